What follows belongs to an exercise in optimizing a design on an open flow for small area; a production flow would make more cautious choices. At most, simulation tests tie the RTL to the original design; equivalence was not proved. The runs stand in the order in which they began. Some may have run side by side, so a run need not build on the results above it, and the first need not be the original design. The series may have gaps, and a smaller design here may also do less where the tests do not look. Function not checked in runs 1, 2 and 4 to 6: the RTL went through the layout flow alone. No activity file was given, so power comes from the tool's default toggle rates.

==> design.v <==
module alu_top (
    input             clk,
    input      [15:0] a,
    input      [15:0] b,
    input      [2:0]  opcode,
    input             mode,
    output reg [15:0] result,
    output reg        za,
    output reg        zb,
    output reg        eq,
    output reg        gt,
    output reg        lt
);
    reg [15:0] a_q, b_q;
    reg [2:0]  opcode_q;
    reg        mode_q;
    wire [15:0] alu_out;
    wire        za_w, zb_w, eq_w, gt_w, lt_w;
    ALU u_alu (.a(a_q), .b(b_q), .opcode(opcode_q), .mode(mode_q),
               .outALU(alu_out), .za(za_w), .zb(zb_w), .eq(eq_w), .gt(gt_w), .lt(lt_w));
    always @(posedge clk) begin
        a_q      <= a;
        b_q      <= b;
        opcode_q <= opcode;
        mode_q   <= mode;
        result   <= alu_out;
        za       <= za_w;
        zb       <= zb_w;
        eq       <= eq_w;
        gt       <= gt_w;
        lt       <= lt_w;
    end
endmodule

module arith(a,b,opcode,outau);
input [15:0] a;
input [15:0] b;
input [2:0] opcode;
output [15:0] outau;
reg [15:0] outau;
always@(*)
begin
	case(opcode)
	3'b000: outau = a+b;
	3'b001: outau = a * b;
	3'b010: if (a > b) begin
		outau = a - b;
		end
		else begin
		outau = b - a;
		end
	3'b011: if (a > b) begin
		outau = (b == 16'h0000) ? 16'h0000 : a / b;
		end
		else begin
		outau = (a == 16'h0000) ? 16'h0000 : b / a;
		end
	default outau = 16'h0000;
	endcase
end
endmodule
module logic_unit(a,b,opcode,outlu,za,zb,eq,gt,lt);
input [15:0] a;
input [15:0] b;
input [2:0] opcode;
output [15:0] outlu;
output za, zb,eq,gt,lt;
reg [15:0] outlu;
reg za,zb,eq,gt,lt;
always@(*)
begin
	case(opcode)
	3'b000: outlu = (a & b);
	3'b001: outlu = (a | b);
	3'b010: outlu = (~(a | b));
	3'b011: outlu = (~(a & b));
	3'b100: outlu = (~ a);
	3'b101: outlu = (~ b);
	3'b110: outlu = (a ^ b);
	3'b111: outlu = (~(a ^ b));
	endcase
end
always@(*)
begin
	if( a == b) begin
	eq = 1;
	end
	else begin
	eq = 0;
	end
	if ( a > b) begin
	gt = 1;
	end
	else begin
	gt = 0;
	end
	if ( a < b) begin
	lt = 1;
	end
	else begin
	lt = 0;
	end
	if( a == 16'h0000) begin
	za = 1;
	end
	else begin
	za = 0;
	end
	if (b == 16'h0000) begin
	zb = 1;
	end
	else begin
	zb = 0;
	end
end
endmodule
module ALU( a, b, opcode, mode, outALU, za, zb, eq, gt, lt);
input [15:0] a;
input [15:0] b;
input [2:0] opcode;
input mode;
output [15:0] outALU;
output za, zb, eq, gt, lt;
reg [15:0] outALU;
reg za, zb, eq, gt, lt;
wire [15:0] outau;
wire [15:0] outlu;
wire tza, tzb, teq, tgt, tlt;
arith a1 (.a(a), .b(b), .opcode(opcode), .outau(outau));
logic_unit l1 (.a(a), .b(b), .opcode(opcode), .outlu(outlu), .za(tza), .zb(tzb), .eq(teq), .gt(tgt), .lt(tlt));
always@(*)
begin
	if(mode == 0) begin
	outALU = outau;
	end
	else if (mode == 1) begin
	outALU = outlu;
	end
	else begin
	outALU = 16'h0000;
	end
	za = tza;
	zb = tzb;
	eq = teq;
	gt = tgt;
	lt = tlt;
end
endmodule
==> run.sh <==
#!/bin/bash
# synth_recipe.tcl (not shown) runs the flow's synth.tcl, then flattens the netlist and writes it again
# the make line also repeats each setting of config.mk as NAME=value (left out here)
make -C /OpenROAD-flow-scripts/flow DESIGN_CONFIG=/design/flow/config.mk WORK_HOME=/design/flow/orfs CLKGATE_MAP_FILE= SYNTH_SCRIPT=/design/flow/synth_recipe.tcl finish
==> config.mk <==
export PLATFORM = sky130hd
export DESIGN_NAME = alu_top
export DESIGN_NICKNAME = alu_top
export VERILOG_FILES = /design/flow/design.v
export SDC_FILE = /design/flow/constraint.sdc
export NUM_CORES = 4
export LEC_CHECK = 0
export CAP_MARGIN = 20
export CORE_MARGIN = 2
export CORE_UTILIZATION = 40
export SLEW_MARGIN = 20
==> constraint.sdc <==
create_clock -name core_clock -period 45.0 [get_ports {clk}]
set_input_delay 9.0000 -clock core_clock [delete_from_list [all_inputs] [get_ports {clk}]]
set_output_delay 9.0000 -clock core_clock [all_outputs]
set_load 0.01 [all_outputs]
==> results of run 1 <==
[placed cells by master (no fill, tap or decap), types with 45 or more instances in the layout]
master,synthesis,routed
xor2_1,63,63
a21o_1,73,73
ha_1,390,390
inv_1,208,207
a21oi_1,213,213
dfxtp_1,57,55
nand2_1,269,269
fa_1,83,83
xnor2_1,123,123
clkdlybuf4s50_1,0,57
nand3_1,57,57
o21ai_0,165,165
mux2_2,59,59
buf_4,0,72
o21a_1,71,71
mux2i_1,45,45
nor3_1,87,86
nor2_1,257,256
[critical path, delay by kind of cell (launching register included)]
kind | cells | cell delay (ns)
multiplexers | 2 | 0.76
AO/OA/AOI/OAI | 75 | 20.71
adder cells (fa/ha/maj) | 15 | 4.73
buffers and inverters | 10 | 2.03
AND/OR/NAND/NOR | 25 | 7.02
flip-flops | 1 | 0.40
[metal layers]
metal / global-route usage / up-vias / part of all wire
met3: 0.0470 / 234 / 0.083
met4: 0.140 / 2 / 0.053
met1: 0.376 / 10744 / 0.42
met2: 0.476 / 987 / 0.44
met5: 0 / - / 0.00013
li1: - / 10592 / -
[state kept, by name, summed over array words and instances (netlist names)]
| name | flops |
|---|---|
| result | 16 |
| eq | 1 |
| gt | 1 |
| za | 1 |
| zb | 1 |
| a_q | 16 |
| b_q | 16 |
| lt | 1 |
| opcode_q | 3 |
| mode_q | 1 |
[synthesized netlist by cell type (all sizes together) (58+ instances only)]
library cell and n:
nand3 58, clkbuf 113, fa 83, inv 209
a21oi 214, mux2 60, o21a 71, nor3 88
nor2 257, xor2 63, a21o 73, xnor2 123
ha 390, o21ai 173, nand2 269
[metrics by stage]
step                 util  hold WS [ns]
floorplan               -         0.612
global placement    0.431         0.737
detailed placement  0.432         0.754
CTS                 0.438         0.763
global route        0.438         0.832
finish              0.438         0.764
[power by group]
group          total (W)  switching, W  internal (W)
combinational   0.000544      0.000318      0.000226
sequential     0.0000578    0.00000261     0.0000552
clock          0.0000830     0.0000328     0.0000502
total           0.000685      0.000354      0.000332
[cell type report]
type	count	area, um^2
clock inverter	6	90.1
clock buffer	10	239
timing repair buffer	130	1120
antenna	1	2.50
fill	5317	30200
sequential	57	1140
inverter	214	803
tap	696	871
multi-input combinational	2526	19300
[cell families (layout without fill, tap and decap cells)]
group / after synthesis / in the layout / share of synthesized area
AO/OA/AOI/OAI: 853 / 853 / 0.259
multiplexers: 105 / 105 / 0.0522
flip-flops: 57 / 57 / 0.0527
AND/OR/NAND/NOR: 909 / 909 / 0.199
buffers and inverters: 341 / 360 / 0.0595
adder cells (fa/ha/maj): 473 / 473 / 0.302
other: 0 / 1 / 0
XOR/XNOR: 186 / 186 / 0.0753
[how the worst max path moves through the flow]
stage / startpoint / endpoint / slack (ns) / cells after the start
after floorplan: b_q[0] / result[0] / 15.80 / 128
after global placement: b_q[14] / result[0] / 8.07 / 125
after detailed placement: b_q[14] / result[0] / 10.11 / 127
after CTS: b_q[14] / result[0] / 9.92 / 127
after global routing: b_q[14] / result[0] / 6.82 / 128
final: b_q[14] / result[0] / 9.22 / 127
==> results.sh, run 1 <==
export IMPL_outcome="finished clean"
export IMPL_cts_resized_gates=0
export IMPL_cts_sinks=57
export IMPL_netlist_instances=2924
export IMPL_r2r_end="result[0]"
export IMPL_r2r_cells=127
export IMPL_drv_cap=0
export IMPL_antenna_left=0
export IMPL_fin_crit_sh=0.795
export IMPL_syn_num_nets=3434
export IMPL_grt_pass1_wl_mm=128
export IMPL_syn2layout_area_growth_pct=8.73
export IMPL_antenna_found_initial=2
export IMPL_ys_warn_count=4
export IMPL_dr_pass1_iters=8
export IMPL_nNetsFinal=3448
export IMPL_power_density_mw_per_mm2=29.1
export IMPL_design_area_mm2=0.0235
export IMPL_relSlewSlack=0.246
export IMPL_period_needed_ns=35.78
export IMPL_rsz0062_at_grt="false"
export IMPL_hold_end="result[5]"
export IMPL_synth_top_area_cell="ha_1"
export IMPL_setup_viol=0
export IMPL_slew_viol_final=0
export IMPL_timing_rr_start="b_q[14]"
export IMPL_cpPeakStageDelay_ns=0.93
export IMPL_die_area_mm2=0.0560
export IMPL_dp_cells=3623
export IMPL_avgSynthCellArea_um2=7.40
export IMPL_finalSetupTns_ns=0
export IMPL_ys_top_cells_by_area="ha_1 23%, fa_1 7.7%, dfxtp_1 5.3%"
export IMPL_start_util=0.403
export IMPL_grt_use_total=0.292
export IMPL_grt_pass1_vias=22212
export IMPL_cts_hold_buffers=0
export IMPL_path_class="flop to flop"
export IMPL_port_buffers=57
export IMPL_insertion_delay_ns=0.39
export IMPL_ys_types=92
export IMPL_skew_ns=0.0181
export IMPL_die_w_um=237
export IMPL_boundaryPins=58
export IMPL_hold_start="opcode_q[2]"
export IMPL_leakagePower_nw=10.7
export IMPL_grt_max_degree=77
export IMPL_setup_ws_ns=9.22
export IMPL_synth_area_mm2=0.0216
export IMPL_hpwl_mm=62.6
export IMPL_cp_max_fo=25
export IMPL_cpMostUsedCell="o21ai_0"
export IMPL_path_clk_slew_ns=0.07
export IMPL_fp_row_count=85
export IMPL_ys_async_sr_fraction=0
export IMPL_peakVddDrop_mv=0.0275
export IMPL_endpoint_kind="flop"
export IMPL_routed_wl_mm=82.9
export IMPL_cts_made_buffers=9
export IMPL_place_congestion=0.987
export IMPL_p_total_w=0.000685
export IMPL_synth_top_area_frac=0.225
export IMPL_cts_tree="yes"
export IMPL_drive_above_1_share=0.0741
export IMPL_clockRootBuffer="clkbuf_16"
export IMPL_vias=22559
export IMPL_required_ns=45.27
export IMPL_cts_max_level=3
export IMPL_via_per_inst=6.20
export IMPL_drc=0
export IMPL_ys_flop_type="dfxtp_1"
export IMPL_final_cells=3640
export IMPL_post_cts_setup_buffers=0
export IMPL_ys_ff_latch=57
export IMPL_clock_path_buffers=2
export IMPL_hold_path_class="flop to flop"
export IMPL_worst_pin_slew_ns=1.13
export IMPL_startpoint_type="flop"
export IMPL_dp_slack_ns=10.11
export IMPL_drt_iter0_markers=2111
export IMPL_core_area_mm2=0.0537
export IMPL_die_h_um=237
export IMPL_r2r_slack_ns=9.22
export IMPL_critPathArrivalTime_ns=36.05
export IMPL_dpl_cell_area_mm2=0.0232
export IMPL_grt_ovfl_total=0
export IMPL_fmax_mhz=27.9
export IMPL_finalHoldViolCount=0
export IMPL_wl_per_cell_um=22.8
export IMPL_whs_path_depth=2
export IMPL_crit_path_top_delay_cell="a41oi_1"
export IMPL_synth_edff_count=0
export IMPL_ys_seq_area_frac=0.0527
==> inputs of run 2 (changes only) <==
==> design.v (replaced) <==
module alu_top (
    input             clk,
    input      [15:0] a,
    input      [15:0] b,
    input      [2:0]  opcode,
    input             mode,
    output reg [15:0] result,
    output reg        za,
    output reg        zb,
    output reg        eq,
    output reg        gt,
    output reg        lt
);
    reg [15:0] a_q, b_q;
    reg [2:0]  opcode_q;
    reg        mode_q;
    wire [15:0] alu_out;
    wire        za_w, zb_w, eq_w, gt_w, lt_w;
    ALU u_alu (.a(a_q), .b(b_q), .opcode(opcode_q), .mode(mode_q),
               .outALU(alu_out), .za(za_w), .zb(zb_w), .eq(eq_w), .gt(gt_w), .lt(lt_w));
    always @(posedge clk) begin
        a_q      <= a;
        b_q      <= b;
        opcode_q <= opcode;
        mode_q   <= mode;
        result   <= alu_out;
        za       <= za_w;
        zb       <= zb_w;
        eq       <= eq_w;
        gt       <= gt_w;
        lt       <= lt_w;
    end
endmodule

module arith(a, b, opcode, gt, divz, outau);
input [15:0] a;
input [15:0] b;
input [2:0] opcode;
input gt;              
input divz;            
output [15:0] outau;
wire mult = opcode[0] & ~opcode[1];
wire div  = opcode[0] & opcode[1];
wire sub  = opcode[1];
wire divok = div & ~divz;
wire [15:0] L = gt ? a : b;       
wire [15:0] S = gt ? b : a;       
wire [15:0] Y = S ^ {16{sub}};
wire [15:0] hz;
assign hz[0] = divok;
genvar i, j;
generate
for (j = 1; j < 16; j = j + 1) begin : hzc
    assign hz[j] = hz[j-1] & Y[16-j];
end
endgenerate
wire [15:0] X [0:16];
wire [15:0] sel;
assign X[16] = L & {16{~mult}};
generate
for (j = 15; j >= 0; j = j - 1) begin : row
    wire [16:j] c;
    wire [15:j] t;
    assign c[j] = sub;
    for (i = j; i < 16; i = i + 1) begin : bc
        wire x = X[j+1][i];
        wire y = Y[i-j];
        assign t[i] = x ^ y ^ c[i];
        assign c[i+1] = (x & y) | (x & c[i]) | (y & c[i]);
    end
    if (j == 0) begin : s0
        assign sel[j] = (mult & L[j]) | (hz[j] & c[16]) | ~opcode[0];
    end else begin : sj
        assign sel[j] = (mult & L[j]) | (hz[j] & c[16]);
    end
    assign X[j][15:j] = sel[j] ? t : X[j+1][15:j];
    if (j > 0) begin : keep
        assign X[j][j-1:0] = X[j+1][j-1:0];
    end
end
endgenerate
assign outau = opcode[2] ? 16'h0000 : (div ? sel : X[0]);
endmodule
module logic_unit(a, b, opcode, outlu, za, zb, eq, gt, lt);
input [15:0] a;
input [15:0] b;
input [2:0] opcode;
output reg [15:0] outlu;
output za, zb, eq, gt, lt;
always @(*)
begin
	case(opcode)
	3'b000: outlu = (a & b);
	3'b001: outlu = (a | b);
	3'b010: outlu = (~(a | b));
	3'b011: outlu = (~(a & b));
	3'b100: outlu = (~ a);
	3'b101: outlu = (~ b);
	3'b110: outlu = (a ^ b);
	default: outlu = (~(a ^ b));
	endcase
end
wire [16:0] g, l;
assign g[0] = 1'b0;
assign l[0] = 1'b0;
genvar i;
generate
for (i = 0; i < 16; i = i + 1) begin : cmp
    assign g[i+1] = (a[i] & ~b[i]) | (~(a[i] ^ b[i]) & g[i]);
    assign l[i+1] = (~a[i] & b[i]) | (~(a[i] ^ b[i]) & l[i]);
end
endgenerate
assign gt = g[16];
assign lt = l[16];
assign eq = ~(gt | lt);
assign za = ~|a;
assign zb = ~|b;
endmodule
module ALU( a, b, opcode, mode, outALU, za, zb, eq, gt, lt);
input [15:0] a;
input [15:0] b;
input [2:0] opcode;
input mode;
output [15:0] outALU;
output za, zb, eq, gt, lt;
wire [15:0] outau;
wire [15:0] outlu;
arith a1 (.a(a), .b(b), .opcode(opcode), .gt(gt), .divz(za | zb), .outau(outau));
logic_unit l1 (.a(a), .b(b), .opcode(opcode), .outlu(outlu), .za(za), .zb(zb), .eq(eq), .gt(gt), .lt(lt));
assign outALU = mode ? outlu : outau;
endmodule
==> results.sh, run 2 <==
export IMPL_vias=11966
export IMPL_core_area_mm2=0.0250
export IMPL_clockRootBuffer="clkbuf_16"
export IMPL_slew_viol_final=0
export IMPL_drive_above_1_share=0.488
export IMPL_regArea_mm2=0.00118
export IMPL_final_common_cell="buf_4"
export IMPL_multi_input_area_mm2=0.00957
export IMPL_cts_made_buffers=9
export IMPL_p_total_w=0.000725
export IMPL_r2r_slack_ns=-7.33
export IMPL_ys_flop_type="dfxtp_1"
export IMPL_finalHoldViolCount=0
export IMPL_fmax_mhz=19.1
export IMPL_rsz0062_at_grt="true"
export IMPL_check_faults="setup timing"
export IMPL_critPathArrivalTime_ns=52.54
export IMPL_fin_util=0.633
export IMPL_worst_pin_slew_ns=1.04
export IMPL_reg_top3="a_q (16), b_q (16), result (16)"
export IMPL_nNetsFinal=1919
export IMPL_cts_sinks=57
export IMPL_synth_edff_count=0
export IMPL_routed_wl_mm=45.5
export IMPL_ys_ff_latch=57
export IMPL_antenna_found_initial=0
export IMPL_synth_area_mm2=0.0102
export IMPL_netlist_instances=1236
export IMPL_final_cell_mix="449 x buf_4, 120 x nand2_1, 120 x fa_2"
export IMPL_setup_viol=16
export IMPL_hold_ws_ns=0.752
export IMPL_avgSynthCellArea_um2=8.23
export IMPL_ys_async_sr_fraction=0
export IMPL_syn_num_nets=1458
export IMPL_startpoint_type="flop"
export IMPL_clock_path_buffers=2
export IMPL_grt_max_degree=58
export IMPL_crit_path_top_delay_cell="or4_4"
export IMPL_hold_path_class="flop to flop"
export IMPL_required_ns=45.21
export IMPL_outcome="complete, but fails checks"
export IMPL_synth_top_area_cell="fa_1"
export IMPL_cpMostUsedCell="fa_2"
export IMPL_path_class="flop to flop"
export IMPL_dr_pass1_iters=5
export IMPL_cpPeakStageDelay_ns=0.56
export IMPL_antenna_left=0
export IMPL_power_density_mw_per_mm2=45.8
export IMPL_start_util=0.406
export IMPL_cts_tree="yes"
export IMPL_finalSetupTns_ns=-115.47
export IMPL_period_needed_ns=52.33
export IMPL_setup_ws_ns=-7.33
export IMPL_synth_top_area_frac=0.236
export IMPL_peakVddDrop_mv=0.0467
export IMPL_place_congestion=0.998
export IMPL_die_w_um=163
export IMPL_endpoint_kind="flop"
export IMPL_syn2layout_area_growth_pct=55.9
export IMPL_dpl_cell_area_mm2=0.0140
export IMPL_design_area_mm2=0.0158
export IMPL_grt_use_total=0.351
export IMPL_port_buffers=57
export IMPL_insertion_delay_ns=0.35
export IMPL_via_per_inst=5.89
export IMPL_grt_pass1_vias=12077
export IMPL_drc=0
export IMPL_grt_ovfl_total=0
export IMPL_ys_top_cells_by_count="125 x nand2_1, 120 x fa_1, 109 x nor2_1"
export IMPL_wl_per_cell_um=22.4
export IMPL_fp_row_count=58
export IMPL_ys_warn_count=3
export IMPL_boundaryPins=58
export IMPL_die_h_um=163
export IMPL_num_antenna_cells=0
export IMPL_fin_crit_sh=1.16
export IMPL_die_area_mm2=0.0267
export IMPL_skew_ns=0.00962
export IMPL_cts_max_level=3
export IMPL_ys_top_cells_by_area="fa_1 24%, dfxtp_1 11%, ha_1 8.0%"
export IMPL_hpwl_mm=32.6
export IMPL_path_clk_slew_ns=0.06
export IMPL_relSlewSlack=0.306
export IMPL_fill_cells=2031
export IMPL_cp_max_fo=4
export IMPL_ys_seq_area_frac=0.112
export IMPL_ys_types=93
export IMPL_synth_most_common_cell="nand2_1"
export IMPL_grt_pass1_wl_mm=70.3
export IMPL_drv_cap=0
export IMPL_leakagePower_nw=6.76
export IMPL_drt_iter0_markers=1010
-- run 2: cell types whose count changed in the layout (fill, tap and decap cells not counted), sizes merged, moves of 115 or more --
cell and delta:
buf +393, nor2 -147, ha -325, a21oi -115, nand2 -142, inv -137
-- run 2: final timing paths --
| check | endpoint | from | cells past startpoint |
|---|---|---|---|
| worst max register to register | result[4] | b_q[6] | 210 |
| worst min-delay path | eq | b_q[15] | 3 |
| worst min register to register | eq | b_q[15] | 3 |
| worst max-delay path | result[4] | b_q[6] | 210 |
-- run 2: kinds of logic (layout without fill, tap and decap cells) --
group / count (synthesis) / in the layout / share of synthesized area
muxes: 58 / 58 / 0.0655
buffers and inverters: 143 / 609 / 0.0561
xor gates and xnor gates: 25 / 25 / 0.0215
and+or+nand+nor: 378 / 378 / 0.174
DFF: 57 / 57 / 0.112
AOI/OAI and AO/OA: 390 / 390 / 0.254
adders and majority gates: 185 / 185 / 0.316
-- run 2: what timing repair did --
action	CTS	global route
buffers inserted	124	22
cloned	0	0
endpoints found under the setup margin	16	16
resized for setup	116	40
pin swaps	86	40
hold buffers	0	0
-- run 2: area by class of cell --
| class | instances | share of cell area |
|---|---|---|
| multi-input cells | 1036 | 0.604 |
| clock buffers | 9 | 0.0142 |
| clock inverters | 7 | 0.00324 |
| well taps | 330 | 0.0261 |
| flip-flops and latches | 57 | 0.0745 |
| inverters | 70 | 0.0167 |
| repair buffers | 523 | 0.262 |
-- run 2: report_power, final --
group	switching, W	internal, W
clock network	0.0000283	0.0000376
logic	0.000306	0.000292
registers	0.00000311	0.0000575
total	0.000338	0.000388
-- run 2: per-layer routing --
metal / GRT usage / share of wire / up-vias
li1: - / - / 5347
met1: 0.432 / 0.40 / 5800
met3: 0.0909 / 0.085 / 210
met5: 0 / 0 / -
met2: 0.547 / 0.44 / 609
met4: 0.222 / 0.073 / 0
-- run 2: per-stage QoR --
| step | instances | setup WS (ns) |
|---|---|---|
| floorplan | 1236 | -6.52 |
| global placement | 1879 | -8.51 |
| detailed placement | 1879 | -9.06 |
| CTS | 2016 | -6.65 |
| global route | 2032 | -8.79 |
| finish | 2032 | -7.33 |
-- run 2: worst max-delay path: cells and delay by family, from the launching register on --
family	cells	cell delay, ns
adders and majority gates	109	36.15
buffers and inverters	46	5.24
AOI/OAI and AO/OA	26	4.36
and+or+nand+nor	21	4.14
muxes	4	1.31
xor gates and xnor gates	4	0.61
DFF	1	0.32
==> inputs of run 3 (changes only) <==
--- a/design.v
+++ b/design.v
@@ -43,6 +43,7 @@
 wire div  = opcode[0] & opcode[1];
 wire sub  = opcode[1];
 wire divok = div & ~divz;
+localparam FAST = 1;
 wire [15:0] L = gt ? a : b;       
 wire [15:0] S = gt ? b : a;       
 wire [15:0] Y = S ^ {16{sub}};
@@ -60,20 +61,28 @@
 generate
 for (j = 15; j >= 0; j = j - 1) begin : row
     wire [16:j] c;
-    wire [15:j] t;
+    wire [15:j] xn;
     assign c[j] = sub;
     for (i = j; i < 16; i = i + 1) begin : bc
         wire x = X[j+1][i];
         wire y = Y[i-j];
-        assign t[i] = x ^ y ^ c[i];
-        assign c[i+1] = (x & y) | (x & c[i]) | (y & c[i]);
+        if ((i - j) % FAST == FAST - 1) begin : f
+            wire d = y ^ c[i];
+            wire h = x ^ y;
+            assign c[i+1] = h ? c[i] : x;
+            assign xn[i] = x ^ (sel[j] & d);
+        end else begin : s
+            wire t = x ^ y ^ c[i];
+            assign c[i+1] = (x & y) | (x & c[i]) | (y & c[i]);
+            assign xn[i] = sel[j] ? t : x;
+        end
     end
     if (j == 0) begin : s0
         assign sel[j] = (mult & L[j]) | (hz[j] & c[16]) | ~opcode[0];
     end else begin : sj
         assign sel[j] = (mult & L[j]) | (hz[j] & c[16]);
     end
-    assign X[j][15:j] = sel[j] ? t : X[j+1][15:j];
+    assign X[j][15:j] = xn;
     if (j > 0) begin : keep
         assign X[j][j-1:0] = X[j+1][j-1:0];
     end
@@ -85,29 +94,35 @@
 input [15:0] a;
 input [15:0] b;
 input [2:0] opcode;
-output reg [15:0] outlu;
+output [15:0] outlu;
 output za, zb, eq, gt, lt;
+reg [3:0] t;
 always @(*)
 begin
 	case(opcode)
-	3'b000: outlu = (a & b);
-	3'b001: outlu = (a | b);
-	3'b010: outlu = (~(a | b));
-	3'b011: outlu = (~(a & b));
-	3'b100: outlu = (~ a);
-	3'b101: outlu = (~ b);
-	3'b110: outlu = (a ^ b);
-	default: outlu = (~(a ^ b));
+	3'b000: t = 4'b1000;	 
+	3'b001: t = 4'b1110;	 
+	3'b010: t = 4'b0001;	 
+	3'b011: t = 4'b0111;	 
+	3'b100: t = 4'b0011;	 
+	3'b101: t = 4'b0101;	 
+	3'b110: t = 4'b0110;	 
+	default: t = 4'b1001;	 
 	endcase
 end
+genvar i;
+generate
+for (i = 0; i < 16; i = i + 1) begin : lu
+    assign outlu[i] = a[i] ? (b[i] ? t[3] : t[2]) : (b[i] ? t[1] : t[0]);
+end
+endgenerate
 wire [16:0] g, l;
 assign g[0] = 1'b0;
 assign l[0] = 1'b0;
-genvar i;
 generate
 for (i = 0; i < 16; i = i + 1) begin : cmp
-    assign g[i+1] = (a[i] & ~b[i]) | (~(a[i] ^ b[i]) & g[i]);
-    assign l[i+1] = (~a[i] & b[i]) | (~(a[i] ^ b[i]) & l[i]);
+    assign g[i+1] = b[i] ? (a[i] & g[i]) : (a[i] | g[i]);
+    assign l[i+1] = a[i] ? (b[i] & l[i]) : (b[i] | l[i]);
 end
 endgenerate
 assign gt = g[16];
--- a/config.mk
+++ b/config.mk
@@ -5,7 +5,8 @@
 export SDC_FILE = /design/flow/constraint.sdc
 export NUM_CORES = 4
 export LEC_CHECK = 0
+export ABC_AREA = 1
 export CAP_MARGIN = 20
 export CORE_MARGIN = 2
-export CORE_UTILIZATION = 40
+export CORE_UTILIZATION = 60
 export SLEW_MARGIN = 20
==> results.sh, run 3 <==
export IMPL_outcome="finished clean"
export IMPL_port_buffers=57
export IMPL_period_needed_ns=25.25
export IMPL_core_area_mm2=0.0189
export IMPL_hpwl_mm=24.2
export IMPL_cts_sinks=57
export IMPL_fill_cells=1869
export IMPL_antenna_left=0
export IMPL_fin_util=0.644
export IMPL_leakagePower_nw=6.32
export IMPL_required_ns=45.19
export IMPL_r2r_end="result[6]"
export IMPL_ys_top_cells_by_count="613 x nand2_1, 236 x inv_1, 226 x nand3_1"
export IMPL_peakVddDrop_mv=0.0349
export IMPL_routed_wl_mm=31.8
export IMPL_crit_path_top_delay_cell="o21ai_0"
export IMPL_crit_buf_inv=8
export IMPL_cts_resized_gates=0
export IMPL_hold_start="a_q[12]"
export IMPL_grt_pass1_wl_mm=52.4
export IMPL_cp_max_fo=58
export IMPL_die_h_um=143
export IMPL_hold_end="result[12]"
export IMPL_cts_max_level=3
export IMPL_dr_pass1_iters=6
export IMPL_clock_path_buffers=2
export IMPL_die_area_mm2=0.0205
export IMPL_skew_ns=0.00459
export IMPL_ys_ff_latch=57
export IMPL_clockRootBuffer="clkbuf_16"
export IMPL_cpPeakStageDelay_ns=0.54
export IMPL_timing_rr_start="b_q[1]"
export IMPL_ys_flop_type="dfxtp_1"
export IMPL_finalHoldViolCount=0
export IMPL_synth_area_mm2=0.0116
export IMPL_drv_cap=0
export IMPL_synth_top_area_cell="nand2_1"
export IMPL_num_antenna_cells=0
export IMPL_dp_slack_ns=20.02
export IMPL_synth_most_common_cell="nand2_1"
export IMPL_drc=0
export IMPL_antenna_found_initial=0
export IMPL_synth_top_area_frac=0.198
export IMPL_setup_viol=0
export IMPL_fin_crit_sh=0.561
export IMPL_boundaryPins=58
export IMPL_post_cts_setup_buffers=0
export IMPL_slew_viol_final=0
export IMPL_power_density_mw_per_mm2=60.3
export IMPL_grt_use_total=0.316
export IMPL_r2r_slack_ns=19.75
export IMPL_setup_ws_ns=19.75
export IMPL_path_clk_slew_ns=0.05
export IMPL_hold_path_class="flop to flop"
export IMPL_netlist_instances=1901
export IMPL_endpoint_kind="flop"
export IMPL_grt_pass1_vias=10602
export IMPL_final_common_cell="nand2_1"
export IMPL_relSlewSlack=0.376
export IMPL_startpoint_type="flop"
export IMPL_ys_types=62
export IMPL_drt_iter0_markers=984
export IMPL_cts_hold_buffers=0
export IMPL_finalSetupTns_ns=0
export IMPL_rsz0062_at_grt="false"
export IMPL_cpMostUsedCell="nand2_1"
export IMPL_whs_path_depth=3
export IMPL_drive_above_1_share=0.194
export IMPL_path_delay_family="simple AND/OR/NAND/NOR gates"
export IMPL_worst_pin_slew_ns=0.934
export IMPL_via_per_inst=5.36
export IMPL_r2r_cells=257
export IMPL_cts_made_buffers=9
export IMPL_reg_top3="a_q (16), b_q (16), result (16)"
export IMPL_grt_ovfl_total=0
export IMPL_grt_max_degree=59
export IMPL_place_congestion=0.938
export IMPL_start_util=0.616
export IMPL_fp_row_count=50
export IMPL_ys_async_sr_fraction=0
export IMPL_die_w_um=143
export IMPL_insertion_delay_ns=0.32
export IMPL_vias=11703
export IMPL_hold_ws_ns=0.644
export IMPL_ys_warn_count=3
export IMPL_nNetsFinal=1959
export IMPL_cts_tree="yes"
export IMPL_critPathArrivalTime_ns=25.43
export IMPL_final_cell_mix="613 x nand2_1, 236 x inv_1, 226 x nand3_1"
export IMPL_syn2layout_area_growth_pct=4.41
export IMPL_fmax_mhz=39.6
export IMPL_synth_edff_count=0
export IMPL_ys_seq_area_frac=0.0980
export IMPL_syn_num_nets=1939
export IMPL_ys_top_cells_by_area="nand2_1 20%, dfxtp_1 9.8%, nand3_1 9.7%"
export IMPL_avgSynthCellArea_um2=6.13
export IMPL_path_class="flop to flop"
export IMPL_wl_per_cell_um=14.6
==> run 3: cell count changes in the layout (fill, tap and decap cells not counted), sizes merged, moves of 39 or more <==
cell	previous run	this run
a21oi	99	27
buf	466	15
fa	120	0
ha	65	1
inv	73	275
mux2	39	0
nand2	127	738
nand3	29	324
xor2	6	121
==> run 3: how the worst max path moves through the flow <==
stage                 from         end  slack, ns  cells past startpoint
floorplan           b_q[2]  result[11]      24.88                    248
global placement    b_q[1]   result[6]      20.60                    249
detailed placement  b_q[1]   result[6]      20.02                    251
CTS                 b_q[1]   result[6]      19.93                    249
global route        b_q[1]   result[5]      16.37                    263
finish              b_q[1]   result[6]      19.75                    257
==> run 3: through the flow <==
stage / total power, W / cell area [um^2] / instances
floorplan: 0.000575 / 11600 / 1901
global placement: 0.000658 / 11900 / 2170
detailed placement: 0.000669 / 11900 / 2170
CTS: 0.000731 / 12200 / 2184
global route: 0.000814 / 12200 / 2184
finish: 0.000733 / 12200 / 2184
==> run 3: tightest hold or removal path, stage by stage, from the launching register on <==
cell     delay, ns
dfxtp_1       0.38
o22ai_1       0.11
nand2_1       0.06
nand2_1       0.04
==> run 3: power by group <==
group,leakage (nW),switching (W),internal (W),total (W)
combinational,5.72,0.000405,0.000207,0.000613
sequential,0.479,0.00000471,0.0000569,0.0000616
clock,0.124,0.0000221,0.0000362,0.0000582
==> run 3: kinds of logic after synthesis <==
group,count (synthesis),synth area share
AND/OR/NAND/NOR,1195,0.530
adder cells (fa/ha/maj),1,0.00107
XOR/XNOR,137,0.128
buffers and inverters,370,0.173
AO/OA/AOI/OAI,141,0.0707
flip-flops,57,0.0980
==> run 3: cell type report <==
type                    instances  area [um^2]  area share
repair buffers                 72          683      0.0562
well taps                     260          325      0.0268
inverters                     307         1250       0.103
multi-input cells            1474         8510       0.700
clock buffers                  10          229      0.0188
clock inverters                 4         22.5     0.00185
flip-flops and latches         57         1140      0.0938
==> run 3: metal layers <==
metal  global-route usage  wire [um]  vias to the layer above
li1                     -          -                     5950
met1                0.432      14500                     5299
met2                0.533      14400                      388
met3               0.0197       1830                       66
met4                0.106       1050                        0
met5                    0          0                        -
==> inputs of run 4 (changes only) <==
--- a/design.v
+++ b/design.v
@@ -43,7 +43,7 @@
 wire div  = opcode[0] & opcode[1];
 wire sub  = opcode[1];
 wire divok = div & ~divz;
-localparam FAST = 1;
+localparam [15:0] FASTROWS = 16'b0001010101010111;
 wire [15:0] L = gt ? a : b;       
 wire [15:0] S = gt ? b : a;       
 wire [15:0] Y = S ^ {16{sub}};
@@ -66,7 +66,7 @@
     for (i = j; i < 16; i = i + 1) begin : bc
         wire x = X[j+1][i];
         wire y = Y[i-j];
-        if ((i - j) % FAST == FAST - 1) begin : f
+        if (FASTROWS[j]) begin : f
             wire d = y ^ c[i];
             wire h = x ^ y;
             assign c[i+1] = h ? c[i] : x;
==> results.sh, run 4 <==
export IMPL_ys_flop_type="dfxtp_1"
export IMPL_r2r_end="result[5]"
export IMPL_required_ns=45.20
export IMPL_wl_per_cell_um=15.8
export IMPL_switchingPower_w=0.000325
export IMPL_cpPeakStageDelay_ns=0.75
export IMPL_fin_crit_sh=0.902
export IMPL_cp_max_fo=63
export IMPL_fp_row_count=46
export IMPL_cts_resized_gates=0
export IMPL_drc=0
export IMPL_r2r_slack_ns=4.40
export IMPL_nNetsFinal=1709
export IMPL_synth_edff_count=0
export IMPL_setup_ws_ns=4.40
export IMPL_antenna_found_initial=0
export IMPL_crit_path_top_delay_cell="xor2_1"
export IMPL_drv_cap=0
export IMPL_ys_async_sr_fraction=0
export IMPL_drive_above_1_share=0.120
export IMPL_cts_max_level=3
export IMPL_drt_iter0_markers=1017
export IMPL_synth_top_area_cell="nand2_1"
export IMPL_power_frac_seq=0.103
export IMPL_ys_warn_count=3
export IMPL_setup_viol=0
export IMPL_core_area_mm2=0.0157
export IMPL_post_cts_setup_buffers=0
export IMPL_hold_start="opcode_q[2]"
export IMPL_antenna_left=0
export IMPL_leakagePower_nw=5.48
export IMPL_ys_top_cells_by_area="nand2_1 21%, dfxtp_1 12%, nand3_1 9.6%"
export IMPL_ys_top_cells_by_count="521 x nand2_1, 216 x inv_1, 182 x nand3_1"
export IMPL_critPathArrivalTime_ns=40.80
export IMPL_reg_top3="a_q (16), b_q (16), result (16)"
export IMPL_crit_buf_inv=23
export IMPL_num_antenna_cells=0
export IMPL_p_clk_frac=0.124
export IMPL_insertion_delay_ns=0.32
export IMPL_hpwl_mm=22.3
export IMPL_slew_viol_final=0
export IMPL_hold_end="result[0]"
export IMPL_timing_rr_start="a_q[0]"
export IMPL_final_common_cell="nand2_1"
export IMPL_boundaryPins=58
export IMPL_peakVddDrop_mv=0.0334
export IMPL_vias=10175
export IMPL_final_cell_mix="521 x nand2_1, 216 x inv_1, 182 x nand3_1"
export IMPL_syn2layout_area_growth_pct=9.34
export IMPL_period_needed_ns=40.60
export IMPL_cts_hold_buffers=0
export IMPL_p_total_w=0.000589
export IMPL_endpoint_kind="flop"
export IMPL_via_per_inst=5.50
export IMPL_grt_pass1_vias=9081
export IMPL_netlist_instances=1592
export IMPL_die_h_um=130
export IMPL_cts_sinks=57
export IMPL_place_congestion=0.979
export IMPL_p_sw_frac=0.552
export IMPL_path_clk_slew_ns=0.05
export IMPL_port_buffers=57
export IMPL_die_w_um=130
export IMPL_clock_path_buffers=2
export IMPL_cts_tree="yes"
export IMPL_worst_pin_slew_ns=0.924
export IMPL_syn_num_nets=1673
export IMPL_routed_wl_mm=29.3
export IMPL_internal_power_w=0.000264
export IMPL_avgSynthCellArea_um2=5.98
export IMPL_fmax_mhz=24.6
export IMPL_finalHoldViolCount=0
export IMPL_grt_pass1_wl_mm=46.6
export IMPL_rsz0062_at_grt="false"
export IMPL_whs_path_depth=3
export IMPL_startpoint_type="flop"
export IMPL_p_comb_frac=0.773
export IMPL_start_util=0.605
export IMPL_dp_slack_ns=4.83
export IMPL_synth_most_common_cell="nand2_1"
export IMPL_dr_pass1_iters=5
export IMPL_synth_top_area_frac=0.206
export IMPL_ys_ff_latch=57
export IMPL_ys_seq_area_frac=0.120
export IMPL_grt_ovfl_total=0
export IMPL_cpMostUsedCell="nand2_1"
export IMPL_power_density_mw_per_mm2=56.6
export IMPL_hold_path_class="flop to flop"
export IMPL_cts_made_buffers=9
export IMPL_outcome="finished clean"
export IMPL_synth_area_mm2=0.00951
export IMPL_clockRootBuffer="clkbuf_16"
export IMPL_die_area_mm2=0.0169
export IMPL_finalSetupTns_ns=0
export IMPL_ys_types=45
export IMPL_grt_max_degree=64
export IMPL_grt_use_total=0.353
export IMPL_r2r_cells=263
export IMPL_skew_ns=0.00406
export IMPL_relSlewSlack=0.382
export IMPL_path_delay_family="simple AND/OR/NAND/NOR gates"
export IMPL_path_class="flop to flop"
==> run 4: routing by layer <==
metal / vias to the layer above / track usage / share of wire
met5: - / 0 / 0
met4: 0 / 0.171 / 0.051
met3: 97 / 0.0541 / 0.083
met2: 431 / 0.561 / 0.44
met1: 4581 / 0.470 / 0.43
li1: 5066 / - / -
==> run 4: cell families after synthesis <==
| logic type | share of synthesized area |
|---|---|
| XOR/XNOR | 0.0868 |
| buffers and inverters | 0.147 |
| adder cells (fa/ha/maj) | 0.0918 |
| AO/OA/AOI/OAI | 0.102 |
| AND/OR/NAND/NOR | 0.453 |
| flip-flops | 0.120 |
==> run 4: layout make-up <==
cell class                 instances  area [um^2]
fill                            1545         5310
timing repair buffer              73          691
multi-input combinational       1230         7010
tap                              216          270
inverter                         257          965
sequential                        57         1140
clock buffer                      11          243
clock inverter                     5         78.8
==> run 4: worst max path at each step <==
stage	startpoint	end	slack, ns	cells after the start
after detailed placement	a_q[0]	result[10]	4.83	263
after global routing	a_q[0]	result[9]	0.87	265
after floorplan	b_q[3]	result[13]	10.32	263
after CTS	a_q[0]	result[10]	4.70	263
after global placement	a_q[0]	result[10]	5.28	263
final	a_q[0]	result[5]	4.40	263
==> run 4: power by group through the flow <==
| stage | sequential [W] | combinational [W] | clock, W |
|---|---|---|---|
| global placement | 0.0000616 | 0.000441 | 0 |
| detailed placement | 0.0000616 | 0.000448 | 0 |
| floorplan | 0.0000623 | 0.000358 | 0 |
| global route | 0.0000614 | 0.000518 | 0.0000761 |
| finish | 0.0000608 | 0.000455 | 0.0000730 |
| CTS | 0.0000606 | 0.000451 | 0.0000738 |
==> run 4: worst reg2reg max path: cells and delay by family, from the launching register on <==
| family | cells | cell delay (ns) |
|---|---|---|
| simple gates | 183 | 17.83 |
| fa+ha+maj | 43 | 16.30 |
| buf+inv | 23 | 2.96 |
| compound gates | 11 | 1.77 |
| xor+xnor | 3 | 1.19 |
| flops | 1 | 0.43 |
==> run 4: metrics by stage <==
stage	instance area, um^2	instances	utilization	hold WS (ns)
floorplan	9510	1592	-	0.494
global placement	10100	1833	0.642	0.584
detailed placement	10100	1833	0.642	0.598
CTS	10400	1849	0.662	0.609
global route	10400	1849	0.662	0.661
finish	10400	1849	0.662	0.624
==> inputs of run 5 (changes only) <==
--- a/design.v
+++ b/design.v
@@ -43,7 +43,7 @@
 wire div  = opcode[0] & opcode[1];
 wire sub  = opcode[1];
 wire divok = div & ~divz;
-localparam [15:0] FASTROWS = 16'b0001010101010111;
+localparam [15:0] FASTROWS = 16'b0000010101010111;
 wire [15:0] L = gt ? a : b;       
 wire [15:0] S = gt ? b : a;       
 wire [15:0] Y = S ^ {16{sub}};
==> results.sh, run 5 <==
export IMPL_cts_made_buffers=9
export IMPL_grt_max_degree=61
export IMPL_rsz0062_at_grt="false"
export IMPL_nNetsFinal=1709
export IMPL_grt_pass1_vias=9208
export IMPL_cts_sinks=57
export IMPL_antenna_found_initial=0
export IMPL_synth_area_mm2=0.00941
export IMPL_synth_most_common_cell="nand2_1"
export IMPL_drc=0
export IMPL_ys_top_cells_by_count="550 x nand2_1, 207 x inv_1, 189 x nand3_1"
export IMPL_hpwl_mm=22.0
export IMPL_die_w_um=129
export IMPL_routed_wl_mm=28.8
export IMPL_period_needed_ns=40.29
export IMPL_r2r_slack_ns=4.71
export IMPL_netlist_instances=1592
export IMPL_drt_iter0_markers=956
export IMPL_clock_path_buffers=2
export IMPL_ys_types=45
export IMPL_cts_tree="yes"
export IMPL_fp_row_count=45
export IMPL_final_cells=1841
export IMPL_slew_viol_final=0
export IMPL_dr_pass1_iters=6
export IMPL_wl_per_cell_um=15.6
export IMPL_boundaryPins=58
export IMPL_finalHoldViolCount=0
export IMPL_required_ns=45.20
export IMPL_drv_cap=0
export IMPL_hold_ws_ns=0.603
export IMPL_ys_seq_area_frac=0.121
export IMPL_ys_flop_type="dfxtp_1"
export IMPL_multi_input_area_mm2=0.00708
export IMPL_final_common_cell="nand2_1"
export IMPL_cpMostUsedCell="nand2_1"
export IMPL_die_h_um=129
export IMPL_final_cell_mix="550 x nand2_1, 207 x inv_1, 189 x nand3_1"
export IMPL_setup_ws_ns=4.71
export IMPL_hold_start="opcode_q[2]"
export IMPL_port_buffers=57
export IMPL_leakagePower_nw=5.48
export IMPL_timing_rr_start="a_q[2]"
export IMPL_finalSetupTns_ns=0
export IMPL_antenna_left=0
export IMPL_syn_num_nets=1676
export IMPL_startpoint_type="flop"
export IMPL_fin_crit_sh=0.895
export IMPL_relSlewSlack=0.326
export IMPL_ys_top_cells_by_area="nand2_1 22%, dfxtp_1 12%, nand3_1 10%"
export IMPL_r2r_end="result[4]"
export IMPL_cpPeakStageDelay_ns=0.56
export IMPL_clockRootBuffer="clkbuf_16"
export IMPL_endpoint_kind="flop"
export IMPL_path_class="flop to flop"
export IMPL_hold_end="result[0]"
export IMPL_peakVddDrop_mv=0.0265
export IMPL_insertion_delay_ns=0.33
export IMPL_core_area_mm2=0.0153
export IMPL_critPathArrivalTime_ns=40.49
export IMPL_grt_ovfl_total=0
export IMPL_reg_top3="a_q (16), b_q (16), result (16)"
export IMPL_outcome="finished clean"
export IMPL_crit_path_top_delay_cell="clkinv_1"
export IMPL_setup_viol=0
export IMPL_r2r_cells=258
export IMPL_ys_async_sr_fraction=0
export IMPL_hold_path_class="flop to flop"
export IMPL_whs_path_depth=3
export IMPL_dp_cells=1824
export IMPL_ys_warn_count=3
export IMPL_num_antenna_cells=0
export IMPL_cts_max_level=3
export IMPL_fill_cells=1457
export IMPL_grt_use_total=0.354
export IMPL_cp_max_fo=60
export IMPL_place_congestion=0.982
export IMPL_avgSynthCellArea_um2=5.91
export IMPL_syn2layout_area_growth_pct=10.4
export IMPL_drive_above_1_share=0.121
export IMPL_cts_resized_gates=0
export IMPL_power_density_mw_per_mm2=55.4
export IMPL_vias=10205
export IMPL_dp_slack_ns=5.03
export IMPL_via_per_inst=5.54
export IMPL_synth_top_area_cell="nand2_1"
export IMPL_grt_pass1_wl_mm=46.3
export IMPL_worst_pin_slew_ns=1.01
export IMPL_post_cts_setup_buffers=0
export IMPL_skew_ns=0.00617
export IMPL_die_area_mm2=0.0167
export IMPL_path_clk_slew_ns=0.06
export IMPL_synth_edff_count=0
export IMPL_regArea_mm2=0.00114
export IMPL_start_util=0.617
export IMPL_ys_ff_latch=57
export IMPL_synth_top_area_frac=0.219
export IMPL_cts_hold_buffers=0
export IMPL_fmax_mhz=24.8
## run 5: critical path: cells and delay by family (launching register included)
family	cells	cell delay, ns
flip-flops	1	0.40
buffers and inverters	22	2.88
AO/OA/AOI/OAI	9	1.96
AND/OR/NAND/NOR	179	17.16
XOR/XNOR	2	0.39
adder cells (fa/ha/maj)	46	17.36
## run 5: logic make-up (layout without fill, tap and decap cells)
family | Yosys count | after routing | share of synthesized area
AND/OR/NAND/NOR | 948 | 948 | 0.469
buffers and inverters | 295 | 333 | 0.130
AO/OA/AOI/OAI | 155 | 155 | 0.0925
XOR/XNOR | 90 | 90 | 0.0881
flip-flops | 57 | 57 | 0.121
adder cells (fa/ha/maj) | 47 | 47 | 0.0992
## run 5: layer usage
layer  part of all wire  up-vias  GRT usage  wire (um)
met3              0.081       91     0.0454       2340
met2               0.44      461      0.558      12600
li1                   -     5065          -          -
met5                  0        -          0          0
met4              0.047        0      0.161       1360
met1               0.44     4588      0.485      12500
## run 5: cell type report
class | count | share of cell area
Clock buffer | 9 | 0.0217
Tap cell | 211 | 0.0254
Inverter | 244 | 0.0882
Sequential cell | 57 | 0.110
Multi-Input combinational cell | 1240 | 0.682
Clock inverter | 7 | 0.00675
Timing Repair Buffer | 73 | 0.0662
## run 5: how the worst max path moves through the flow
stage | slack (ns) | from | endpoint
2_1_floorplan | 10.34 | b_q[3] | result[15]
3_3_place_gp | 5.79 | a_q[2] | result[4]
3_5_place_dp | 5.03 | b_q[2] | result[4]
4_1_cts | 4.89 | b_q[3] | result[4]
5_1_grt | 1.49 | a_q[2] | result[13]
6_report | 4.71 | a_q[2] | result[4]
## run 5: power breakdown
group	switching, W	leakage (nW)	internal (W)
Combinational	0.000291	4.85	0.000157
Sequential	0.00000489	0.479	0.0000564
Clock	0.0000245	0.146	0.0000427
Total	0.000320	5.48	0.000256
## run 5: through the flow
| step | power (W) | cell area (um^2) | util |
|---|---|---|---|
| final | 0.000576 | 10400 | 0.681 |
| after global routing | 0.000643 | 10400 | 0.681 |
| after CTS | 0.000574 | 10400 | 0.680 |
| after detailed placement | 0.000504 | 10100 | 0.661 |
| after global placement | 0.000494 | 10100 | 0.661 |
| after floorplan | 0.000415 | 9410 | - |
==> inputs of run 6 (changes only) <==
--- a/design.v
+++ b/design.v
@@ -43,7 +43,7 @@
 wire div  = opcode[0] & opcode[1];
 wire sub  = opcode[1];
 wire divok = div & ~divz;
-localparam [15:0] FASTROWS = 16'b0000010101010111;
+localparam [15:0] FASTROWS = 16'b0000000101010111;
 wire [15:0] L = gt ? a : b;       
 wire [15:0] S = gt ? b : a;       
 wire [15:0] Y = S ^ {16{sub}};
--- a/config.mk
+++ b/config.mk
@@ -8,5 +8,6 @@
 export ABC_AREA = 1
 export CAP_MARGIN = 20
 export CORE_MARGIN = 2
-export CORE_UTILIZATION = 60
+export CORE_UTILIZATION = 70
+export CTS_BUF_LIST = sky130_fd_sc_hd__clkbuf_2 sky130_fd_sc_hd__clkbuf_4
 export SLEW_MARGIN = 20
==> results.sh, run 6 <==
export IMPL_netlist_instances=1564
export IMPL_crit_buf_inv=21
export IMPL_relSlewSlack=0.458
export IMPL_place_congestion=1.03
export IMPL_grt_use_total=0.419
export IMPL_path_delay_family="adder cells"
export IMPL_cts_made_buffers=9
export IMPL_slew_viol_final=0
export IMPL_synth_edff_count=0
export IMPL_dpl_cell_area_mm2=0.00993
export IMPL_ys_ff_latch=57
export IMPL_skew_ns=0.0133
export IMPL_port_buffers=57
export IMPL_dr_pass1_iters=8
export IMPL_boundaryPins=58
export IMPL_setup_viol=0
export IMPL_die_w_um=119
export IMPL_num_antenna_cells=0
export IMPL_p_comb_frac=0.826
export IMPL_peakVddDrop_mv=0.0261
export IMPL_cts_sinks=57
export IMPL_synth_top_area_cell="nand2_1"
export IMPL_fmax_mhz=23.7
export IMPL_insertion_delay_ns=0.41
export IMPL_synth_area_mm2=0.00932
export IMPL_critPathArrivalTime_ns=42.39
export IMPL_ys_top_cells_by_count="527 x nand2_1, 215 x nand3_1, 184 x inv_1"
export IMPL_die_h_um=119
export IMPL_clock_path_buffers=2
export IMPL_core_area_mm2=0.0131
export IMPL_hold_end="result[0]"
export IMPL_cpMostUsedCell="nand2_1"
export IMPL_start_util=0.709
export IMPL_fin_crit_sh=0.936
export IMPL_endpoint_kind="flop"
export IMPL_clockRootBuffer="clkbuf_4"
export IMPL_design_area_mm2=0.0102
export IMPL_outcome="finished clean"
export IMPL_cts_tree="yes"
export IMPL_hold_path_class="flop to flop"
export IMPL_wl_per_cell_um=16.5
export IMPL_avgSynthCellArea_um2=5.96
export IMPL_timing_rr_start="a_q[1]"
export IMPL_grt_max_degree=57
export IMPL_hold_ws_ns=0.631
export IMPL_grt_pass1_vias=9664
export IMPL_dp_cells=1758
export IMPL_hpwl_mm=22.8
export IMPL_leakagePower_nw=5.32
export IMPL_finalSetupTns_ns=0
export IMPL_r2r_slack_ns=2.89
export IMPL_die_area_mm2=0.0143
export IMPL_p_clk_frac=0.065
export IMPL_fp_row_count=42
export IMPL_whs_path_depth=3
export IMPL_p_sw_frac=0.584
export IMPL_ys_async_sr_fraction=0
export IMPL_rsz0062_at_grt="false"
export IMPL_reg_top3="a_q (16), b_q (16), result (16)"
export IMPL_fill_cells=1100
export IMPL_required_ns=45.27
export IMPL_via_per_inst=5.97
export IMPL_final_common_cell="nand2_1"
export IMPL_cp_max_fo=32
export IMPL_cpPeakStageDelay_ns=0.42
export IMPL_power_frac_seq=0.109
export IMPL_r2r_end="result[4]"
export IMPL_nNetsFinal=1695
export IMPL_grt_ovfl_total=0
export IMPL_finalHoldViolCount=0
export IMPL_final_cell_mix="524 x nand2_1, 215 x nand3_1, 180 x inv_1"
export IMPL_cts_max_level=3
export IMPL_syn_num_nets=1653
export IMPL_path_clk_slew_ns=0.11
export IMPL_ys_types=47
export IMPL_drt_iter0_markers=1446
export IMPL_grt_pass1_wl_mm=47.7
export IMPL_ys_top_cells_by_area="nand2_1 21%, dfxtp_1 12%, nand3_1 12%"
export IMPL_ys_seq_area_frac=0.122
export IMPL_antenna_left=0
export IMPL_drc=0
export IMPL_ys_warn_count=3
export IMPL_drive_above_1_share=0.128
export IMPL_startpoint_type="flop"
export IMPL_final_cells=1786
export IMPL_antenna_found_initial=0
export IMPL_synth_top_area_frac=0.212
export IMPL_internal_power_w=0.000232
export IMPL_synth_most_common_cell="nand2_1"
export IMPL_switchingPower_w=0.000325
export IMPL_power_density_mw_per_mm2=54.3
export IMPL_path_class="flop to flop"
export IMPL_period_needed_ns=42.11
export IMPL_worst_pin_slew_ns=0.804
export IMPL_hold_start="opcode_q[2]"
export IMPL_crit_path_top_delay_cell="fa_1"
export IMPL_syn2layout_area_growth_pct=9.84
export IMPL_routed_wl_mm=29.5
export IMPL_drv_cap=0
export IMPL_vias=10658
export IMPL_ys_flop_type="dfxtp_1"
export IMPL_r2r_cells=274
==> run 6: changes by cell type in the layout (fill, tap and decap cells not counted), moves of 9 or more <==
cell,before,now
clkbuf_4,0,9
nand2_1,550,524
clkbuf_16,9,0
nand2_2,56,67
inv_1,207,180
nand3_1,189,215
nand3_2,36,20
==> run 6: final cells by class <==
type / instances / area [um^2] / share of cell area
multi-input combinational: 1229 / 7130 / 0.696
inverter: 228 / 873 / 0.0853
sequential: 57 / 1140 / 0.111
clock buffer: 9 / 67.6 / 0.00660
tap: 176 / 220 / 0.0215
clock inverter: 6 / 60.1 / 0.00587
timing repair inverter: 1 / 5.00 / 0.000489
timing repair buffer: 80 / 743 / 0.0726
==> run 6: worst max-delay path by stage <==
stage | to | slack (ns) | cells past startpoint | start
after floorplan | result[7] | 8.00 | 276 | b_q[3]
after global placement | result[4] | 2.28 | 276 | a_q[1]
after detailed placement | result[11] | 1.51 | 276 | a_q[1]
after CTS | result[11] | 1.40 | 276 | a_q[1]
after global routing | result[4] | 0.03 | 277 | a_q[1]
final | result[4] | 2.89 | 274 | a_q[1]
==> run 6: logic make-up after synthesis <==
logic type               synth area share
flip-flops                          0.122
XOR/XNOR                           0.0941
adder cells (fa/ha/maj)             0.111
AND/OR/NAND/NOR                     0.462
AO/OA/AOI/OAI                      0.0882
buffers and inverters               0.122
==> run 6: tightest hold or removal path, cell delays in order (launching register included) <==
cell and delay (ns):
dfxtp_1 0.39, nor2_1 0.08, nand3_1 0.08, nand2_1 0.04
==> run 6: through the flow <==
stage	power [W]	util	worst slack [ns]
after floorplan	0.000410	-	8.00
after global placement	0.000488	0.756	2.28
after detailed placement	0.000505	0.756	1.51
after CTS	0.000542	0.765	1.40
after global routing	0.000619	0.779	0.0250
final	0.000556	0.779	2.89
==> run 6: routing by layer <==
layer	vias up	share of wire	wire length [um]	GRT usage
met5	-	0	0	0
li1	5008	-	-	-
met4	0	0.058	1730	0.213
met2	700	0.44	13000	0.665
met1	4802	0.39	11400	0.567
met3	148	0.11	3370	0.0469
==> run 6: power by group through the flow <==
stage               combinational [W]  sequential [W]   clock, W
global route                 0.000519       0.0000613  0.0000389
CTS                          0.000445       0.0000605  0.0000362
detailed placement           0.000444       0.0000617          0
global placement             0.000426       0.0000615          0
finish                       0.000459       0.0000608  0.0000362
floorplan                    0.000348       0.0000622          0
==> run 6: what timing repair did <==
action | 4_1_cts | 5_1_grt
buffers inserted | 0 | 11
hold buffers | 0 | 0
resized for setup | 0 | 16
endpoints found under the setup margin | 0 | 16
==> inputs of run 7 (changes only) <==
==> design.v (replaced) <==
module alu_top (
    input             clk,
    input      [15:0] a,
    input      [15:0] b,
    input      [2:0]  opcode,
    input             mode,
    output reg [15:0] result,
    output reg        za,
    output reg        zb,
    output reg        eq,
    output reg        gt,
    output reg        lt
);
    reg [15:0] a_q, b_q;
    reg [2:0]  opcode_q;
    reg        mode_q;
    wire [15:0] alu_out;
    wire        za_w, zb_w, eq_w, gt_w, lt_w;
    ALU u_alu (.a(a_q), .b(b_q), .opcode(opcode_q), .mode(mode_q),
               .outALU(alu_out), .za(za_w), .zb(zb_w), .eq(eq_w), .gt(gt_w), .lt(lt_w));
    always @(posedge clk) begin
        a_q      <= a;
        b_q      <= b;
        opcode_q <= opcode;
        mode_q   <= mode;
        result   <= alu_out;
        za       <= za_w;
        zb       <= zb_w;
        eq       <= eq_w;
        gt       <= gt_w;
        lt       <= lt_w;
    end
endmodule

module arith(a, b, opcode, mode, divz, gt, lt, xo, q);
input [15:0] a;
input [15:0] b;
input [2:0] opcode;
input mode;
input divz;              
output gt, lt;           
output [15:0] xo;        
output [15:0] q;         
genvar i, j;
wire [16:0] g, l;
assign g[0] = 1'b0;
assign l[0] = 1'b0;
generate
for (i = 0; i < 16; i = i + 1) begin : cmp
    assign g[i+1] = (a[i] & ~b[i]) | ((a[i] | ~b[i]) & g[i]);
    assign l[i+1] = (~a[i] & b[i]) | ((~a[i] | b[i]) & l[i]);
end
endgenerate
assign gt = g[16];
assign lt = l[16];
wire m0    = ~mode & ~opcode[2];
wire mult  = m0 & ~opcode[1] & opcode[0];
wire div   = m0 & opcode[1] & opcode[0];
wire as    = m0 & ~opcode[0];               
wire keepx = m0 & (~opcode[0] | opcode[1]);
wire sub   = opcode[1];
wire divok = div & ~divz;
wire sw    = gt | mult;
wire [15:0] L = sw ? a : b;
wire [15:0] S = sw ? b : a;
wire [15:0] Y = S ^ {16{sub}};
wire [15:0] hz;
assign hz[0] = divok;
generate
for (j = 1; j < 16; j = j + 1) begin : hzc
    assign hz[j] = divok & ~|S[15:16-j];
end
endgenerate
wire [15:0] X [0:16];
wire [15:0] sel;
assign X[16] = L & {16{keepx}};
generate
for (j = 15; j >= 0; j = j - 1) begin : row
    wire [16:j] c;
    wire [15:j] t;
    assign c[j] = sub;
    for (i = j; i < 16; i = i + 1) begin : bc
        wire x = X[j+1][i];
        wire y = Y[i-j];
        assign t[i] = x ^ y ^ c[i];
        assign c[i+1] = (x & y) | (x & c[i]) | (y & c[i]);
    end
    if (j == 0) begin : s0
        assign sel[j] = (mult & a[j]) | (hz[j] & c[16]) | as;
    end else begin : sj
        assign sel[j] = (mult & a[j]) | (hz[j] & c[16]);
    end
    assign X[j][15:j] = sel[j] ? t : X[j+1][15:j];
    if (j > 0) begin : keep
        assign X[j][j-1:0] = X[j+1][j-1:0];
    end
end
endgenerate
assign xo = X[0];
assign q  = sel;
endmodule
module logic_unit(a, b, opcode, outlu, za, zb);
input [15:0] a;
input [15:0] b;
input [2:0] opcode;
output [15:0] outlu;
output za, zb;
reg [3:0] t;
always @(*)
begin
	case(opcode)
	3'b000: t = 4'b1000;	 
	3'b001: t = 4'b1110;	 
	3'b010: t = 4'b0001;	 
	3'b011: t = 4'b0111;	 
	3'b100: t = 4'b0011;	 
	3'b101: t = 4'b0101;	 
	3'b110: t = 4'b0110;	 
	default: t = 4'b1001;	 
	endcase
end
genvar i;
generate
for (i = 0; i < 16; i = i + 1) begin : lu
    assign outlu[i] = a[i] ? (b[i] ? t[3] : t[2]) : (b[i] ? t[1] : t[0]);
end
endgenerate
assign za = ~|a;
assign zb = ~|b;
endmodule
module ALU( a, b, opcode, mode, outALU, za, zb, eq, gt, lt);
input [15:0] a;
input [15:0] b;
input [2:0] opcode;
input mode;
output [15:0] outALU;
output za, zb, eq, gt, lt;
wire [15:0] xo, q;
wire [15:0] outlu;
arith a1 (.a(a), .b(b), .opcode(opcode), .mode(mode), .divz(za | zb),
          .gt(gt), .lt(lt), .xo(xo), .q(q));
logic_unit l1 (.a(a), .b(b), .opcode(opcode), .outlu(outlu), .za(za), .zb(zb));
wire div = ~opcode[2] & opcode[1] & opcode[0];
assign eq = ~(gt | lt);
assign outALU = mode ? outlu : (div ? q : xo);
endmodule
==> flow/run.sh (new file) <==
#!/bin/bash
# Layout flow: the standard flow (standard.sh), with module arith of the
# design replaced by a cell-level netlist of the same function written by
# flow/gen_core.py, and the ports buffered with buf_1 cells.
set -euo pipefail
python3 flow/gen_core.py design.v design_core.v > gen_core.log 2>&1
bash standard.sh VERILOG_FILES="$PWD/design_core.v" \
    "BUFFER_PORTS_ARGS=-buffer_cell sky130_fd_sc_hd__buf_1" finish > standard.log 2>&1
==> flow/gen_core.py (new file) <==
#!/usr/bin/env python3
"""Write a cell-level (sky130hd) netlist of module arith, equivalent to the
module arith in rtl/ArithUnit.v, and put it in place of that module.

usage: gen_core.py design.v out.v      (replace module arith in design.v)
       gen_core.py - out.v             (write module arith alone)

The array rows use full adders (fa_1) except in the columns listed in FAST,
where the carry goes through a mux2i: it inverts, so the rows' carry chains
alternate between the full adder's slow falling and fast rising edge.
Signals are tracked with their polarity so that the restoring multiplexers
are mux2i cells and few inverters are needed.
"""
import re
import sys

FAST = {2, 5, 8, 11, 14}     # columns (bit positions) with a mux2i carry


class Netlist:
    def __init__(self):
        self.insts = []
        self.wires = []
        self.n = 0
        self.invcache = {}

    def wire(self):
        self.n += 1
        w = "n%d" % self.n
        self.wires.append(w)
        return w

    def cell(self, typ, out, **pins):
        """Add a cell; out is the output pin name (or a tuple); returns net(s)."""
        outs = out if isinstance(out, tuple) else (out,)
        nets = {o: self.wire() for o in outs}
        conn = dict(pins)
        conn.update(nets)
        self.n += 1
        self.insts.append((typ, "g%d" % self.n, conn))
        r = tuple(nets[o] for o in outs)
        return r if isinstance(out, tuple) else r[0]

    def inv(self, net):
        if net not in self.invcache:
            y = self.cell("inv_1", "Y", A=net)
            self.invcache[net] = y
            self.invcache[y] = net
        return self.invcache[net]

    def pol(self, lit, inv):
        """net carrying lit (net, inverted) with the polarity inv."""
        net, i = lit
        return net if i == inv else self.inv(net)

    def verilog(self, name, ports):
        out = ["module %s(%s);" % (name, ", ".join(p for p, _, _ in ports))]
        for p, d, w in ports:
            out.append("  %s %s%s;" % (d, "[%d:0] " % (w - 1) if w > 1 else "", p))
        for w in self.wires:
            out.append("  wire %s;" % w)
        for typ, nm, conn in self.insts:
            c = ", ".join(".%s(%s)" % (k, v) for k, v in conn.items())
            out.append("  sky130_fd_sc_hd__%s %s (%s);" % (typ, nm, c))
        return out


def build():
    N = Netlist()
    a = ["a[%d]" % i for i in range(16)]
    b = ["b[%d]" % i for i in range(16)]
    op = ["opcode[%d]" % i for i in range(3)]
    assigns = []

    # --- comparators: g, l chains alternating polarity -------------------
    an = [N.inv(x) for x in a]
    bn = [N.inv(x) for x in b]
    g = ("", False)
    l = ("", False)
    for i in range(16):
        if i == 0:
            g = (N.cell("nor2_1", "Y", A=an[0], B=b[0]), False)      # a0 & ~b0
            l = (N.cell("nand2_1", "Y", A=an[0], B=b[0]), True)      # ~(~a0 & b0)
        elif i % 2 == 1:
            # g true, l inverted in; p = a|~b, q = a&~b
            p = N.cell("nand2_1", "Y", A=an[i], B=b[i])
            q = N.cell("nor2_1", "Y", A=an[i], B=b[i])
            gn = N.cell("a21oi_1", "Y", A1=N.pol(g, False), A2=p, B1=q)
            lt = N.cell("o21ai_0", "Y", A1=q, A2=N.pol(l, True), B1=p)
            g, l = (gn, True), (lt, False)
        else:
            # g inverted, l true in; pn = ~a&b, qn = ~a|b
            pn = N.cell("nor2_1", "Y", A=a[i], B=bn[i])
            qn = N.cell("nand2_1", "Y", A=a[i], B=bn[i])
            gt = N.cell("o21ai_0", "Y", A1=pn, A2=N.pol(g, True), B1=qn)
            ln = N.cell("a21oi_1", "Y", A1=qn, A2=N.pol(l, False), B1=pn)
            g, l = (gt, False), (ln, True)
    assigns.append("  assign gt = %s;" % N.pol(g, False))
    assigns.append("  assign lt = %s;" % N.pol(l, False))

    # --- decode -----------------------------------------------------------
    m0 = N.cell("nor2_1", "Y", A="mode", B=op[2])
    op1n = N.inv(op[1])
    multn = N.cell("nand3_1", "Y", A=m0, B=op[0], C=op1n)
    mult = N.inv(multn)
    divzn = N.inv("divz")
    divokn = N.cell("nand4_1", "Y", A=m0, B=op[0], C=op[1], D=divzn)
    divok = N.inv(divokn)
    t = N.cell("nand2_1", "Y", A=op[0], B=op1n)                   # ~op0 | op1
    keepxn = N.cell("nand2_1", "Y", A=m0, B=t)
    sub = (op[1], False)
    sw = N.cell("nand2_1", "Y", A=N.pol(g, True), B=multn)       # gt | mult

    # --- operand order ------------------------------------------------------
    Sn = [N.cell("mux2i_1", "Y", A0=a[i], A1=b[i], S=sw) for i in range(16)]
    Y = [N.cell("xnor2_1", "Y", A=Sn[i], B=op[1]) for i in range(16)]  # S ^ sub

    def xinit(k, inv):
        """X[16][k] = keepx & L[k], with polarity inv."""
        if not inv:
            Ln = N.cell("mux2i_1", "Y", A0=b[k], A1=a[k], S=sw)
            return N.cell("nor2_1", "Y", A=Ln, B=keepxn)
        L = N.cell("mux2_1", "X", A0=b[k], A1=a[k], S=sw)
        return N.cell("nand2_1", "Y", A=L, B=N.inv(keepxn))

    # --- hz: divok & S[15:16-j] == 0 -------------------------------------
    P = {}
    P[1] = Sn[15]
    for j in range(2, 13):
        P[j] = N.cell("and2_1", "X", A=P[j - 1], B=Sn[16 - j])
    A4 = N.cell("nand4_1", "Y", A=Sn[15], B=Sn[14], C=Sn[13], D=Sn[12])
    B4 = N.cell("nand4_1", "Y", A=Sn[11], B=Sn[10], C=Sn[9], D=Sn[8])
    C4 = N.cell("nand4_1", "Y", A=Sn[7], B=Sn[6], C=Sn[5], D=Sn[4])
    P[13] = N.cell("nor4_1", "Y", A=A4, B=B4, C=C4, D=N.inv(Sn[3]))
    P[14] = N.cell("nor4_1", "Y", A=A4, B=B4, C=C4,
                   D=N.cell("nand2_1", "Y", A=Sn[3], B=Sn[2]))
    P[15] = N.cell("nor4_1", "Y", A=A4, B=B4, C=C4,
                   D=N.cell("nand3_1", "Y", A=Sn[3], B=Sn[2], C=Sn[1]))

    # --- the array ----------------------------------------------------------
    # polarity of the carry into row j (True: inverted); chosen so that the
    # restoring muxes all invert (mux2i)
    pc = {15: False}
    for j in range(15, 0, -1):
        pc[j - 1] = (not pc[j]) ^ (j in FAST)

    xrow = {}            # xrow[k] = (net, inverted): running X bit k
    sel = [None] * 16
    qs = [None] * 16
    for j in range(15, -1, -1):
        c = (N.pol(sub, pc[j]), pc[j])
        xrow[j] = (xinit(j, pc[j]), pc[j])
        T = {}
        for k in range(j, 16):
            x = xrow[k]
            d = c[1]
            assert x[1] == d, (j, k)
            if k in FAST and k != j:
                y = (Y[k - j], False)
                h = N.cell("xor2_1", "X", A=x[0], B=y[0])
                hi = x[1] ^ y[1]                  # h net = h ^ hi
                if not hi:
                    co = N.cell("mux2i_1", "Y", A0=x[0], A1=c[0], S=h)
                else:
                    co = N.cell("mux2i_1", "Y", A0=c[0], A1=x[0], S=h)
                # T net with polarity d: h_net ^ c_net ^ hi ^ d
                if hi:
                    tn = N.cell("xnor2_1", "Y", A=h, B=c[0])
                else:
                    tn = N.cell("xor2_1", "X", A=h, B=c[0])
                T[k] = (tn, d)
                c = (co, not d)
            else:
                co, s = N.cell("fa_1", ("COUT", "SUM"), A=x[0],
                               B=N.pol((Y[k - j], False), d), CIN=c[0])
                T[k] = (s, d)
                c = (co, d)
        # quotient / select bit
        if j == 0:
            if c[1]:
                man = N.cell("a21oi_1", "Y", A1=mult, A2=a[0],
                             B1=N.cell("nor2_1", "Y", A=N.inv(m0), B=op[0]))
                s_ = (N.cell("o21ai_0", "Y", A1=divokn, A2=c[0], B1=man), False)
            else:
                ma = N.cell("a21o_1", "X", A1=mult, A2=a[0],
                            B1=N.cell("nor2_1", "Y", A=N.inv(m0), B=op[0]))
                s_ = (N.cell("a21oi_1", "Y", A1=divok, A2=c[0], B1=ma), True)
        else:
            if c[1]:
                man = N.cell("nand2_1", "Y", A=mult, B=a[j])
                s_ = (N.cell("o31ai_1", "Y", A1=divokn, A2=N.inv(P[j]),
                             A3=c[0], B1=man), False)
            else:
                ma = N.cell("nor2_1", "Y", A=multn, B=an[j])
                s_ = (N.cell("a31oi_1", "Y", A1=divok, A2=P[j], A3=c[0],
                             B1=ma), True)
        sel[j] = s_
        qs[j] = N.pol(s_, False)
        # restoring muxes
        for k in range(j, 16):
            x = xrow[k]
            tk = T[k]
            if s_[1]:
                A0, A1 = tk[0], x[0]
            else:
                A0, A1 = x[0], tk[0]
            want = pc[j - 1] if j > 0 else False
            if j > 0:
                # polarity needed by row j-1 at bit k
                dn = pc[j - 1] ^ (sum(1 for m in range(j, k) if m in FAST) % 2 == 1)
                want = dn
            if want != x[1]:
                xrow[k] = (N.cell("mux2i_1", "Y", A0=A0, A1=A1, S=s_[0]), want)
            else:
                xrow[k] = (N.cell("mux2_1", "X", A0=A0, A1=A1, S=s_[0]), want)
    for k in range(16):
        assigns.append("  assign xo[%d] = %s;" % (k, N.pol(xrow[k], False)))
        assigns.append("  assign q[%d] = %s;" % (k, qs[k]))

    ports = [("a", "input", 16), ("b", "input", 16), ("opcode", "input", 3),
             ("mode", "input", 1), ("divz", "input", 1), ("gt", "output", 1),
             ("lt", "output", 1), ("xo", "output", 16), ("q", "output", 16)]
    lines = N.verilog("arith", ports) + assigns + ["endmodule"]
    return "\n".join(lines) + "\n", N


def main():
    src, dst = sys.argv[1], sys.argv[2]
    mod, N = build()
    if src == "-":
        text = mod
    else:
        text = open(src).read()
        m = re.search(r"^\s*module\s+arith\s*\(.*?^\s*endmodule\b", text, re.S | re.M)
        assert m, "module arith not found"
        text = text[:m.start()] + "\n" + mod + text[m.end():]
    open(dst, "w").write(text)
    cnt = {}
    for typ, _, _ in N.insts:
        cnt[typ] = cnt.get(typ, 0) + 1
    print("arith: %d cells" % len(N.insts), sorted(cnt.items()))


if __name__ == "__main__":
    main()
==> standard.sh (new file) <==
#!/bin/bash
# synth_recipe.tcl (not shown) runs the flow's synth.tcl, then flattens the netlist and writes it again
# the make line also repeats each setting of config.mk as NAME=value (left out here)
make -C /OpenROAD-flow-scripts/flow DESIGN_CONFIG=/design/flow/config.mk WORK_HOME=/design/flow/orfs CLKGATE_MAP_FILE= SYNTH_SCRIPT=/design/flow/synth_recipe.tcl "${@:-finish}"
--- a/config.mk
+++ b/config.mk
@@ -9,5 +9,5 @@
 export CAP_MARGIN = 20
 export CORE_MARGIN = 2
 export CORE_UTILIZATION = 70
-export CTS_BUF_LIST = sky130_fd_sc_hd__clkbuf_2 sky130_fd_sc_hd__clkbuf_4
+export CTS_BUF_LIST = sky130_fd_sc_hd__clkbuf_4 sky130_fd_sc_hd__clkbuf_8
 export SLEW_MARGIN = 20
removed: run.sh
==> results.sh, run 7 <==
export IMPL_outcome="stopped before the end"
export IMPL_lastStage="5_1_grt"
export IMPL_error_line="[ERROR GRT-0232] Routing congestion too high. Check the congestion heatmap in the GUI."
export IMPL_dp_cells=1132
export IMPL_synth_top_area_cell="fa_1"
export IMPL_ys_async_sr_fraction=0
export IMPL_endpoint_type="sequential cell input"
export IMPL_crit_endpoint="result[8]$_DFF_P_/D"
export IMPL_clockRootBuffer="clkbuf_8"
export IMPL_ys_top_cells_by_area="fa_1 24%, mux2i_1 23%, dfxtp_1 14%"
export IMPL_ys_flop_type="dfxtp_1"
export IMPL_ys_types=28
export IMPL_grt_ovfl_total=1380
export IMPL_grt_use_total=1.07
export IMPL_synth_most_common_cell="mux2i_1"
export IMPL_synth_top_area_frac=0.239
export IMPL_syn_num_nets=1020
export IMPL_ys_top_cells_by_count="184 x mux2i_1, 96 x fa_1, 92 x nand2_1"
export IMPL_die_h_um=111
export IMPL_ys_seq_area_frac=0.142
export IMPL_hpwl_mm=20.7
export IMPL_avgSynthCellArea_um2=9.08
export IMPL_ys_ff_latch=57
export IMPL_boundaryPins=58
export IMPL_clock_path_buffers=2
export IMPL_cts_hold_buffers=0
export IMPL_synth_edff_count=0
export IMPL_dpl_cell_area_mm2=0.00932
export IMPL_cts_made_buffers=9
export IMPL_place_congestion=0.987
export IMPL_die_w_um=111
export IMPL_grt_max_degree=34
export IMPL_cts_sinks=57
export IMPL_netlist_instances=887
export IMPL_ys_warn_count=2
export IMPL_start_util=0.712
export IMPL_cts_max_level=3
export IMPL_fp_row_count=39
export IMPL_synth_area_mm2=0.00806
export IMPL_port_buffers=57
-- run 7: changes by cell type after synthesis, moves of 45 or more --
cell,before,now
fa_1,51,96
inv_1,184,72
mux2i_1,0,184
nand2_1,527,92
nand2_2,66,2
nand3_1,215,50
-- run 7: what timing repair did --
action | in CTS
endpoints found under the setup margin | 16
gates resized for setup | 61
cloned | 2
setup buffers | 33
pin swaps | 23
-- run 7: power groups by stage --
| stage | clock network [W] | logic (W) | registers [W] |
|---|---|---|---|
| after CTS | 0.0000479 | 0.000216 | 0.0000598 |
| after detailed placement | 0 | 0.000203 | 0.0000606 |
| after global placement | 0 | 0.000183 | 0.0000604 |
| after floorplan | 0 | 0.000145 | 0.0000617 |
-- run 7: how the worst max path moves through the flow --
| stage | to | slack, ns | start | depth (start not counted) |
|---|---|---|---|---|
| after floorplan | result[0] | 0.001 | a_q[1] | 181 |
| after global placement | result[2] | 0.72 | a_q[0] | 184 |
| after detailed placement | result[1] | -1.51 | a_q[0] | 184 |
| after CTS | result[6] | 0.02 | a_q[0] | 183 |
-- run 7: routing by layer --
| metal | GRT overflow | global-route usage |
|---|---|---|
| met1 | 20 | 0.945 |
| met2 | 1003 | 1.39 |
| met3 | 20 | 0.814 |
| met4 | 337 | 1.20 |
| met5 | 0 | 0.596 |
-- run 7: metrics by stage --
stage / total power (W) / setup WS (ns) / util / hold slack [ns]
after floorplan: 0.000206 / 0.00131 / - / 0.527
after global placement: 0.000244 / 0.722 / 0.823 / 0.578
after detailed placement: 0.000264 / -1.51 / 0.823 / 0.590
after CTS: 0.000324 / 0.0176 / 0.892 / 0.623
-- run 7: logic make-up after synthesis --
| kind of cell | after synthesis | share of synthesized area |
|---|---|---|
| and+or+nand+nor | 263 | 0.152 |
| muxes | 208 | 0.262 |
| xor gates and xnor gates | 96 | 0.104 |
| adders and majority gates | 96 | 0.239 |
| buffers and inverters | 88 | 0.0484 |
| AOI/OAI and AO/OA | 79 | 0.0525 |
| DFF | 57 | 0.142 |
==> inputs of run 8 (changes only) <==
--- a/flow/gen_core.py
+++ b/flow/gen_core.py
@@ -11,10 +11,13 @@
 Signals are tracked with their polarity so that the restoring multiplexers
 are mux2i cells and few inverters are needed.
 """
+import os
 import re
 import sys
 
-FAST = {2, 5, 8, 11, 14}     # columns (bit positions) with a mux2i carry
+FAST = {1, 3, 5, 7, 9, 11, 13, 15}   # columns (bit positions) with a mux2i carry
+if os.environ.get("GEN_FAST"):
+    FAST = {int(v) for v in os.environ["GEN_FAST"].split(",")}
 
 
 class Netlist:
@@ -41,9 +44,9 @@
         r = tuple(nets[o] for o in outs)
         return r if isinstance(out, tuple) else r[0]
 
-    def inv(self, net):
+    def inv(self, net, typ="inv_1"):
         if net not in self.invcache:
-            y = self.cell("inv_1", "Y", A=net)
+            y = self.cell(typ, "Y", A=net)
             self.invcache[net] = y
             self.invcache[y] = net
         return self.invcache[net]
@@ -73,8 +76,14 @@
     assigns = []
 
     # --- comparators: g, l chains alternating polarity -------------------
-    an = [N.inv(x) for x in a]
-    bn = [N.inv(x) for x in b]
+    class Lazy:
+        def __init__(self, nets):
+            self.nets = nets
+
+        def __getitem__(self, i):
+            return N.inv(self.nets[i])
+    an = Lazy(a)
+    bn = Lazy(b)
     g = ("", False)
     l = ("", False)
     for i in range(16):
@@ -112,15 +121,18 @@
     sw = N.cell("nand2_1", "Y", A=N.pol(g, True), B=multn)       # gt | mult
 
     # --- operand order ------------------------------------------------------
-    Sn = [N.cell("mux2i_1", "Y", A0=a[i], A1=b[i], S=sw) for i in range(16)]
+    swn = [N.cell("inv_2", "Y", A=sw) for _ in range(4)]   # ~sw, 8 loads each
+    # ~S = ~(sw ? b : a)
+    Sn = [N.cell("mux2i_1", "Y", A0=b[i], A1=a[i], S=swn[i // 4]) for i in range(16)]
     Y = [N.cell("xnor2_1", "Y", A=Sn[i], B=op[1]) for i in range(16)]  # S ^ sub
 
     def xinit(k, inv):
         """X[16][k] = keepx & L[k], with polarity inv."""
         if not inv:
-            Ln = N.cell("mux2i_1", "Y", A0=b[k], A1=a[k], S=sw)
+            # ~L = ~(sw ? a : b)
+            Ln = N.cell("mux2i_1", "Y", A0=a[k], A1=b[k], S=swn[k // 4])
             return N.cell("nor2_1", "Y", A=Ln, B=keepxn)
-        L = N.cell("mux2_1", "X", A0=b[k], A1=a[k], S=sw)
+        L = N.cell("mux2i_1", "Y", A0=an[k], A1=bn[k], S=swn[k // 4])
         return N.cell("nand2_1", "Y", A=L, B=N.inv(keepxn))
 
     # --- hz: divok & S[15:16-j] == 0 -------------------------------------
@@ -138,11 +150,38 @@
                    D=N.cell("nand3_1", "Y", A=Sn[3], B=Sn[2], C=Sn[1]))
 
     # --- the array ----------------------------------------------------------
-    # polarity of the carry into row j (True: inverted); chosen so that the
-    # restoring muxes all invert (mux2i)
+    def is_m(j, k):
+        return k in FAST and k != j
+
+    def carry_pols(j, p0):
+        """polarity of the carry into each cell of row j, from p0 at bit j."""
+        cp = {j: p0}
+        for k in range(j, 16):
+            cp[k + 1] = cp[k] ^ is_m(j, k)
+        return cp
+
+    def x_need(j, p0):
+        """polarity row j needs for x at each bit (None: any)."""
+        cp = carry_pols(j, p0)
+        return {k: (None if is_m(j, k) else cp[k]) for k in range(j, 16)}
+
+    # carry polarity at the low end of each row (True: inverted); chosen so
+    # that few restoring muxes keep the polarity (mux2 instead of mux2i)
     pc = {15: False}
     for j in range(15, 0, -1):
-        pc[j - 1] = (not pc[j]) ^ (j in FAST)
+        pj = carry_pols(j, pc[j])
+        xpol = {k: pj[k] if not is_m(j, k) else None for k in range(j, 16)}
+        best = None
+        for p0 in (False, True):
+            need = x_need(j - 1, p0)
+            # a mux at bit k keeps polarity when need == polarity of x there;
+            # x polarity at an M cell is chosen later, count it as free
+            cost = sum(1 for k in range(j, 16)
+                       if need[k] is not None and xpol[k] is not None
+                       and need[k] == xpol[k])
+            if best is None or cost < best[0]:
+                best = (cost, p0)
+        pc[j - 1] = best[1]
 
     xrow = {}            # xrow[k] = (net, inverted): running X bit k
     sel = [None] * 16
@@ -154,26 +193,23 @@
         for k in range(j, 16):
             x = xrow[k]
             d = c[1]
-            assert x[1] == d, (j, k)
-            if k in FAST and k != j:
-                y = (Y[k - j], False)
-                h = N.cell("xor2_1", "X", A=x[0], B=y[0])
-                hi = x[1] ^ y[1]                  # h net = h ^ hi
+            yn = Y[k - j] if not d else N.inv(Y[k - j], "inv_2")   # y with polarity d
+            if is_m(j, k):
+                # h = x ^ y; carry = h ? c : y (y == x when h == 0)
+                h = N.cell("xor2_1", "X", A=x[0], B=yn)
+                hi = x[1] ^ d                     # h net = h ^ hi
                 if not hi:
-                    co = N.cell("mux2i_1", "Y", A0=x[0], A1=c[0], S=h)
+                    co = N.cell("mux2i_1", "Y", A0=yn, A1=c[0], S=h)
                 else:
-                    co = N.cell("mux2i_1", "Y", A0=c[0], A1=x[0], S=h)
-                # T net with polarity d: h_net ^ c_net ^ hi ^ d
-                if hi:
-                    tn = N.cell("xnor2_1", "Y", A=h, B=c[0])
-                else:
-                    tn = N.cell("xor2_1", "X", A=h, B=c[0])
-                T[k] = (tn, d)
+                    co = N.cell("mux2i_1", "Y", A0=c[0], A1=yn, S=h)
+                # h_net ^ c_net = h ^ c ^ x[1]: T with the polarity of x
+                tn = N.cell("xor2_1", "X", A=h, B=c[0])
+                T[k] = (tn, x[1])
                 c = (co, not d)
             else:
-                co, s = N.cell("fa_1", ("COUT", "SUM"), A=x[0],
-                               B=N.pol((Y[k - j], False), d), CIN=c[0])
-                T[k] = (s, d)
+                assert x[1] == d, (j, k)
+                co, s_sum = N.cell("fa_1", ("COUT", "SUM"), A=x[0], B=yn, CIN=c[0])
+                T[k] = (s_sum, d)
                 c = (co, d)
         # quotient / select bit
         if j == 0:
@@ -194,25 +230,26 @@
                 ma = N.cell("nor2_1", "Y", A=multn, B=an[j])
                 s_ = (N.cell("a31oi_1", "Y", A1=divok, A2=P[j], A3=c[0],
                              B1=ma), True)
+        if 16 - j > 4:
+            s_ = (N.cell("inv_4" if 16 - j > 8 else "inv_2", "Y", A=s_[0]),
+                  not s_[1])
         sel[j] = s_
         qs[j] = N.pol(s_, False)
         # restoring muxes
+        need = x_need(j - 1, pc[j - 1]) if j > 0 else {k: False for k in range(16)}
         for k in range(j, 16):
             x = xrow[k]
             tk = T[k]
+            assert tk[1] == x[1]
             if s_[1]:
                 A0, A1 = tk[0], x[0]
             else:
                 A0, A1 = x[0], tk[0]
-            want = pc[j - 1] if j > 0 else False
-            if j > 0:
-                # polarity needed by row j-1 at bit k
-                dn = pc[j - 1] ^ (sum(1 for m in range(j, k) if m in FAST) % 2 == 1)
-                want = dn
-            if want != x[1]:
-                xrow[k] = (N.cell("mux2i_1", "Y", A0=A0, A1=A1, S=s_[0]), want)
-            else:
-                xrow[k] = (N.cell("mux2_1", "X", A0=A0, A1=A1, S=s_[0]), want)
+            want = need[k]
+            if want is None or want != x[1]:
+                xrow[k] = (N.cell("mux2i_1", "Y", A0=A0, A1=A1, S=s_[0]), not x[1])
+            else:
+                xrow[k] = (N.cell("mux2_1", "X", A0=A0, A1=A1, S=s_[0]), x[1])
     for k in range(16):
         assigns.append("  assign xo[%d] = %s;" % (k, N.pol(xrow[k], False)))
         assigns.append("  assign q[%d] = %s;" % (k, qs[k]))
--- a/config.mk
+++ b/config.mk
@@ -8,6 +8,6 @@
 export ABC_AREA = 1
 export CAP_MARGIN = 20
 export CORE_MARGIN = 2
-export CORE_UTILIZATION = 70
+export CORE_UTILIZATION = 55
 export CTS_BUF_LIST = sky130_fd_sc_hd__clkbuf_4 sky130_fd_sc_hd__clkbuf_8
 export SLEW_MARGIN = 20
==> results.sh, run 8 <==
export IMPL_outcome="finished clean"
export IMPL_path_clk_slew_ns=0.09
export IMPL_drt_iter0_markers=692
export IMPL_synth_edff_count=0
export IMPL_antenna_left=0
export IMPL_grt_ovfl_total=0
export IMPL_endpoint_kind="flop"
export IMPL_cpMostUsedCell="fa_2"
export IMPL_grt_pass1_wl_mm=38.8
export IMPL_nNetsFinal=1258
export IMPL_fin_util=0.757
export IMPL_dr_pass1_iters=6
export IMPL_path_class="flop to flop"
export IMPL_die_h_um=127
export IMPL_avgSynthCellArea_um2=8.68
export IMPL_clockRootBuffer="clkbuf_8"
export IMPL_crit_buf_inv=18
export IMPL_grt_use_total=0.307
export IMPL_synth_area_mm2=0.00833
export IMPL_via_per_inst=5.81
export IMPL_die_area_mm2=0.0161
export IMPL_vias=7779
export IMPL_ys_ff_latch=57
export IMPL_antenna_found_initial=0
export IMPL_setup_ws_ns=1.10
export IMPL_syn2layout_area_growth_pct=33.1
export IMPL_dp_slack_ns=-0.207
export IMPL_r2r_end="result[8]"
export IMPL_p_comb_frac=0.719
export IMPL_skew_ns=0.0165
export IMPL_worst_pin_slew_ns=1.14
export IMPL_crit_path_top_delay_cell="fa_2"
export IMPL_ys_seq_area_frac=0.137
export IMPL_fp_row_count=44
export IMPL_critPathArrivalTime_ns=44.15
export IMPL_relSlewSlack=0.232
export IMPL_drv_cap=0
export IMPL_power_frac_seq=0.150
export IMPL_ys_async_sr_fraction=0
export IMPL_clock_path_buffers=2
export IMPL_r2r_cells=202
export IMPL_netlist_instances=959
export IMPL_fin_crit_sh=0.976
export IMPL_core_area_mm2=0.0146
export IMPL_grt_pass1_vias=7082
export IMPL_rsz0062_at_grt="true"
export IMPL_hpwl_mm=18.9
export IMPL_timing_rr_start="a_q[1]"
export IMPL_peakVddDrop_mv=0.0215
export IMPL_final_cell_mix="135 x mux2i_1, 130 x buf_4, 115 x xor2_1"
export IMPL_r2r_slack_ns=1.10
export IMPL_ys_types=29
export IMPL_period_needed_ns=43.90
export IMPL_final_common_cell="mux2i_1"
export IMPL_crit_cells=202
export IMPL_finalHoldViolCount=0
export IMPL_ys_top_cells_by_area="mux2i_1 27%, fa_1 17%, dfxtp_1 14%"
export IMPL_place_congestion=0.906
export IMPL_required_ns=45.26
export IMPL_synth_top_area_frac=0.269
export IMPL_crit_start="a_q[1]"
export IMPL_fmax_mhz=22.8
export IMPL_port_buffers=57
export IMPL_ys_flop_type="dfxtp_1"
export IMPL_p_clk_frac=0.131
export IMPL_reg_top3="a_q (16), b_q (16), result (16)"
export IMPL_insertion_delay_ns=0.36
export IMPL_p_sw_frac=0.462
export IMPL_drive_above_1_share=0.336
export IMPL_ys_top_cells_by_count="224 x mux2i_1, 128 x xor2_1, 90 x nand2_1"
export IMPL_cp_max_fo=8
export IMPL_cts_sinks=57
export IMPL_num_antenna_cells=0
export IMPL_hold_path_class="flop to flop"
export IMPL_cts_max_level=3
export IMPL_grt_max_degree=34
export IMPL_drc=0
export IMPL_slew_viol_final=0
export IMPL_endpoint="result[8]"
export IMPL_start_util=0.569
export IMPL_synth_most_common_cell="mux2i_1"
export IMPL_finalSetupTns_ns=0
export IMPL_cts_made_buffers=9
export IMPL_cts_tree="yes"
export IMPL_path_delay_family="adder cells"
export IMPL_ys_warn_count=2
export IMPL_leakagePower_nw=4.89
export IMPL_startpoint_type="flop"
export IMPL_routed_wl_mm=27.0
export IMPL_power_density_mw_per_mm2=36.1
export IMPL_boundaryPins=58
export IMPL_syn_num_nets=1068
export IMPL_switchingPower_w=0.000185
export IMPL_internal_power_w=0.000215
export IMPL_cpPeakStageDelay_ns=0.44
export IMPL_synth_top_area_cell="mux2i_1"
export IMPL_setup_viol=0
export IMPL_die_w_um=127
export IMPL_p_total_w=0.000400
export IMPL_wl_per_cell_um=20.2
-- run 8: cell types whose count changed after synthesis, moves of 8 or more --
cell,before,now
inv_2,4,27
fa_1,96,72
xnor2_1,37,16
xor2_1,59,128
mux2_1,24,8
mux2i_1,184,224
inv_4,0,8
-- run 8: how the worst min path moves through the flow --
stage          slack [ns]         end    start  depth (start not counted)
6_report             0.65  result[13]  a_q[13]                          3
5_1_grt              0.67  result[13]  a_q[13]                          3
4_1_cts              0.61  result[13]  a_q[13]                          3
3_5_place_dp         0.58  result[13]  a_q[13]                          3
3_3_place_gp         0.59  result[13]  a_q[13]                          3
2_1_floorplan        0.52  result[13]  a_q[13]                          3
-- run 8: power groups by stage --
stage	Combinational [W]	Sequential, W	Clock [W]
after floorplan	0.000161	0.0000620	0
after global placement	0.000206	0.0000604	0
after detailed placement	0.000210	0.0000606	0
after CTS	0.000212	0.0000594	0.0000531
after global routing	0.000312	0.0000605	0.0000555
final	0.000288	0.0000600	0.0000524
-- run 8: cell families after synthesis --
group	after synthesis	share of synthesized area
xor gates and xnor gates	144	0.151
adders and majority gates	72	0.173
buffers and inverters	112	0.0601
and+or+nand+nor	263	0.148
DFF	57	0.137
muxes	232	0.280
AOI/OAI and AO/OA	79	0.0508
-- run 8: area by class of cell --
type | instances | area (um^2)
multi-input cells | 790 | 7750
repair buffers | 189 | 1220
fillers | 1067 | 3560
flip-flops and latches | 57 | 1150
clock inverters | 7 | 85.1
repair inverters | 2 | 11.3
inverters | 100 | 513
well taps | 184 | 230
clock buffers | 9 | 124
-- run 8: worst reg2reg max path, delay by kind of cell (launching register included) --
kind | cells | cell delay [ns]
AOI/OAI and AO/OA | 32 | 4.95
xor gates and xnor gates | 14 | 3.15
adders and majority gates | 52 | 17.68
buffers and inverters | 18 | 3.10
DFF | 1 | 0.32
muxes | 81 | 13.99
and+or+nand+nor | 5 | 0.65
-- run 8: metrics by stage --
stage | hold slack [ns] | instances | cell area [um^2]
floorplan | 0.522 | 959 | 8330
global placement | 0.589 | 1231 | 8990
detailed placement | 0.582 | 1231 | 8990
CTS | 0.612 | 1247 | 9250
global route | 0.672 | 1338 | 11100
finish | 0.655 | 1338 | 11100
-- run 8: routing by layer --
metal | vias up | track usage | share of wire
met4 | 0 | 0.0524 | 0.025
met3 | 61 | 0.0616 | 0.069
li1 | 3599 | - | -
met1 | 3772 | 0.443 | 0.43
met5 | - | 0 | 0
met2 | 347 | 0.488 | 0.47
-- run 8: what timing repair did --
action	in CTS	in global routing
gates cloned	0	2
pin swaps	1	105
resized for setup	6	273
setup buffers	0	89
setup endpoints to repair	14	16
hold buffers	0	0
==> inputs of run 9 (changes only) <==
--- a/flow/gen_core.py
+++ b/flow/gen_core.py
@@ -95,13 +95,13 @@
             p = N.cell("nand2_1", "Y", A=an[i], B=b[i])
             q = N.cell("nor2_1", "Y", A=an[i], B=b[i])
             gn = N.cell("a21oi_1", "Y", A1=N.pol(g, False), A2=p, B1=q)
-            lt = N.cell("o21ai_0", "Y", A1=q, A2=N.pol(l, True), B1=p)
+            lt = N.cell("o21ai_1", "Y", A1=q, A2=N.pol(l, True), B1=p)
             g, l = (gn, True), (lt, False)
         else:
             # g inverted, l true in; pn = ~a&b, qn = ~a|b
             pn = N.cell("nor2_1", "Y", A=a[i], B=bn[i])
             qn = N.cell("nand2_1", "Y", A=a[i], B=bn[i])
-            gt = N.cell("o21ai_0", "Y", A1=pn, A2=N.pol(g, True), B1=qn)
+            gt = N.cell("o21ai_1", "Y", A1=pn, A2=N.pol(g, True), B1=qn)
             ln = N.cell("a21oi_1", "Y", A1=qn, A2=N.pol(l, False), B1=pn)
             g, l = (gt, False), (ln, True)
     assigns.append("  assign gt = %s;" % N.pol(g, False))
@@ -135,29 +135,48 @@
         L = N.cell("mux2i_1", "Y", A0=an[k], A1=bn[k], S=swn[k // 4])
         return N.cell("nand2_1", "Y", A=L, B=N.inv(keepxn))
 
-    # --- hz: divok & S[15:16-j] == 0 -------------------------------------
-    P = {}
-    P[1] = Sn[15]
-    for j in range(2, 13):
-        P[j] = N.cell("and2_1", "X", A=P[j - 1], B=Sn[16 - j])
+    # --- H[j] = divok & S[15:16-j] == 0 -----------------------------------
+    H = {0: divok}
+    for j in range(1, 13):
+        H[j] = N.cell("and2_1", "X", A=H[j - 1], B=Sn[16 - j])
     A4 = N.cell("nand4_1", "Y", A=Sn[15], B=Sn[14], C=Sn[13], D=Sn[12])
     B4 = N.cell("nand4_1", "Y", A=Sn[11], B=Sn[10], C=Sn[9], D=Sn[8])
     C4 = N.cell("nand4_1", "Y", A=Sn[7], B=Sn[6], C=Sn[5], D=Sn[4])
-    P[13] = N.cell("nor4_1", "Y", A=A4, B=B4, C=C4, D=N.inv(Sn[3]))
-    P[14] = N.cell("nor4_1", "Y", A=A4, B=B4, C=C4,
-                   D=N.cell("nand2_1", "Y", A=Sn[3], B=Sn[2]))
-    P[15] = N.cell("nor4_1", "Y", A=A4, B=B4, C=C4,
-                   D=N.cell("nand3_1", "Y", A=Sn[3], B=Sn[2], C=Sn[1]))
+    H[13] = N.cell("nor4_1", "Y", A=A4, B=B4, C=C4,
+                   D=N.cell("nand2_1", "Y", A=Sn[3], B=divok))
+    H[14] = N.cell("nor4_1", "Y", A=A4, B=B4, C=C4,
+                   D=N.cell("nand3_1", "Y", A=Sn[3], B=Sn[2], C=divok))
+    H[15] = N.cell("nor4_1", "Y", A=A4, B=B4, C=C4,
+                   D=N.cell("nand4_1", "Y", A=Sn[3], B=Sn[2], C=Sn[1], D=divok))
+
+    # Y with buffered copies of both polarities for the wide columns
+    Yl = {}
+    for m in range(16):
+        if 16 - m > 6:
+            yn = N.cell("inv_2", "Y", A=Y[m])
+            Yl[m] = {False: N.cell("inv_2", "Y", A=yn), True: yn}
+        else:
+            Yl[m] = {False: Y[m], True: None}
+
+    def ylit(m, p):
+        if Yl[m][p] is None:
+            Yl[m][p] = N.inv(Y[m], "inv_2")
+        return Yl[m][p]
 
     # --- the array ----------------------------------------------------------
     def is_m(j, k):
         return k in FAST and k != j
 
     def carry_pols(j, p0):
-        """polarity of the carry into each cell of row j, from p0 at bit j."""
+        """polarity of the carry into each cell of row j, from p0 at bit j.
+        Rows below 15 select the carry out of bit j+1 with a mux2i between
+        two precomputed candidates (for both values of sel[j+1])."""
         cp = {j: p0}
         for k in range(j, 16):
-            cp[k + 1] = cp[k] ^ is_m(j, k)
+            if k == j + 1:
+                cp[k + 1] = not pc[j + 1]
+            else:
+                cp[k + 1] = cp[k] ^ is_m(j, k)
         return cp
 
     def x_need(j, p0):
@@ -168,6 +187,8 @@
     # carry polarity at the low end of each row (True: inverted); chosen so
     # that few restoring muxes keep the polarity (mux2 instead of mux2i)
     pc = {15: False}
+    xin = {}             # xin[j] = (net, inverted): X[16][j]
+    lsum = {}            # lsum[j] = (net, inverted): sum of row j's low bit
     for j in range(15, 0, -1):
         pj = carry_pols(j, pc[j])
         xpol = {k: pj[k] if not is_m(j, k) else None for k in range(j, 16)}
@@ -185,15 +206,41 @@
 
     xrow = {}            # xrow[k] = (net, inverted): running X bit k
     sel = [None] * 16
+    selraw = [None] * 16
     qs = [None] * 16
     for j in range(15, -1, -1):
         c = (N.pol(sub, pc[j]), pc[j])
         xrow[j] = (xinit(j, pc[j]), pc[j])
+        xin[j] = xrow[j]
         T = {}
         for k in range(j, 16):
             x = xrow[k]
             d = c[1]
-            yn = Y[k - j] if not d else N.inv(Y[k - j], "inv_2")   # y with polarity d
+            yn = ylit(k - j, d)                   # y with polarity d
+            if k == j + 1:
+                # carry out = maj(x, y, c) for x = X[16][k] (sel[k] = 0) or
+                # x = low-bit sum of row k (sel[k] = 1), chosen by sel[k]
+                q = pc[k]
+                cq = N.pol(c, q)
+                yq = ylit(1, q)
+                w0 = N.cell("maj3_1", "X", A=xin[k][0], B=yq, C=cq)
+                w1 = N.cell("maj3_1", "X", A=lsum[k][0], B=yq, C=cq)
+                sr = selraw[k]
+                if sr[1]:
+                    A0, A1 = w1, w0
+                else:
+                    A0, A1 = w0, w1
+                co = N.cell("mux2i_1", "Y", A0=A0, A1=A1, S=sr[0])
+                if is_m(j, k):
+                    h = N.cell("xor2_1", "X", A=x[0], B=yn)
+                    tn = N.cell("xor2_1", "X", A=h, B=c[0])
+                    T[k] = (tn, x[1])
+                else:
+                    assert x[1] == d, (j, k)
+                    _, s_sum = N.cell("fa_1", ("COUT", "SUM"), A=x[0], B=yn, CIN=c[0])
+                    T[k] = (s_sum, d)
+                c = (co, not q)
+                continue
             if is_m(j, k):
                 # h = x ^ y; carry = h ? c : y (y == x when h == 0)
                 h = N.cell("xor2_1", "X", A=x[0], B=yn)
@@ -211,36 +258,38 @@
                 co, s_sum = N.cell("fa_1", ("COUT", "SUM"), A=x[0], B=yn, CIN=c[0])
                 T[k] = (s_sum, d)
                 c = (co, d)
-        # quotient / select bit
+        lsum[j] = T[j]
+        # quotient / select bit: sel = ma | (H & c16), ma = mult & a[j] (| as)
         if j == 0:
+            asb = N.cell("nor2_1", "Y", A=N.inv(m0), B=op[0])
             if c[1]:
-                man = N.cell("a21oi_1", "Y", A1=mult, A2=a[0],
-                             B1=N.cell("nor2_1", "Y", A=N.inv(m0), B=op[0]))
-                s_ = (N.cell("o21ai_0", "Y", A1=divokn, A2=c[0], B1=man), False)
+                man = N.cell("a21oi_1", "Y", A1=mult, A2=a[0], B1=asb)
+                s_ = (N.cell("o21ai_1", "Y", A1=divokn, A2=c[0], B1=man), False)
             else:
-                ma = N.cell("a21o_1", "X", A1=mult, A2=a[0],
-                            B1=N.cell("nor2_1", "Y", A=N.inv(m0), B=op[0]))
+                ma = N.cell("a21o_1", "X", A1=mult, A2=a[0], B1=asb)
                 s_ = (N.cell("a21oi_1", "Y", A1=divok, A2=c[0], B1=ma), True)
         else:
             if c[1]:
                 man = N.cell("nand2_1", "Y", A=mult, B=a[j])
-                s_ = (N.cell("o31ai_1", "Y", A1=divokn, A2=N.inv(P[j]),
-                             A3=c[0], B1=man), False)
+                s_ = (N.cell("o21ai_1", "Y", A1=N.inv(H[j]), A2=c[0], B1=man), False)
             else:
                 ma = N.cell("nor2_1", "Y", A=multn, B=an[j])
-                s_ = (N.cell("a31oi_1", "Y", A1=divok, A2=P[j], A3=c[0],
-                             B1=ma), True)
-        if 16 - j > 4:
-            s_ = (N.cell("inv_4" if 16 - j > 8 else "inv_2", "Y", A=s_[0]),
+                s_ = (N.cell("a21oi_1", "Y", A1=H[j], A2=c[0], B1=ma), True)
+        selraw[j] = s_
+        if 16 - j > 3:
+            sb = (N.cell("inv_4" if 16 - j > 8 else "inv_2", "Y", A=s_[0]),
                   not s_[1])
-        sel[j] = s_
-        qs[j] = N.pol(s_, False)
+        else:
+            sb = s_
+        sel[j] = sb
+        qs[j] = N.pol(s_, False) if not s_[1] else N.pol(sb, False)
         # restoring muxes
         need = x_need(j - 1, pc[j - 1]) if j > 0 else {k: False for k in range(16)}
         for k in range(j, 16):
             x = xrow[k]
             tk = T[k]
             assert tk[1] == x[1]
+            s_ = selraw[j] if k == j + 1 else sel[j]
             if s_[1]:
                 A0, A1 = tk[0], x[0]
             else:
==> results.sh, run 9 <==
export IMPL_outcome="finished clean"
export IMPL_crit_path_top_delay_cell="fa_1"
export IMPL_wl_per_cell_um=17.6
export IMPL_via_per_inst=5.46
export IMPL_fill_cells=1515
export IMPL_place_congestion=0.912
export IMPL_reg_top3="a_q (16), b_q (16), result (16)"
export IMPL_internal_power_w=0.000172
export IMPL_ys_top_cells_by_area="mux2i_1 23%, fa_1 16%, dfxtp_1 13%"
export IMPL_ys_async_sr_fraction=0
export IMPL_cts_sinks=57
export IMPL_grt_pass1_vias=6978
export IMPL_path_clk_slew_ns=0.07
export IMPL_insertion_delay_ns=0.34
export IMPL_finalSetupTns_ns=0
export IMPL_final_common_cell="mux2i_1"
export IMPL_fin_util=0.600
export IMPL_setup_viol=0
export IMPL_final_cell_mix="206 x mux2i_1, 128 x xor2_1, 89 x nand2_1"
export IMPL_routed_wl_mm=22.8
export IMPL_start_util=0.559
export IMPL_syn_num_nets=1124
export IMPL_fin_crit_sh=0.932
export IMPL_skew_ns=0.00989
export IMPL_startpoint_type="flop"
export IMPL_grt_use_total=0.279
export IMPL_peakVddDrop_mv=0.0270
export IMPL_cts_made_buffers=9
export IMPL_synth_edff_count=0
export IMPL_vias=7069
export IMPL_power_density_mw_per_mm2=33.8
export IMPL_dr_pass1_iters=4
export IMPL_post_cts_setup_buffers=0
export IMPL_ys_top_cells_by_count="206 x mux2i_1, 128 x xor2_1, 89 x nand2_1"
export IMPL_p_clk_frac=0.155
export IMPL_synth_most_common_cell="mux2i_1"
export IMPL_cts_hold_buffers=0
export IMPL_p_comb_frac=0.658
export IMPL_fmax_mhz=23.8
export IMPL_power_frac_seq=0.187
export IMPL_nNetsFinal=1183
export IMPL_netlist_instances=1015
export IMPL_regArea_mm2=0.00114
export IMPL_synth_top_area_cell="mux2i_1"
export IMPL_die_w_um=130
export IMPL_worst_pin_slew_ns=0.828
export IMPL_port_buffers=57
export IMPL_hold_path_class="flop to flop"
export IMPL_clockRootBuffer="clkbuf_8"
export IMPL_ys_seq_area_frac=0.130
export IMPL_avgSynthCellArea_um2=8.65
export IMPL_drt_iter0_markers=321
export IMPL_die_h_um=130
export IMPL_multi_input_area_mm2=0.00711
export IMPL_clock_path_buffers=2
export IMPL_required_ns=45.22
export IMPL_grt_max_degree=34
export IMPL_hpwl_mm=18.3
export IMPL_ys_flop_type="dfxtp_1"
export IMPL_core_area_mm2=0.0157
export IMPL_grt_ovfl_total=0
export IMPL_drv_cap=0
export IMPL_cpMostUsedCell="mux2i_1"
export IMPL_antenna_found_initial=0
export IMPL_p_sw_frac=0.461
export IMPL_drive_above_1_share=0.0769
export IMPL_boundaryPins=58
export IMPL_fp_row_count=46
export IMPL_ys_ff_latch=57
export IMPL_period_needed_ns=41.96
export IMPL_syn2layout_area_growth_pct=7.41
export IMPL_leakagePower_nw=4.44
export IMPL_synth_top_area_frac=0.235
export IMPL_num_antenna_cells=0
export IMPL_cts_max_level=3
export IMPL_slew_viol_final=0
export IMPL_finalHoldViolCount=0
export IMPL_die_area_mm2=0.0170
export IMPL_antenna_left=0
export IMPL_path_class="flop to flop"
export IMPL_endpoint_kind="flop"
export IMPL_relSlewSlack=0.444
export IMPL_cts_tree="yes"
export IMPL_switchingPower_w=0.000147
export IMPL_ys_types=28
export IMPL_drc=0
export IMPL_critPathArrivalTime_ns=42.18
export IMPL_cp_max_fo=15
export IMPL_grt_pass1_wl_mm=36.8
export IMPL_cpPeakStageDelay_ns=0.45
export IMPL_synth_area_mm2=0.00878
export IMPL_ys_warn_count=2
==> run 9: changes by cell type after synthesis, sizes merged, moves of 7 or more <==
cell / change
o31ai: -7
mux2i: -18
mux2: +25
a31oi: -8
maj3: +30
inv: +17
o21ai: +7
a21oi: +8
==> run 9: through the flow <==
stage	total power, W	setup WS [ns]	cell area, um^2	cells	hold WS, ns
5_1_grt	0.000350	-0.0609	9430	1295	0.660
3_5_place_dp	0.000269	2.35	9180	1279	0.593
3_3_place_gp	0.000265	2.98	9180	1279	0.601
2_1_floorplan	0.000226	7.39	8780	1015	0.522
4_1_cts	0.000320	2.23	9390	1295	0.616
6_report	0.000319	3.04	9430	1295	0.605
==> run 9: cell families (layout without fill, tap and decap cells) <==
group / count (synthesis) / count (layout) / share of synthesized area
and+or+nand+nor: 265 / 265 / 0.141
muxes: 239 / 239 / 0.277
xor gates and xnor gates: 144 / 144 / 0.144
buffers and inverters: 129 / 193 / 0.0643
adders and majority gates: 102 / 102 / 0.198
AOI/OAI and AO/OA: 79 / 79 / 0.0450
DFF: 57 / 57 / 0.130
==> run 9: final timing paths <==
check	depth (start not counted)	endpoint	slack, ns	from
setup reg to reg	180	result[10]	3.04	a_q[1]
hold / removal	3	result[9]	0.61	a_q[9]
setup / recovery	180	result[10]	3.04	a_q[1]
hold reg to reg	3	result[9]	0.61	a_q[9]
==> run 9: cell type report <==
cell class,count,share of cell area
Tap cell,216,0.0287
Sequential cell,57,0.121
Timing Repair Buffer,60,0.0251
Multi-Input combinational cell,829,0.754
Clock buffer,12,0.0169
Inverter,117,0.0487
Clock inverter,4,0.00544
==> run 9: what timing repair did <==
item | CTS | global route
endpoints found under the hold margin | 0 | 0
endpoints found under the setup margin | 0 | 16
gates resized for setup | 0 | 10
==> run 9: power groups by stage <==
| stage | Combinational [W] | Sequential, W | Clock (W) |
|---|---|---|---|
| final | 0.000210 | 0.0000596 | 0.0000493 |
| after global routing | 0.000237 | 0.0000602 | 0.0000527 |
| after CTS | 0.000209 | 0.0000596 | 0.0000509 |
| after detailed placement | 0.000209 | 0.0000606 | 0 |
| after global placement | 0.000204 | 0.0000606 | 0 |
| after floorplan | 0.000164 | 0.0000620 | 0 |
==> run 9: critical path: cells and delay by family (launching register included) <==
kind | cells | cell delay [ns]
compound gates | 31 | 5.73
xor+xnor | 16 | 4.00
fa+ha+maj | 44 | 14.47
buf+inv | 11 | 2.26
flops | 1 | 0.36
mux | 73 | 14.13
simple gates | 5 | 0.77
==> run 9: layer usage <==
metal  vias up  wire (um)  GRT usage  part of all wire
met5         -          0          0                 0
met4         0        584     0.0895             0.026
met3        30        810     0.0226             0.035
met2       187      11000      0.487              0.48
met1      3330      10400      0.368              0.46
li1       3522          -          -                 -
==> inputs of run 10 (changes only) <==
--- a/flow/gen_core.py
+++ b/flow/gen_core.py
@@ -167,42 +167,43 @@
     def is_m(j, k):
         return k in FAST and k != j
 
-    def carry_pols(j, p0):
+    def carry_pols(j, p0, ci=True):
         """polarity of the carry into each cell of row j, from p0 at bit j.
         Rows below 15 select the carry out of bit j+1 with a mux2i between
         two precomputed candidates (for both values of sel[j+1])."""
         cp = {j: p0}
         for k in range(j, 16):
             if k == j + 1:
-                cp[k + 1] = not pc[j + 1]
+                cp[k + 1] = (not pc[j + 1]) if ci else pc[j + 1]
             else:
                 cp[k + 1] = cp[k] ^ is_m(j, k)
         return cp
 
-    def x_need(j, p0):
+    def x_need(j, p0, ci=True):
         """polarity row j needs for x at each bit (None: any)."""
-        cp = carry_pols(j, p0)
+        cp = carry_pols(j, p0, ci)
         return {k: (None if is_m(j, k) else cp[k]) for k in range(j, 16)}
 
     # carry polarity at the low end of each row (True: inverted); chosen so
     # that few restoring muxes keep the polarity (mux2 instead of mux2i)
     pc = {15: False}
+    csinv = {15: True}   # carry select of row j by a mux2i (else mux2)
     xin = {}             # xin[j] = (net, inverted): X[16][j]
     lsum = {}            # lsum[j] = (net, inverted): sum of row j's low bit
-    for j in range(15, 0, -1):
-        pj = carry_pols(j, pc[j])
-        xpol = {k: pj[k] if not is_m(j, k) else None for k in range(j, 16)}
+
+    def choose_pc(j):
+        """carry polarity at the low end of row j-1: the one that lets the
+        most restoring muxes of row j invert (mux2i rather than mux2)."""
         best = None
         for p0 in (False, True):
-            need = x_need(j - 1, p0)
-            # a mux at bit k keeps polarity when need == polarity of x there;
-            # x polarity at an M cell is chosen later, count it as free
-            cost = sum(1 for k in range(j, 16)
-                       if need[k] is not None and xpol[k] is not None
-                       and need[k] == xpol[k])
-            if best is None or cost < best[0]:
-                best = (cost, p0)
-        pc[j - 1] = best[1]
+            for ci in (True, False):
+                need = x_need(j - 1, p0, ci)
+                cost = sum(1 for k in range(j, 16)
+                           if need[k] is not None and need[k] == xrow[k][1])
+                cost += 0 if ci or j - 1 > 14 else 1
+                if best is None or cost < best[0]:
+                    best = (cost, p0, ci)
+        return best[1], best[2]
 
     xrow = {}            # xrow[k] = (net, inverted): running X bit k
     sel = [None] * 16
@@ -230,7 +231,10 @@
                     A0, A1 = w1, w0
                 else:
                     A0, A1 = w0, w1
-                co = N.cell("mux2i_1", "Y", A0=A0, A1=A1, S=sr[0])
+                if csinv[j]:
+                    co = N.cell("mux2i_1", "Y", A0=A0, A1=A1, S=sr[0])
+                else:
+                    co = N.cell("mux2_1", "X", A0=A0, A1=A1, S=sr[0])
                 if is_m(j, k):
                     h = N.cell("xor2_1", "X", A=x[0], B=yn)
                     tn = N.cell("xor2_1", "X", A=h, B=c[0])
@@ -239,7 +243,7 @@
                     assert x[1] == d, (j, k)
                     _, s_sum = N.cell("fa_1", ("COUT", "SUM"), A=x[0], B=yn, CIN=c[0])
                     T[k] = (s_sum, d)
-                c = (co, not q)
+                c = (co, (not q) if csinv[j] else q)
                 continue
             if is_m(j, k):
                 # h = x ^ y; carry = h ? c : y (y == x when h == 0)
@@ -284,7 +288,9 @@
         sel[j] = sb
         qs[j] = N.pol(s_, False) if not s_[1] else N.pol(sb, False)
         # restoring muxes
-        need = x_need(j - 1, pc[j - 1]) if j > 0 else {k: False for k in range(16)}
+        if j > 0:
+            pc[j - 1], csinv[j - 1] = choose_pc(j)
+        need = x_need(j - 1, pc[j - 1], csinv[j - 1]) if j > 0 else {k: False for k in range(16)}
         for k in range(j, 16):
             x = xrow[k]
             tk = T[k]
@@ -298,6 +304,8 @@
             if want is None or want != x[1]:
                 xrow[k] = (N.cell("mux2i_1", "Y", A0=A0, A1=A1, S=s_[0]), not x[1])
             else:
+                if os.environ.get("GEN_DEBUG"):
+                    print("mux2", j, k, want, x[1], is_m(j - 1, k) if j > 0 else None)
                 xrow[k] = (N.cell("mux2_1", "X", A0=A0, A1=A1, S=s_[0]), x[1])
     for k in range(16):
         assigns.append("  assign xo[%d] = %s;" % (k, N.pol(xrow[k], False)))
==> results.sh, run 10 <==
export IMPL_avgSynthCellArea_um2=8.63
export IMPL_die_h_um=130
export IMPL_fin_crit_sh=0.937
export IMPL_cp_max_fo=15
export IMPL_cpPeakStageDelay_ns=0.47
export IMPL_p_total_w=0.000315
export IMPL_path_class="flop to flop"
export IMPL_synth_top_area_frac=0.248
export IMPL_start_util=0.558
export IMPL_vias=7419
export IMPL_period_needed_ns=42.16
export IMPL_peakVddDrop_mv=0.0231
export IMPL_switchingPower_w=0.000152
export IMPL_r2r_cells=177
export IMPL_hpwl_mm=19.8
export IMPL_power_density_mw_per_mm2=33.5
export IMPL_r2r_end="result[6]"
export IMPL_routed_wl_mm=25.6
export IMPL_ys_seq_area_frac=0.130
export IMPL_antenna_left=0
export IMPL_worst_pin_slew_ns=0.800
export IMPL_grt_max_degree=34
export IMPL_synth_edff_count=0
export IMPL_reg_top3="a_q (16), b_q (16), result (16)"
export IMPL_hold_path_class="flop to flop"
export IMPL_power_frac_seq=0.190
export IMPL_ys_async_sr_fraction=0
export IMPL_ys_flop_type="dfxtp_1"
export IMPL_setup_ws_ns=2.84
export IMPL_fill_cells=1478
export IMPL_clock_path_buffers=2
export IMPL_grt_ovfl_total=0
export IMPL_final_cells=1298
export IMPL_finalSetupTns_ns=0
export IMPL_ys_types=28
export IMPL_hold_end="result[13]"
export IMPL_num_antenna_cells=0
export IMPL_p_sw_frac=0.483
export IMPL_hold_ws_ns=0.587
export IMPL_clockRootBuffer="clkbuf_8"
export IMPL_setup_viol=0
export IMPL_relSlewSlack=0.466
export IMPL_antenna_found_initial=0
export IMPL_required_ns=45.23
export IMPL_rsz0062_at_grt="false"
export IMPL_ys_top_cells_by_area="mux2i_1 25%, fa_1 16%, dfxtp_1 13%"
export IMPL_syn2layout_area_growth_pct=7.02
export IMPL_crit_path_top_delay_cell="dfxtp_1"
export IMPL_wl_per_cell_um=19.7
export IMPL_dr_pass1_iters=5
export IMPL_skew_ns=0.0142
export IMPL_die_area_mm2=0.0170
export IMPL_final_cell_mix="217 x mux2i_1, 128 x xor2_1, 90 x nand2_1"
export IMPL_grt_pass1_wl_mm=38.8
export IMPL_outcome="finished clean"
export IMPL_dp_slack_ns=1.81
export IMPL_die_w_um=130
export IMPL_synth_most_common_cell="mux2i_1"
export IMPL_netlist_instances=1017
export IMPL_synth_area_mm2=0.00877
export IMPL_slew_viol_final=0
export IMPL_p_comb_frac=0.678
export IMPL_path_clk_slew_ns=0.07
export IMPL_cts_made_buffers=9
export IMPL_endpoint_kind="flop"
export IMPL_internal_power_w=0.000163
export IMPL_cts_hold_buffers=0
export IMPL_drt_iter0_markers=477
export IMPL_place_congestion=0.890
export IMPL_fp_row_count=46
export IMPL_final_common_cell="mux2i_1"
export IMPL_ys_top_cells_by_count="217 x mux2i_1, 128 x xor2_1, 90 x nand2_1"
export IMPL_dp_cells=1283
export IMPL_timing_rr_start="b_q[2]"
export IMPL_finalHoldViolCount=0
export IMPL_cpMostUsedCell="mux2i_1"
export IMPL_core_area_mm2=0.0157
export IMPL_drc=0
export IMPL_hold_start="a_q[13]"
export IMPL_port_buffers=57
export IMPL_whs_path_depth=3
export IMPL_startpoint_type="flop"
export IMPL_boundaryPins=58
export IMPL_critPathArrivalTime_ns=42.39
export IMPL_ys_ff_latch=57
export IMPL_via_per_inst=5.72
export IMPL_cts_max_level=3
export IMPL_grt_pass1_vias=6902
export IMPL_fmax_mhz=23.7
export IMPL_p_clk_frac=0.131
export IMPL_leakagePower_nw=4.45
export IMPL_grt_use_total=0.309
export IMPL_cts_sinks=57
export IMPL_syn_num_nets=1126
export IMPL_drive_above_1_share=0.0804
export IMPL_drv_cap=0
export IMPL_nNetsFinal=1187
export IMPL_synth_top_area_cell="mux2i_1"
export IMPL_r2r_slack_ns=2.84
export IMPL_cts_tree="yes"
export IMPL_ys_warn_count=2
export IMPL_insertion_delay_ns=0.36
-- run 10: cell count changes in the layout (fill, tap and decap cells not counted), sizes merged, moves of 2 or more --
cell    delta
clkbuf     -3
mux2      -11
inv        +2
buf        +2
clkinv     +3
mux2i     +11
-- run 10: area by class of cell --
type,count,area [um^2],area share
clock buffers,9,124,0.0132
clock inverters,6,36.3,0.00387
inverters,119,467,0.0497
multi-input cells,829,7100,0.756
flip-flops and latches,57,1140,0.122
well taps,216,270,0.0288
repair buffers,62,251,0.0268
-- run 10: worst max-delay path: cells and delay by family, from the launching register on --
family | cells | cell delay [ns]
fa+ha+maj | 45 | 14.89
mux | 73 | 14.03
compound gates | 30 | 6.09
xor+xnor | 15 | 3.76
buf+inv | 9 | 2.01
simple gates | 5 | 0.68
flops | 1 | 0.47
-- run 10: how the worst max path moves through the flow --
stage / from / end / cells after the start
6_report: b_q[2] / result[6] / 177
5_1_grt: a_q[0] / result[0] / 178
4_1_cts: a_q[0] / result[6] / 178
3_5_place_dp: b_q[2] / result[6] / 177
3_3_place_gp: b_q[0] / result[9] / 177
2_1_floorplan: opcode_q[1] / result[0] / 163
-- run 10: what timing repair did --
item | in CTS | in global routing
setup endpoints to repair | 0 | 16
setup buffers | 0 | 0
resized for setup | 0 | 10
-- run 10: metal layers --
| layer | share of wire | GRT usage | vias to the layer above |
|---|---|---|---|
| met5 | 0 | 0 | - |
| met4 | 0.024 | 0.0930 | 0 |
| met3 | 0.051 | 0.0504 | 39 |
| met2 | 0.48 | 0.516 | 221 |
| met1 | 0.45 | 0.412 | 3616 |
| li1 | - | - | 3543 |
-- run 10: stage by stage --
stage          instance area (um^2)   util
5_1_grt                        9390  0.597
6_report                       9390  0.597
3_3_place_gp                   9190  0.585
3_5_place_dp                   9190  0.585
2_1_floorplan                  8770      -
4_1_cts                        9350  0.595
-- run 10: cells by family (layout without fill, tap and decap cells) --
| family | Yosys count | in the layout | share of synthesized area |
|---|---|---|---|
| buf+inv | 131 | 196 | 0.0652 |
| simple gates | 265 | 265 | 0.141 |
| mux | 239 | 239 | 0.276 |
| fa+ha+maj | 102 | 102 | 0.199 |
| xor+xnor | 144 | 144 | 0.144 |
| compound gates | 79 | 79 | 0.0451 |
| flops | 57 | 57 | 0.130 |
-- run 10: power by group through the flow --
stage	clock network, W	registers, W	logic (W)
6_report	0.0000414	0.0000600	0.000214
5_1_grt	0.0000444	0.0000606	0.000237
4_1_cts	0.0000429	0.0000599	0.000212
3_5_place_dp	0	0.0000611	0.000211
3_3_place_gp	0	0.0000611	0.000207
2_1_floorplan	0	0.0000620	0.000165
==> inputs of run 11 (changes only) <==
--- a/design.v
+++ b/design.v
@@ -32,15 +32,15 @@
     end
 endmodule
 
-module arith(a, b, opcode, mode, divz, gt, lt, xo, q);
+module arith(a, b, opcode, mode, divz, tn, gt, lt, result);
 input [15:0] a;
 input [15:0] b;
 input [2:0] opcode;
 input mode;
 input divz;              
+input [3:0] tn;          
 output gt, lt;           
-output [15:0] xo;        
-output [15:0] q;         
+output [15:0] result;
 genvar i, j;
 wire [16:0] g, l;
 assign g[0] = 1'b0;
@@ -56,7 +56,6 @@
 wire m0    = ~mode & ~opcode[2];
 wire mult  = m0 & ~opcode[1] & opcode[0];
 wire div   = m0 & opcode[1] & opcode[0];
-wire as    = m0 & ~opcode[0];               
 wire keepx = m0 & (~opcode[0] | opcode[1]);
 wire sub   = opcode[1];
 wire divok = div & ~divz;
@@ -71,6 +70,7 @@
     assign hz[j] = divok & ~|S[15:16-j];
 end
 endgenerate
+wire g0 = keepx | (mult & a[0]);
 wire [15:0] X [0:16];
 wire [15:0] sel;
 assign X[16] = L & {16{keepx}};
@@ -78,32 +78,36 @@
 for (j = 15; j >= 0; j = j - 1) begin : row
     wire [16:j] c;
     wire [15:j] t;
-    assign c[j] = sub;
+    assign c[j] = (j == 0) ? (sub & g0) : sub;
     for (i = j; i < 16; i = i + 1) begin : bc
         wire x = X[j+1][i];
-        wire y = Y[i-j];
+        wire y = (j == 0) ? (Y[i] & g0) : Y[i-j];
         assign t[i] = x ^ y ^ c[i];
         assign c[i+1] = (x & y) | (x & c[i]) | (y & c[i]);
     end
     if (j == 0) begin : s0
-        assign sel[j] = (mult & a[j]) | (hz[j] & c[16]) | as;
+        assign sel[j] = hz[j] & c[16];
+        assign X[j] = t;
     end else begin : sj
         assign sel[j] = (mult & a[j]) | (hz[j] & c[16]);
-    end
-    assign X[j][15:j] = sel[j] ? t : X[j+1][15:j];
-    if (j > 0) begin : keep
+        assign X[j][15:j] = sel[j] ? t : X[j+1][15:j];
         assign X[j][j-1:0] = X[j+1][j-1:0];
     end
 end
 endgenerate
-assign xo = X[0];
-assign q  = sel;
+wire divsel = ~opcode[2] & opcode[1] & opcode[0];
+generate
+for (i = 0; i < 16; i = i + 1) begin : res
+    wire lu = ~tn[{a[i], b[i]}];
+    assign result[i] = mode ? lu : (divsel ? sel[i] : X[0][i]);
+end
+endgenerate
 endmodule
-module logic_unit(a, b, opcode, outlu, za, zb);
+module logic_unit(a, b, opcode, tn, za, zb);
 input [15:0] a;
 input [15:0] b;
 input [2:0] opcode;
-output [15:0] outlu;
+output [3:0] tn;         
 output za, zb;
 reg [3:0] t;
 always @(*)
@@ -119,12 +123,7 @@
 	default: t = 4'b1001;	 
 	endcase
 end
-genvar i;
-generate
-for (i = 0; i < 16; i = i + 1) begin : lu
-    assign outlu[i] = a[i] ? (b[i] ? t[3] : t[2]) : (b[i] ? t[1] : t[0]);
-end
-endgenerate
+assign tn = ~t;
 assign za = ~|a;
 assign zb = ~|b;
 endmodule
@@ -135,12 +134,9 @@
 input mode;
 output [15:0] outALU;
 output za, zb, eq, gt, lt;
-wire [15:0] xo, q;
-wire [15:0] outlu;
-arith a1 (.a(a), .b(b), .opcode(opcode), .mode(mode), .divz(za | zb),
-          .gt(gt), .lt(lt), .xo(xo), .q(q));
-logic_unit l1 (.a(a), .b(b), .opcode(opcode), .outlu(outlu), .za(za), .zb(zb));
-wire div = ~opcode[2] & opcode[1] & opcode[0];
+wire [3:0] tn;
+logic_unit l1 (.a(a), .b(b), .opcode(opcode), .tn(tn), .za(za), .zb(zb));
+arith a1 (.a(a), .b(b), .opcode(opcode), .mode(mode), .divz(za | zb), .tn(tn),
+          .gt(gt), .lt(lt), .result(outALU));
 assign eq = ~(gt | lt);
-assign outALU = mode ? outlu : (div ? q : xo);
 endmodule
--- a/flow/gen_core.py
+++ b/flow/gen_core.py
@@ -163,6 +163,24 @@
             Yl[m][p] = N.inv(Y[m], "inv_2")
         return Yl[m][p]
 
+    # row 0 takes its operand only when g0 = keepx | (mult & a[0])
+    keepx = N.inv(keepxn)
+    g0n = N.cell("a21oi_1", "Y", A1=mult, A2=a[0], B1=keepx)
+    Yg = {}
+
+    def ylit0(m, p):
+        if (m, p) not in Yg:
+            if not p:
+                Yg[(m, p)] = N.cell("nor2_1", "Y", A=ylit(m, True), B=g0n)
+            else:
+                Yg[(m, p)] = N.cell("nand2_1", "Y", A=ylit(m, False), B=N.inv(g0n))
+        return Yg[(m, p)]
+
+    def cin0(p):
+        if not p:
+            return N.cell("nor2_1", "Y", A=N.inv(op[1]), B=g0n)
+        return N.cell("nand2_1", "Y", A=op[1], B=N.inv(g0n))
+
     # --- the array ----------------------------------------------------------
     def is_m(j, k):
         return k in FAST and k != j
@@ -208,22 +226,25 @@
     xrow = {}            # xrow[k] = (net, inverted): running X bit k
     sel = [None] * 16
     selraw = [None] * 16
-    qs = [None] * 16
+    qlit = [None] * 16
     for j in range(15, -1, -1):
-        c = (N.pol(sub, pc[j]), pc[j])
+        if j == 0:
+            c = (cin0(pc[0]), pc[0])
+        else:
+            c = (N.pol(sub, pc[j]), pc[j])
         xrow[j] = (xinit(j, pc[j]), pc[j])
         xin[j] = xrow[j]
         T = {}
         for k in range(j, 16):
             x = xrow[k]
             d = c[1]
-            yn = ylit(k - j, d)                   # y with polarity d
+            yn = ylit(k - j, d) if j else ylit0(k, d)   # y with polarity d
             if k == j + 1:
                 # carry out = maj(x, y, c) for x = X[16][k] (sel[k] = 0) or
                 # x = low-bit sum of row k (sel[k] = 1), chosen by sel[k]
                 q = pc[k]
                 cq = N.pol(c, q)
-                yq = ylit(1, q)
+                yq = ylit(1, q) if j else ylit0(1, q)
                 w0 = N.cell("maj3_1", "X", A=xin[k][0], B=yq, C=cq)
                 w1 = N.cell("maj3_1", "X", A=lsum[k][0], B=yq, C=cq)
                 sr = selraw[k]
@@ -263,16 +284,17 @@
                 T[k] = (s_sum, d)
                 c = (co, d)
         lsum[j] = T[j]
-        # quotient / select bit: sel = ma | (H & c16), ma = mult & a[j] (| as)
+        # quotient / select bit: sel = ma | (H & c16), ma = mult & a[j]
         if j == 0:
-            asb = N.cell("nor2_1", "Y", A=N.inv(m0), B=op[0])
+            # quotient bit 0; row 0's sum is the final X
             if c[1]:
-                man = N.cell("a21oi_1", "Y", A1=mult, A2=a[0], B1=asb)
-                s_ = (N.cell("o21ai_1", "Y", A1=divokn, A2=c[0], B1=man), False)
+                qlit[0] = (N.cell("nor2_1", "Y", A=divokn, B=c[0]), False)
             else:
-                ma = N.cell("a21o_1", "X", A1=mult, A2=a[0], B1=asb)
-                s_ = (N.cell("a21oi_1", "Y", A1=divok, A2=c[0], B1=ma), True)
-        else:
+                qlit[0] = (N.cell("nand2_1", "Y", A=divok, B=c[0]), True)
+            for k in range(16):
+                xrow[k] = T[k]
+            break
+        if True:
             if c[1]:
                 man = N.cell("nand2_1", "Y", A=mult, B=a[j])
                 s_ = (N.cell("o21ai_1", "Y", A1=N.inv(H[j]), A2=c[0], B1=man), False)
@@ -286,11 +308,11 @@
         else:
             sb = s_
         sel[j] = sb
-        qs[j] = N.pol(s_, False) if not s_[1] else N.pol(sb, False)
+        qlit[j] = s_ if not s_[1] else sb
         # restoring muxes
         if j > 0:
             pc[j - 1], csinv[j - 1] = choose_pc(j)
-        need = x_need(j - 1, pc[j - 1], csinv[j - 1]) if j > 0 else {k: False for k in range(16)}
+        need = x_need(j - 1, pc[j - 1], csinv[j - 1]) if j > 0 else {k: None for k in range(16)}
         for k in range(j, 16):
             x = xrow[k]
             tk = T[k]
@@ -307,13 +329,29 @@
                 if os.environ.get("GEN_DEBUG"):
                     print("mux2", j, k, want, x[1], is_m(j - 1, k) if j > 0 else None)
                 xrow[k] = (N.cell("mux2_1", "X", A0=A0, A1=A1, S=s_[0]), x[1])
+    # --- result: mode ? ~tn[{a,b}] : (divsel ? q : X) --------------------
+    dsn = N.cell("nand3_1", "Y", A=N.inv(op[2]), B=op[1], C=op[0])   # ~divsel
+    dsb = [N.cell("inv_2", "Y", A=dsn) for _ in range(2)]             # divsel
+    mb = [N.cell("inv_2", "Y", A=N.cell("inv_2", "Y", A="mode")) for _ in range(2)]
+    t = ["tn[%d]" % i for i in range(4)]
     for k in range(16):
-        assigns.append("  assign xo[%d] = %s;" % (k, N.pol(xrow[k], False)))
-        assigns.append("  assign q[%d] = %s;" % (k, qs[k]))
+        # ARn = ~(divsel ? q : X)
+        xk = xrow[k]
+        qk = qlit[k]
+        if xk[1] and qk[1]:
+            arn = N.cell("mux2_1", "X", A0=xk[0], A1=qk[0], S=dsb[k // 8])
+        else:
+            arn = N.cell("mux2i_1", "Y", A0=N.pol(xk, False), A1=N.pol(qk, False),
+                         S=dsb[k // 8])
+        # LUn = ~lu = tn[{a,b}]
+        lun = N.cell("mux4_1", "X", A0=t[0], A1=t[1], A2=t[2], A3=t[3],
+                     S0=b[k], S1=a[k])
+        r = N.cell("mux2i_1", "Y", A0=arn, A1=lun, S=mb[k // 8])
+        assigns.append("  assign result[%d] = %s;" % (k, r))
 
     ports = [("a", "input", 16), ("b", "input", 16), ("opcode", "input", 3),
-             ("mode", "input", 1), ("divz", "input", 1), ("gt", "output", 1),
-             ("lt", "output", 1), ("xo", "output", 16), ("q", "output", 16)]
+             ("mode", "input", 1), ("divz", "input", 1), ("tn", "input", 4),
+             ("gt", "output", 1), ("lt", "output", 1), ("result", "output", 16)]
     lines = N.verilog("arith", ports) + assigns + ["endmodule"]
     return "\n".join(lines) + "\n", N
 
--- a/config.mk
+++ b/config.mk
@@ -8,6 +8,6 @@
 export ABC_AREA = 1
 export CAP_MARGIN = 20
 export CORE_MARGIN = 2
-export CORE_UTILIZATION = 55
+export CORE_UTILIZATION = 60
 export CTS_BUF_LIST = sky130_fd_sc_hd__clkbuf_4 sky130_fd_sc_hd__clkbuf_8
 export SLEW_MARGIN = 20
==> results.sh, run 11 <==
export IMPL_vias=6691
export IMPL_hold_ws_ns=0.681
export IMPL_synth_area_mm2=0.00842
export IMPL_clockRootBuffer="clkbuf_8"
export IMPL_cp_max_fo=15
export IMPL_core_area_mm2=0.0138
export IMPL_ys_seq_area_frac=0.135
export IMPL_fp_row_count=43
export IMPL_worst_pin_slew_ns=0.876
export IMPL_endpoint_kind="flop"
export IMPL_die_w_um=122
export IMPL_synth_edff_count=0
export IMPL_relSlewSlack=0.413
export IMPL_grt_pass1_wl_mm=37.8
export IMPL_dr_pass1_iters=5
export IMPL_final_cell_mix="244 x mux2i_1, 128 x xor2_1, 72 x fa_1"
export IMPL_path_class="flop to flop"
export IMPL_fin_util=0.661
export IMPL_wl_per_cell_um=21.1
export IMPL_peakVddDrop_mv=0.0283
export IMPL_post_cts_setup_buffers=0
export IMPL_num_antenna_cells=0
export IMPL_required_ns=45.29
export IMPL_cts_made_buffers=9
export IMPL_setup_viol=0
export IMPL_clock_path_buffers=2
export IMPL_fill_cells=1207
export IMPL_hpwl_mm=19.1
export IMPL_rsz0062_at_grt="false"
export IMPL_ys_warn_count=2
export IMPL_ys_flop_type="dfxtp_1"
export IMPL_critPathArrivalTime_ns=42.53
export IMPL_p_sw_frac=0.481
export IMPL_syn_num_nets=991
export IMPL_synth_top_area_cell="mux2i_1"
export IMPL_power_frac_seq=0.195
export IMPL_antenna_found_initial=0
export IMPL_cts_tree="yes"
export IMPL_drv_cap=0
export IMPL_netlist_instances=882
export IMPL_ys_top_cells_by_area="mux2i_1 29%, fa_1 17%, dfxtp_1 14%"
export IMPL_drt_iter0_markers=421
export IMPL_insertion_delay_ns=0.37
export IMPL_nNetsFinal=1062
export IMPL_syn2layout_area_growth_pct=8.07
export IMPL_finalHoldViolCount=0
export IMPL_outcome="finished clean"
export IMPL_ys_ff_latch=57
export IMPL_p_clk_frac=0.147
export IMPL_skew_ns=0.0155
export IMPL_fin_crit_sh=0.939
export IMPL_routed_wl_mm=24.0
export IMPL_grt_pass1_vias=7075
export IMPL_ys_async_sr_fraction=0
export IMPL_drc=0
export IMPL_leakagePower_nw=4.26
export IMPL_grt_max_degree=33
export IMPL_die_area_mm2=0.0150
export IMPL_die_h_um=122
export IMPL_synth_most_common_cell="mux2i_1"
export IMPL_setup_ws_ns=2.76
export IMPL_hold_path_class="flop to flop"
export IMPL_startpoint_type="flop"
export IMPL_internal_power_w=0.000162
export IMPL_ys_types=21
export IMPL_cpPeakStageDelay_ns=0.49
export IMPL_cpMostUsedCell="mux2i_1"
export IMPL_power_density_mw_per_mm2=34.3
export IMPL_switchingPower_w=0.000150
export IMPL_grt_ovfl_total=0
export IMPL_multi_input_area_mm2=0.00689
export IMPL_ys_top_cells_by_count="244 x mux2i_1, 128 x xor2_1, 72 x fa_1"
export IMPL_slew_viol_final=0
export IMPL_period_needed_ns=42.24
export IMPL_avgSynthCellArea_um2=9.55
export IMPL_finalSetupTns_ns=0
export IMPL_via_per_inst=5.88
export IMPL_reg_top3="a_q (16), b_q (16), result (16)"
export IMPL_final_common_cell="mux2i_1"
export IMPL_cts_max_level=3
export IMPL_cts_sinks=57
export IMPL_drive_above_1_share=0.0804
export IMPL_grt_use_total=0.337
export IMPL_path_clk_slew_ns=0.07
export IMPL_p_comb_frac=0.658
export IMPL_regArea_mm2=0.00114
export IMPL_place_congestion=0.908
export IMPL_dp_slack_ns=2.38
export IMPL_port_buffers=57
export IMPL_start_util=0.611
export IMPL_boundaryPins=58
export IMPL_crit_path_top_delay_cell="fa_1"
export IMPL_fmax_mhz=23.7
export IMPL_synth_top_area_frac=0.290
export IMPL_antenna_left=0
run 11: changes by cell type after synthesis, sizes merged, moves of 7 or more:
cell / previous run / this run
nand3: 51 / 3
nand2: 96 / 59
mux2i: 217 / 244
nand4: 25 / 5
o21ai: 40 / 23
mux4: 0 / 16
a21oi: 39 / 24
buf: 12 / 0
mux2: 22 / 11
inv: 119 / 110
nor2: 74 / 67
run 11: power groups by stage:
stage / sequential (W) / combinational (W) / clock (W)
2_1_floorplan: 0.0000635 / 0.000150 / 0
3_3_place_gp: 0.0000617 / 0.000193 / 0
3_5_place_dp: 0.0000620 / 0.000200 / 0
4_1_cts: 0.0000609 / 0.000202 / 0.0000467
5_1_grt: 0.0000615 / 0.000225 / 0.0000491
6_report: 0.0000609 / 0.000205 / 0.0000458
run 11: routing by layer:
metal	global-route usage	wire length, um
met1	0.423	10100
met5	0	0
met4	0.166	1040
met2	0.567	11700
met3	0.0493	1180
run 11: worst paths after layout:
path | startpoint | end | slack [ns] | cells after the start
setup / recovery | a_q[1] | result[15] | 2.76 | 173
hold / removal | a_q[13] | result[13] | 0.68 | 2
setup reg to reg | a_q[1] | result[15] | 2.76 | 173
hold reg to reg | a_q[13] | result[13] | 0.68 | 2
run 11: area by class of cell:
cell class                 count  share of cell area
clock inverter                 6             0.00467
inverter                     110              0.0473
sequential                    57               0.125
clock buffer                  10              0.0151
tap                          180              0.0247
timing repair buffer          60              0.0260
multi-input combinational    715               0.757
run 11: kinds of logic (layout without fill, tap and decap cells):
family	after synthesis	after routing	synth area share
buffers and inverters	110	186	0.0511
AOI/OAI and AO/OA	48	48	0.0287
DFF	57	57	0.135
muxes	271	271	0.355
xor gates and xnor gates	144	144	0.150
and+or+nand+nor	150	150	0.0735
adders and majority gates	102	102	0.207
run 11: repair_timing:
item / in CTS / in global routing
endpoints found under the setup margin: 0 / 6
hold buffers: 0 / 0
endpoints found under the hold margin: 0 / 0
gates resized for setup: 0 / 9
run 11: critical path, delay by kind of cell (launching register included):
kind / cells / cell delay, ns
AO/OA/AOI/OAI: 29 / 5.60
flip-flops: 1 / 0.34
adder cells (fa/ha/maj): 45 / 15.26
multiplexers: 73 / 14.84
buffers and inverters: 8 / 1.63
XOR/XNOR: 16 / 4.11
AND/OR/NAND/NOR: 2 / 0.27
run 11: metrics by stage:
step | instances | total power, W | area, um^2
3_3_place_gp | 1122 | 0.000254 | 8880
3_5_place_dp | 1122 | 0.000262 | 8880
2_1_floorplan | 882 | 0.000214 | 8420
6_report | 1138 | 0.000312 | 9100
5_1_grt | 1138 | 0.000335 | 9100
4_1_cts | 1138 | 0.000310 | 9060
==> inputs of run 12 (changes only) <==
--- a/flow/gen_core.py
+++ b/flow/gen_core.py
@@ -16,6 +16,9 @@
 import sys
 
 FAST = {1, 3, 5, 7, 9, 11, 13, 15}   # columns (bit positions) with a mux2i carry
+CS = set(range(15))          # rows whose carry out of bit j+1 is selected
+if os.environ.get("GEN_CS") is not None:
+    CS = {int(v) for v in os.environ["GEN_CS"].split(",") if v}
 if os.environ.get("GEN_FAST"):
     FAST = {int(v) for v in os.environ["GEN_FAST"].split(",")}
 
@@ -191,7 +194,7 @@
         two precomputed candidates (for both values of sel[j+1])."""
         cp = {j: p0}
         for k in range(j, 16):
-            if k == j + 1:
+            if k == j + 1 and j in CS:
                 cp[k + 1] = (not pc[j + 1]) if ci else pc[j + 1]
             else:
                 cp[k + 1] = cp[k] ^ is_m(j, k)
@@ -218,7 +221,9 @@
                 need = x_need(j - 1, p0, ci)
                 cost = sum(1 for k in range(j, 16)
                            if need[k] is not None and need[k] == xrow[k][1])
-                cost += 0 if ci or j - 1 > 14 else 1
+                cost += 0 if ci or j - 1 not in CS else 1
+                if j - 1 in CS and p0 != pc[j]:
+                    cost += 3          # inverter on the carry into the select
                 if best is None or cost < best[0]:
                     best = (cost, p0, ci)
         return best[1], best[2]
@@ -239,7 +244,7 @@
             x = xrow[k]
             d = c[1]
             yn = ylit(k - j, d) if j else ylit0(k, d)   # y with polarity d
-            if k == j + 1:
+            if k == j + 1 and j in CS:
                 # carry out = maj(x, y, c) for x = X[16][k] (sel[k] = 0) or
                 # x = low-bit sum of row k (sel[k] = 1), chosen by sel[k]
                 q = pc[k]
==> results.sh, run 12 <==
export IMPL_netlist_instances=868
export IMPL_cts_made_buffers=9
export IMPL_insertion_delay_ns=0.37
export IMPL_peakVddDrop_mv=0.0240
export IMPL_die_h_um=122
export IMPL_dp_cells=1108
export IMPL_crit_path_top_delay_cell="fa_1"
export IMPL_r2r_cells=172
export IMPL_cpPeakStageDelay_ns=0.49
export IMPL_synth_most_common_cell="mux2i_1"
export IMPL_hpwl_mm=17.5
export IMPL_ys_seq_area_frac=0.136
export IMPL_vias=6332
export IMPL_fp_row_count=43
export IMPL_power_density_mw_per_mm2=33.8
export IMPL_ys_top_cells_by_area="mux2i_1 28%, fa_1 17%, dfxtp_1 14%"
export IMPL_fill_cells=1183
export IMPL_ys_warn_count=2
export IMPL_cp_max_fo=15
export IMPL_final_common_cell="mux2i_1"
export IMPL_endpoint_kind="flop"
export IMPL_grt_pass1_vias=6657
export IMPL_whs_path_depth=2
export IMPL_num_antenna_cells=0
export IMPL_cts_tree="yes"
export IMPL_setup_viol=0
export IMPL_skew_ns=0.0239
export IMPL_port_buffers=57
export IMPL_ys_types=21
export IMPL_place_congestion=0.918
export IMPL_nNetsFinal=1048
export IMPL_path_class="flop to flop"
export IMPL_ys_ff_latch=57
export IMPL_die_w_um=122
export IMPL_outcome="finished clean"
export IMPL_start_util=0.608
export IMPL_ys_top_cells_by_count="237 x mux2i_1, 128 x xor2_1, 72 x fa_1, 72 x nor2_1, 57 x dfxtp_1"
export IMPL_finalSetupTns_ns=0
export IMPL_avgSynthCellArea_um2=9.65
export IMPL_grt_ovfl_total=0
export IMPL_ys_async_sr_fraction=0
export IMPL_final_cell_mix="237 x mux2i_1, 128 x xor2_1, 72 x nor2_1, 72 x fa_1, 57 x buf_1"
export IMPL_period_needed_ns=41.99
export IMPL_drive_above_1_share=0.0785
export IMPL_hold_path_class="flop to flop"
export IMPL_antenna_left=0
export IMPL_drt_iter0_markers=307
export IMPL_path_clk_slew_ns=0.07
export IMPL_final_cells=1123
export IMPL_via_per_inst=5.64
export IMPL_synth_top_area_frac=0.283
export IMPL_relSlewSlack=0.233
export IMPL_leakagePower_nw=4.30
export IMPL_reg_top3="a_q (16), b_q (16), result (16)"
export IMPL_cts_resized_gates=0
export IMPL_antenna_found_initial=0
export IMPL_cts_sinks=57
export IMPL_fin_crit_sh=0.933
export IMPL_clockRootBuffer="clkbuf_8"
export IMPL_drc=0
export IMPL_grt_pass1_wl_mm=35.3
export IMPL_critPathArrivalTime_ns=42.27
export IMPL_clock_path_buffers=2
export IMPL_synth_area_mm2=0.00838
export IMPL_fmax_mhz=23.8
export IMPL_required_ns=45.28
export IMPL_core_area_mm2=0.0138
export IMPL_routed_wl_mm=22.1
export IMPL_boundaryPins=58
export IMPL_dr_pass1_iters=5
export IMPL_post_cts_setup_buffers=0
export IMPL_cpMostUsedCell="mux2i_1"
export IMPL_cts_max_level=3
export IMPL_rsz0062_at_grt="false"
export IMPL_slew_viol_final=0
export IMPL_grt_max_degree=33
export IMPL_worst_pin_slew_ns=1.15
export IMPL_cts_hold_buffers=0
export IMPL_finalHoldViolCount=0
export IMPL_ys_flop_type="dfxtp_1"
export IMPL_synth_edff_count=0
export IMPL_synth_top_area_cell="mux2i_1"
export IMPL_drv_cap=0
export IMPL_syn2layout_area_growth_pct=8.11
export IMPL_syn_num_nets=977
export IMPL_startpoint_type="flop"
export IMPL_wl_per_cell_um=19.7
export IMPL_die_area_mm2=0.0149
export IMPL_grt_use_total=0.313
[run 12: cell count changes after synthesis]
cell	change
a21oi_1	+1
inv_1	-11
inv_2	-2
mux2_1	+7
mux2i_1	-7
nand2_1	-6
nor2_1	+5
o21ai_1	-1
[run 12: final cells by class]
class                           instances  area [um^2]  area share
Clock buffer                           11          151      0.0167
Timing Repair Buffer                   60          236      0.0261
Multi-Input combinational cell        714         6890       0.761
Tap cell                              180          225      0.0249
Inverter                               97          384      0.0424
Sequential cell                        57         1140       0.126
Clock inverter                          4         28.8     0.00318
[run 12: kinds of logic after synthesis]
kind of cell | after synthesis | synth area share
muxes | 271 | 0.358
xor gates and xnor gates | 144 | 0.151
AOI/OAI and AO/OA | 48 | 0.0288
adders and majority gates | 102 | 0.208
DFF | 57 | 0.136
buffers and inverters | 97 | 0.0455
and+or+nand+nor | 149 | 0.0735
[run 12: through the flow]
stage | hold WS [ns] | setup slack, ns | instance area [um^2] | total power, W | utilization
6_report | 0.632 | 3.01 | 9060 | 0.000306 | 0.658
5_1_grt | 0.653 | 0.0872 | 9060 | 0.000332 | 0.658
4_1_cts | 0.631 | 1.97 | 9020 | 0.000307 | 0.655
3_5_place_dp | 0.623 | 2.22 | 8840 | 0.000259 | 0.642
3_3_place_gp | 0.611 | 3.35 | 8840 | 0.000251 | 0.642
2_1_floorplan | 0.533 | 8.21 | 8380 | 0.000214 | -
[run 12: path summary, 6_finish.rpt]
| check | startpoint | endpoint | slack, ns |
|---|---|---|---|
| worst min register to register | b_q[15] | lt | 0.63 |
| worst max register to register | b_q[1] | result[15] | 3.01 |
| worst max-delay path | b_q[1] | result[15] | 3.01 |
| worst min-delay path | b_q[15] | lt | 0.63 |
[run 12: worst max-delay path: cells and delay by family, from the launching register on]
| family | cells | cell delay, ns |
|---|---|---|
| xor+xnor | 16 | 3.97 |
| compound gates | 29 | 6.00 |
| mux | 73 | 14.76 |
| flops | 1 | 0.44 |
| simple gates | 2 | 0.33 |
| fa+ha+maj | 45 | 15.10 |
| buf+inv | 7 | 1.26 |
[run 12: routing by layer]
metal / up-vias / share of wire / track usage
met5: - / 0 / 0
met4: 0 / 0.033 / 0.120
met3: 46 / 0.046 / 0.0609
met2: 164 / 0.47 / 0.514
met1: 3036 / 0.45 / 0.408
li1: 3086 / - / -
[run 12: where the power goes]
part           switching [W]  internal [W]  leakage (nW)   total, W
clock              0.0000236     0.0000227        0.0874  0.0000462
sequential        0.00000420     0.0000566         0.480  0.0000608
combinational       0.000116     0.0000835          3.74   0.000199
total               0.000144      0.000163          4.30   0.000306
==> inputs of run 13 (changes only) <==
--- a/flow/gen_core.py
+++ b/flow/gen_core.py
@@ -16,7 +16,7 @@
 import sys
 
 FAST = {1, 3, 5, 7, 9, 11, 13, 15}   # columns (bit positions) with a mux2i carry
-CS = set(range(15))          # rows whose carry out of bit j+1 is selected
+CS = set(range(10))          # rows whose carry out of bit j+1 is selected
 if os.environ.get("GEN_CS") is not None:
     CS = {int(v) for v in os.environ["GEN_CS"].split(",") if v}
 if os.environ.get("GEN_FAST"):
--- a/config.mk
+++ b/config.mk
@@ -8,6 +8,6 @@
 export ABC_AREA = 1
 export CAP_MARGIN = 20
 export CORE_MARGIN = 2
-export CORE_UTILIZATION = 60
+export CORE_UTILIZATION = 68
 export CTS_BUF_LIST = sky130_fd_sc_hd__clkbuf_4 sky130_fd_sc_hd__clkbuf_8
 export SLEW_MARGIN = 20
==> results.sh, run 13 <==
export IMPL_outcome="finished clean"
export IMPL_num_antenna_cells=0
export IMPL_design_area_mm2=0.00899
export IMPL_avgSynthCellArea_um2=9.63
export IMPL_relSlewSlack=0.341
export IMPL_ys_flop_type="dfxtp_1"
export IMPL_grt_ovfl_total=0
export IMPL_synth_top_area_frac=0.290
export IMPL_p_total_w=0.000307
export IMPL_startpoint_type="flop"
export IMPL_worst_pin_slew_ns=0.988
export IMPL_ys_seq_area_frac=0.138
export IMPL_cts_sinks=57
export IMPL_clock_path_buffers=2
export IMPL_drv_cap=0
export IMPL_final_common_cell="mux2i_1"
export IMPL_wl_per_cell_um=20.5
export IMPL_ys_top_cells_by_area="mux2i_1 29%, fa_1 17%, dfxtp_1 14%"
export IMPL_antenna_found_initial=0
export IMPL_dp_cells=1063
export IMPL_leakagePower_nw=4.29
export IMPL_peakVddDrop_mv=0.0275
export IMPL_drive_above_1_share=0.0947
export IMPL_path_class="flop to flop"
export IMPL_syn_num_nets=967
export IMPL_grt_max_degree=38
export IMPL_reg_top3="a_q (16), b_q (16), result (16)"
export IMPL_p_sw_frac=0.470
export IMPL_fin_crit_sh=0.945
export IMPL_cp_max_fo=14
export IMPL_ys_warn_count=2
export IMPL_grt_pass1_wl_mm=35.4
export IMPL_multi_input_area_mm2=0.00680
export IMPL_ys_types=21
export IMPL_cts_max_level=3
export IMPL_ys_top_cells_by_count="239 x mux2i_1, 128 x xor2_1, 72 x fa_1"
export IMPL_final_cells=1087
export IMPL_boundaryPins=58
export IMPL_cts_tree="yes"
export IMPL_finalHoldViolCount=0
export IMPL_synth_top_area_cell="mux2i_1"
export IMPL_period_needed_ns=42.54
export IMPL_ys_async_sr_fraction=0
export IMPL_hold_path_class="flop to flop"
export IMPL_fin_util=0.755
export IMPL_dr_pass1_iters=6
export IMPL_antenna_left=0
export IMPL_vias=6722
export IMPL_nNetsFinal=1045
export IMPL_cts_hold_buffers=0
export IMPL_final_cell_mix="236 x mux2i_1, 128 x xor2_1, 72 x fa_1"
export IMPL_setup_viol=0
export IMPL_die_h_um=114
export IMPL_endpoint_kind="flop"
export IMPL_synth_most_common_cell="mux2i_1"
export IMPL_internal_power_w=0.000163
export IMPL_p_comb_frac=0.657
export IMPL_die_area_mm2=0.0130
export IMPL_core_area_mm2=0.0119
export IMPL_fp_row_count=40
export IMPL_drc=0
export IMPL_cpPeakStageDelay_ns=0.48
export IMPL_fill_cells=912
export IMPL_regArea_mm2=0.00114
export IMPL_p_clk_frac=0.145
export IMPL_place_congestion=1.05
export IMPL_clockRootBuffer="clkbuf_8"
export IMPL_crit_path_top_delay_cell="mux2i_1"
export IMPL_via_per_inst=6.18
export IMPL_hpwl_mm=17.4
export IMPL_power_density_mw_per_mm2=34.2
export IMPL_port_buffers=57
export IMPL_insertion_delay_ns=0.36
export IMPL_slew_viol_final=0
export IMPL_synth_area_mm2=0.00826
export IMPL_ys_ff_latch=57
export IMPL_grt_use_total=0.355
export IMPL_drt_iter0_markers=446
export IMPL_dpl_cell_area_mm2=0.00867
export IMPL_skew_ns=0.0141
export IMPL_path_clk_slew_ns=0.08
export IMPL_r2r_slack_ns=2.46
export IMPL_fmax_mhz=23.5
export IMPL_critPathArrivalTime_ns=42.84
export IMPL_grt_pass1_vias=6859
export IMPL_routed_wl_mm=22.3
export IMPL_start_util=0.693
export IMPL_cts_made_buffers=9
export IMPL_required_ns=45.30
export IMPL_netlist_instances=858
export IMPL_synth_edff_count=0
export IMPL_power_frac_seq=0.198
export IMPL_switchingPower_w=0.000145
export IMPL_cpMostUsedCell="mux2i_1"
export IMPL_die_w_um=114
export IMPL_syn2layout_area_growth_pct=8.88
run 13: changes by cell type in the layout (fill, tap and decap cells not counted), moves of 2 or more:
cell     delta
a21oi_2     +2
nand2_1     +2
mux2i_2     +3
mux2_1      -4
inv_1       +2
maj3_1     -10
buf_4       +7
nor2_1      -2
o21ai_1     -2
a21oi_1     -2
run 13: path summary, 6_finish.rpt:
path | start | endpoint | depth (start not counted)
hold reg to reg | b_q[15] | lt | 2
setup reg to reg | b_q[1] | result[15] | 179
hold / removal | b_q[15] | lt | 2
setup / recovery | b_q[1] | result[15] | 179
run 13: final cells by class:
| class | count | area share |
|---|---|---|
| well taps | 147 | 0.0205 |
| repair buffers | 67 | 0.0321 |
| clock inverters | 4 | 0.00320 |
| multi-input cells | 702 | 0.757 |
| inverters | 99 | 0.0438 |
| flip-flops and latches | 57 | 0.127 |
| clock buffers | 11 | 0.0168 |
run 13: kinds of logic (layout without fill, tap and decap cells):
family                   Yosys count  count (layout)  synth area share
AND/OR/NAND/NOR                  149             149            0.0745
buffers and inverters             99             181            0.0471
flip-flops                        57              57             0.138
multiplexers                     269             269             0.360
AO/OA/AOI/OAI                     48              48            0.0292
adder cells (fa/ha/maj)           92              92             0.199
XOR/XNOR                         144             144             0.153
run 13: metal layers:
layer  global-route usage  share of wire  wire, um
met4                0.124          0.035       776
met2                0.598           0.48     10800
met1                0.471           0.41      9080
met3               0.0524          0.074      1650
met5                    0              0         0
run 13: metrics by stage:
stage / setup WS (ns) / hold WS (ns) / TNS, ns
CTS: 0.742 / 0.619 / 0
floorplan: 7.04 / 0.533 / 0
detailed placement: 0.878 / 0.617 / 0
finish: 2.46 / 0.633 / 0
global route: -0.146 / 0.667 / -0.146
global placement: 2.36 / 0.596 / 0
run 13: power groups by stage:
stage               registers [W]  clock network, W  logic, W
floorplan               0.0000636                 0  0.000149
global placement        0.0000616                 0  0.000186
detailed placement      0.0000618                 0  0.000195
CTS                     0.0000607         0.0000453  0.000197
global route            0.0000615         0.0000475  0.000221
finish                  0.0000609         0.0000447  0.000202
run 13: repair_timing:
action / 4_1_cts / 5_1_grt
setup buffers: 0 / 9
setup endpoints to repair: 0 / 11
gates resized for setup: 0 / 19
run 13: critical path, delay by kind of cell (launching register included):
kind / cells / cell delay (ns)
multiplexers: 76 / 15.08
flip-flops: 1 / 0.43
adder cells (fa/ha/maj): 44 / 15.13
AND/OR/NAND/NOR: 4 / 1.07
XOR/XNOR: 16 / 4.44
buffers and inverters: 9 / 1.66
AO/OA/AOI/OAI: 30 / 4.61
==> inputs of run 14 (changes only) <==
--- a/design.v
+++ b/design.v
@@ -61,16 +61,24 @@
 wire divok = div & ~divz;
 wire sw    = gt | mult;
 wire [15:0] L = sw ? a : b;
-wire [15:0] S = sw ? b : a;
-wire [15:0] Y = S ^ {16{sub}};
+wire e = sw ^ sub;
+wire [3:0] u = mode ? ~tn : {~sub, ~e, e, sub};
+wire [15:0] Y;
+genvar m;
+generate
+for (m = 0; m < 16; m = m + 1) begin : ycol
+    assign Y[m] = u[{a[m], b[m]}];
+end
+endgenerate
 wire [15:0] hz;
 assign hz[0] = divok;
 generate
 for (j = 1; j < 16; j = j + 1) begin : hzc
-    assign hz[j] = divok & ~|S[15:16-j];
+    assign hz[j] = divok & &Y[15:16-j];
 end
 endgenerate
 wire g0 = keepx | (mult & a[0]);
+wire g0y = g0 | mode;
 wire [15:0] X [0:16];
 wire [15:0] sel;
 assign X[16] = L & {16{keepx}};
@@ -81,7 +89,7 @@
     assign c[j] = (j == 0) ? (sub & g0) : sub;
     for (i = j; i < 16; i = i + 1) begin : bc
         wire x = X[j+1][i];
-        wire y = (j == 0) ? (Y[i] & g0) : Y[i-j];
+        wire y = (j == 0) ? (Y[i] & g0y) : Y[i-j];
         assign t[i] = x ^ y ^ c[i];
         assign c[i+1] = (x & y) | (x & c[i]) | (y & c[i]);
     end
@@ -95,13 +103,7 @@
     end
 end
 endgenerate
-wire divsel = ~opcode[2] & opcode[1] & opcode[0];
-generate
-for (i = 0; i < 16; i = i + 1) begin : res
-    wire lu = ~tn[{a[i], b[i]}];
-    assign result[i] = mode ? lu : (divsel ? sel[i] : X[0][i]);
-end
-endgenerate
+assign result = div ? sel : X[0];
 endmodule
 module logic_unit(a, b, opcode, tn, za, zb);
 input [15:0] a;
--- a/flow/gen_core.py
+++ b/flow/gen_core.py
@@ -16,7 +16,7 @@
 import sys
 
 FAST = {1, 3, 5, 7, 9, 11, 13, 15}   # columns (bit positions) with a mux2i carry
-CS = set(range(10))          # rows whose carry out of bit j+1 is selected
+CS = set(range(15))          # rows whose carry out of bit j+1 is selected
 if os.environ.get("GEN_CS") is not None:
     CS = {int(v) for v in os.environ["GEN_CS"].split(",") if v}
 if os.environ.get("GEN_FAST"):
@@ -124,18 +124,28 @@
     sw = N.cell("nand2_1", "Y", A=N.pol(g, True), B=multn)       # gt | mult
 
     # --- operand order ------------------------------------------------------
-    swn = [N.cell("inv_2", "Y", A=sw) for _ in range(4)]   # ~sw, 8 loads each
-    # ~S = ~(sw ? b : a)
-    Sn = [N.cell("mux2i_1", "Y", A0=b[i], A1=a[i], S=swn[i // 4]) for i in range(16)]
-    Y = [N.cell("xnor2_1", "Y", A=Sn[i], B=op[1]) for i in range(16)]  # S ^ sub
+    swn = [N.cell("inv_2", "Y", A=sw) for _ in range(2)]   # ~sw, 8 loads each
+    # Y[i] = u[{a[i], b[i]}]: S ^ sub (S = sw ? b : a), or the logic operation
+    # ~tn[{a[i], b[i]}] when mode is set
+    t = ["tn[%d]" % i for i in range(4)]
+    e = N.cell("xor2_1", "X", A=sw, B=op[1])                  # sw ^ sub
+    en = N.cell("xnor2_1", "Y", A=sw, B=op[1])
+    u = [None] * 4
+    u[0] = [N.cell("mux2i_1", "Y", A0=op1n, A1=t[0], S="mode")]       # sub
+    u[3] = [N.cell("mux2i_1", "Y", A0=op[1], A1=t[3], S="mode")]      # ~sub
+    u[1] = [N.cell("mux2i_1", "Y", A0=en, A1=t[1], S="mode") for _ in range(2)]  # e
+    u[2] = [N.cell("mux2i_1", "Y", A0=e, A1=t[2], S="mode") for _ in range(2)]   # ~e
+    Y = [N.cell("mux4_2", "X", A0=u[0][0], A1=u[1][i // 8], A2=u[2][i // 8],
+                A3=u[3][0], S0=b[i], S1=a[i]) for i in range(16)]
+    Sn = Y               # when dividing, Y = ~S
 
     def xinit(k, inv):
         """X[16][k] = keepx & L[k], with polarity inv."""
         if not inv:
             # ~L = ~(sw ? a : b)
-            Ln = N.cell("mux2i_1", "Y", A0=a[k], A1=b[k], S=swn[k // 4])
+            Ln = N.cell("mux2i_1", "Y", A0=a[k], A1=b[k], S=swn[k // 8])
             return N.cell("nor2_1", "Y", A=Ln, B=keepxn)
-        L = N.cell("mux2i_1", "Y", A0=an[k], A1=bn[k], S=swn[k // 4])
+        L = N.cell("mux2i_1", "Y", A0=an[k], A1=bn[k], S=swn[k // 8])
         return N.cell("nand2_1", "Y", A=L, B=N.inv(keepxn))
 
     # --- H[j] = divok & S[15:16-j] == 0 -----------------------------------
@@ -169,14 +179,15 @@
     # row 0 takes its operand only when g0 = keepx | (mult & a[0])
     keepx = N.inv(keepxn)
     g0n = N.cell("a21oi_1", "Y", A1=mult, A2=a[0], B1=keepx)
+    g0yn = N.cell("a211oi_1", "Y", A1=mult, A2=a[0], B1=keepx, C1="mode")
     Yg = {}
 
     def ylit0(m, p):
         if (m, p) not in Yg:
             if not p:
-                Yg[(m, p)] = N.cell("nor2_1", "Y", A=ylit(m, True), B=g0n)
+                Yg[(m, p)] = N.cell("nor2_1", "Y", A=ylit(m, True), B=g0yn)
             else:
-                Yg[(m, p)] = N.cell("nand2_1", "Y", A=ylit(m, False), B=N.inv(g0n))
+                Yg[(m, p)] = N.cell("nand2_1", "Y", A=ylit(m, False), B=N.inv(g0yn))
         return Yg[(m, p)]
 
     def cin0(p):
@@ -334,24 +345,17 @@
                 if os.environ.get("GEN_DEBUG"):
                     print("mux2", j, k, want, x[1], is_m(j - 1, k) if j > 0 else None)
                 xrow[k] = (N.cell("mux2_1", "X", A0=A0, A1=A1, S=s_[0]), x[1])
-    # --- result: mode ? ~tn[{a,b}] : (divsel ? q : X) --------------------
-    dsn = N.cell("nand3_1", "Y", A=N.inv(op[2]), B=op[1], C=op[0])   # ~divsel
-    dsb = [N.cell("inv_2", "Y", A=dsn) for _ in range(2)]             # divsel
-    mb = [N.cell("inv_2", "Y", A=N.cell("inv_2", "Y", A="mode")) for _ in range(2)]
-    t = ["tn[%d]" % i for i in range(4)]
+    # --- result: div ? q : X ------------------------------------------------
+    divn = N.cell("nand3_1", "Y", A=m0, B=op[0], C=op[1])
+    dsb = [N.cell("inv_2", "Y", A=divn) for _ in range(2)]             # div
     for k in range(16):
-        # ARn = ~(divsel ? q : X)
         xk = xrow[k]
         qk = qlit[k]
-        if xk[1] and qk[1]:
-            arn = N.cell("mux2_1", "X", A0=xk[0], A1=qk[0], S=dsb[k // 8])
+        if not xk[1] and not qk[1]:
+            r = N.cell("mux2_1", "X", A0=xk[0], A1=qk[0], S=dsb[k // 8])
         else:
-            arn = N.cell("mux2i_1", "Y", A0=N.pol(xk, False), A1=N.pol(qk, False),
-                         S=dsb[k // 8])
-        # LUn = ~lu = tn[{a,b}]
-        lun = N.cell("mux4_1", "X", A0=t[0], A1=t[1], A2=t[2], A3=t[3],
-                     S0=b[k], S1=a[k])
-        r = N.cell("mux2i_1", "Y", A0=arn, A1=lun, S=mb[k // 8])
+            r = N.cell("mux2i_1", "Y", A0=N.pol(xk, True), A1=N.pol(qk, True),
+                       S=dsb[k // 8])
         assigns.append("  assign result[%d] = %s;" % (k, r))
 
     ports = [("a", "input", 16), ("b", "input", 16), ("opcode", "input", 3),
--- a/config.mk
+++ b/config.mk
@@ -8,6 +8,6 @@
 export ABC_AREA = 1
 export CAP_MARGIN = 20
 export CORE_MARGIN = 2
-export CORE_UTILIZATION = 68
+export CORE_UTILIZATION = 60
 export CTS_BUF_LIST = sky130_fd_sc_hd__clkbuf_4 sky130_fd_sc_hd__clkbuf_8
 export SLEW_MARGIN = 20
==> results.sh, run 14 <==
export IMPL_design_area_mm2=0.00862
export IMPL_final_cell_mix="206 x mux2i_1, 129 x xor2_1, 72 x nor2_1, 72 x fa_1"
export IMPL_synth_top_area_frac=0.265
export IMPL_clockRootBuffer="clkbuf_8"
export IMPL_die_w_um=119
export IMPL_synth_simple_area_share=0.0777
export IMPL_synth_edff_count=0
export IMPL_power_frac_seq=0.193
export IMPL_finalSetupTns_ns=0
export IMPL_cpPeakStageDelay_ns=0.50
export IMPL_relSlewSlack=0.407
export IMPL_grt_pass1_wl_mm=33.5
export IMPL_peakVddDrop_mv=0.0275
export IMPL_worst_pin_slew_ns=0.873
export IMPL_grt_pass1_vias=6370
export IMPL_setup_viol=0
export IMPL_grt_use_total=0.305
export IMPL_drv_cap=0
export IMPL_required_ns=45.23
export IMPL_hold_path_class="flop to flop"
export IMPL_wl_per_cell_um=19.5
export IMPL_cts_sinks=57
export IMPL_antenna_found_initial=0
export IMPL_ys_seq_area_frac=0.144
export IMPL_vias=6221
export IMPL_critPathArrivalTime_ns=42.69
export IMPL_synth_top_family_by_area="multiplexers"
export IMPL_cts_hold_buffers=0
export IMPL_synth_compound_area_frac=0.0314
export IMPL_endpoint_kind="flop"
export IMPL_cpMostUsedCell="mux2i_1"
export IMPL_switchingPower_w=0.000157
export IMPL_ys_warn_count=2
export IMPL_skew_ns=0.0234
export IMPL_synthXorXnorAreaFrac=0.144
export IMPL_die_area_mm2=0.0141
export IMPL_endpoint="result[15]"
export IMPL_ys_ff_latch=57
export IMPL_cts_tree="yes"
export IMPL_fp_row_count=41
export IMPL_period_needed_ns=42.46
export IMPL_nNetsFinal=1002
export IMPL_cts_resized_gates=0
export IMPL_p_comb_frac=0.655
export IMPL_hpwl_mm=16.7
export IMPL_finalHoldViolCount=0
export IMPL_ys_top_cells_by_count="210 x mux2i_1, 129 x xor2_1, 72 x fa_1, 72 x nor2_1, 57 x dfxtp_1"
export IMPL_place_congestion=0.929
export IMPL_cts_max_level=3
export IMPL_routed_wl_mm=20.9
export IMPL_core_area_mm2=0.0128
export IMPL_final_common_cell="mux2i_1"
export IMPL_ys_flop_type="dfxtp_1"
export IMPL_syn_num_nets=931
export IMPL_drive_above_1_share=0.0969
export IMPL_clock_path_buffers=2
export IMPL_outcome="finished clean"
export IMPL_drt_iter0_markers=482
export IMPL_fmax_mhz=23.6
export IMPL_leakagePower_nw=3.98
export IMPL_fin_crit_sh=0.944
export IMPL_start_util=0.620
export IMPL_synth_top_area_cell="mux2i_1"
export IMPL_slew_viol_final=0
export IMPL_port_buffers=57
export IMPL_path_class="flop to flop"
export IMPL_cts_made_buffers=9
export IMPL_p_sw_frac=0.473
export IMPL_drc=0
export IMPL_netlist_instances=822
export IMPL_p_clk_frac=0.152
export IMPL_synth_adder_area_share=0.220
export IMPL_power_density_mw_per_mm2=38.6
export IMPL_die_h_um=119
export IMPL_reg_top3="a_q (16), b_q (16), result (16)"
export IMPL_crit_start="b_q[1]"
export IMPL_path_clk_slew_ns=0.08
export IMPL_timing_rr_start="b_q[1]"
export IMPL_via_per_inst=5.81
export IMPL_fill_cells=1045
export IMPL_dr_pass1_iters=5
export IMPL_crit_path_top_delay_cell="mux4_2"
export IMPL_grt_max_degree=43
export IMPL_r2r_end="result[15]"
export IMPL_insertion_delay_ns=0.37
export IMPL_grt_ovfl_total=0
export IMPL_startpoint_type="flop"
export IMPL_antenna_left=0
export IMPL_internal_power_w=0.000175
export IMPL_ys_types=22
export IMPL_avgSynthCellArea_um2=9.63
export IMPL_r2r_cells=171
export IMPL_cp_max_fo=15
export IMPL_synthMuxAreaShare=0.338
export IMPL_ys_async_sr_fraction=0
export IMPL_post_cts_setup_buffers=0
export IMPL_r2r_slack_ns=2.54
export IMPL_dpl_cell_area_mm2=0.00837
export IMPL_boundaryPins=58
export IMPL_syn2layout_area_growth_pct=8.82
export IMPL_synth_area_mm2=0.00792
export IMPL_ys_top_cells_by_area="mux2i_1 27%, fa_1 18%, dfxtp_1 14%"
export IMPL_synth_most_common_cell="mux2i_1"
export IMPL_num_antenna_cells=0
run 14: changes by cell type in the layout (fill, tap and decap cells not counted), moves of 3 or more:
| cell | delta |
|---|---|
| mux2_1 | +5 |
| xnor2_1 | -15 |
| mux4_2 | +16 |
| buf_4 | -7 |
| a21oi_2 | -3 |
| mux2i_1 | -30 |
| inv_2 | -4 |
| inv_1 | -3 |
| maj3_1 | +10 |
| a21oi_1 | +3 |
| mux4_1 | -16 |
run 14: layout make-up:
type                    instances  area, um^2  share of cell area
multi-input cells             675        6470               0.751
clock inverters                 7        77.6             0.00900
well taps                     172         215              0.0250
inverters                      90         355              0.0412
repair buffers                 60         236              0.0274
clock buffers                   9         124              0.0144
flip-flops and latches         57        1140               0.132
run 14: logic make-up after synthesis:
group	Yosys count
muxes	245
and+or+nand+nor	149
xor gates and xnor gates	130
adders and majority gates	102
buffers and inverters	90
DFF	57
AOI/OAI and AO/OA	49
run 14: worst min path at each step:
stage | slack [ns] | from | endpoint | cells past startpoint
after floorplan | 0.53 | b_q[15] | lt | 2
after global placement | 0.59 | b_q[15] | lt | 2
after detailed placement | 0.59 | b_q[15] | lt | 2
after CTS | 0.61 | b_q[15] | lt | 2
after global routing | 0.66 | b_q[15] | lt | 2
final | 0.60 | b_q[15] | lt | 2
run 14: metrics by stage:
stage               std cells   util  hold WS (ns)  worst slack [ns]  power (W)
global placement         1054  0.655         0.589              3.40   0.000271
floorplan                 822      -         0.530              8.23   0.000227
finish                   1070  0.675         0.605              2.54   0.000332
detailed placement       1054  0.655         0.588              2.14   0.000279
global route             1070  0.675         0.657           -0.0111   0.000360
CTS                      1070  0.671         0.611              1.96   0.000332
run 14: critical path, delay by kind of cell, from the launching register on:
kind / cells / cell delay [ns]
flops: 1 / 0.46
xor+xnor: 16 / 4.27
simple gates: 2 / 0.31
fa+ha+maj: 45 / 15.39
mux: 73 / 14.96
buf+inv: 6 / 1.07
compound gates: 29 / 5.78
run 14: per-layer routing:
layer,up-vias,track usage,wire length (um)
met5,-,0,0
met4,0,0.106,534
li1,2920,-,-
met2,209,0.501,10100
met3,44,0.0556,1220
met1,3048,0.404,9010
run 14: power groups by stage:
stage	combinational, W	clock [W]	sequential [W]
finish	0.000218	0.0000506	0.0000640
global route	0.000240	0.0000549	0.0000650
CTS	0.000215	0.0000524	0.0000640
detailed placement	0.000214	0	0.0000652
global placement	0.000206	0	0.0000648
floorplan	0.000159	0	0.0000682
==> inputs of run 15 (changes only) <==
--- a/flow/gen_core.py
+++ b/flow/gen_core.py
@@ -139,14 +139,15 @@
                 A3=u[3][0], S0=b[i], S1=a[i]) for i in range(16)]
     Sn = Y               # when dividing, Y = ~S
 
+    # X[16][k] = keepx & (sw ? a[k] : b[k]) = (a[k] & ka) | (b[k] & kb)
+    ka = [N.cell("nor2_1", "Y", A=keepxn, B=swn[i]) for i in range(2)]     # keepx & sw
+    kb = [N.cell("nor2_1", "Y", A=keepxn, B=sw) for i in range(2)]         # keepx & ~sw
+
     def xinit(k, inv):
         """X[16][k] = keepx & L[k], with polarity inv."""
         if not inv:
-            # ~L = ~(sw ? a : b)
-            Ln = N.cell("mux2i_1", "Y", A0=a[k], A1=b[k], S=swn[k // 8])
-            return N.cell("nor2_1", "Y", A=Ln, B=keepxn)
-        L = N.cell("mux2i_1", "Y", A0=an[k], A1=bn[k], S=swn[k // 8])
-        return N.cell("nand2_1", "Y", A=L, B=N.inv(keepxn))
+            return N.cell("a22o_1", "X", A1=a[k], A2=ka[k // 8], B1=b[k], B2=kb[k // 8])
+        return N.cell("a22oi_1", "Y", A1=a[k], A2=ka[k // 8], B1=b[k], B2=kb[k // 8])
 
     # --- H[j] = divok & S[15:16-j] == 0 -----------------------------------
     H = {0: divok}
--- a/config.mk
+++ b/config.mk
@@ -10,4 +10,6 @@
 export CORE_MARGIN = 2
 export CORE_UTILIZATION = 60
 export CTS_BUF_LIST = sky130_fd_sc_hd__clkbuf_4 sky130_fd_sc_hd__clkbuf_8
+export CTS_CLUSTER_DIAMETER = 100
+export CTS_CLUSTER_SIZE = 30
 export SLEW_MARGIN = 20
==> results.sh, run 15 <==
export IMPL_core_area_mm2=0.0127
export IMPL_rsz0062_at_grt="false"
export IMPL_antenna_left=0
export IMPL_start_util=0.617
export IMPL_insertion_delay_ns=0.36
export IMPL_cts_tree="yes"
export IMPL_fin_crit_sh=0.938
export IMPL_drive_above_1_share=0.0948
export IMPL_grt_pass1_wl_mm=32.4
export IMPL_ys_top_cells_by_area="mux2i_1 25%, fa_1 18%, dfxtp_1 15%"
export IMPL_timing_rr_start="b_q[2]"
export IMPL_worst_pin_slew_ns=1.01
export IMPL_wl_per_cell_um=18.5
export IMPL_syn2layout_area_growth_pct=8.60
export IMPL_ys_async_sr_fraction=0
export IMPL_synth_top_area_cell="mux2i_1"
export IMPL_skew_ns=0.0128
export IMPL_finalHoldViolCount=0
export IMPL_ys_seq_area_frac=0.145
export IMPL_clockRootBuffer="clkbuf_8"
export IMPL_ys_ff_latch=57
export IMPL_finalSetupTns_ns=0
export IMPL_crit_start="b_q[2]"
export IMPL_cts_max_level=3
export IMPL_crit_path_top_delay_cell="mux4_2"
export IMPL_power_frac_seq=0.197
export IMPL_synth_top_area_frac=0.247
export IMPL_netlist_instances=810
export IMPL_grt_max_degree=43
export IMPL_die_area_mm2=0.0140
export IMPL_dpl_cell_area_mm2=0.00831
export IMPL_reg_top3="a_q (16), b_q (16), result (16)"
export IMPL_fp_row_count=41
export IMPL_via_per_inst=5.80
export IMPL_p_comb_frac=0.661
export IMPL_antenna_found_initial=0
export IMPL_cts_sinks=57
export IMPL_endpoint_kind="flop"
export IMPL_met2_usage=0.488
export IMPL_cpPeakStageDelay_ns=0.50
export IMPL_die_h_um=118
export IMPL_peakVddDrop_mv=0.0222
export IMPL_leakagePower_nw=3.92
export IMPL_ys_flop_type="dfxtp_1"
export IMPL_period_needed_ns=42.22
export IMPL_drv_cap=0
export IMPL_outcome="finished clean"
export IMPL_final_cells=1058
export IMPL_slew_viol_final=0
export IMPL_place_congestion=0.952
export IMPL_p_clk_frac=0.141
export IMPL_p_total_w=0.000323
export IMPL_synth_area_mm2=0.00785
export IMPL_dr_pass1_iters=5
export IMPL_nNetsFinal=990
export IMPL_setup_viol=0
export IMPL_ys_warn_count=2
export IMPL_hold_start="b_q[15]"
export IMPL_drc=0
export IMPL_switchingPower_w=0.000150
export IMPL_grt_use_total=0.292
export IMPL_internal_power_w=0.000174
export IMPL_grt_pass1_vias=6403
export IMPL_port_buffers=57
export IMPL_clock_path_buffers=2
export IMPL_hpwl_mm=15.8
export IMPL_synth_edff_count=0
export IMPL_ys_types=23
export IMPL_critPathArrivalTime_ns=42.51
export IMPL_grt_busiest_layer="met2"
export IMPL_num_antenna_cells=0
export IMPL_boundaryPins=58
export IMPL_hold_path_class="flop to flop"
export IMPL_cp_max_fo=15
export IMPL_routed_wl_mm=19.6
export IMPL_cpMostUsedCell="mux2i_1"
export IMPL_p_sw_frac=0.463
export IMPL_fin_util=0.670
export IMPL_path_clk_slew_ns=0.07
export IMPL_power_density_mw_per_mm2=37.9
export IMPL_post_cts_setup_buffers=0
export IMPL_vias=6133
export IMPL_design_area_mm2=0.00853
export IMPL_synth_most_common_cell="mux2i_1"
export IMPL_drt_iter0_markers=312
export IMPL_ys_top_cells_by_count="194 x mux2i_1, 129 x xor2_1, 72 x fa_1"
export IMPL_path_class="flop to flop"
export IMPL_dp_cells=1042
export IMPL_grt_ovfl_total=0
export IMPL_required_ns=45.29
export IMPL_final_cell_mix="192 x mux2i_1, 129 x xor2_1, 72 x fa_1"
export IMPL_startpoint_type="flop"
export IMPL_relSlewSlack=0.308
export IMPL_final_common_cell="mux2i_1"
export IMPL_fmax_mhz=23.7
export IMPL_met3_usage=0.0391
export IMPL_avgSynthCellArea_um2=9.69
export IMPL_die_w_um=118
export IMPL_syn_num_nets=919
export IMPL_grtUsageMet1=0.386
export IMPL_cts_made_buffers=9
[run 15: timing repair]
item | CTS | global route
hold buffers | 0 | 0
gates resized for setup | 0 | 10
endpoints found under the setup margin | 0 | 6
[run 15: metal layers]
layer  vias up  wire (um)
li1       2896          -
met1      3044       8660
met2       155       9580
met3        38        739
met4         0        574
met5         -          0
[run 15: cell type report]
| cell class | count | area [um^2] |
|---|---|---|
| timing repair buffer | 60 | 236 |
| inverter | 90 | 358 |
| tap | 172 | 215 |
| sequential | 57 | 1140 |
| multi-input combinational | 663 | 6390 |
| clock buffer | 12 | 159 |
| fill | 1125 | 4190 |
| clock inverter | 4 | 27.5 |
[run 15: kinds of logic after synthesis]
| kind of cell | Yosys count | share of synthesized area |
|---|---|---|
| AOI/OAI and AO/OA | 65 | 0.0496 |
| xor gates and xnor gates | 130 | 0.145 |
| adders and majority gates | 102 | 0.222 |
| buffers and inverters | 90 | 0.0453 |
| DFF | 57 | 0.145 |
| muxes | 229 | 0.320 |
| and+or+nand+nor | 137 | 0.0727 |
[run 15: worst paths after layout]
check | endpoint | slack (ns) | cells past startpoint
max reg2reg | result[0] | 2.78 | 173
min reg2reg | lt | 0.64 | 2
max | result[0] | 2.78 | 173
min | lt | 0.64 | 2
[run 15: power by group through the flow]
stage	registers (W)	clock network, W	logic, W
6_report	0.0000638	0.0000457	0.000214
2_1_floorplan	0.0000684	0	0.000162
4_1_cts	0.0000638	0.0000467	0.000213
3_3_place_gp	0.0000648	0	0.000203
5_1_grt	0.0000648	0.0000490	0.000239
3_5_place_dp	0.0000650	0	0.000211
[run 15: through the flow]
| step | hold slack [ns] | setup slack, ns |
|---|---|---|
| after floorplan | 0.530 | 8.20 |
| after global placement | 0.626 | 3.38 |
| after detailed placement | 0.618 | 2.22 |
| after CTS | 0.627 | 2.02 |
| after global routing | 0.694 | 0.0381 |
| final | 0.638 | 2.78 |
[run 15: worst max-delay path, delay by kind of cell, from the launching register on]
kind | cells | cell delay (ns)
xor+xnor | 16 | 4.32
fa+ha+maj | 44 | 14.74
flops | 1 | 0.45
simple gates | 3 | 0.49
buf+inv | 8 | 1.24
mux | 74 | 14.82
compound gates | 28 | 5.95
==> inputs of run 16 (changes only) <==
--- a/flow/gen_core.py
+++ b/flow/gen_core.py
@@ -166,7 +166,7 @@
     # Y with buffered copies of both polarities for the wide columns
     Yl = {}
     for m in range(16):
-        if 16 - m > 6:
+        if 16 - m > int(os.environ.get("GEN_YBUF", "16")):
             yn = N.cell("inv_2", "Y", A=Y[m])
             Yl[m] = {False: N.cell("inv_2", "Y", A=yn), True: yn}
         else:
@@ -234,6 +234,7 @@
                 cost = sum(1 for k in range(j, 16)
                            if need[k] is not None and need[k] == xrow[k][1])
                 cost += 0 if ci or j - 1 not in CS else 1
+                cost += 0 if p0 else 1     # a22o rather than a22oi for X[16]
                 if j - 1 in CS and p0 != pc[j]:
                     cost += 3          # inverter on the carry into the select
                 if best is None or cost < best[0]:
@@ -273,14 +274,10 @@
                     co = N.cell("mux2i_1", "Y", A0=A0, A1=A1, S=sr[0])
                 else:
                     co = N.cell("mux2_1", "X", A0=A0, A1=A1, S=sr[0])
-                if is_m(j, k):
-                    h = N.cell("xor2_1", "X", A=x[0], B=yn)
-                    tn = N.cell("xor2_1", "X", A=h, B=c[0])
-                    T[k] = (tn, x[1])
-                else:
-                    assert x[1] == d, (j, k)
-                    _, s_sum = N.cell("fa_1", ("COUT", "SUM"), A=x[0], B=yn, CIN=c[0])
-                    T[k] = (s_sum, d)
+                # this cell's carry is not used: its sum by two xors
+                h = N.cell("xor2_1", "X", A=x[0], B=yn)
+                tn = N.cell("xor2_1", "X", A=h, B=c[0])
+                T[k] = (tn, x[1])
                 c = (co, (not q) if csinv[j] else q)
                 continue
             if is_m(j, k):
--- a/config.mk
+++ b/config.mk
@@ -9,7 +9,7 @@
 export CAP_MARGIN = 20
 export CORE_MARGIN = 2
 export CORE_UTILIZATION = 60
-export CTS_BUF_LIST = sky130_fd_sc_hd__clkbuf_4 sky130_fd_sc_hd__clkbuf_8
-export CTS_CLUSTER_DIAMETER = 100
-export CTS_CLUSTER_SIZE = 30
+export CTS_BUF_LIST = sky130_fd_sc_hd__clkbuf_4
+export CTS_CLUSTER_DIAMETER = 50
+export CTS_CLUSTER_SIZE = 10
 export SLEW_MARGIN = 20
==> results.sh, run 16 <==
export IMPL_p_sw_frac=0.461
export IMPL_netlist_instances=807
export IMPL_skew_ns=0.0311
export IMPL_p_comb_frac=0.664
export IMPL_path_class="flop to flop"
export IMPL_grt_ovfl_total=0
export IMPL_peakVddDrop_mv=0.0282
export IMPL_start_util=0.615
export IMPL_cts_tree="yes"
export IMPL_die_h_um=118
export IMPL_crit_path_top_delay_cell="mux4_2"
export IMPL_drive_above_1_share=0.0838
export IMPL_period_needed_ns=42.18
export IMPL_antenna_found_initial=0
export IMPL_hold_ws_ns=0.647
export IMPL_ys_ff_latch=57
export IMPL_cts_max_level=3
export IMPL_cts_hold_buffers=0
export IMPL_cpPeakStageDelay_ns=0.67
export IMPL_r2r_cells=169
export IMPL_path_clk_slew_ns=0.12
export IMPL_ys_seq_area_frac=0.146
export IMPL_cp_max_fo=14
export IMPL_ys_types=23
export IMPL_slew_viol_final=0
export IMPL_vias=6112
export IMPL_final_cell_mix="193 x mux2i_1, 143 x xor2_1, 65 x fa_1"
export IMPL_startpoint_type="flop"
export IMPL_reg_top3="a_q (16), b_q (16), result (16)"
export IMPL_met2_usage=0.511
export IMPL_fp_row_count=41
export IMPL_grt_pass1_vias=6329
export IMPL_insertion_delay_ns=0.44
export IMPL_via_per_inst=5.79
export IMPL_grt_max_degree=45
export IMPL_ys_warn_count=2
export IMPL_worst_pin_slew_ns=1.04
export IMPL_power_density_mw_per_mm2=38.3
export IMPL_finalHoldViolCount=0
export IMPL_syn_num_nets=909
export IMPL_grt_busiest_layer="met2"
export IMPL_synth_top_area_frac=0.249
export IMPL_boundaryPins=58
export IMPL_setup_viol=0
export IMPL_rsz0062_at_grt="false"
export IMPL_avgSynthCellArea_um2=9.66
export IMPL_ys_top_cells_by_area="mux2i_1 25%, fa_1 17%, xor2_1 16%"
export IMPL_grt_use_total=0.294
export IMPL_clockRootBuffer="clkbuf_4"
export IMPL_syn2layout_area_growth_pct=8.38
export IMPL_drc=0
export IMPL_hold_path_class="flop to flop"
export IMPL_synth_area_mm2=0.00780
export IMPL_ys_async_sr_fraction=0
export IMPL_core_area_mm2=0.0127
export IMPL_met3_usage=0.0315
export IMPL_fin_util=0.667
export IMPL_hpwl_mm=15.6
export IMPL_grtUsageMet1=0.380
export IMPL_synth_edff_count=0
export IMPL_ys_top_cells_by_count="194 x mux2i_1, 143 x xor2_1, 65 x fa_1"
export IMPL_die_area_mm2=0.0139
export IMPL_fmax_mhz=23.7
export IMPL_synth_most_common_cell="mux2i_1"
export IMPL_power_frac_seq=0.198
export IMPL_synth_top_area_cell="mux2i_1"
export IMPL_whs_path_depth=2
export IMPL_die_w_um=118
export IMPL_ys_flop_type="dfxtp_1"
export IMPL_endpoint_kind="flop"
export IMPL_design_area_mm2=0.00845
export IMPL_dr_pass1_iters=5
export IMPL_routed_wl_mm=19.8
export IMPL_p_clk_frac=0.138
export IMPL_place_congestion=0.971
export IMPL_cts_made_buffers=9
export IMPL_finalSetupTns_ns=0
export IMPL_internal_power_w=0.000174
export IMPL_fill_cells=1084
export IMPL_antenna_left=0
export IMPL_outcome="finished clean"
export IMPL_cpMostUsedCell="mux2i_1"
export IMPL_switchingPower_w=0.000149
export IMPL_clock_path_buffers=2
export IMPL_critPathArrivalTime_ns=42.50
export IMPL_fin_crit_sh=0.937
export IMPL_p_total_w=0.000323
export IMPL_leakagePower_nw=3.89
export IMPL_grt_pass1_wl_mm=32.1
export IMPL_num_antenna_cells=0
export IMPL_final_common_cell="mux2i_1"
export IMPL_required_ns=45.32
export IMPL_nNetsFinal=980
export IMPL_cts_sinks=57
export IMPL_wl_per_cell_um=18.7
export IMPL_relSlewSlack=0.286
export IMPL_dpl_cell_area_mm2=0.00825
export IMPL_drv_cap=0
export IMPL_port_buffers=57
export IMPL_drt_iter0_markers=366
## run 16: logic make-up (layout without fill, tap and decap cells)
| group | count (synthesis) | count (layout) | synth area share |
|---|---|---|---|
| mux | 229 | 229 | 0.323 |
| xor+xnor | 144 | 144 | 0.162 |
| simple gates | 137 | 137 | 0.0732 |
| fa+ha+maj | 95 | 95 | 0.205 |
| buf+inv | 80 | 156 | 0.0408 |
| compound gates | 65 | 65 | 0.0499 |
| flops | 57 | 57 | 0.146 |
## run 16: repair_timing
item                                    in CTS  in global routing
buffers inserted                             0                  0
gates resized for setup                      0                  9
endpoints found under the setup margin       0                  7
## run 16: per-stage QoR
| step | cells | worst slack, ns |
|---|---|---|
| floorplan | 807 | 8.11 |
| global placement | 1039 | 3.23 |
| detailed placement | 1039 | 2.18 |
| CTS | 1055 | 2.04 |
| global route | 1055 | 0.160 |
| finish | 1055 | 2.82 |
## run 16: power by group through the flow
stage / Clock, W / Combinational [W] / Sequential, W
6_report: 0.0000448 / 0.000215 / 0.0000640
4_1_cts: 0.0000464 / 0.000213 / 0.0000641
2_1_floorplan: 0 / 0.000162 / 0.0000684
3_3_place_gp: 0 / 0.000204 / 0.0000650
5_1_grt: 0.0000484 / 0.000239 / 0.0000652
3_5_place_dp: 0 / 0.000212 / 0.0000653
## run 16: worst paths after layout
| path | slack (ns) | end | from |
|---|---|---|---|
| worst max-delay path | 2.82 | result[15] | a_q[1] |
| worst min-delay path | 0.65 | lt | b_q[15] |
| worst max register to register | 2.82 | result[15] | a_q[1] |
| worst min register to register | 0.65 | lt | b_q[15] |
## run 16: area by class of cell
type | count | area (um^2) | area share
tap | 172 | 215 | 0.0255
sequential | 57 | 1140 | 0.135
clock inverter | 5 | 80.1 | 0.00948
timing repair buffer | 60 | 240 | 0.0284
inverter | 80 | 318 | 0.0376
clock buffer | 11 | 82.6 | 0.00977
multi-input combinational | 670 | 6370 | 0.754
## run 16: critical path, delay by kind of cell, from the launching register on
kind | cells | cell delay, ns
adders and majority gates | 46 | 15.23
muxes | 73 | 14.75
AOI/OAI and AO/OA | 30 | 6.79
xor gates and xnor gates | 12 | 3.27
and+or+nand+nor | 4 | 0.89
buffers and inverters | 4 | 0.68
DFF | 1 | 0.38
## run 16: metal layers
metal	vias up	routed length [um]
met2	166	9820
met3	29	778
met5	-	0
met1	3000	8720
li1	2917	-
met4	0	443
==> inputs of run 17 (changes only) <==
--- a/config.mk
+++ b/config.mk
@@ -9,7 +9,5 @@
 export CAP_MARGIN = 20
 export CORE_MARGIN = 2
 export CORE_UTILIZATION = 60
-export CTS_BUF_LIST = sky130_fd_sc_hd__clkbuf_4
-export CTS_CLUSTER_DIAMETER = 50
-export CTS_CLUSTER_SIZE = 10
+export CTS_BUF_LIST = sky130_fd_sc_hd__clkbuf_4 sky130_fd_sc_hd__clkbuf_8
 export SLEW_MARGIN = 20
==> results.sh, run 17 <==
export IMPL_setup_ws_ns=2.98
export IMPL_wl_per_cell_um=18.8
export IMPL_vias=6120
export IMPL_ys_warn_count=2
export IMPL_worst_pin_slew_ns=1.04
export IMPL_slew_viol_final=0
export IMPL_setup_viol=0
export IMPL_cts_hold_buffers=0
export IMPL_synth_edff_count=0
export IMPL_cts_max_level=3
export IMPL_leakagePower_nw=3.91
export IMPL_dpl_cell_area_mm2=0.00825
export IMPL_required_ns=45.24
export IMPL_fp_row_count=41
export IMPL_die_w_um=118
export IMPL_reg_top3="a_q (16), b_q (16), result (16)"
export IMPL_clockRootBuffer="clkbuf_8"
export IMPL_antenna_found_initial=0
export IMPL_place_congestion=0.971
export IMPL_start_util=0.615
export IMPL_peakVddDrop_mv=0.0282
export IMPL_ys_flop_type="dfxtp_1"
export IMPL_ys_top_cells_by_count="194 x mux2i_1, 143 x xor2_1, 65 x fa_1"
export IMPL_grt_use_total=0.297
export IMPL_drv_cap=0
export IMPL_final_cell_mix="193 x mux2i_1, 143 x xor2_1, 65 x fa_1"
export IMPL_finalSetupTns_ns=0
export IMPL_final_common_cell="mux2i_1"
export IMPL_ys_top_cells_by_area="mux2i_1 25%, fa_1 17%, xor2_1 16%"
export IMPL_grt_ovfl_total=0
export IMPL_critPathArrivalTime_ns=42.26
export IMPL_nNetsFinal=980
export IMPL_drt_iter0_markers=364
export IMPL_fin_util=0.671
export IMPL_crit_path_top_delay_cell="mux4_2"
export IMPL_drive_above_1_share=0.0838
export IMPL_outcome="finished clean"
export IMPL_synth_top_area_cell="mux2i_1"
export IMPL_cts_tree="yes"
export IMPL_boundaryPins=58
export IMPL_via_per_inst=5.80
export IMPL_path_class="flop to flop"
export IMPL_hpwl_mm=15.6
export IMPL_ys_types=23
export IMPL_num_antenna_cells=0
export IMPL_dr_pass1_iters=5
export IMPL_hold_path_class="flop to flop"
export IMPL_clock_path_buffers=2
export IMPL_rsz0062_at_grt="false"
export IMPL_grt_max_degree=45
export IMPL_routed_wl_mm=19.8
export IMPL_r2r_slack_ns=2.98
export IMPL_syn2layout_area_growth_pct=9.10
export IMPL_cts_sinks=57
export IMPL_fmax_mhz=23.8
export IMPL_synth_top_area_frac=0.249
export IMPL_startpoint_type="flop"
export IMPL_die_h_um=118
export IMPL_cts_made_buffers=9
export IMPL_avgSynthCellArea_um2=9.66
export IMPL_port_buffers=57
export IMPL_syn_num_nets=909
export IMPL_ys_ff_latch=57
export IMPL_ys_async_sr_fraction=0
export IMPL_endpoint_kind="flop"
export IMPL_synth_area_mm2=0.00780
export IMPL_insertion_delay_ns=0.37
export IMPL_post_cts_setup_buffers=0
export IMPL_fill_cells=1084
export IMPL_die_area_mm2=0.0139
export IMPL_netlist_instances=807
export IMPL_design_area_mm2=0.00851
export IMPL_fin_crit_sh=0.934
export IMPL_finalHoldViolCount=0
export IMPL_core_area_mm2=0.0127
export IMPL_drc=0
export IMPL_skew_ns=0.0200
export IMPL_cts_resized_gates=0
export IMPL_dp_slack_ns=2.18
export IMPL_period_needed_ns=42.02
export IMPL_path_clk_slew_ns=0.08
export IMPL_ys_seq_area_frac=0.146
export IMPL_grt_pass1_vias=6348
export IMPL_relSlewSlack=0.286
export IMPL_grt_pass1_wl_mm=32.3
export IMPL_cpMostUsedCell="mux2i_1"
export IMPL_synth_most_common_cell="mux2i_1"
export IMPL_cpPeakStageDelay_ns=0.67
export IMPL_antenna_left=0
export IMPL_cp_max_fo=14
export IMPL_power_density_mw_per_mm2=39.2
run 17: cell counts after synthesis:
No cell type changed its count.
run 17: final cells by class:
cell class                      count  area (um^2)  area share
Multi-Input combinational cell    670         6370       0.749
Clock inverter                      5         80.1     0.00941
Timing Repair Buffer               60          240      0.0282
Sequential cell                    57         1140       0.134
Tap cell                          172          215      0.0253
Inverter                           80          318      0.0374
Clock buffer                       11          139      0.0163
run 17: worst paths after layout:
path | depth (start not counted) | startpoint | to
max | 170 | a_q[1] | result[15]
min | 2 | b_q[15] | lt
max reg2reg | 170 | a_q[1] | result[15]
min reg2reg | 2 | b_q[15] | lt
run 17: worst max-delay path: cells and delay by family, from the launching register on:
kind            cells  cell delay (ns)
mux                73            14.80
fa+ha+maj          45            14.68
compound gates     30             6.78
xor+xnor           13             3.54
simple gates        4             0.83
buf+inv             5             0.82
flops               1             0.37
run 17: stage by stage:
stage	hold slack (ns)	total power, W	instances
after floorplan	0.530	0.000231	807
after global placement	0.607	0.000269	1039
after detailed placement	0.599	0.000277	1039
after CTS	0.619	0.000334	1055
after global routing	0.660	0.000363	1055
final	0.634	0.000334	1055
run 17: cells by family (layout without fill, tap and decap cells):
group	Yosys count	in the layout	share of synthesized area
mux	229	229	0.323
xor+xnor	144	144	0.162
simple gates	137	137	0.0732
fa+ha+maj	95	95	0.205
buf+inv	80	156	0.0408
compound gates	65	65	0.0499
flops	57	57	0.146
run 17: power by group:
group          internal, W  total [W]  switching [W]
clock network    0.0000323  0.0000551      0.0000228
registers        0.0000595  0.0000641     0.00000458
logic            0.0000913   0.000214       0.000123
total             0.000183   0.000334       0.000151
run 17: per-layer routing:
metal | GRT usage | part of all wire | up-vias
met5 | 0 | 0 | -
met2 | 0.515 | 0.50 | 164
met3 | 0.0397 | 0.038 | 28
met1 | 0.383 | 0.44 | 3016
li1 | - | - | 2912
met4 | 0.0949 | 0.021 | 0
==> inputs of run 18 (changes only) <==
--- a/flow/gen_core.py
+++ b/flow/gen_core.py
@@ -19,6 +19,10 @@
 CS = set(range(15))          # rows whose carry out of bit j+1 is selected
 if os.environ.get("GEN_CS") is not None:
     CS = {int(v) for v in os.environ["GEN_CS"].split(",") if v}
+CSE = set(range(15))         # rows whose bit j+1 carry is e ? x : y, e = y ^ c
+if os.environ.get("GEN_CSE") is not None:
+    CSE = {int(v) for v in os.environ["GEN_CSE"].split(",") if v}
+CS = CS - CSE
 if os.environ.get("GEN_FAST"):
     FAST = {int(v) for v in os.environ["GEN_FAST"].split(",")}
 
@@ -208,6 +212,8 @@
         for k in range(j, 16):
             if k == j + 1 and j in CS:
                 cp[k + 1] = (not pc[j + 1]) if ci else pc[j + 1]
+            elif k == j + 1 and j in CSE:
+                cp[k + 1] = pc[j + 1] if ci else (not pc[j + 1])
             else:
                 cp[k + 1] = cp[k] ^ is_m(j, k)
         return cp
@@ -215,7 +221,8 @@
     def x_need(j, p0, ci=True):
         """polarity row j needs for x at each bit (None: any)."""
         cp = carry_pols(j, p0, ci)
-        return {k: (None if is_m(j, k) else cp[k]) for k in range(j, 16)}
+        return {k: (None if is_m(j, k) or (k == j + 1 and j in CSE) else cp[k])
+                for k in range(j, 16)}
 
     # carry polarity at the low end of each row (True: inverted); chosen so
     # that few restoring muxes keep the polarity (mux2 instead of mux2i)
@@ -233,7 +240,7 @@
                 need = x_need(j - 1, p0, ci)
                 cost = sum(1 for k in range(j, 16)
                            if need[k] is not None and need[k] == xrow[k][1])
-                cost += 0 if ci or j - 1 not in CS else 1
+                cost += 0 if ci or (j - 1 not in CS and j - 1 not in CSE) else 1
                 cost += 0 if p0 else 1     # a22o rather than a22oi for X[16]
                 if j - 1 in CS and p0 != pc[j]:
                     cost += 3          # inverter on the carry into the select
@@ -257,6 +264,21 @@
             x = xrow[k]
             d = c[1]
             yn = ylit(k - j, d) if j else ylit0(k, d)   # y with polarity d
+            if k == j + 1 and j in CSE:
+                # carry = maj(x, y, c) = e ? x : y with e = y ^ c early; x
+                # comes from a restoring mux driven by the unbuffered sel
+                p = x[1]
+                e = N.cell("xor2_1", "X", A=yn, B=c[0])       # e (true)
+                yp = ylit(1, p) if j else ylit0(1, p)
+                if csinv[j]:
+                    co = N.cell("mux2i_1", "Y", A0=yp, A1=x[0], S=e)
+                else:
+                    co = N.cell("mux2_1", "X", A0=yp, A1=x[0], S=e)
+                assert not p == pc[k], (j, k)
+                tn = N.cell("xor2_1", "X", A=x[0], B=e)
+                T[k] = (tn, p)
+                c = (co, (not p) if csinv[j] else p)
+                continue
             if k == j + 1 and j in CS:
                 # carry out = maj(x, y, c) for x = X[16][k] (sel[k] = 0) or
                 # x = low-bit sum of row k (sel[k] = 1), chosen by sel[k]
@@ -331,7 +353,7 @@
             x = xrow[k]
             tk = T[k]
             assert tk[1] == x[1]
-            s_ = selraw[j] if k == j + 1 else sel[j]
+            s_ = selraw[j] if k == j + 1 or (k == j and j - 1 in CSE) else sel[j]
             if s_[1]:
                 A0, A1 = tk[0], x[0]
             else:
==> results.sh, run 18 <==
export IMPL_reg_top3="a_q (16), b_q (16), result (16)"
export IMPL_cpPeakStageDelay_ns=0.59
export IMPL_slew_viol_final=0
export IMPL_final_cells=1029
export IMPL_skew_ns=0.0137
export IMPL_cts_max_level=3
export IMPL_grt_ovfl_total=0
export IMPL_finalHoldViolCount=0
export IMPL_required_ns=45.26
export IMPL_crit_path_top_delay_cell="mux4_2"
export IMPL_finalSetupTns_ns=0
export IMPL_dp_slack_ns=1.09
export IMPL_path_clk_slew_ns=0.06
export IMPL_endpoint="result[15]"
export IMPL_synth_top_area_cell="mux2i_1"
export IMPL_core_area_mm2=0.0121
export IMPL_ys_types=23
export IMPL_clockRootBuffer="clkbuf_8"
export IMPL_nNetsFinal=958
export IMPL_routed_wl_mm=19.5
export IMPL_clock_path_buffers=2
export IMPL_cts_sinks=57
export IMPL_crit_start="b_q[1]"
export IMPL_fp_row_count=40
export IMPL_power_density_mw_per_mm2=41.1
export IMPL_startpoint_type="flop"
export IMPL_r2r_slack_ns=2.28
export IMPL_antenna_left=0
export IMPL_drc=0
export IMPL_outcome="finished clean"
export IMPL_synth_top_area_frac=0.262
export IMPL_ys_top_cells_by_count="195 x mux2i_1, 143 x xor2_1, 65 x fa_1"
export IMPL_drive_above_1_share=0.111
export IMPL_endpoint_kind="flop"
export IMPL_netlist_instances=772
export IMPL_start_util=0.618
export IMPL_ys_ff_latch=57
export IMPL_hold_path_class="flop to flop"
export IMPL_hpwl_mm=15.1
export IMPL_cts_tree="yes"
export IMPL_final_common_cell="mux2i_1"
export IMPL_grt_max_degree=18
export IMPL_cts_made_buffers=9
export IMPL_avgSynthCellArea_um2=9.66
export IMPL_drv_cap=0
export IMPL_worst_pin_slew_ns=1.08
export IMPL_leakagePower_nw=3.86
export IMPL_port_buffers=57
export IMPL_fin_crit_sh=0.949
export IMPL_antenna_found_initial=0
export IMPL_setup_ws_ns=2.28
export IMPL_crit_buf_inv=0
export IMPL_critPathArrivalTime_ns=42.98
export IMPL_crit_cells=172
export IMPL_cpMostUsedCell="mux2i_1"
export IMPL_insertion_delay_ns=0.37
export IMPL_r2r_end="result[15]"
export IMPL_syn_num_nets=874
export IMPL_die_h_um=115
export IMPL_die_w_um=115
export IMPL_r2r_cells=172
export IMPL_final_cell_mix="190 x mux2i_1, 143 x xor2_1, 65 x fa_1"
export IMPL_path_class="flop to flop"
export IMPL_synth_area_mm2=0.00746
export IMPL_grt_use_total=0.304
export IMPL_ys_seq_area_frac=0.153
export IMPL_boundaryPins=58
export IMPL_peakVddDrop_mv=0.0270
export IMPL_ys_async_sr_fraction=0
export IMPL_ys_flop_type="dfxtp_1"
export IMPL_ys_warn_count=2
export IMPL_drt_iter0_markers=361
export IMPL_grt_pass1_vias=5941
export IMPL_syn2layout_area_growth_pct=11.1
export IMPL_grt_pass1_wl_mm=30.9
export IMPL_dr_pass1_iters=5
export IMPL_via_per_inst=5.72
export IMPL_cp_max_fo=8
export IMPL_hold_ws_ns=0.622
export IMPL_place_congestion=0.899
export IMPL_dp_cells=998
export IMPL_period_needed_ns=42.72
export IMPL_timing_rr_start="b_q[1]"
export IMPL_die_area_mm2=0.0133
export IMPL_synth_most_common_cell="mux2i_1"
export IMPL_setup_viol=0
export IMPL_wl_per_cell_um=19.0
export IMPL_vias=5881
export IMPL_num_antenna_cells=0
export IMPL_synth_edff_count=0
export IMPL_path_delay_family="adder cells"
export IMPL_fill_cells=1006
export IMPL_ys_top_cells_by_area="mux2i_1 26%, fa_1 17%, xor2_1 17%"
export IMPL_relSlewSlack=0.262
export IMPL_fmax_mhz=23.4
-- run 18: changes by cell type in the layout (fill, tap and decap cells not counted), sizes merged --
cell / change
mux2i: +1
a21oi: +1
nand2: +2
a22o: -15
inv: -6
o21ai: -1
bufinv: -1
nor2: -1
mux2: -1
buf: +13
maj3: -30
a22oi: +15
clkbuf: +1
-- run 18: how the worst min path moves through the flow --
stage	startpoint	cells past startpoint	to
finish	b_q[15]	2	lt
global route	b_q[15]	2	lt
CTS	b_q[15]	2	lt
detailed placement	b_q[15]	2	lt
global placement	b_q[15]	2	lt
floorplan	b_q[15]	2	lt
-- run 18: repair_timing --
item / CTS / global route
gates resized for setup: 0 / 17
setup endpoints to repair: 0 / 10
hold buffers: 0 / 0
setup buffers: 0 / 15
-- run 18: cells by family after synthesis --
kind of cell	after synthesis	share of synthesized area
XOR/XNOR	144	0.169
buffers and inverters	74	0.0396
AND/OR/NAND/NOR	138	0.0770
multiplexers	229	0.337
AO/OA/AOI/OAI	65	0.0497
flip-flops	57	0.153
adder cells (fa/ha/maj)	65	0.174
-- run 18: tightest hold or removal path: stages, from the launching register on --
cell	delay [ns]
dfxtp_1	0.36
nand2_1	0.11
o21ai_1	0.10
-- run 18: report_power, final --
part           internal [W]  switching (W)
registers         0.0000597     0.00000461
logic             0.0000948       0.000129
clock network     0.0000300      0.0000227
-- run 18: layer usage --
layer / vias up / GRT usage / part of all wire
met1: 2876 / 0.410 / 0.44
met3: 32 / 0.0350 / 0.049
met5: - / 0 / 0
li1: 2801 / - / -
met4: 0 / 0.127 / 0.025
met2: 172 / 0.501 / 0.48
-- run 18: area by class of cell --
| cell class | count | area, um^2 | area share |
|---|---|---|---|
| repair buffers | 73 | 334 | 0.0403 |
| clock inverters | 4 | 50.0 | 0.00604 |
| flip-flops and latches | 57 | 1140 | 0.138 |
| clock buffers | 12 | 165 | 0.0199 |
| inverters | 74 | 295 | 0.0356 |
| well taps | 168 | 210 | 0.0254 |
| multi-input cells | 641 | 6090 | 0.735 |
-- run 18: through the flow --
step	power, W	util	cell area, um^2
6_report	0.000341	0.687	8290
4_1_cts	0.000336	0.672	8110
3_5_place_dp	0.000281	0.654	7890
3_3_place_gp	0.000273	0.654	7890
2_1_floorplan	0.000232	-	7460
5_1_grt	0.000368	0.687	8290
==> inputs of run 19 (changes only) <==
--- a/flow/gen_core.py
+++ b/flow/gen_core.py
@@ -170,7 +170,7 @@
     # Y with buffered copies of both polarities for the wide columns
     Yl = {}
     for m in range(16):
-        if 16 - m > int(os.environ.get("GEN_YBUF", "16")):
+        if 16 - m > int(os.environ.get("GEN_YBUF", "8")):
             yn = N.cell("inv_2", "Y", A=Y[m])
             Yl[m] = {False: N.cell("inv_2", "Y", A=yn), True: yn}
         else:
==> results.sh, run 19 <==
export IMPL_cpMostUsedCell="mux2i_1"
export IMPL_internal_power_w=0.000183
export IMPL_vias=5781
export IMPL_cpPeakStageDelay_ns=0.57
export IMPL_cts_max_level=3
export IMPL_clock_path_buffers=2
export IMPL_drc=0
export IMPL_finalHoldViolCount=0
export IMPL_die_h_um=116
export IMPL_ys_async_sr_fraction=0
export IMPL_fp_row_count=40
export IMPL_dp_cells=1006
export IMPL_synth_area_mm2=0.00749
export IMPL_outcome="finished clean"
export IMPL_start_util=0.618
export IMPL_place_congestion=0.877
export IMPL_peakVddDrop_mv=0.0283
export IMPL_port_buffers=57
export IMPL_drt_iter0_markers=367
export IMPL_fill_cells=1026
export IMPL_cts_sinks=57
export IMPL_netlist_instances=780
export IMPL_final_cells=1023
export IMPL_via_per_inst=5.65
export IMPL_ys_types=23
export IMPL_syn_num_nets=882
export IMPL_ys_flop_type="dfxtp_1"
export IMPL_insertion_delay_ns=0.35
export IMPL_ys_warn_count=2
export IMPL_grt_pass1_wl_mm=30.2
export IMPL_r2r_cells=175
export IMPL_synth_edff_count=0
export IMPL_crit_path_top_delay_cell="mux4_2"
export IMPL_whs_path_depth=2
export IMPL_finalSetupTns_ns=0
export IMPL_power_density_mw_per_mm2=41.1
export IMPL_synth_top_area_cell="mux2i_1"
export IMPL_fmax_mhz=23.6
export IMPL_slew_viol_final=0
export IMPL_cts_tree="yes"
export IMPL_cts_hold_buffers=0
export IMPL_ys_seq_area_frac=0.152
export IMPL_multi_input_area_mm2=0.00609
export IMPL_antenna_left=0
export IMPL_clockRootBuffer="clkbuf_8"
export IMPL_regArea_mm2=0.00114
export IMPL_worst_pin_slew_ns=1.08
export IMPL_hold_ws_ns=0.609
export IMPL_p_clk_frac=0.160
export IMPL_dp_slack_ns=1.11
export IMPL_switchingPower_w=0.000155
export IMPL_required_ns=45.26
export IMPL_wl_per_cell_um=18.5
export IMPL_endpoint_kind="flop"
export IMPL_cp_max_fo=15
export IMPL_cts_made_buffers=9
export IMPL_leakagePower_nw=3.83
export IMPL_setup_viol=0
export IMPL_p_sw_frac=0.459
export IMPL_p_comb_frac=0.650
export IMPL_fin_crit_sh=0.941
export IMPL_power_frac_seq=0.191
export IMPL_ys_ff_latch=57
export IMPL_die_w_um=116
export IMPL_path_clk_slew_ns=0.07
export IMPL_boundaryPins=58
export IMPL_cts_resized_gates=0
export IMPL_nNetsFinal=952
export IMPL_startpoint_type="flop"
export IMPL_drv_cap=0
export IMPL_hold_path_class="flop to flop"
export IMPL_ys_top_cells_by_count="195 x mux2i_1, 143 x xor2_1, 65 x fa_1"
export IMPL_p_total_w=0.000338
export IMPL_grt_use_total=0.297
export IMPL_final_cell_mix="190 x mux2i_1, 143 x xor2_1, 65 x fa_1"
export IMPL_drive_above_1_share=0.104
export IMPL_ys_top_cells_by_area="mux2i_1 26%, fa_1 17%, xor2_1 17%"
export IMPL_antenna_found_initial=0
export IMPL_core_area_mm2=0.0121
export IMPL_r2r_slack_ns=2.67
export IMPL_critPathArrivalTime_ns=42.59
export IMPL_period_needed_ns=42.33
export IMPL_relSlewSlack=0.262
export IMPL_post_cts_setup_buffers=0
export IMPL_path_class="flop to flop"
export IMPL_grt_max_degree=18
export IMPL_grt_ovfl_total=0
export IMPL_die_area_mm2=0.0134
export IMPL_routed_wl_mm=18.9
export IMPL_syn2layout_area_growth_pct=9.77
export IMPL_grt_pass1_vias=5894
export IMPL_final_common_cell="mux2i_1"
export IMPL_synth_top_area_frac=0.261
export IMPL_synth_most_common_cell="mux2i_1"
export IMPL_skew_ns=0.0121
export IMPL_reg_top3="a_q (16), b_q (16), result (16)"
export IMPL_hpwl_mm=15.3
export IMPL_num_antenna_cells=0
export IMPL_dr_pass1_iters=5
export IMPL_avgSynthCellArea_um2=9.60
export IMPL_setup_ws_ns=2.67
[run 19: cell types whose count changed after synthesis]
cell / before / now
inv_2: 23 / 31
[run 19: cell families (layout without fill, tap and decap cells)]
family | count (synthesis) | count (layout) | synth area share
muxes | 229 | 229 | 0.336
adders and majority gates | 65 | 65 | 0.174
AOI/OAI and AO/OA | 65 | 65 | 0.0495
DFF | 57 | 57 | 0.152
xor gates and xnor gates | 144 | 144 | 0.168
buffers and inverters | 82 | 157 | 0.0434
and+or+nand+nor | 138 | 138 | 0.0767
[run 19: critical path: cells and delay by family, from the launching register on]
family | cells | cell delay [ns]
adder cells (fa/ha/maj) | 49 | 16.54
flip-flops | 1 | 0.44
AO/OA/AOI/OAI | 30 | 5.68
multiplexers | 81 | 16.05
AND/OR/NAND/NOR | 3 | 0.42
XOR/XNOR | 9 | 2.57
buffers and inverters | 3 | 0.51
[run 19: final timing paths]
path,startpoint,end
setup / recovery,b_q[1],result[0]
hold reg to reg,b_q[15],lt
hold / removal,b_q[15],lt
setup reg to reg,b_q[1],result[0]
[run 19: area by class of cell]
| type | count | area share |
|---|---|---|
| Tap cell | 168 | 0.0256 |
| Sequential cell | 57 | 0.139 |
| Timing Repair Buffer | 59 | 0.0275 |
| Clock buffer | 9 | 0.0151 |
| Clock inverter | 7 | 0.0116 |
| Multi-Input combinational cell | 641 | 0.741 |
| Inverter | 82 | 0.0402 |
[run 19: stage by stage]
| stage | instance area, um^2 | utilization |
|---|---|---|
| finish | 8220 | 0.679 |
| global route | 8220 | 0.679 |
| CTS | 8140 | 0.672 |
| detailed placement | 7920 | 0.654 |
| global placement | 7920 | 0.654 |
| floorplan | 7490 | - |
[run 19: layer usage]
| layer | routed length (um) | track usage | vias to the layer above | share of wire |
|---|---|---|---|---|
| met5 | 0 | 0 | - | 0 |
| met3 | 680 | 0.0340 | 26 | 0.036 |
| met4 | 501 | 0.111 | 0 | 0.026 |
| met2 | 9390 | 0.507 | 138 | 0.50 |
| li1 | - | - | 2789 | - |
| met1 | 8350 | 0.391 | 2828 | 0.44 |
[run 19: power groups by stage]
stage / Clock, W / Sequential [W] / Combinational [W]
final: 0.0000539 / 0.0000645 / 0.000220
after global routing: 0.0000576 / 0.0000653 / 0.000243
after CTS: 0.0000552 / 0.0000646 / 0.000217
after detailed placement: 0 / 0.0000657 / 0.000216
after global placement: 0 / 0.0000653 / 0.000208
after floorplan: 0 / 0.0000684 / 0.000165
==> inputs of run 20 (changes only) <==
==> flow/run.sh (replaced) <==
#!/bin/bash
# Layout flow: the standard flow (standard.sh), with module arith of the
# design replaced by a cell-level netlist of the same function written by
# flow/gen_core.py, the ports buffered with buf_1 cells, and the clock tree
# built without dummy loads.
set -euo pipefail
python3 flow/gen_core.py design.v design_core.v > gen_core.log 2>&1
bash standard.sh VERILOG_FILES="$PWD/design_core.v" \
    "BUFFER_PORTS_ARGS=-buffer_cell sky130_fd_sc_hd__buf_1" \
    "CTS_ARGS=-sink_clustering_enable -repair_clock_nets -dont_use_dummy_load -buf_list sky130_fd_sc_hd__clkbuf_8" \
    finish > standard.log 2>&1
--- a/config.mk
+++ b/config.mk
@@ -9,5 +9,4 @@
 export CAP_MARGIN = 20
 export CORE_MARGIN = 2
 export CORE_UTILIZATION = 60
-export CTS_BUF_LIST = sky130_fd_sc_hd__clkbuf_4 sky130_fd_sc_hd__clkbuf_8
 export SLEW_MARGIN = 20
==> results.sh, run 20 <==
export IMPL_outcome="finished clean"
export IMPL_ys_flop_type="dfxtp_1"
export IMPL_port_buffers=57
export IMPL_synth_most_common_cell="mux2i_1"
export IMPL_ys_top_cells_by_area="mux2i_1 26%, fa_1 17%, xor2_1 17%"
export IMPL_start_util=0.618
export IMPL_via_per_inst=5.68
export IMPL_period_needed_ns=42.40
export IMPL_drt_iter0_markers=295
export IMPL_regArea_mm2=0.00114
export IMPL_cts_made_buffers=9
export IMPL_clockRootBuffer="clkbuf_8"
export IMPL_die_area_mm2=0.0134
export IMPL_finalHoldViolCount=0
export IMPL_avgSynthCellArea_um2=9.60
export IMPL_netlist_instances=780
export IMPL_grt_ovfl_total=0
export IMPL_drc=0
export IMPL_fin_crit_sh=0.942
export IMPL_dp_slack_ns=1.11
export IMPL_setup_ws_ns=2.60
export IMPL_place_congestion=0.877
export IMPL_die_h_um=116
export IMPL_wl_per_cell_um=18.5
export IMPL_synth_top_area_cell="mux2i_1"
export IMPL_cts_resized_gates=0
export IMPL_endpoint_kind="flop"
export IMPL_ys_types=23
export IMPL_leakagePower_nw=3.78
export IMPL_cts_sinks=57
export IMPL_multi_input_area_mm2=0.00609
export IMPL_cpMostUsedCell="mux2i_1"
export IMPL_antenna_found_initial=0
export IMPL_relSlewSlack=0.273
export IMPL_die_w_um=116
export IMPL_num_antenna_cells=0
export IMPL_hpwl_mm=15.3
export IMPL_boundaryPins=58
export IMPL_ys_seq_area_frac=0.152
export IMPL_power_density_mw_per_mm2=39.4
export IMPL_ys_ff_latch=57
export IMPL_clock_path_buffers=2
export IMPL_critPathArrivalTime_ns=42.64
export IMPL_post_cts_setup_buffers=0
export IMPL_setup_viol=0
export IMPL_cp_max_fo=15
export IMPL_insertion_delay_ns=0.35
export IMPL_p_total_w=0.000320
export IMPL_nNetsFinal=952
export IMPL_startpoint_type="flop"
export IMPL_synth_edff_count=0
export IMPL_routed_wl_mm=18.8
export IMPL_cts_tree="yes"
export IMPL_syn_num_nets=882
export IMPL_ys_warn_count=2
export IMPL_syn2layout_area_growth_pct=8.50
export IMPL_path_class="flop to flop"
export IMPL_cts_hold_buffers=0
export IMPL_grt_max_degree=18
export IMPL_drive_above_1_share=0.0967
export IMPL_skew_ns=0.0170
export IMPL_worst_pin_slew_ns=1.06
export IMPL_finalSetupTns_ns=0
export IMPL_ys_async_sr_fraction=0
export IMPL_ys_top_cells_by_count="195 x mux2i_1, 143 x xor2_1, 65 x fa_1"
export IMPL_grt_pass1_wl_mm=30.0
export IMPL_dr_pass1_iters=6
export IMPL_final_common_cell="mux2i_1"
export IMPL_reg_top3="a_q (16), b_q (16), result (16)"
export IMPL_fill_cells=1030
export IMPL_cts_max_level=3
export IMPL_synth_area_mm2=0.00749
export IMPL_fin_util=0.671
export IMPL_fmax_mhz=23.6
export IMPL_hold_path_class="flop to flop"
export IMPL_synth_top_area_frac=0.261
export IMPL_grt_pass1_vias=5870
export IMPL_fp_row_count=40
export IMPL_peakVddDrop_mv=0.0233
export IMPL_grt_use_total=0.295
export IMPL_drv_cap=0
export IMPL_path_clk_slew_ns=0.07
export IMPL_final_cell_mix="190 x mux2i_1, 143 x xor2_1, 65 x fa_1"
export IMPL_core_area_mm2=0.0121
export IMPL_slew_viol_final=0
export IMPL_crit_path_top_delay_cell="mux4_2"
export IMPL_required_ns=45.25
export IMPL_cpPeakStageDelay_ns=0.57
export IMPL_hold_ws_ns=0.600
export IMPL_antenna_left=0
export IMPL_vias=5769
[run 20: area by class of cell]
class / instances / share of cell area
clock buffer: 9 / 0.0152
sequential: 57 / 0.140
timing repair buffer: 59 / 0.0279
tap: 168 / 0.0259
inverter: 82 / 0.0407
multi-input combinational: 641 / 0.750
[run 20: critical path: cells and delay by family, from the launching register on]
kind                       cells  cell delay, ns
adders and majority gates     49           16.55
muxes                         81           16.08
AOI/OAI and AO/OA             30            5.68
xor gates and xnor gates       9            2.57
buffers and inverters          3            0.49
DFF                            1            0.44
and+or+nand+nor                3            0.43
[run 20: cells by family after synthesis]
group,Yosys count,synth area share
muxes,229,0.336
xor gates and xnor gates,144,0.168
and+or+nand+nor,138,0.0767
buffers and inverters,82,0.0434
AOI/OAI and AO/OA,65,0.0495
adders and majority gates,65,0.174
DFF,57,0.152
[run 20: path summary, 6_finish.rpt]
check          start         to  slack, ns  depth (start not counted)
min reg2reg  b_q[15]         lt       0.60                          2
max           b_q[1]  result[0]       2.60                        175
max reg2reg   b_q[1]  result[0]       2.60                        175
min          b_q[15]         lt       0.60                          2
[run 20: per-layer routing]
layer | global-route usage | vias to the layer above | share of wire
li1 | - | 2786 | -
met1 | 0.388 | 2830 | 0.45
met2 | 0.502 | 125 | 0.50
met3 | 0.0340 | 28 | 0.028
met4 | 0.112 | 0 | 0.027
met5 | 0 | - | 0
[run 20: where the power goes]
part,internal (W),total (W),switching (W)
logic,0.0000921,0.000219,0.000127
clock network,0.0000177,0.0000363,0.0000185
registers,0.0000598,0.0000646,0.00000480
[run 20: metrics by stage]
step	area, um^2	cells
6_report	8130	1016
5_1_grt	8130	1016
4_1_cts	8040	1015
3_5_place_dp	7920	1006
3_3_place_gp	7920	1006
2_1_floorplan	7490	780
==> inputs of run 21 (changes only) <==
--- a/flow/run.sh
+++ b/flow/run.sh
@@ -7,5 +7,5 @@
 python3 flow/gen_core.py design.v design_core.v > gen_core.log 2>&1
 bash standard.sh VERILOG_FILES="$PWD/design_core.v" \
     "BUFFER_PORTS_ARGS=-buffer_cell sky130_fd_sc_hd__buf_1" \
-    "CTS_ARGS=-sink_clustering_enable -repair_clock_nets -dont_use_dummy_load -buf_list sky130_fd_sc_hd__clkbuf_8" \
+    "CTS_ARGS=-sink_clustering_enable -repair_clock_nets -dont_use_dummy_load -root_buf sky130_fd_sc_hd__clkbuf_8 -buf_list sky130_fd_sc_hd__clkbuf_4 -sink_clustering_size 10" \
     finish > standard.log 2>&1
==> results.sh, run 21 <==
export IMPL_outcome="finished clean"
export IMPL_synth_area_mm2=0.00749
export IMPL_vias=5769
export IMPL_die_h_um=116
export IMPL_syn2layout_area_growth_pct=8.50
export IMPL_die_area_mm2=0.0134
export IMPL_drv_cap=0
export IMPL_fp_row_count=40
export IMPL_final_cell_mix="190 x mux2i_1, 143 x xor2_1, 65 x fa_1"
export IMPL_cts_made_buffers=9
export IMPL_synth_most_common_cell="mux2i_1"
export IMPL_power_density_mw_per_mm2=39.4
export IMPL_port_buffers=57
export IMPL_ys_ff_latch=57
export IMPL_whs_path_depth=2
export IMPL_drc=0
export IMPL_ys_types=23
export IMPL_critPathArrivalTime_ns=42.64
export IMPL_required_ns=45.25
export IMPL_ys_top_cells_by_count="195 x mux2i_1, 143 x xor2_1, 65 x fa_1"
export IMPL_final_common_cell="mux2i_1"
export IMPL_crit_start="b_q[1]"
export IMPL_synth_top_area_frac=0.261
export IMPL_hpwl_mm=15.3
export IMPL_slew_viol_final=0
export IMPL_ys_seq_area_frac=0.152
export IMPL_netlist_instances=780
export IMPL_setup_ws_ns=2.60
export IMPL_grt_max_degree=18
export IMPL_grt_use_total=0.295
export IMPL_hold_path_class="flop to flop"
export IMPL_endpoint_kind="flop"
export IMPL_hold_start="b_q[15]"
export IMPL_clock_path_buffers=2
export IMPL_insertion_delay_ns=0.35
export IMPL_hold_end="lt"
export IMPL_leakagePower_nw=3.78
export IMPL_startpoint_type="flop"
export IMPL_r2r_end="result[0]"
export IMPL_num_antenna_cells=0
export IMPL_synth_top_area_cell="mux2i_1"
export IMPL_core_area_mm2=0.0121
export IMPL_avgSynthCellArea_um2=9.60
export IMPL_synth_edff_count=0
export IMPL_skew_ns=0.0170
export IMPL_ys_async_sr_fraction=0
export IMPL_finalHoldViolCount=0
export IMPL_cts_sinks=57
export IMPL_cts_max_level=3
export IMPL_clockRootBuffer="clkbuf_8"
export IMPL_ys_flop_type="dfxtp_1"
export IMPL_wl_per_cell_um=18.5
export IMPL_grt_pass1_vias=5870
export IMPL_cts_resized_gates=0
export IMPL_r2r_cells=175
export IMPL_grt_ovfl_total=0
export IMPL_path_class="flop to flop"
export IMPL_die_w_um=116
export IMPL_timing_rr_start="b_q[1]"
export IMPL_start_util=0.618
export IMPL_antenna_left=0
export IMPL_via_per_inst=5.68
export IMPL_dpl_cell_area_mm2=0.00792
export IMPL_cpMostUsedCell="mux2i_1"
export IMPL_worst_pin_slew_ns=1.06
export IMPL_dr_pass1_iters=6
export IMPL_reg_top3="a_q (16), b_q (16), result (16)"
export IMPL_grt_pass1_wl_mm=30.0
export IMPL_relSlewSlack=0.273
export IMPL_path_clk_slew_ns=0.07
export IMPL_fill_cells=1030
export IMPL_cts_tree="yes"
export IMPL_cp_max_fo=15
export IMPL_fmax_mhz=23.6
export IMPL_post_cts_setup_buffers=0
export IMPL_peakVddDrop_mv=0.0233
export IMPL_nNetsFinal=952
export IMPL_fin_crit_sh=0.942
export IMPL_setup_viol=0
export IMPL_routed_wl_mm=18.8
export IMPL_place_congestion=0.877
export IMPL_design_area_mm2=0.00813
export IMPL_ys_warn_count=2
export IMPL_syn_num_nets=882
export IMPL_boundaryPins=58
export IMPL_crit_path_top_delay_cell="mux4_2"
export IMPL_ys_top_cells_by_area="mux2i_1 26%, fa_1 17%, xor2_1 17%"
export IMPL_dp_slack_ns=1.11
export IMPL_drive_above_1_share=0.0967
export IMPL_drt_iter0_markers=295
export IMPL_cpPeakStageDelay_ns=0.57
export IMPL_period_needed_ns=42.40
export IMPL_r2r_slack_ns=2.60
export IMPL_cts_hold_buffers=0
export IMPL_antenna_found_initial=0
## run 21: cell counts after synthesis
No cell type changed its count.
## run 21: worst max path at each step
stage,slack (ns),end,cells past startpoint
after floorplan,7.38,result[0],175
after global placement,2.40,result[0],175
after detailed placement,1.11,result[0],175
after CTS,1.0,result[0],175
after global routing,-0.002,result[0],175
final,2.60,result[0],175
## run 21: cell type report
cell class,count,area [um^2],share of cell area
multi-input combinational,641,6090,0.750
sequential,57,1140,0.140
inverter,82,330,0.0407
timing repair buffer,59,226,0.0279
tap,168,210,0.0259
clock buffer,9,124,0.0152
## run 21: through the flow
stage / TNS [ns] / utilization / hold slack [ns] / cells / power [W]
floorplan: 0 / - / 0.530 / 780 / 0.000233
global placement: 0 / 0.654 / 0.607 / 1006 / 0.000273
detailed placement: 0 / 0.654 / 0.621 / 1006 / 0.000281
CTS: 0 / 0.664 / 0.613 / 1015 / 0.000319
global route: -0.00248 / 0.671 / 0.651 / 1016 / 0.000348
finish: 0 / 0.671 / 0.600 / 1016 / 0.000320
## run 21: layer usage
metal  vias up  wire, um  track usage
met5         -         0            0
met4         0       505        0.112
met3        28       521       0.0340
met2       125      9300        0.502
met1      2830      8450        0.388
li1       2786         -            -
## run 21: cells by family after synthesis
group,synth area share
buffers and inverters,0.0434
xor gates and xnor gates,0.168
adders and majority gates,0.174
DFF,0.152
muxes,0.336
AOI/OAI and AO/OA,0.0495
and+or+nand+nor,0.0767
## run 21: critical path, delay by kind of cell (launching register included)
kind | cells | cell delay, ns
AOI/OAI and AO/OA | 30 | 5.68
and+or+nand+nor | 3 | 0.43
buffers and inverters | 3 | 0.49
adders and majority gates | 49 | 16.55
DFF | 1 | 0.44
xor gates and xnor gates | 9 | 2.57
muxes | 81 | 16.08
## run 21: where the power goes
part	internal, W	leakage, nW	switching, W	total (W)
clock network	0.0000177	0.0647	0.0000185	0.0000363
logic	0.0000921	3.24	0.000127	0.000219
registers	0.0000598	0.480	0.00000480	0.0000646
==> inputs of run 22 (changes only) <==
--- a/flow/run.sh
+++ b/flow/run.sh
@@ -7,5 +7,5 @@
 python3 flow/gen_core.py design.v design_core.v > gen_core.log 2>&1
 bash standard.sh VERILOG_FILES="$PWD/design_core.v" \
     "BUFFER_PORTS_ARGS=-buffer_cell sky130_fd_sc_hd__buf_1" \
-    "CTS_ARGS=-sink_clustering_enable -repair_clock_nets -dont_use_dummy_load -root_buf sky130_fd_sc_hd__clkbuf_8 -buf_list sky130_fd_sc_hd__clkbuf_4 -sink_clustering_size 10" \
+    "CTS_ARGS=-sink_clustering_enable -repair_clock_nets -dont_use_dummy_load -buf_list sky130_fd_sc_hd__clkbuf_8" \
     finish > standard.log 2>&1
--- a/flow/gen_core.py
+++ b/flow/gen_core.py
@@ -252,6 +252,7 @@
     sel = [None] * 16
     selraw = [None] * 16
     qlit = [None] * 16
+    qalt = [None] * 16
     for j in range(15, -1, -1):
         if j == 0:
             c = (cin0(pc[0]), pc[0])
@@ -345,6 +346,7 @@
             sb = s_
         sel[j] = sb
         qlit[j] = s_ if not s_[1] else sb
+        qalt[j] = sb if not s_[1] else s_      # the other polarity, if buffered
         # restoring muxes
         if j > 0:
             pc[j - 1], csinv[j - 1] = choose_pc(j)
@@ -371,6 +373,8 @@
     for k in range(16):
         xk = xrow[k]
         qk = qlit[k]
+        if qalt[k] is not None and qalt[k][1] != qk[1] and qalt[k][1] == xk[1]:
+            qk = qalt[k]
         if not xk[1] and not qk[1]:
             r = N.cell("mux2_1", "X", A0=xk[0], A1=qk[0], S=dsb[k // 8])
         else:
==> results.sh, run 22 <==
export IMPL_startpoint_type="flop"
export IMPL_hpwl_mm=15.3
export IMPL_r2r_cells=175
export IMPL_ys_types=23
export IMPL_hold_start="b_q[15]"
export IMPL_timing_rr_start="b_q[1]"
export IMPL_p_total_w=0.000319
export IMPL_die_area_mm2=0.0134
export IMPL_hold_ws_ns=0.595
export IMPL_grt_pass1_vias=6075
export IMPL_drive_above_1_share=0.0957
export IMPL_design_area_mm2=0.00811
export IMPL_vias=5914
export IMPL_peakVddDrop_mv=0.0197
export IMPL_path_class="flop to flop"
export IMPL_finalSetupTns_ns=0
export IMPL_grt_ovfl_total=0
export IMPL_reg_top3="a_q (16), b_q (16), result (16)"
export IMPL_cts_made_buffers=9
export IMPL_fill_cells=1076
export IMPL_die_w_um=116
export IMPL_netlist_instances=777
export IMPL_synth_top_area_frac=0.261
export IMPL_die_h_um=116
export IMPL_syn_num_nets=879
export IMPL_hold_end="lt"
export IMPL_synth_top_area_cell="mux2i_1"
export IMPL_ys_top_cells_by_count="195 x mux2i_1, 143 x xor2_1, 65 x fa_1"
export IMPL_ys_ff_latch=57
export IMPL_hold_path_class="flop to flop"
export IMPL_port_buffers=57
export IMPL_via_per_inst=5.83
export IMPL_cts_hold_buffers=0
export IMPL_dr_pass1_iters=5
export IMPL_antenna_found_initial=0
export IMPL_setup_viol=0
export IMPL_cts_max_level=3
export IMPL_r2r_end="result[0]"
export IMPL_ys_top_cells_by_area="mux2i_1 26%, fa_1 17%, xor2_1 17%"
export IMPL_finalHoldViolCount=0
export IMPL_final_cell_mix="193 x mux2i_1, 143 x xor2_1, 65 x fa_1"
export IMPL_cpMostUsedCell="mux2i_1"
export IMPL_slew_viol_final=0
export IMPL_boundaryPins=58
export IMPL_fin_util=0.670
export IMPL_fmax_mhz=23.5
export IMPL_place_congestion=0.872
export IMPL_antenna_left=0
export IMPL_path_clk_slew_ns=0.07
export IMPL_ys_flop_type="dfxtp_1"
export IMPL_cts_sinks=57
export IMPL_outcome="finished clean"
export IMPL_start_util=0.617
export IMPL_cp_max_fo=15
export IMPL_wl_per_cell_um=19.0
export IMPL_cpPeakStageDelay_ns=0.58
export IMPL_ys_warn_count=2
export IMPL_power_density_mw_per_mm2=39.4
export IMPL_required_ns=45.25
export IMPL_relSlewSlack=0.263
export IMPL_grt_pass1_wl_mm=30.9
export IMPL_endpoint_kind="flop"
export IMPL_drt_iter0_markers=328
export IMPL_drc=0
export IMPL_whs_path_depth=2
export IMPL_synth_most_common_cell="mux2i_1"
export IMPL_ys_async_sr_fraction=0
export IMPL_clock_path_buffers=2
export IMPL_grt_max_degree=18
export IMPL_period_needed_ns=42.48
export IMPL_fin_crit_sh=0.944
export IMPL_avgSynthCellArea_um2=9.62
export IMPL_syn2layout_area_growth_pct=8.45
export IMPL_worst_pin_slew_ns=1.07
export IMPL_drv_cap=0
export IMPL_r2r_slack_ns=2.52
export IMPL_routed_wl_mm=19.2
export IMPL_clockRootBuffer="clkbuf_8"
export IMPL_fp_row_count=40
export IMPL_grt_use_total=0.302
export IMPL_nNetsFinal=950
export IMPL_synth_edff_count=0
export IMPL_synth_area_mm2=0.00748
export IMPL_cts_tree="yes"
export IMPL_final_common_cell="mux2i_1"
export IMPL_core_area_mm2=0.0121
export IMPL_skew_ns=0.0258
export IMPL_critPathArrivalTime_ns=42.73
export IMPL_crit_path_top_delay_cell="mux4_2"
export IMPL_num_antenna_cells=0
export IMPL_leakagePower_nw=3.80
export IMPL_insertion_delay_ns=0.35
export IMPL_dpl_cell_area_mm2=0.00791
export IMPL_ys_seq_area_frac=0.153
## run 22: changes by cell type after synthesis, sizes merged
cell / previous run / this run
inv: 82 / 79
## run 22: timing repair
| action | in CTS | in global routing |
|---|---|---|
| buffers inserted | 0 | 1 |
| setup endpoints to repair | 0 | 10 |
| gates resized for setup | 0 | 18 |
## run 22: through the flow
step                instances  setup WS (ns)
floorplan                 777           7.34
global placement         1003           2.27
detailed placement       1003           1.10
CTS                      1012          0.860
global route             1014        -0.0390
finish                   1014           2.52
## run 22: cells by family (layout without fill, tap and decap cells)
group	after synthesis	after routing	synth area share
adders and majority gates	65	65	0.174
buffers and inverters	79	148	0.0420
and+or+nand+nor	138	138	0.0768
xor gates and xnor gates	144	144	0.169
muxes	229	229	0.336
AOI/OAI and AO/OA	65	65	0.0495
DFF	57	57	0.153
## run 22: worst max-delay path by stage
| stage | start | endpoint | slack [ns] | depth (start not counted) |
|---|---|---|---|---|
| after floorplan | b_q[1] | result[0] | 7.34 | 175 |
| after CTS | b_q[1] | result[0] | 0.86 | 175 |
| after global placement | b_q[1] | result[0] | 2.27 | 175 |
| after detailed placement | b_q[1] | result[0] | 1.10 | 175 |
| final | b_q[1] | result[0] | 2.52 | 175 |
| after global routing | b_q[1] | result[0] | -0.04 | 175 |
## run 22: layout make-up
| cell class | count | area, um^2 | area share |
|---|---|---|---|
| multi-input combinational | 641 | 6080 | 0.750 |
| tap | 168 | 210 | 0.0259 |
| timing repair buffer | 60 | 236 | 0.0292 |
| sequential | 57 | 1140 | 0.141 |
| clock buffer | 9 | 124 | 0.0153 |
| inverter | 79 | 319 | 0.0393 |
## run 22: report_power, final
| group | internal, W | switching, W | leakage (nW) |
|---|---|---|---|
| logic | 0.0000916 | 0.000127 | 3.25 |
| clock network | 0.0000177 | 0.0000186 | 0.0647 |
| registers | 0.0000597 | 0.00000459 | 0.480 |
| total | 0.000169 | 0.000150 | 3.80 |
## run 22: layer usage
layer / wire [um] / track usage / part of all wire / vias to the layer above
met5: 0 / 0 / 0 / -
met3: 1040 / 0.0350 / 0.054 / 58
met2: 9310 / 0.517 / 0.48 / 204
li1: - / - / - / 2775
met1: 8090 / 0.386 / 0.42 / 2877
met4: 779 / 0.137 / 0.041 / 0
## run 22: critical path: cells and delay by family, from the launching register on
family,cells,cell delay [ns]
DFF,1,0.46
adders and majority gates,50,16.96
xor gates and xnor gates,8,2.24
AOI/OAI and AO/OA,30,5.68
buffers and inverters,3,0.51
and+or+nand+nor,3,0.42
muxes,81,16.04
==> inputs of run 23 (changes only) <==
--- a/flow/gen_core.py
+++ b/flow/gen_core.py
@@ -1,9 +1,10 @@
 #!/usr/bin/env python3
-"""Write a cell-level (sky130hd) netlist of module arith, equivalent to the
-module arith in rtl/ArithUnit.v, and put it in place of that module.
+"""Write cell-level (sky130hd) netlists of modules arith and logic_unit,
+equivalent to those in rtl/ArithUnit.v and rtl/LogicUnit.v, and put them in
+place of those modules.
 
-usage: gen_core.py design.v out.v      (replace module arith in design.v)
-       gen_core.py - out.v             (write module arith alone)
+usage: gen_core.py design.v out.v      (replace the modules in design.v)
+       gen_core.py - out.v             (write the two modules alone)
 
 The array rows use full adders (fa_1) except in the columns listed in FAST,
 where the carry goes through a mux2i: it inverts, so the rows' carry chains
@@ -389,16 +390,49 @@
     return "\n".join(lines) + "\n", N
 
 
+def build_lu():
+    """module logic_unit: the inverted truth table tn of the logic operation
+    (tn[{a[i], b[i]}] = ~result[i]) and the zero flags."""
+    N = Netlist()
+    o0, o1, o2 = "opcode[0]", "opcode[1]", "opcode[2]"
+    assigns = []
+    # tn3 = o2 ? ~(o0 & o1) : o1; tn1 = ~(o0 ^ o2); tn2 = o2 ? ~(o0 ^ o1) : ~o0;
+    # tn0 = o2 ? (o1 & ~o0) : ~o1
+    assigns.append("  assign tn[3] = %s;" % N.cell(
+        "mux2_1", "X", A0=o1, A1=N.cell("nand2_1", "Y", A=o0, B=o1), S=o2))
+    assigns.append("  assign tn[1] = %s;" % N.cell("xnor2_1", "Y", A=o0, B=o2))
+    x01 = N.cell("xor2_1", "X", A=o0, B=o1)
+    assigns.append("  assign tn[2] = %s;" % N.cell("mux2i_1", "Y", A0=o0, A1=x01, S=o2))
+    t = N.cell("nand2_1", "Y", A=o1, B=N.inv(o0))                    # o0 | ~o1
+    assigns.append("  assign tn[0] = %s;" % N.cell("mux2i_1", "Y", A0=o1, A1=t, S=o2))
+    for v in ("a", "b"):
+        q = [N.cell("nor4_1", "Y", A="%s[%d]" % (v, 4 * i), B="%s[%d]" % (v, 4 * i + 1),
+                    C="%s[%d]" % (v, 4 * i + 2), D="%s[%d]" % (v, 4 * i + 3))
+             for i in range(4)]
+        assigns.append("  assign z%s = %s;" % (v, N.cell("and4_1", "X", A=q[0], B=q[1],
+                                                         C=q[2], D=q[3])))
+    ports = [("a", "input", 16), ("b", "input", 16), ("opcode", "input", 3),
+             ("tn", "output", 4), ("za", "output", 1), ("zb", "output", 1)]
+    lines = N.verilog("logic_unit", ports) + assigns + ["endmodule"]
+    return "\n".join(lines) + "\n", N
+
+
+def replace_module(text, name, mod):
+    m = re.search(r"^\s*module\s+%s\s*\(.*?^\s*endmodule\b" % name, text, re.S | re.M)
+    assert m, "module %s not found" % name
+    return text[:m.start()] + "\n" + mod + text[m.end():]
+
+
 def main():
     src, dst = sys.argv[1], sys.argv[2]
     mod, N = build()
+    lmod, LN = build_lu()
     if src == "-":
-        text = mod
+        text = mod + lmod
     else:
         text = open(src).read()
-        m = re.search(r"^\s*module\s+arith\s*\(.*?^\s*endmodule\b", text, re.S | re.M)
-        assert m, "module arith not found"
-        text = text[:m.start()] + "\n" + mod + text[m.end():]
+        text = replace_module(text, "arith", mod)
+        text = replace_module(text, "logic_unit", lmod)
     open(dst, "w").write(text)
     cnt = {}
     for typ, _, _ in N.insts:
==> results.sh, run 23 <==
export IMPL_crit_start="b_q[1]"
export IMPL_cts_tree="yes"
export IMPL_r2r_end="result[14]"
export IMPL_die_w_um=115
export IMPL_r2r_slack_ns=2.62
export IMPL_ys_top_cells_by_area="mux2i_1 27%, fa_1 17%, xor2_1 17%"
export IMPL_synth_edff_count=0
export IMPL_nNetsFinal=924
export IMPL_final_common_cell="mux2i_1"
export IMPL_syn_num_nets=855
export IMPL_r2r_cells=173
export IMPL_synth_area_mm2=0.00744
export IMPL_die_area_mm2=0.0133
export IMPL_setup_ws_ns=2.62
export IMPL_ys_warn_count=1
export IMPL_worst_pin_slew_ns=1.05
export IMPL_cpMostUsedCell="mux2i_1"
export IMPL_wl_per_cell_um=19.8
export IMPL_synth_most_common_cell="mux2i_1"
export IMPL_grt_use_total=0.313
export IMPL_period_needed_ns=42.38
export IMPL_drc=0
export IMPL_routed_wl_mm=19.6
export IMPL_cts_hold_buffers=0
export IMPL_ys_top_cells_by_count="197 x mux2i_1, 144 x xor2_1, 65 x fa_1"
export IMPL_fp_row_count=40
export IMPL_endpoint="result[14]"
export IMPL_grt_pass1_vias=5942
export IMPL_fin_crit_sh=0.942
export IMPL_die_h_um=115
export IMPL_relSlewSlack=0.277
export IMPL_timing_rr_start="b_q[1]"
export IMPL_endpoint_kind="flop"
export IMPL_grt_max_degree=18
export IMPL_finalHoldViolCount=0
export IMPL_grt_pass1_wl_mm=31.3
export IMPL_crit_path_top_delay_cell="mux4_2"
export IMPL_outcome="finished clean"
export IMPL_skew_ns=0.0143
export IMPL_drt_iter0_markers=319
export IMPL_slew_viol_final=0
export IMPL_netlist_instances=753
export IMPL_startpoint_type="flop"
export IMPL_dp_slack_ns=1.60
export IMPL_finalSetupTns_ns=0
export IMPL_cpPeakStageDelay_ns=0.58
export IMPL_grt_ovfl_total=0
export IMPL_port_buffers=57
export IMPL_antenna_found_initial=0
export IMPL_peakVddDrop_mv=0.0269
export IMPL_boundaryPins=58
export IMPL_path_class="flop to flop"
export IMPL_place_congestion=0.889
export IMPL_path_clk_slew_ns=0.07
export IMPL_antenna_left=0
export IMPL_num_antenna_cells=0
export IMPL_power_density_mw_per_mm2=40.5
export IMPL_leakagePower_nw=3.72
export IMPL_avgSynthCellArea_um2=9.88
export IMPL_dr_pass1_iters=5
export IMPL_cts_max_level=3
export IMPL_clock_path_buffers=2
export IMPL_cts_made_buffers=9
export IMPL_synth_top_area_frac=0.265
export IMPL_cts_sinks=57
export IMPL_syn2layout_area_growth_pct=8.44
export IMPL_start_util=0.617
export IMPL_hpwl_mm=15.8
export IMPL_vias=5785
export IMPL_reg_top3="a_q (16), b_q (16), result (16)"
export IMPL_final_cell_mix="192 x mux2i_1, 144 x xor2_1, 65 x fa_1"
export IMPL_ys_ff_latch=57
export IMPL_drv_cap=0
export IMPL_required_ns=45.27
export IMPL_core_area_mm2=0.0121
export IMPL_via_per_inst=5.86
export IMPL_fmax_mhz=23.6
export IMPL_cp_max_fo=15
export IMPL_ys_seq_area_frac=0.153
export IMPL_critPathArrivalTime_ns=42.65
export IMPL_clockRootBuffer="clkbuf_8"
export IMPL_synth_top_area_cell="mux2i_1"
export IMPL_ys_types=22
export IMPL_ys_flop_type="dfxtp_1"
export IMPL_drive_above_1_share=0.100
export IMPL_ys_async_sr_fraction=0
export IMPL_hold_path_class="flop to flop"
export IMPL_setup_viol=0
export IMPL_insertion_delay_ns=0.36
-- run 23: cell families (layout without fill, tap and decap cells) --
family / count (synthesis) / count (layout) / synth area share
xor+xnor: 146 / 146 / 0.172
flops: 57 / 57 / 0.153
compound gates: 63 / 63 / 0.0483
mux: 232 / 232 / 0.342
fa+ha+maj: 65 / 65 / 0.175
buf+inv: 78 / 145 / 0.0417
simple gates: 112 / 112 / 0.0678
-- run 23: how the worst min path moves through the flow --
stage / from / endpoint / slack [ns] / depth (start not counted)
CTS: b_q[15] / lt / 0.60 / 2
global placement: b_q[15] / lt / 0.59 / 2
floorplan: b_q[15] / lt / 0.53 / 2
detailed placement: b_q[15] / lt / 0.60 / 2
finish: b_q[15] / lt / 0.61 / 2
global route: b_q[15] / lt / 0.66 / 2
-- run 23: per-layer routing --
layer / vias up / share of wire / global-route usage / routed length [um]
met3: 40 / 0.046 / 0.0522 / 900
met4: 0 / 0.032 / 0.131 / 627
met2: 171 / 0.50 / 0.534 / 9810
met5: - / 0 / 0 / 0
met1: 2846 / 0.42 / 0.394 / 8230
li1: 2728 / - / - / -
-- run 23: final cells by class --
type / count / area, um^2
multi-input combinational: 618 / 6060
tap: 168 / 210
timing repair buffer: 58 / 221
fill: 1008 / 3990
sequential: 57 / 1140
clock buffer: 9 / 124
inverter: 78 / 315
-- run 23: power breakdown --
| part | internal, W | switching (W) |
|---|---|---|
| sequential | 0.0000598 | 0.00000507 |
| combinational | 0.0000930 | 0.000132 |
| clock | 0.0000177 | 0.0000190 |
| total | 0.000170 | 0.000156 |
-- run 23: timing repair --
| item | CTS | global route |
|---|---|---|
| endpoints found under the setup margin | 0 | 10 |
| resized for setup | 0 | 20 |
| buffers inserted | 0 | 0 |
-- run 23: critical path, delay by kind of cell, from the launching register on --
kind                     cells  cell delay (ns)
AO/OA/AOI/OAI               30             5.43
XOR/XNOR                     7             2.01
adder cells (fa/ha/maj)     49            16.90
buffers and inverters        3             0.55
flip-flops                   1             0.44
multiplexers                82            16.52
AND/OR/NAND/NOR              2             0.33
-- run 23: through the flow --
stage	std cells	hold slack, ns	area, um^2	power (W)	util
after global routing	988	0.662	8070	0.000356	0.669
after floorplan	753	0.530	7440	0.000234	-
after detailed placement	979	0.605	7870	0.000286	0.653
after global placement	979	0.593	7870	0.000276	0.653
after CTS	988	0.598	8000	0.000325	0.663
final	988	0.609	8070	0.000327	0.669
==> inputs of run 24 (changes only) <==
--- a/flow/run.sh
+++ b/flow/run.sh
@@ -7,5 +7,5 @@
 python3 flow/gen_core.py design.v design_core.v > gen_core.log 2>&1
 bash standard.sh VERILOG_FILES="$PWD/design_core.v" \
     "BUFFER_PORTS_ARGS=-buffer_cell sky130_fd_sc_hd__buf_1" \
-    "CTS_ARGS=-sink_clustering_enable -repair_clock_nets -dont_use_dummy_load -buf_list sky130_fd_sc_hd__clkbuf_8" \
+    "CTS_ARGS=-sink_clustering_enable -repair_clock_nets -dont_use_dummy_load -sink_clustering_size 64 -sink_clustering_max_diameter 1000 -buf_list sky130_fd_sc_hd__clkbuf_16" \
     finish > standard.log 2>&1
==> results.sh, run 24 <==
export IMPL_reg_top3="a_q (16), b_q (16), result (16)"
export IMPL_p_total_w=0.000345
export IMPL_final_common_cell="mux2i_1"
export IMPL_switchingPower_w=0.000158
export IMPL_cts_tree="yes"
export IMPL_routed_wl_mm=19.5
export IMPL_start_util=0.617
export IMPL_drt_iter0_markers=324
export IMPL_dp_cells=979
export IMPL_required_ns=45.24
export IMPL_period_needed_ns=42.26
export IMPL_met2_usage=0.535
export IMPL_core_area_mm2=0.0121
export IMPL_grt_pass1_vias=5950
export IMPL_cts_sinks=57
export IMPL_synth_top_family_by_area="multiplexers"
export IMPL_drc=0
export IMPL_netlist_instances=753
export IMPL_critPathArrivalTime_ns=42.50
export IMPL_synth_simple_area_share=0.0678
export IMPL_antenna_found_initial=0
export IMPL_relSlewSlack=0.277
export IMPL_power_frac_seq=0.188
export IMPL_ys_top_cells_by_count="197 x mux2i_1, 144 x xor2_1, 65 x fa_1"
export IMPL_setup_viol=0
export IMPL_fmax_mhz=23.7
export IMPL_finalSetupTns_ns=0
export IMPL_grt_busiest_layer="met2"
export IMPL_num_antenna_cells=0
export IMPL_place_congestion=0.889
export IMPL_fp_row_count=40
export IMPL_leakagePower_nw=3.77
export IMPL_cts_max_level=3
export IMPL_ys_seq_area_frac=0.153
export IMPL_drv_cap=0
export IMPL_worst_pin_slew_ns=1.05
export IMPL_boundaryPins=58
export IMPL_hpwl_mm=15.8
export IMPL_drive_above_1_share=0.0988
export IMPL_crit_path_top_delay_cell="mux4_2"
export IMPL_syn_num_nets=855
export IMPL_cpMostUsedCell="mux2i_1"
export IMPL_p_comb_frac=0.651
export IMPL_syn2layout_area_growth_pct=9.75
export IMPL_cts_made_buffers=9
export IMPL_outcome="finished clean"
export IMPL_path_clk_slew_ns=0.05
export IMPL_met3_usage=0.0527
export IMPL_vias=5779
export IMPL_dr_pass1_iters=5
export IMPL_cpPeakStageDelay_ns=0.58
export IMPL_grt_pass1_wl_mm=31.3
export IMPL_port_buffers=57
export IMPL_cp_max_fo=15
export IMPL_finalHoldViolCount=0
export IMPL_grt_ovfl_total=0
export IMPL_die_area_mm2=0.0133
export IMPL_endpoint_kind="flop"
export IMPL_peakVddDrop_mv=0.0265
export IMPL_hold_path_class="flop to flop"
export IMPL_ys_async_sr_fraction=0
export IMPL_ys_flop_type="dfxtp_1"
export IMPL_synth_adder_area_share=0.175
export IMPL_die_w_um=115
export IMPL_synthMuxAreaShare=0.342
export IMPL_synth_top_area_cell="mux2i_1"
export IMPL_ys_ff_latch=57
export IMPL_regArea_mm2=0.00114
export IMPL_path_class="flop to flop"
export IMPL_power_density_mw_per_mm2=42.3
export IMPL_fin_util=0.677
export IMPL_cts_hold_buffers=0
export IMPL_synth_top_area_frac=0.265
export IMPL_nNetsFinal=924
export IMPL_avgSynthCellArea_um2=9.88
export IMPL_internal_power_w=0.000188
export IMPL_multi_input_area_mm2=0.00605
export IMPL_grt_use_total=0.311
export IMPL_wl_per_cell_um=19.7
export IMPL_slew_viol_final=0
export IMPL_die_h_um=115
export IMPL_synth_edff_count=0
export IMPL_clock_path_buffers=2
export IMPL_via_per_inst=5.85
export IMPL_synthXorXnorAreaFrac=0.172
export IMPL_fill_cells=1003
export IMPL_clockRootBuffer="clkbuf_16"
export IMPL_insertion_delay_ns=0.34
export IMPL_antenna_left=0
export IMPL_final_cell_mix="193 x mux2i_1, 144 x xor2_1, 65 x fa_1"
export IMPL_p_sw_frac=0.457
export IMPL_final_cells=988
export IMPL_grtUsageMet1=0.392
export IMPL_startpoint_type="flop"
export IMPL_synth_compound_area_frac=0.0483
export IMPL_ys_warn_count=1
export IMPL_synth_most_common_cell="mux2i_1"
export IMPL_ys_top_cells_by_area="mux2i_1 27%, fa_1 17%, xor2_1 17%"
export IMPL_p_clk_frac=0.161
export IMPL_grt_max_degree=18
export IMPL_fin_crit_sh=0.939
export IMPL_synth_area_mm2=0.00744
export IMPL_ys_types=22
export IMPL_skew_ns=0.0130
==> run 24: layout make-up <==
type / instances / share of cell area
Clock buffer: 9 / 0.0276
Inverter: 78 / 0.0386
Multi-Input combinational cell: 618 / 0.741
Sequential cell: 57 / 0.140
Tap cell: 168 / 0.0257
Timing Repair Buffer: 58 / 0.0271
==> run 24: timing repair <==
item                                    4_1_cts  5_1_grt
endpoints found under the hold margin         0        0
endpoints found under the setup margin        0       10
setup buffers                                 0        0
gates resized for setup                       0       19
==> run 24: worst max-delay path, delay by kind of cell, from the launching register on <==
kind / cells / cell delay [ns]
compound gates: 30 / 5.37
xor+xnor: 9 / 2.58
fa+ha+maj: 49 / 16.86
buf+inv: 3 / 0.55
flops: 1 / 0.43
mux: 80 / 15.96
simple gates: 2 / 0.34
==> run 24: metrics by stage <==
stage | hold slack, ns | area, um^2 | setup slack, ns
5_1_grt | 0.664 | 8170 | -0.0638
6_report | 0.606 | 8170 | 2.74
3_5_place_dp | 0.605 | 7870 | 1.60
4_1_cts | 0.600 | 8100 | 1.46
2_1_floorplan | 0.530 | 7440 | 7.34
3_3_place_gp | 0.593 | 7870 | 3.09
==> run 24: cells by family (layout without fill, tap and decap cells) <==
logic type,count (synthesis),after routing
muxes,232,232
adders and majority gates,65,65
xor gates and xnor gates,146,146
buffers and inverters,78,145
AOI/OAI and AO/OA,63,63
DFF,57,57
and+or+nand+nor,112,112
==> run 24: final timing paths <==
path / from / endpoint / slack [ns] / depth (start not counted)
setup / recovery: b_q[1] / result[14] / 2.74 / 173
hold reg to reg: b_q[15] / lt / 0.61 / 2
hold / removal: b_q[15] / lt / 0.61 / 2
setup reg to reg: b_q[1] / result[14] / 2.74 / 173
==> run 24: per-layer routing <==
metal,wire length [um],vias to the layer above
li1,-,2724
met1,8130,2849
met2,9770,162
met3,954,44
met4,622,0
met5,0,-
==> run 24: power by group through the flow <==
stage               sequential, W  combinational (W)  clock (W)
global placement        0.0000655           0.000211          0
global route            0.0000659           0.000249  0.0000595
CTS                     0.0000649           0.000222  0.0000572
detailed placement      0.0000659           0.000221          0
finish                  0.0000649           0.000225  0.0000557
floorplan               0.0000685           0.000165          0

-- separate check: timing with driven ports --
No port has a modelled driver above. Below, the same layouts with a new extraction and two added sets of constraints.
Step 1: set_driving_cell puts a clkbuf_16 on clk and a buf_2 on each other input, an assumption about the parent block.
Step 2 moves the port delays by t, midway between the first and last clock arrival at a register: inputs arrive t later, outputs are due t later. That takes back most of the time a late clock gives input paths.
a / b / c = ideal ports / drivers / drivers and shift; a / b = the first two.
run	shift t [ns]	slack for setup (ns)	worst setup path after step 2	latest minus earliest clock arrival (ns)	pins driven straight from the clock port
run 1	0.438	9.219 / 9.219 / 9.219	register to register	0.018 / 0.018	1
run 2	0.393	-7.329 / -7.329 / -7.329	register to register	0.010 / 0.009	1
run 3	0.355	19.753 / 19.753 / 19.753	register to register	0.005 / 0.004	1
run 4	0.357	4.399 / 4.399 / 4.399	register to register	0.004 / 0.004	1
run 5	0.361	4.710 / 4.710 / 4.710	register to register	0.007 / 0.007	1
run 6	0.430	2.888 / 2.888 / 2.888	register to register	0.014 / 0.013	1
run 8	0.389	1.102 / 1.102 / 1.102	register to register	0.017 / 0.017	1
run 9	0.364	3.039 / 3.039 / 3.039	register to register	0.010 / 0.010	1
run 10	0.391	2.836 / 2.836 / 2.836	register to register	0.015 / 0.015	1
run 11	0.400	2.759 / 2.759 / 2.759	register to register	0.015 / 0.015	1
run 12	0.395	3.011 / 3.011 / 3.011	register to register	0.024 / 0.024	1
run 13	0.387	2.457 / 2.457 / 2.457	register to register	0.014 / 0.014	1
run 14	0.395	2.539 / 2.539 / 2.539	register to register	0.023 / 0.024	1
run 15	0.390	2.776 / 2.776 / 2.776	register to register	0.012 / 0.012	1
run 16	0.462	2.825 / 2.825 / 2.825	register to register	0.031 / 0.031	1
run 17	0.398	2.982 / 2.982 / 2.982	register to register	0.020 / 0.020	1
run 18	0.397	2.280 / 2.280 / 2.280	register to register	0.014 / 0.015	1
run 19	0.386	2.668 / 2.668 / 2.668	register to register	0.012 / 0.013	1
run 20	0.375	2.603 / 2.603 / 2.603	register to register	0.017 / 0.018	1
run 21	0.375	2.603 / 2.603 / 2.603	register to register	0.017 / 0.018	1
run 22	0.371	2.523 / 2.523 / 2.523	register to register	0.025 / 0.026	1
run 23	0.389	2.618 / 2.618 / 2.618	register to register	0.015 / 0.014	1
run 24	0.367	2.737 / 2.737 / 2.737	register to register	0.013 / 0.013	1
